Source: an optimization exercise on an open RTL-to-GDS flow (aim: small area). Production flows keep margins and buffers that such runs may drop.
Function was checked by simulation only, so behaviour that the tests miss may differ from the original.
The runs stand in the order in which they began. Some may have run side by side, so a run need not build on the results above it, and the first need not be the original design.
Not every run is shown, and edits may drop behaviour that the tests do not exercise.
Power and IR drop assume default switching activity.

$ cat design/flow/design.v
`timescale 1ns / 1ps
module ascii2hex(
    input [7:0] ascii_input,
    output [3:0] hex_output,
	 output error
    );
	wire [3:0] hex_data;
	assign hex_data = ((ascii_input >= "0") & (ascii_input <= "9"))? ascii_input - "0" :
								( 
									(ascii_input >= "A" & ascii_input <= "F") ? ascii_input - "A" + 8'hA :
									( 
										(ascii_input >= "a" & ascii_input <= "f") ? ascii_input - "a" + 8'hA : 4'h0
									)
								);
	assign hex_output = hex_data;
	assign error = (ascii_input < "0") | ((ascii_input > "9") & (ascii_input < "A")) | 
						((ascii_input > "F") & (ascii_input < "a")) | (ascii_input > "f");
endmodule
`timescale 1ns / 1ps
module hex2ascii(
    input [3:0] hex_input,
    output [7:0] ascii_output
    );
	assign ascii_output = ((hex_input < 4'hA) ? "0" : "A"-8'h0A) +{4'h0, hex_input};
endmodule
module async_receiver(clk, rst, RxD, RxD_data_ready, RxD_data, RxD_endofpacket, RxD_idle);
input clk, rst, RxD;
output RxD_data_ready;   
output [7:0] RxD_data;
parameter ClkFrequency = 100000000;  
parameter Baud = 460800;
output RxD_endofpacket;   
output RxD_idle;   
parameter Baud8 = Baud*8;
parameter Baud8GeneratorAccWidth = 16;
wire [Baud8GeneratorAccWidth:0] Baud8GeneratorInc = ((Baud8<<(Baud8GeneratorAccWidth-7))+(ClkFrequency>>8))/(ClkFrequency>>7);
reg [Baud8GeneratorAccWidth:0] Baud8GeneratorAcc;
always @(posedge clk) if(rst) Baud8GeneratorAcc <= 0; else Baud8GeneratorAcc <= Baud8GeneratorAcc[Baud8GeneratorAccWidth-1:0] + Baud8GeneratorInc;
wire Baud8Tick = Baud8GeneratorAcc[Baud8GeneratorAccWidth];
reg [1:0] RxD_sync_inv;
always @(posedge clk) if(rst) RxD_sync_inv <= 0; else if(Baud8Tick) RxD_sync_inv <= {RxD_sync_inv[0], ~RxD};
reg [1:0] RxD_cnt_inv;
reg RxD_bit_inv;
always @(posedge clk)
if(rst)
begin
	RxD_cnt_inv <= 0;
	RxD_bit_inv <= 0;
end
else if(Baud8Tick)
begin
	if( RxD_sync_inv[1] && RxD_cnt_inv!=2'b11) RxD_cnt_inv <= RxD_cnt_inv + 2'h1;
	else 
	if(~RxD_sync_inv[1] && RxD_cnt_inv!=2'b00) RxD_cnt_inv <= RxD_cnt_inv - 2'h1;
	if(RxD_cnt_inv==2'b00) RxD_bit_inv <= 1'b0;
	else
	if(RxD_cnt_inv==2'b11) RxD_bit_inv <= 1'b1;
end
reg [3:0] state;
reg [3:0] bit_spacing;
wire next_bit = (bit_spacing==4'd10);
always @(posedge clk)
if(rst || state==0)
	bit_spacing <= 4'b0000;
else
if(Baud8Tick)
	bit_spacing <= {bit_spacing[2:0] + 4'b0001} | {bit_spacing[3], 3'b000};
always @(posedge clk)
if(rst)
	state <= 4'b0000;
else if(Baud8Tick)
case(state)
	4'b0000: if(RxD_bit_inv) state <= 4'b1000;   
	4'b1000: if(next_bit) state <= 4'b1001;   
	4'b1001: if(next_bit) state <= 4'b1010;   
	4'b1010: if(next_bit) state <= 4'b1011;   
	4'b1011: if(next_bit) state <= 4'b1100;   
	4'b1100: if(next_bit) state <= 4'b1101;   
	4'b1101: if(next_bit) state <= 4'b1110;   
	4'b1110: if(next_bit) state <= 4'b1111;   
	4'b1111: if(next_bit) state <= 4'b0001;   
	4'b0001: if(next_bit) state <= 4'b0000;   
	default: state <= 4'b0000;
endcase
reg [7:0] RxD_data;
always @(posedge clk)
if(rst) RxD_data <= 8'h00; else
if(Baud8Tick && next_bit && state[3]) RxD_data <= {~RxD_bit_inv, RxD_data[7:1]};
reg RxD_data_ready, RxD_data_error;
always @(posedge clk)
if(rst)
begin
	RxD_data_ready <= 1'b0;
	RxD_data_error <= 1'b0;
end
else
begin
	RxD_data_ready <= (Baud8Tick && next_bit && state==4'b0001 && ~RxD_bit_inv);   
	RxD_data_error <= (Baud8Tick && next_bit && state==4'b0001 &&  RxD_bit_inv);   
end
reg [4:0] gap_count;
always @(posedge clk) if (rst || state!=0) gap_count<=5'h00; else if(Baud8Tick & ~gap_count[4]) gap_count <= gap_count + 5'h01;
assign RxD_idle = gap_count[4];
reg RxD_endofpacket; always @(posedge clk) if (rst) RxD_endofpacket <= 1'b0; else RxD_endofpacket <= Baud8Tick & (gap_count==5'h0F);
endmodule
module async_transmitter(clk, rst, TxD_start, TxD_data, TxD, TxD_busy);
input clk, rst, TxD_start;
input [7:0] TxD_data;
output TxD, TxD_busy;
parameter ClkFrequency = 25000000;	 
parameter Baud = 115200;
parameter RegisterInputData = 1;	 
parameter BaudGeneratorAccWidth = 16;
reg [BaudGeneratorAccWidth:0] BaudGeneratorAcc;
wire [BaudGeneratorAccWidth:0] BaudGeneratorInc = ((Baud<<(BaudGeneratorAccWidth-4))+(ClkFrequency>>5))/(ClkFrequency>>4);
wire BaudTick = BaudGeneratorAcc[BaudGeneratorAccWidth];
wire TxD_busy;
always @(posedge clk) if(rst) BaudGeneratorAcc <= 'h0; else if(TxD_busy) BaudGeneratorAcc <= BaudGeneratorAcc[BaudGeneratorAccWidth-1:0] + BaudGeneratorInc;
reg [3:0] state;
wire TxD_ready = (state==0);
assign TxD_busy = ~TxD_ready;
reg [7:0] TxD_dataReg;
always @(posedge clk) if(rst) TxD_dataReg <= 8'h00; else if(TxD_ready & TxD_start) TxD_dataReg <= TxD_data;
wire [7:0] TxD_dataD = RegisterInputData ? TxD_dataReg : TxD_data;
always @(posedge clk)
if(rst) state <= 4'b0000; else
case(state)
	4'b0000: if(TxD_start) state <= 4'b0001;
	4'b0001: if(BaudTick) state <= 4'b0100;
	4'b0100: if(BaudTick) state <= 4'b1000;   
	4'b1000: if(BaudTick) state <= 4'b1001;   
	4'b1001: if(BaudTick) state <= 4'b1010;   
	4'b1010: if(BaudTick) state <= 4'b1011;   
	4'b1011: if(BaudTick) state <= 4'b1100;   
	4'b1100: if(BaudTick) state <= 4'b1101;   
	4'b1101: if(BaudTick) state <= 4'b1110;   
	4'b1110: if(BaudTick) state <= 4'b1111;   
	4'b1111: if(BaudTick) state <= 4'b0010;   
	4'b0010: if(BaudTick) state <= 4'b0011;   
	4'b0011: if(BaudTick) state <= 4'b0000;   
	default: if(BaudTick) state <= 4'b0000;
endcase
reg muxbit;
always @( * )
case(state[2:0])
	3'd0: muxbit <= TxD_dataD[0];
	3'd1: muxbit <= TxD_dataD[1];
	3'd2: muxbit <= TxD_dataD[2];
	3'd3: muxbit <= TxD_dataD[3];
	3'd4: muxbit <= TxD_dataD[4];
	3'd5: muxbit <= TxD_dataD[5];
	3'd6: muxbit <= TxD_dataD[6];
	3'd7: muxbit <= TxD_dataD[7];
endcase
reg TxD;
always @(posedge clk) if(rst) TxD <= 1'b0; else TxD <= (state<4) | (state[3] & muxbit);   
endmodule
`timescale 1ns / 1ps
module tx_fifo #(
    parameter DEPTH_LOG2 = 6
) (
    input  wire       clk,
    input  wire       rst,
    input  wire [7:0] din,
    input  wire       wr_en,
    input  wire       rd_en,
    output wire [7:0] dout,
    output wire       full,
    output reg        overflow,
    output wire       empty,
    output reg        underflow
);
reg [7:0] mem [0:(1<<DEPTH_LOG2)-1];
reg [DEPTH_LOG2:0] wr_ptr;
reg [DEPTH_LOG2:0] rd_ptr;
assign empty = (wr_ptr == rd_ptr);
assign full  = (wr_ptr[DEPTH_LOG2-1:0] == rd_ptr[DEPTH_LOG2-1:0]) && (wr_ptr[DEPTH_LOG2] != rd_ptr[DEPTH_LOG2]);
assign dout  = mem[rd_ptr[DEPTH_LOG2-1:0]];
always @(posedge clk) begin
    if (wr_en && !full && !rst)
        mem[wr_ptr[DEPTH_LOG2-1:0]] <= din;
end
always @(posedge clk) begin
    if (rst) begin
        wr_ptr <= 'd0;
        rd_ptr <= 'd0;
        overflow <= 1'b0;
        underflow <= 1'b0;
    end
    else begin
        overflow <= wr_en && full;
        underflow <= rd_en && empty;
        if (wr_en && !full)
            wr_ptr <= wr_ptr + 'd1;
        if (rd_en && !empty)
            rd_ptr <= rd_ptr + 'd1;
    end
end
endmodule
`timescale 1ns / 1ps
module data_receiver
    #(
      parameter BTF_RX_BUFFER_COUNT_WIDTH = 9,
      parameter BTF_RX_BUFFER_BYTES = 9'h100,  
      parameter BTF_RX_BUFFER_WIDTH = 8 * BTF_RX_BUFFER_BYTES,
      parameter BaudRate = 57600,     
      parameter ClkFreq = 100000000,	 
      parameter CMD_RX_BUFFER_BYTES = 4'hf,
      parameter CMD_RX_BUFFER_WIDTH = 8 * CMD_RX_BUFFER_BYTES,
      parameter WAVEFORM_WIDTH = 16,
      parameter WAVEFORM_MAX_DEPTH = 1024-1,
      parameter WAVEFORM_COUNTER_WIDTH = 10
      )  
    (
    input RxD,
    input clk,
    input rst,
    output reg [BTF_RX_BUFFER_WIDTH-1:0] BTF_Buffer,
    output reg [BTF_RX_BUFFER_COUNT_WIDTH-1:0] BTF_Length,
    output reg [CMD_RX_BUFFER_WIDTH-1:0] CMD_Buffer,
    output reg [3:0] CMD_Length,
    output reg CMD_Ready,
    output reg BTF_Ready,
    output reg esc_char_detected,
    output reg [7:0] esc_char,
    output reg wrong_format,
    output reg [WAVEFORM_WIDTH-1:0] trigger_mask,
    output reg [WAVEFORM_WIDTH-1:0] trigger_pattern,
    output reg [WAVEFORM_COUNTER_WIDTH-1:0] points_to_capture_after_trigger,
    output [3:0] FSMState,
    output reg debug1,
    output reg debug2,
    output reg debug3    
    );
	wire [7:0] usbdata ;
	wire usbready ;
	async_receiver RXUSB(.clk(clk), .rst(rst), .RxD(RxD), .RxD_data_ready(usbready), .RxD_data(usbdata));
	defparam RXUSB.ClkFrequency = ClkFreq;
	defparam RXUSB.Baud         = BaudRate;
	wire [3:0] hexadecimal_value;
	wire non_hexadecimal;
	ascii2hex ascii2hex_moudule(.ascii_input(usbdata), .hex_output(hexadecimal_value), .error(non_hexadecimal));
	reg [3:0] escape_state;
	parameter ESC_IDLE = 4'h0;
    parameter ESC_DETECT = 4'h1;
    parameter ESC_C_FOUND = 4'h2;
    parameter ESC_R_FOUND = 4'h3;
    parameter ESC_W_FOUND = 4'h4;
    parameter ESC_A_FOUND = 4'h5;
    always @ (posedge clk)
        if (rst) begin
            escape_state <= ESC_IDLE;
            esc_char_detected <= 1'b0;
            esc_char <= 8'h00;
            trigger_mask <= 16'hffff;  
            trigger_pattern <= 16'h0001;  
            points_to_capture_after_trigger <= WAVEFORM_MAX_DEPTH-'d32;
        end
        else
        case (escape_state)
            ESC_IDLE: begin
                    esc_char_detected <= 1'b0;
                    if (usbready == 1) begin
                        if (usbdata[7:0] == 8'h10) begin
                            escape_state <= ESC_DETECT;
                        end
                    end
                end
            ESC_DETECT:
                if (usbready == 1) begin
                    if (usbdata[7:0] == 8'h10) begin  
                        escape_state <= ESC_IDLE;
                    end
                    else if (usbdata[7:0] == "C") begin
                        escape_state <= ESC_C_FOUND;
                        esc_char_detected <= 1'b1;
                        esc_char <= "C";
                    end
                    else if (usbdata[7:0] == "R") begin
                        escape_state <= ESC_R_FOUND;
                        esc_char_detected <= 1'b1;
                        esc_char <= "R";
                     end
                    else if (usbdata[7:0] == "T") begin  
                        trigger_mask <= BTF_Buffer[2*WAVEFORM_WIDTH+16-1:WAVEFORM_WIDTH+16];
                        trigger_pattern <= BTF_Buffer[WAVEFORM_WIDTH+16-1:16];
                        points_to_capture_after_trigger <= BTF_Buffer[16-1:0];
                        escape_state <= ESC_IDLE;
                       end
                    else if (usbdata[7:0] == "A") begin  
                             escape_state <= ESC_A_FOUND;
                             esc_char_detected <= 1'b1;
                             esc_char <= "A";
                          end
                    else if (usbdata[7:0] == "W") begin  
                         escape_state <= ESC_W_FOUND;
                         esc_char_detected <= 1'b1;
                         esc_char <= "W";
                      end
                    else begin  
                        escape_state <= ESC_IDLE;
                    end
                end
            ESC_C_FOUND: begin
                    escape_state <= ESC_IDLE;
                    esc_char_detected <= 1'b0;
                end  
            ESC_R_FOUND: begin
                    escape_state <= ESC_IDLE;
                    esc_char_detected <= 1'b0;
                end  
            ESC_A_FOUND: begin
                    escape_state <= ESC_IDLE;
                    esc_char_detected <= 1'b0;
                end  
            ESC_W_FOUND: begin
                    escape_state <= ESC_IDLE;
                    esc_char_detected <= 1'b0;
                end  
            default:  
                escape_state <= ESC_IDLE;
        endcase  
	reg [3:0] main_state;
	assign FSMState = main_state;
	parameter MAIN_IDLE = 4'h0;
	parameter MAIN_BTF_READ_NUM_DIGITS = 4'h1;
	reg [3:0] btf_num_digits;
	parameter MAIN_BTF_READ_BYTE_COUNT = 4'h2;
	reg [BTF_RX_BUFFER_COUNT_WIDTH-1:0] btf_byte_count;
	reg [BTF_RX_BUFFER_COUNT_WIDTH-1:0] btf_actual_byte_count;
	parameter MAIN_BTF_READ_RAW_DATA = 4'h3;
    reg [BTF_RX_BUFFER_WIDTH-1:0] BTF_RXBuffer;
    parameter MAIN_BTF_READ_RAW_DATA_ESC_DETECTED = 4'h4;
	parameter MAIN_BTF_CHECK_TERMINATOR = 4'h5;
	parameter MAIN_BTF_EXECUTION = 4'h6;  
    parameter MAIN_CMD_READ_BYTE_COUNT = 4'h7;
    reg [3:0] cmd_byte_count;
    reg [3:0] cmd_actual_byte_count;
    parameter MAIN_CMD_READ_ASCII_STRING = 4'h8;
    reg [CMD_RX_BUFFER_WIDTH-1:0] CMD_RXBuffer;
    parameter MAIN_CMD_READ_ASCII_STRING_ESC_DETECTED = 4'h9;
	parameter MAIN_CMD_CHECK_TERMINATOR = 4'ha;
	parameter MAIN_CMD_EXECUTION = 4'hb;
    parameter MAIN_ESC_CHAR_DETECTED = 4'hc;
    parameter MAIN_WRONG_FORMAT = 4'hd;
    parameter MAIN_IDLE_FIRST_ESC_DETECTED = 4'he;
    reg [7:0] TERMINATOR_CURRENT_CHAR;
    parameter TERMINATOR_LENGTH = 'd2;
    reg TERMINATOR_CURRENT_CHAR_POINTER;
    always @(TERMINATOR_CURRENT_CHAR_POINTER)
        case(TERMINATOR_CURRENT_CHAR_POINTER)
            0: TERMINATOR_CURRENT_CHAR = 13;
            1: TERMINATOR_CURRENT_CHAR = 10;  
            default: TERMINATOR_CURRENT_CHAR = 'd0;
        endcase
    always @ (posedge clk)
        if (rst) begin
            main_state <= MAIN_IDLE;
            CMD_Ready <= 1'b0;
            BTF_Ready <= 1'b0;
            wrong_format <= 1'b0;
            BTF_RXBuffer <= 0;
            BTF_Buffer <= 0;
            BTF_Length <= 0;
            btf_num_digits <= 0;
            btf_byte_count <= 0;
            btf_actual_byte_count <= 0;
            CMD_RXBuffer <= 0;
            CMD_Buffer <= 0;
            CMD_Length <= 0;
            cmd_byte_count <= 0;
            cmd_actual_byte_count <= 0;
            TERMINATOR_CURRENT_CHAR_POINTER <= 1'h0;
            debug1 <= 1'b0;
            debug2 <= 1'b0;
            debug3 <= 1'b0;
        end
        else if (esc_char_detected == 1'b1) begin
            main_state <= MAIN_ESC_CHAR_DETECTED;
            CMD_Ready <= 1'b0;
            BTF_Ready <= 1'b0;
            wrong_format <= 1'b0;
        end
        else begin  
            case (main_state)
                MAIN_IDLE: begin 
                        CMD_Ready <= 1'b0;
                        BTF_Ready <= 1'b0;
                        wrong_format <= 1'b0;
                        if (usbready == 1) begin
                            if (usbdata[7:0] == "#") begin
                                main_state <= MAIN_BTF_READ_NUM_DIGITS;
                            end
                            else if (usbdata[7:0] == "!") begin
                                main_state <=  MAIN_CMD_READ_BYTE_COUNT;
                            end
                            else if (usbdata[7:0] == 8'h10) begin  
                                main_state <=  MAIN_IDLE_FIRST_ESC_DETECTED;
                            end
                            else begin
                                main_state <= MAIN_WRONG_FORMAT;
                            end
                        end
                    end
                MAIN_IDLE_FIRST_ESC_DETECTED:
                    if (usbready == 1) begin
                        if ((usbdata[7:0] != "C") && (usbdata[7:0] != "R") && (usbdata[7:0] != "T") &&
                            (usbdata[7:0] != "A") && (usbdata[7:0] != "W")) begin
                            main_state <= MAIN_WRONG_FORMAT;
                        end
                        else begin
                            main_state <= MAIN_IDLE;
                        end
                    end
                MAIN_BTF_READ_NUM_DIGITS: 
                    if (usbready == 1) begin
                        if (non_hexadecimal == 0) begin
                            btf_num_digits[3:0] <= hexadecimal_value[3:0];
                            main_state <= MAIN_BTF_READ_BYTE_COUNT;
                            btf_byte_count[BTF_RX_BUFFER_COUNT_WIDTH-1:0] <= 0;
                        end
                        else begin
                            main_state <= MAIN_WRONG_FORMAT;
                        end
                    end
                MAIN_BTF_READ_BYTE_COUNT: 
                    if  (usbready == 1) begin
                        if (non_hexadecimal == 0) begin
                            btf_byte_count[BTF_RX_BUFFER_COUNT_WIDTH-1:0] <= {btf_byte_count[BTF_RX_BUFFER_COUNT_WIDTH-1-4:0], hexadecimal_value[3:0]};
                            btf_num_digits[3:0] <= btf_num_digits[3:0] - 'h1;
                            if (btf_num_digits[3:0] == 'h1) begin
                                main_state <= MAIN_BTF_READ_RAW_DATA;
                                btf_actual_byte_count <= 'h0;
                            end
                        end
                        else begin
                            main_state <= MAIN_WRONG_FORMAT;
                        end
                    end
                MAIN_BTF_READ_RAW_DATA: 
                    if  (usbready == 1) begin
                        BTF_RXBuffer[BTF_RX_BUFFER_WIDTH-1:0] <= {BTF_RXBuffer[BTF_RX_BUFFER_WIDTH-1-8:0], usbdata[7:0]};
                        btf_byte_count[BTF_RX_BUFFER_COUNT_WIDTH-1:0] <= btf_byte_count[BTF_RX_BUFFER_COUNT_WIDTH-1:0] - 'h1;
                        btf_actual_byte_count[BTF_RX_BUFFER_COUNT_WIDTH-1:0] <= btf_actual_byte_count[BTF_RX_BUFFER_COUNT_WIDTH-1:0] + 'h1;
                        if (usbdata[7:0] == 8'h10) begin  
                            main_state <= MAIN_BTF_READ_RAW_DATA_ESC_DETECTED;
                        end
                        else if (btf_byte_count[BTF_RX_BUFFER_COUNT_WIDTH-1:0] == 'h1) begin
                            main_state <= MAIN_BTF_CHECK_TERMINATOR;
                            TERMINATOR_CURRENT_CHAR_POINTER <= 'h0;
                        end
                    end
                MAIN_BTF_READ_RAW_DATA_ESC_DETECTED: 
                    if  (usbready == 1) begin
                        if (usbdata[7:0] == 8'h10) begin  
                            if (btf_byte_count[BTF_RX_BUFFER_COUNT_WIDTH-1:0] == 'h0) begin  
                                main_state <= MAIN_BTF_CHECK_TERMINATOR;
                                TERMINATOR_CURRENT_CHAR_POINTER <= 'h0;
                            end
                            else begin
                                main_state <= MAIN_BTF_READ_RAW_DATA;
                            end
                        end
                        else begin
                            main_state <= MAIN_WRONG_FORMAT;
                        end
                    end
                MAIN_BTF_CHECK_TERMINATOR: 
                    if  (usbready == 1) begin
                        if (usbdata[7:0] == TERMINATOR_CURRENT_CHAR) begin
                            if (TERMINATOR_CURRENT_CHAR_POINTER == (TERMINATOR_LENGTH - 1)) begin
                                main_state <= MAIN_BTF_EXECUTION;
                                TERMINATOR_CURRENT_CHAR_POINTER <= 'd0;
                                BTF_Buffer <= BTF_RXBuffer;
                                BTF_Length <= btf_actual_byte_count;
                                BTF_Ready <= 1'b1;
                            end
                            else begin
                                TERMINATOR_CURRENT_CHAR_POINTER <= TERMINATOR_CURRENT_CHAR_POINTER + 'd1;
                            end
                        end
                        else begin
                            main_state <= MAIN_WRONG_FORMAT;
                        end
                    end
                MAIN_BTF_EXECUTION: 
                    begin
                        main_state <= MAIN_IDLE;
                        BTF_Ready <= 1'b0;
                        debug2 <= ~debug2;
                    end
                MAIN_CMD_READ_BYTE_COUNT:
                    if  (usbready == 1'b1) begin
                        if (non_hexadecimal == 1'b0) begin
                            cmd_byte_count[3:0] <= hexadecimal_value[3:0];
                            main_state <= MAIN_CMD_READ_ASCII_STRING;
                            cmd_actual_byte_count[3:0] <= 'd0;
                        end
                        else begin
                            main_state <= MAIN_WRONG_FORMAT;
                        end
                    end
                MAIN_CMD_READ_ASCII_STRING:
                    if  (usbready == 1) begin
                        CMD_RXBuffer[CMD_RX_BUFFER_WIDTH-1:0] <= {CMD_RXBuffer[CMD_RX_BUFFER_WIDTH-1-8:0], usbdata[7:0]};
                        cmd_byte_count[3:0] <= cmd_byte_count[3:0] - 'd1;
                        cmd_actual_byte_count[3:0] <= cmd_actual_byte_count[3:0] + 'd1;
                        if (usbdata[7:0] == 8'h10) begin  
                            main_state <= MAIN_CMD_READ_ASCII_STRING_ESC_DETECTED;
                        end
                        else if (cmd_byte_count[3:0] == 'd1) begin  
                            main_state <= MAIN_CMD_CHECK_TERMINATOR;
                            TERMINATOR_CURRENT_CHAR_POINTER <= 'h0;
                        end
                    end
                MAIN_CMD_READ_ASCII_STRING_ESC_DETECTED:
                    if  (usbready == 1) begin
                        if (usbdata[7:0] == 8'h10) begin  
                            if (cmd_byte_count[3:0] == 'd0) begin 
                                main_state <= MAIN_CMD_CHECK_TERMINATOR;
                                TERMINATOR_CURRENT_CHAR_POINTER <= 'h0;
                            end
                            else begin
                                main_state <= MAIN_CMD_READ_ASCII_STRING;
                            end
                        end
                        else begin
                            main_state <= MAIN_WRONG_FORMAT;
                        end
                    end
                MAIN_CMD_CHECK_TERMINATOR:
                    if  (usbready == 1) begin
                        if (usbdata[7:0] == TERMINATOR_CURRENT_CHAR) begin
                            if (TERMINATOR_CURRENT_CHAR_POINTER == (TERMINATOR_LENGTH - 1)) begin
                                main_state <= MAIN_CMD_EXECUTION;
                                TERMINATOR_CURRENT_CHAR_POINTER <= 'd0;
                                CMD_Buffer <= CMD_RXBuffer;
                                CMD_Length <= cmd_actual_byte_count;
                                CMD_Ready <= 1'b1;
                            end
                            else begin
                                TERMINATOR_CURRENT_CHAR_POINTER <= TERMINATOR_CURRENT_CHAR_POINTER + 'd1;
                            end
                        end
                        else begin
                            main_state <= MAIN_WRONG_FORMAT;
                        end
                    end
                MAIN_CMD_EXECUTION: begin
                        CMD_Ready <= 1'b0;
                        main_state <= MAIN_IDLE;
                        debug3 <= ~debug3;
                    end
                MAIN_ESC_CHAR_DETECTED: begin
                        debug1 <= ~debug1;
                        main_state <= MAIN_IDLE;
                    end
                MAIN_WRONG_FORMAT: begin
                        wrong_format <= 1'b1;
                        main_state <= MAIN_IDLE;
                    end
                default: 
                    main_state <= MAIN_IDLE;
            endcase  
        end
endmodule
`timescale 1ns / 1ps
module data_sender
#(parameter BaudRate = 57600,     
  parameter ClkFreq = 100000000,     
  parameter TX_BUFFER1_BYTES = 4'hf,
  parameter TX_BUFFER1_WIDTH = 8 * TX_BUFFER1_BYTES,
  parameter TX_BUFFER1_LENGTH_WIDTH = 4, 
  parameter TX_BUFFER2_BYTES = 9'h100,
  parameter TX_BUFFER2_WIDTH = 8 * TX_BUFFER2_BYTES,
  parameter TX_BUFFER2_LENGTH_WIDTH = 9,
  parameter TX_WAVEFORM_BUFFER_BYTES =  8'h80,
  parameter TX_WAVEFORM_BTF_HEADER = "#280",
  parameter TX_WAVEFORM_BUFFER_WIDTH = 8 * TX_WAVEFORM_BUFFER_BYTES,
  parameter TX_WAVEFORM_BUFFER_LENGTH_WIDTH = 8
)  
(
    output [3:0] FSMState,
    input clk,
    input rst,
    output TxD,
    input esc_char_detected,
    input [7:0] esc_char,
    input wrong_format,
    input [TX_BUFFER1_LENGTH_WIDTH-1:0] TX_buffer1_length,
    input [1:TX_BUFFER1_WIDTH] TX_buffer1,
    input TX_buffer1_ready,
    input [TX_BUFFER2_LENGTH_WIDTH-1:0] TX_buffer2_length,
    input [1:TX_BUFFER2_WIDTH] TX_buffer2,
    input TX_buffer2_ready,
    input [1:TX_WAVEFORM_BUFFER_WIDTH] TX_waveform_buffer,
    input TX_waveform_buffer_ready,  
    output TX_FIFO_ready,
    input [1:32] bits_to_send,
    input capture_waveform_data_implemented,
    input armed, 
    input triggered
);
    wire [7:0] TX_buffer1_length_ascii;
    hex2ascii buffer1_length_ascii(.hex_input(TX_buffer1_length), .ascii_output(TX_buffer1_length_ascii));
    wire [3*8-1:0] TX_buffer2_length_ascii;
    wire [8:0] TX_buffer2_length_9 = TX_buffer2_length;
    hex2ascii buffer2_0_length_ascii(.hex_input(TX_buffer2_length_9[3:0]), .ascii_output(TX_buffer2_length_ascii[1*8-1:0*8]));
    hex2ascii buffer2_1_length_ascii(.hex_input(TX_buffer2_length_9[7:4]), .ascii_output(TX_buffer2_length_ascii[2*8-1:1*8]));
    hex2ascii buffer2_2_length_ascii(.hex_input({3'b000, TX_buffer2_length_9[8]}), .ascii_output(TX_buffer2_length_ascii[3*8-1:2*8]));
	wire TX_buffer1_PosEdge;
	reg TX_buffer1_ready_delay;
	assign TX_buffer1_PosEdge = (TX_buffer1_ready & ~TX_buffer1_ready_delay);
	wire TX_buffer2_PosEdge;
	reg TX_buffer2_ready_delay;
	assign TX_buffer2_PosEdge = (TX_buffer2_ready & ~TX_buffer2_ready_delay);
	wire TX_waveform_buffer_PosEdge;
	reg TX_waveform_buffer_ready_delay;
	assign TX_waveform_buffer_PosEdge = (TX_waveform_buffer_ready & ~TX_waveform_buffer_ready_delay);
    always @ (posedge clk)
        if (rst) begin
            TX_buffer1_ready_delay <= 1'b0;
            TX_buffer2_ready_delay <= 1'b0;
            TX_waveform_buffer_ready_delay <= 1'b0;
        end
        else begin
            TX_buffer1_ready_delay <= TX_buffer1_ready;
            TX_buffer2_ready_delay <= TX_buffer2_ready;
            TX_waveform_buffer_ready_delay <= TX_waveform_buffer_ready;
        end
    reg reset_FIFO;
    reg [7:0] FIFO_din;
    reg FIFO_wr_en;
    reg FIFO_rd_en;
    wire [7:0] FIFO_dout;
    wire FIFO_full;
    wire FIFO_overflow;
    wire FIFO_empty;
    wire FIFO_underflow;
    tx_fifo transmitter_FIFO(
    .clk(clk),
    .rst(reset_FIFO | rst),
    .din(FIFO_din),
    .wr_en(FIFO_wr_en),
    .rd_en(FIFO_rd_en),
    .dout(FIFO_dout),
    .full(FIFO_full),
    .overflow(FIFO_overflow),
    .empty(FIFO_empty),
    .underflow(FIFO_underflow)
  );
	reg [7:0] TERMINATOR_CURRENT_CHAR;
    parameter TERMINATOR_LENGTH = 'd2;
    reg [1:0] TERMINATOR_CURRENT_CHAR_POINTER;
    always @(TERMINATOR_CURRENT_CHAR_POINTER)
        case(TERMINATOR_CURRENT_CHAR_POINTER)
            'd0: TERMINATOR_CURRENT_CHAR = "\r";
            'd1: TERMINATOR_CURRENT_CHAR = "\n";  
            default: TERMINATOR_CURRENT_CHAR = 'd0;
        endcase
	reg [5:0] main_state;
	assign FSMState = main_state;
	parameter MAIN_FIFO_INITIALIZE = 'd0;
	parameter MAIN_FIFO_INITIALIZE_WAIT = 'd1;
	parameter MAIN_IDLE = 'd4;
    parameter MAIN_ESC_CHAR_SEND = 'd5;
    parameter MAIN_SEND_FINISH = 'd6;
    reg [7:0] esc_char_latch;
	parameter MAIN_BUFFER1_SEND = 'd8;
    reg [1+TX_BUFFER1_LENGTH_WIDTH-1:0] TX_full_buffer1_length;
    parameter TX_FULL_BUFFER1_WIDTH = 2*8+TX_BUFFER1_WIDTH; 
    reg [1:TX_FULL_BUFFER1_WIDTH] TX_full_buffer1;
    reg esc_already_encountered;
	parameter MAIN_BUFFER2_SEND = 'd9;    
    reg [1+TX_BUFFER2_LENGTH_WIDTH-1:0] TX_full_buffer2_length;
    parameter TX_FULL_BUFFER2_WIDTH = 5*8+TX_BUFFER2_WIDTH; 
    reg [1:TX_FULL_BUFFER2_WIDTH] TX_full_buffer2;
	parameter MAIN_WAVEFORM_BUFFER_SEND = 'd10;
    reg [1+TX_WAVEFORM_BUFFER_LENGTH_WIDTH-1:0] TX_full_waveform_buffer_length;
    parameter TX_FULL_WAVEFORM_BUFFER_WIDTH = $bits(TX_WAVEFORM_BTF_HEADER)+TX_WAVEFORM_BUFFER_WIDTH;
    reg [1:TX_FULL_WAVEFORM_BUFFER_WIDTH] TX_full_waveform_buffer;
	parameter MAIN_SEND_TERMINATOR = 'd16;
    parameter MAIN_ESC_DETECTED = 'd17;
    parameter FIFO_RESET_WAIT_COUNTER_WIDTH = 4;
    parameter FIFO_RESET_WAIT_INTERVAL = 2 ** FIFO_RESET_WAIT_COUNTER_WIDTH - 1;
    reg [FIFO_RESET_WAIT_COUNTER_WIDTH-1:0] FIFO_reset_wait_counter;  
    reg TX_FIFO_busy;
    always @ (posedge clk)
        if (rst) begin
            main_state <= MAIN_FIFO_INITIALIZE;
            esc_char_latch <= 'd0;
            TX_FIFO_busy <= 1'b0;
            FIFO_reset_wait_counter <= FIFO_RESET_WAIT_INTERVAL;
            esc_already_encountered <= 1'b0;
            reset_FIFO <= 1'b0;
            FIFO_din <= 8'h00;
            FIFO_wr_en <= 1'b0;
            TERMINATOR_CURRENT_CHAR_POINTER <= 'd0;
            TX_full_buffer1_length <= 'd0;
            TX_full_buffer1 <= 'd0;
            TX_full_buffer2_length <= 'd0;
            TX_full_buffer2 <= 'd0;
            TX_full_waveform_buffer_length <= 'd0;
            TX_full_waveform_buffer <= 'd0;
        end
        else if (esc_char_detected == 1'b1) begin
            if ((esc_char == "C") || (esc_char == "R") || (esc_char == "W")) begin
                reset_FIFO <= 1'b1;
                FIFO_wr_en <= 1'b0;
                esc_char_latch <= esc_char;
                main_state <= MAIN_ESC_DETECTED;
                FIFO_reset_wait_counter <= FIFO_RESET_WAIT_INTERVAL;
            end
        end
        else begin
            case (main_state)
                MAIN_FIFO_INITIALIZE: begin
                        main_state <= MAIN_FIFO_INITIALIZE_WAIT;
                        reset_FIFO <= 1'b1;
                        FIFO_wr_en <= 1'b0;
                        FIFO_reset_wait_counter <= FIFO_RESET_WAIT_INTERVAL;
                        TX_FIFO_busy <= 1'b1;
                    end
                MAIN_FIFO_INITIALIZE_WAIT: begin
                        reset_FIFO <= 1'b0;
                        if (FIFO_reset_wait_counter == 'd0) begin
                            main_state <= MAIN_IDLE;
                            TX_FIFO_busy <= 1'b0;
                        end
                        else begin
                            FIFO_reset_wait_counter <= FIFO_reset_wait_counter - 'd1;
                        end
                    end
                MAIN_IDLE:
                    if (wrong_format == 1'b1) begin
                        main_state <= MAIN_BUFFER1_SEND;
                        TX_FIFO_busy <= 1'b1;
                        TX_full_buffer1_length <= 'd2 + 'd12;
                        TX_full_buffer1[1:14*8] <= {"!", "C", "Wrong format"};
                    end
                    else if (TX_buffer1_PosEdge == 1'b1) begin
                        main_state <= MAIN_BUFFER1_SEND;
                        TX_FIFO_busy <= 1'b1;
                        TX_full_buffer1_length <= 'd2 + {1'b0, TX_buffer1_length};
                        TX_full_buffer1[1:TX_FULL_BUFFER1_WIDTH] <= {"!", TX_buffer1_length_ascii[7:0], TX_buffer1[1:TX_BUFFER1_WIDTH]};
                    end
                    else if (TX_buffer2_PosEdge == 1'b1) begin
                        main_state <= MAIN_BUFFER2_SEND;
                        TX_FIFO_busy <= 1'b1;
                        TX_full_buffer2_length <= 'd2 +'d3 + {1'b0, TX_buffer2_length};
                        TX_full_buffer2[1:TX_FULL_BUFFER2_WIDTH] <= {"#3", TX_buffer2_length_ascii[3*8-1:0], TX_buffer2[1:TX_BUFFER2_WIDTH]};
                        esc_already_encountered <= 1'b0;
                    end
                    else if (TX_waveform_buffer_PosEdge == 1'b1) begin
                        main_state <= MAIN_WAVEFORM_BUFFER_SEND;
                        TX_FIFO_busy <= 1'b1;
                        TX_full_waveform_buffer_length <= $bits(TX_WAVEFORM_BTF_HEADER)/8 + TX_WAVEFORM_BUFFER_BYTES;
                        TX_full_waveform_buffer[1:TX_FULL_WAVEFORM_BUFFER_WIDTH] <= {TX_WAVEFORM_BTF_HEADER, TX_waveform_buffer[1:TX_WAVEFORM_BUFFER_WIDTH]};
                        esc_already_encountered <= 1'b0;
                    end
                    else begin
                        TX_FIFO_busy <= 1'b0;
                    end
                MAIN_ESC_DETECTED: begin
                        reset_FIFO <= 1'b0;
                        if (FIFO_reset_wait_counter == 'd0) begin
                            main_state <= MAIN_ESC_CHAR_SEND;
                            TX_FIFO_busy <= 1'b1;
                            FIFO_din <= 8'h10;
                            FIFO_wr_en <= 1'b1;
                        end
                        else begin
                            FIFO_reset_wait_counter <= FIFO_reset_wait_counter - 'd1;
                        end
                    end
                MAIN_ESC_CHAR_SEND: begin
                        TX_FIFO_busy <= 1'b1;
                        FIFO_din <= esc_char_latch;
                        FIFO_wr_en <= 1'b1;
                        if (esc_char_latch == "R") begin
                            main_state <= MAIN_BUFFER1_SEND;
                            TX_full_buffer1_length <= 'd5;
                            TX_full_buffer1[1:5*8] <= {bits_to_send, {5{1'b0}}, capture_waveform_data_implemented, armed, triggered };
                            TERMINATOR_CURRENT_CHAR_POINTER <= 'd0;
                        end
                        else begin  
                            main_state <= MAIN_SEND_FINISH;
                        end
                    end
                MAIN_SEND_FINISH: begin
                        main_state <= MAIN_IDLE;
                        TX_FIFO_busy <= 1'b0;
                        FIFO_wr_en <= 1'b0;
                    end
                MAIN_BUFFER1_SEND:
                    if (TX_full_buffer1_length > 0) begin
                        FIFO_din <= TX_full_buffer1[1:8];
                        FIFO_wr_en <= 1'b1;
                        TERMINATOR_CURRENT_CHAR_POINTER <= 'd0;
                        if ((TX_full_buffer1[1:8] == 8'h10) && (esc_already_encountered == 1'b0)) begin  
                            esc_already_encountered <= 1'b1;
                        end
                        else begin
                            esc_already_encountered <= 1'b0;
                            TX_full_buffer1_length <= TX_full_buffer1_length - 'd1;
                            TX_full_buffer1[1:TX_FULL_BUFFER1_WIDTH] <= {TX_full_buffer1[9:TX_FULL_BUFFER1_WIDTH], 8'h00};
                        end
                    end
                    else begin
                        main_state <= MAIN_SEND_TERMINATOR;
                        FIFO_din <= TERMINATOR_CURRENT_CHAR;
                        FIFO_wr_en <= 1'b1;
                        TERMINATOR_CURRENT_CHAR_POINTER <= TERMINATOR_CURRENT_CHAR_POINTER + 'd1;
                    end
                MAIN_SEND_TERMINATOR:
                    if (TERMINATOR_CURRENT_CHAR_POINTER == TERMINATOR_LENGTH) begin
                        main_state <= MAIN_IDLE;
                        FIFO_din <= TERMINATOR_CURRENT_CHAR;
                        FIFO_wr_en <= 1'b0;
                        TX_FIFO_busy <= 1'b0;
                        TERMINATOR_CURRENT_CHAR_POINTER <= 'd0;
                    end
                    else begin
                        FIFO_din <= TERMINATOR_CURRENT_CHAR;
                        FIFO_wr_en <= 1'b1;
                        TERMINATOR_CURRENT_CHAR_POINTER <= TERMINATOR_CURRENT_CHAR_POINTER + 'd1;
                    end
                MAIN_BUFFER2_SEND:
                        if (TX_full_buffer2_length > 0) begin
                            FIFO_din <= TX_full_buffer2[1:8];
                            FIFO_wr_en <= 1'b1;
                            TERMINATOR_CURRENT_CHAR_POINTER <= 'd0;
                            if ((TX_full_buffer2[1:8] == 8'h10) && (esc_already_encountered == 1'b0)) begin  
                                esc_already_encountered <= 1'b1;
                            end
                            else begin
                                esc_already_encountered <= 1'b0;
                                TX_full_buffer2_length <= TX_full_buffer2_length - 'd1;
                                TX_full_buffer2[1:TX_FULL_BUFFER2_WIDTH] <= {TX_full_buffer2[9:TX_FULL_BUFFER2_WIDTH], 8'h00};
                            end
                        end
                        else begin
                            main_state <= MAIN_SEND_TERMINATOR;
                            FIFO_din <= TERMINATOR_CURRENT_CHAR;
                            FIFO_wr_en <= 1'b1;
                            TERMINATOR_CURRENT_CHAR_POINTER <= TERMINATOR_CURRENT_CHAR_POINTER + 'd1;
                        end
                MAIN_WAVEFORM_BUFFER_SEND:
                        if (TX_full_waveform_buffer_length > 0) begin
                            FIFO_din <= TX_full_waveform_buffer[1:8];
                            FIFO_wr_en <= 1'b1;
                            TERMINATOR_CURRENT_CHAR_POINTER <= 'd0;
                            if ((TX_full_waveform_buffer[1:8] == 8'h10) && (esc_already_encountered == 1'b0)) begin  
                                esc_already_encountered <= 1'b1;
                            end
                            else begin
                                esc_already_encountered <= 1'b0;
                                TX_full_waveform_buffer_length <= TX_full_waveform_buffer_length - 'd1;
                                TX_full_waveform_buffer[1:TX_FULL_WAVEFORM_BUFFER_WIDTH] <= {TX_full_waveform_buffer[9:TX_FULL_WAVEFORM_BUFFER_WIDTH], 8'h00};
                            end
                        end
                        else begin
                            main_state <= MAIN_SEND_TERMINATOR;
                            FIFO_din <= TERMINATOR_CURRENT_CHAR;
                            FIFO_wr_en <= 1'b1;
                            TERMINATOR_CURRENT_CHAR_POINTER <= TERMINATOR_CURRENT_CHAR_POINTER + 'd1;
                        end
                default:
                    main_state <= MAIN_IDLE;
		endcase
	end
    assign TX_FIFO_ready = ~(TX_FIFO_busy | FIFO_full); 
	wire TxD_busy;
	reg TxD_start;
	async_transmitter TXUSB(.clk(clk), .rst(rst), .TxD(TxD), .TxD_busy(TxD_busy), .TxD_start(TxD_start),
									.TxD_data(FIFO_dout));
	defparam TXUSB.ClkFrequency = ClkFreq;
	defparam TXUSB.Baud         = BaudRate;
	reg [3:0] transmitter_state;
	parameter TX_IDLE = 4'h0;
	parameter TX_WAIT1 = 4'h1;
	parameter TX_WAIT2 = 4'h2;
    always @ (posedge clk)
        if (rst) begin
            transmitter_state <= TX_IDLE;
            TxD_start <= 1'b0;
            FIFO_rd_en <= 1'b0;
        end
        else
        case (transmitter_state)
            TX_IDLE:
                if (FIFO_empty != 1'b1) begin
                    TxD_start <= 1'b1;
                    transmitter_state <= TX_WAIT1;
                end
                else begin
                    TxD_start <= 1'b0;
                end
            TX_WAIT1:  
                begin
                    TxD_start <= 1'b0;
                    FIFO_rd_en <= 1'b1;
                    transmitter_state <= TX_WAIT2;
                end
            TX_WAIT2:
                begin
                    FIFO_rd_en <= 1'b0;
                    if (TxD_busy == 1'b0)  
                    transmitter_state <= TX_IDLE;
                end
            default:
                transmitter_state <= TX_IDLE;
		endcase
endmodule
`timescale 1ns / 1ps
module clock_divider(
    input wire CLK100MHZ,
    input wire reset,
    input wire [7:0] divide,
    input wire count_enable,
    output wire count_end
    );
reg[7:0] count;
assign count_end = (count == 8'h0);
always @(posedge CLK100MHZ) begin
    if(reset) begin
        count[7:0] <= 8'h0;
    end
    else begin
        if(count_enable == 1'b1) begin
            count[7:0] <= count[7:0] - 8'h1;
            if( count[7:0] == 8'h0 ) begin
                count[7:0] <= {1'b0,divide[7:1]} - 8'h1;
            end
        end
        else begin
            count[7:0] <= {1'b0,divide[7:1]} - 8'h1;
        end
    end
end
endmodule
`timescale 1ns / 1ps
module shift_register_out(
    input wire CLK100MHZ,
    input wire reset,
    input wire lsb_first,
    input wire data_load,
    input wire [31:0] data_in,
    input wire write,
    output wire sdo
    );
reg [33:0] data;
assign sdo = (lsb_first)? data[0]:data[33];
always @(posedge CLK100MHZ) begin
    if(reset) begin
        data[33:0] <= 34'h0;
    end
    else begin
        if(write == 1'b1) begin
            data[33:0] <= {1'b0,data_in[31:0],1'b0};
        end
        else if(data_load == 1'b1) begin
            if( lsb_first == 1'b1 ) begin
                data[33:0] <= {1'b0, data[33:1]};
            end
            else begin
                data[33:0] <= {data[32:0], 1'b0};
            end
        end
    end
end
endmodule
`timescale 1ns / 1ps
module shift_register_in(
    input wire CLK100MHZ,
    input wire reset,
    input wire lsb_first,
    input wire data_load,
    input wire sdi,
    input wire clear_register,
    output wire [31:0] data_out
    );
reg[31:0] data;
assign data_out[31:0] = data[31:0];
always@(posedge CLK100MHZ) begin
    if(reset) begin
        data[31:0] <= 32'h0;
    end
    else begin
        if( clear_register == 1'b1) begin
            data[31:0] <= 32'b0;
        end
        else if(data_load == 1'b1) begin
            if(lsb_first == 1'b1) begin
                data[31:0] <= {data[30:0], sdi};
            end
            else begin
                data[31:0] <= {sdi,data[31:1]};
            end
        end
    end
end
endmodule
`timescale 1ns / 1ps
module spi_fsm_module
#(
    parameter NUM_CS = 1
)
(
    input  wire CLK100MHZ,
    input  wire reset,
    input  wire [31:0] spi_config_in,
    input  wire spi_config_selected,
    input  wire [31:0] spi_data_in,
    input  wire spi_data_selected,
    input  wire sdi,
    output wire busy,
    output wire [31:0] spi_data_out,
    output wire data_write,
    output wire sdo,
    output wire cpha,
    output wire cpol,
    output wire cspol,
    output wire slave_en,
    output wire cs_next,
    output wire sck_next,
    output wire[NUM_CS-1:0] cs_val
);
reg config_lsb_first;
reg config_slave_en;
reg config_end_spi;
reg[4:0] config_dummy;
reg[7:0] config_cs;
reg[4:0] config_length;
reg config_cspol;
reg config_cpol;
reg config_cpha;
reg[7:0] clk_div;
reg busy_state;
reg spi_start;
reg [4:0] data_remain;
reg data_load;
reg sck_next_state;
reg cs_next_state;
reg spi_counter_state;
reg write_en;
reg initialize_reg;
reg [31:0] data_buffer;
wire spi_counter_end;
wire reduced_config_cpha;
typedef enum logic [3:0] {IDLE, LOW, HIGH, WAIT_LOW, LAST_HIGH, LAST_LOW, EXTEND_LOW} state_type;
state_type spi_fsm_state;
assign busy = busy_state;
assign cpha = config_cpha;
assign cpol = config_cpol;
assign cspol = config_cspol;
assign slave_en = config_slave_en;
assign cs_next = cs_next_state;
assign sck_next = sck_next_state;
assign cs_val[NUM_CS-1:0] = config_cs[NUM_CS-1:0];
assign reduced_config_cpha = config_cpha ^ config_slave_en;
assign data_write = write_en;
clock_divider clock_divider_0 (
    .CLK100MHZ(CLK100MHZ),
    .reset(reset),
    .divide(clk_div),
    .count_enable(spi_counter_state),
    .count_end(spi_counter_end)
);
shift_register_out shift_register_out_0(
    .CLK100MHZ(CLK100MHZ),
    .reset(reset),
    .lsb_first(config_lsb_first),
    .data_load(data_load),
    .data_in(data_buffer),
    .write(initialize_reg),
    .sdo(sdo)
);
shift_register_in shift_register_in_0(
    .CLK100MHZ(CLK100MHZ),
    .reset(reset),
    .lsb_first(config_lsb_first),
    .data_load(data_load),
    .sdi(sdi),
    .clear_register(initialize_reg),
    .data_out(spi_data_out)
);
always @(posedge CLK100MHZ) begin
    if(reset) begin
        spi_start <= 1'b0;
        data_buffer[31:0] <= 32'h0;
        {config_lsb_first, config_slave_en, config_end_spi, config_dummy, config_cs, config_length, config_cspol, config_cpol, config_cpha, clk_div} <= 32'h0;
    end
    else begin
        if( spi_config_selected & ~busy_state) begin
            {config_lsb_first, config_slave_en, config_end_spi, config_dummy, config_cs, config_length, config_cspol, config_cpol, config_cpha, clk_div} <= spi_config_in;
        end
        spi_start <= spi_data_selected & ~busy_state;
        data_buffer[31:0] <= spi_data_in[31:0];
    end
end
always @(posedge CLK100MHZ) begin
    if(reset) begin
        busy_state <= 1'b0;
        spi_fsm_state <= IDLE;
        data_remain[4:0] <= 5'h0;
        data_load <= 1'b0;
        sck_next_state <= 1'b0;
        cs_next_state <= 1'b0;
        spi_counter_state <= 1'b0;
        write_en <= 1'b0;
        initialize_reg <= 1'b0;
    end
    else begin
        case(spi_fsm_state)
            IDLE:
            begin
                data_remain[4:0] <= config_length[4:0];
                if(spi_start == 1'b1) begin
                    busy_state <= 1'b1;
                    cs_next_state <= 1'b1;
                    if(reduced_config_cpha == 1'b0) begin
                        data_load <= 1'b1;
                        spi_fsm_state <= LOW;
                    end
                    else begin
                        data_load <= 1'b0;
                        spi_fsm_state <= EXTEND_LOW;
                    end
                    spi_counter_state <= 1'b1;
                    sck_next_state <= 1'b0;
                    write_en <= 1'b0;
                    initialize_reg <= 1'b0;
                end
                else begin
                    cs_next_state <= 1'b0;
                    sck_next_state <= 1'b0;
                    busy_state <= spi_data_selected;
                    data_load <= 1'b0;
                    spi_counter_state <= 1'b0;
                    initialize_reg <= 1'b1;
                    write_en <= 1'b0;
                end
            end
            LOW:
            begin
                initialize_reg <= 1'b0;
                if(spi_counter_end == 1'b1) begin
                    if(data_remain[4:0] == 5'h0) begin
                        spi_fsm_state <= LAST_HIGH;
                        sck_next_state <= 1'b1;
                        if( reduced_config_cpha == 1'b1 ) begin
                            data_load <= 1'b1;
                        end
                        else begin
                            data_load <= 1'b0;
                        end
                    end
                    else begin
                        spi_fsm_state <= HIGH;
                        sck_next_state <= 1'b1;
                        if( reduced_config_cpha == 1'b1 ) begin
                            data_load <= 1'b1;
                        end
                        else begin
                            data_load <= 1'b0;
                        end
                    end
                end
                else begin
                    sck_next_state <= 1'b0;
                    data_load <= 1'b0;
                end
            end
            HIGH:
            begin
                if( spi_counter_end == 1'b1 ) begin
                    data_remain[4:0] <= data_remain[4:0] - 5'h1;
                    spi_fsm_state <= LOW;
                    if( reduced_config_cpha == 1'b1 ) begin
                        data_load <= 1'b0;
                    end
                    else begin
                        data_load <= 1'b1;
                    end
                    sck_next_state <= 1'b0;
                end
                else begin
                    sck_next_state <= 1'b1;
                    data_load <= 1'b0;
                end
            end
            WAIT_LOW:
            begin
                data_remain[4:0] <= config_length[4:0];
                if(spi_start == 1'b1) begin
                    busy_state <= 1'b1;
                    if(reduced_config_cpha == 1'b0) begin
                        spi_fsm_state <= LOW;
                        data_load <= 1'b1;
                    end
                    else begin
                        spi_fsm_state <= EXTEND_LOW;
                        data_load <= 1'b0;
                    end
                    write_en <= 1'b0;
                    spi_counter_state <= 1'b1;
                    initialize_reg <= 1'b0;
                    sck_next_state <= 1'b0;
                end
                else begin
                    initialize_reg <= 1'b1;
                    spi_counter_state <= 1'b0;
                    busy_state <= 1'b0;
                    data_load <= 1'b0;
                    write_en <= 1'b0;
                    sck_next_state <= 1'b0;
                end
            end
            LAST_HIGH:
            begin
                if(spi_counter_end == 1'b1) begin
                    spi_fsm_state <= LAST_LOW;
                    if( reduced_config_cpha == 1'b1 ) begin
                        data_load <= 1'b0;
                    end
                    else if( config_slave_en == 1'b0) begin
                        data_load <= 1'b1;
                    end
                    sck_next_state <= 1'b0;
                end
                else begin
                    sck_next_state <= 1'b1;
                    data_load <= 1'b0;
                end
            end
            LAST_LOW:
            begin
                if(spi_counter_end == 1'b1) begin
                    if(config_end_spi == 1'b1) begin
                        sck_next_state <= 1'b0;
                        spi_fsm_state <= IDLE;
                        data_load <= 1'b0;
                        busy_state <= 1'b1;
                        write_en <= config_slave_en;
                        cs_next_state <= 1'b0;
                    end
                    else begin
                        spi_fsm_state <= WAIT_LOW;
                        sck_next_state <= 1'b0;
                        data_load <= 1'b0;
                        busy_state <= 1'b1;
                        write_en <= config_slave_en;
                    end
                end
                else begin
                    sck_next_state <= 1'b0;
                    data_load <= 1'b0;
                end
            end
            EXTEND_LOW:
            begin
                initialize_reg <= 1'b0;
                if(spi_counter_end == 1'b1) begin
                    begin
                        spi_fsm_state <= LOW;
                        sck_next_state <= 1'b0;
                        data_load <= 1'b0;
                    end
                end
                else begin
                    sck_next_state <= 1'b0;
                    data_load <= 1'b0;
                end
            end
        endcase
    end
end
endmodule
`timescale 1ns / 1ps
module spi_multiple_single_output
#(
    parameter NUM_CS = 1
)
(
    input wire CLK100MHZ,
    input wire cpol,
    input wire cspol,
    input wire slave_en,
    input wire cs_next,
    input wire sdo,
    input wire sck_next,
    input wire [NUM_CS - 1:0]cs_val,
    output wire io_out,
    output wire io_oe,
    output wire sck,
    output wire [NUM_CS - 1:0] cs
);
genvar i;
reg sck_buffer;
reg[NUM_CS -1 :0] cs_buffer;
generate
    for (i = 0; i < NUM_CS; i = i + 1) begin : io_buf_gen
        always @(posedge CLK100MHZ) begin
            cs_buffer[i] <= ~ ( cspol ^( cs_next && cs_val[i] ));
        end
    end
endgenerate
assign io_out = sdo;
assign io_oe = ~slave_en;
assign sck = sck_buffer;
assign cs[NUM_CS-1:0] = cs_buffer[NUM_CS-1:0];
always @(posedge CLK100MHZ) begin
    sck_buffer <= sck_next ^ cpol;
end
endmodule
`timescale 1ns / 1ps
module dac8734_ctrl(
    input  wire       clk,
    input  wire       reset,
    input  wire       uart_rxd,
    output wire       uart_txd,
    output wire       sck,
    output wire [7:0] cs,
    output wire       io_out,
    output wire       io_oe,
    output wire       ldac_n
);
    function integer bits_to_represent;  
        input integer value;
        begin
            for (bits_to_represent=0; value>0; bits_to_represent=bits_to_represent+1)
                value = value>>1;
        end
    endfunction
wire CLK100MHZ = clk;
wire Uart_RXD = uart_rxd;
wire Uart_TXD;
assign uart_txd = Uart_TXD;
parameter ClkFreq                       = 100000000;	 
parameter BaudRate                      = 460800;     
parameter BTF_MAX_BYTES                 = 32;
parameter BTF_MAX_BUFFER_WIDTH          = 8 * BTF_MAX_BYTES;
parameter BTF_MAX_BUFFER_COUNT_WIDTH    = bits_to_represent(BTF_MAX_BYTES);
parameter BTF_RX_BUFFER_BYTES           = BTF_MAX_BYTES;
parameter BTF_RX_BUFFER_WIDTH           = BTF_MAX_BUFFER_WIDTH;
parameter BTF_RX_BUFFER_COUNT_WIDTH     = BTF_MAX_BUFFER_COUNT_WIDTH;
parameter CMD_RX_BUFFER_BYTES           = 4'hf;
parameter CMD_RX_BUFFER_WIDTH           = 8 * CMD_RX_BUFFER_BYTES;
wire [BTF_RX_BUFFER_WIDTH:1] BTF_Buffer;
wire [BTF_RX_BUFFER_COUNT_WIDTH-1:0] BTF_Length;
wire [CMD_RX_BUFFER_WIDTH:1] CMD_Buffer;
wire [3:0] CMD_Length;    
wire CMD_Ready;
wire esc_char_detected;
wire [7:0] esc_char;
wire wrong_format;
data_receiver receiver(
    .RxD                                (Uart_RXD), 
    .clk                                (CLK100MHZ), 
    .rst                                (reset), 
    .BTF_Buffer                         (BTF_Buffer), 
    .BTF_Length                         (BTF_Length), 
    .CMD_Buffer                         (CMD_Buffer), 
    .CMD_Length                         (CMD_Length), 
    .CMD_Ready                          (CMD_Ready), 
    .esc_char_detected                  (esc_char_detected), 
    .esc_char                           (esc_char),
    .wrong_format                       (wrong_format)
);
defparam receiver.BTF_RX_BUFFER_COUNT_WIDTH = BTF_RX_BUFFER_COUNT_WIDTH;
defparam receiver.BTF_RX_BUFFER_BYTES   = BTF_RX_BUFFER_BYTES;  
defparam receiver.BTF_RX_BUFFER_WIDTH   = BTF_RX_BUFFER_WIDTH;
defparam receiver.ClkFreq               = ClkFreq;
defparam receiver.BaudRate              = BaudRate;
defparam receiver.CMD_RX_BUFFER_BYTES   = CMD_RX_BUFFER_BYTES;
defparam receiver.CMD_RX_BUFFER_WIDTH   = CMD_RX_BUFFER_WIDTH;
parameter TX_BUFFER1_BYTES              = 4'hf;
parameter TX_BUFFER1_WIDTH              = 8 * TX_BUFFER1_BYTES;
parameter TX_BUFFER1_LENGTH_WIDTH       = bits_to_represent(TX_BUFFER1_BYTES);
parameter TX_BUFFER2_BYTES              = BTF_MAX_BYTES;
parameter TX_BUFFER2_WIDTH              = BTF_MAX_BUFFER_WIDTH;
parameter TX_BUFFER2_LENGTH_WIDTH       = BTF_MAX_BUFFER_COUNT_WIDTH;
reg [TX_BUFFER1_LENGTH_WIDTH-1:0] TX_buffer1_length;
reg [1:TX_BUFFER1_WIDTH] TX_buffer1;
reg TX_buffer1_ready;
reg [TX_BUFFER2_LENGTH_WIDTH-1:0] TX_buffer2_length;
reg [1:TX_BUFFER2_WIDTH] TX_buffer2;
reg TX_buffer2_ready;
wire TX_FIFO_ready;
wire [1:32] monitoring_32bits;
data_sender sender(
    .FSMState                               (),
    .clk                                    (CLK100MHZ),
    .rst                                    (reset),
    .TxD                                    (Uart_TXD),
    .esc_char_detected                      (esc_char_detected),
    .esc_char                               (esc_char),
    .wrong_format                           (wrong_format),
    .TX_buffer1_length                      (TX_buffer1_length),
    .TX_buffer1                             (TX_buffer1),
    .TX_buffer1_ready                       (TX_buffer1_ready),
    .TX_buffer2_length                      (TX_buffer2_length),
    .TX_buffer2                             (TX_buffer2),
    .TX_buffer2_ready                       (TX_buffer2_ready),
    .TX_FIFO_ready                          (TX_FIFO_ready),
    .bits_to_send                           (monitoring_32bits),
    .TX_waveform_buffer                     ({(8*8'h80){1'b0}}),
    .TX_waveform_buffer_ready               (1'b0),
    .capture_waveform_data_implemented      (1'b0),
    .armed                                  (1'b0),
    .triggered                              (1'b0)
);
defparam sender.ClkFreq                 = ClkFreq;
defparam sender.BaudRate                = BaudRate;
defparam sender.TX_BUFFER1_LENGTH_WIDTH = TX_BUFFER1_LENGTH_WIDTH;
defparam sender.TX_BUFFER1_BYTES        =  TX_BUFFER1_BYTES;
defparam sender.TX_BUFFER1_WIDTH        = TX_BUFFER1_WIDTH;
defparam sender.TX_BUFFER2_LENGTH_WIDTH = TX_BUFFER2_LENGTH_WIDTH;
defparam sender.TX_BUFFER2_BYTES        = TX_BUFFER2_BYTES;
defparam sender.TX_BUFFER2_WIDTH        = TX_BUFFER2_WIDTH;
reg waveform_capture_start_trigger;
reg [7:0] LED_intensity;  
parameter CMD_IDN                       = "*IDN?";
parameter IDN_REPLY                     = "DAC v1_10";  
parameter CMD_TEST                      = {8'h10, "TEST", 8'h10};
localparam NUM_CS                        = 8;
parameter CMD_SET_SPI_CONFIG            = "SET CONFIG";
parameter CMD_WRITE_REG                 = "WRITE REG";  
parameter CMD_RESET                     = "RESET";
parameter DAC_DATA_WIDTH                = 24;
reg spi_reset;
reg [31:0] spi_config_in;
reg spi_config_selected;
reg [31:0] spi_data_in;
reg spi_data_selected;
wire sdi;
wire busy;
wire [31:0] spi_data_out;
wire data_write;
wire sdo;
wire cpha;
wire cpol;
wire cspol;
wire slave_en;
wire cs_next;
wire sck_next;
wire [NUM_CS-1:0] cs_val;
wire io;
spi_fsm_module #(
    .NUM_CS                              (NUM_CS)
) spi_fsm_inst (
    .CLK100MHZ                           (CLK100MHZ),
    .reset                               (spi_reset | reset),
    .spi_config_in                       (spi_config_in),
    .spi_config_selected                 (spi_config_selected),
    .spi_data_in                         (spi_data_in),
    .spi_data_selected                   (spi_data_selected),
    .sdi                                 (sdi),
    .busy                                (busy),
    .spi_data_out                        (spi_data_out),
    .data_write                          (data_write),
    .sdo                                 (sdo),
    .cpha                                (cpha),
    .cpol                                (cpol),
    .cspol                               (cspol),
    .slave_en                            (slave_en),
    .cs_next                             (cs_next),
    .sck_next                            (sck_next),
    .cs_val                              (cs_val)
);
spi_multiple_single_output #(
    .NUM_CS                              (NUM_CS)
) spi_mso_inst (
    .CLK100MHZ                           (CLK100MHZ),
    .cpol                                (cpol),
    .cspol                               (cspol),
    .slave_en                            (slave_en),
    .cs_next                             (cs_next),
    .sdo                                 (sdo),
    .sck_next                            (sck_next),
    .cs_val                              (cs_val),
    .io_out                              (io_out),
    .io_oe                               (io_oe),
    .sck                                 (sck),
    .cs                                  (cs)
);
reg ldac_bar;  
assign sdi = 1'b0;  
assign ldac_n = ldac_bar;
parameter CMD_LDAC                      = "LDAC";  
parameter CMD_UPDATE_LDAC_LENGTH        = "LDAC LENGTH";  
reg [7:0] ldac_length;
reg [7:0] ldac_pause_count;  
parameter CMD_ADJUST_INTENSITY          = "ADJ INTENSITY";  
parameter CMD_READ_INTENSITY            = "READ INTENSITY";  
parameter CMD_CAPTURE_BTF_BUFFER        = "CAPTURE BTF";  
reg [BTF_RX_BUFFER_WIDTH:1] BTF_capture;
parameter CMD_SET_BTF_BUFFER_READING_COUNT = "BTF READ COUNT";  
reg [BTF_RX_BUFFER_COUNT_WIDTH-1:0] BTF_read_count;
parameter CMD_READ_BTF_BUFFER           = "READ BTF";  
parameter CMD_UPDATE_BIT_PATTERNS       = "UPDATE BITS";  
parameter PATTERN_BYTES = 4;
parameter PATTERN_WIDTH = PATTERN_BYTES * 8; 
reg [1:PATTERN_WIDTH] patterns;
wire [1:PATTERN_WIDTH] pattern_masks;
wire [1:PATTERN_WIDTH] pattern_data;
assign pattern_masks = BTF_Buffer[2*PATTERN_WIDTH:PATTERN_WIDTH+1];
assign pattern_data = BTF_Buffer[PATTERN_WIDTH:1];
parameter CMD_READ_BIT_PATTERNS         = "READ BITS";  
typedef enum logic [3:0] {MAIN_IDLE, 
                        MAIN_SPI_CONFIG,
                        MAIN_RESET,
                        MAIN_DAC_WAIT_FOR_BUSY_ON, 
                        MAIN_DAC_WAIT_FOR_BUSY_OFF,
                        MAIN_DAC_LDAC_PAUSE, 
                        MAIN_DAC_LDAC_OFF, 
                        MAIN_UNKNOWN_CMD} state_type;
state_type main_state;
wire [7:0] BTF_Length_8 = BTF_Length;  
always @ (posedge CLK100MHZ) begin
    if (reset) begin
        main_state <= MAIN_IDLE;
        patterns <= 'd0;
        TX_buffer1_ready <= 1'b0;
        TX_buffer2_ready <= 1'b0;
        waveform_capture_start_trigger <= 1'b0;
        TX_buffer1_length <= 'd0;
        TX_buffer1 <= 'd0;
        TX_buffer2_length <= 'd0;
        TX_buffer2 <= 'd0;
        LED_intensity <= 8'd0;
        spi_reset <= 1'b0;
        spi_config_in <= 32'h0;
        spi_config_selected <= 1'b0;
        spi_data_in <= 32'h0;
        spi_data_selected <= 1'b0;
        ldac_bar <= 1'b1;
        ldac_length <= 8'd40;
        ldac_pause_count <= 8'd0;
        BTF_capture <= 'd0;
        BTF_read_count <= 'd0;
    end
    else if (esc_char_detected == 1'b1) begin
        if (esc_char == "C") begin
            TX_buffer1_ready <= 1'b0;
            TX_buffer2_ready <= 1'b0;
            main_state <= MAIN_IDLE;
            spi_reset <= 1'b0;
            spi_config_in <= 32'h0;
            spi_config_selected <= 1'b0;
            spi_data_in <= 32'h0;
            spi_data_selected <= 1'b0;
        end
    end
    else begin
        case (main_state)
            MAIN_IDLE: begin
                spi_config_in <= 32'h0;
                spi_config_selected <= 1'b0;
                spi_data_in <= 32'h0;
                spi_data_selected <= 1'b0;
                if (CMD_Ready == 1'b1) begin
                    if ((CMD_Length == $bits(CMD_IDN)/8) && (CMD_Buffer[$bits(CMD_IDN):1] == CMD_IDN)) begin
                        TX_buffer1[1:$bits(IDN_REPLY)] <= IDN_REPLY;
                        TX_buffer1_length[TX_BUFFER1_LENGTH_WIDTH-1:0] <= $bits(IDN_REPLY)/8;
                        TX_buffer1_ready <= 1'b1;
                    end
                    else if ((CMD_Length == $bits(CMD_TEST)/8) && (CMD_Buffer[$bits(CMD_TEST):1] == CMD_TEST)) begin
                        TX_buffer1[1:10*8] <= "Test rec'd";
                        TX_buffer1_length[TX_BUFFER1_LENGTH_WIDTH-1:0] <= 'd10;
                        TX_buffer1_ready <= 1'b1;
                    end
                    else if ((CMD_Length == $bits(CMD_WRITE_REG)/8) && (CMD_Buffer[$bits(CMD_WRITE_REG):1] == CMD_WRITE_REG)) begin
                        if (BTF_Length != (4)) begin
                            TX_buffer1[1:13*8] <= {"Wrong length", BTF_Length_8};  
                            TX_buffer1_length[TX_BUFFER1_LENGTH_WIDTH-1:0] <= 'd13;
                            TX_buffer1_ready <= 1'b1;
                        end
                        else if (busy != 1'b1) begin
                            spi_data_in <= BTF_Buffer[32:1];
                            main_state <= MAIN_DAC_WAIT_FOR_BUSY_ON;
                            spi_data_selected <= 1'b1;
                        end
                    end
                    else if ((CMD_Length == $bits(CMD_SET_SPI_CONFIG)/8) && (CMD_Buffer[$bits(CMD_SET_SPI_CONFIG):1] == CMD_SET_SPI_CONFIG)) begin
                        if (BTF_Length != (8)) begin
                            TX_buffer1[1:13*8] <= {"Wrong length", BTF_Length_8};  
                            TX_buffer1_length[TX_BUFFER1_LENGTH_WIDTH-1:0] <= 'd13;
                            TX_buffer1_ready <= 1'b1;
                        end
                        else if (busy != 1'b1) begin
                            spi_config_in <= BTF_Buffer[32:1];
                            main_state <= MAIN_SPI_CONFIG;
                            spi_config_selected <= 1'b1;
                        end
                    end
                    else if ((CMD_Length == $bits(CMD_RESET)/8) && (CMD_Buffer[$bits(CMD_RESET):1] == CMD_RESET)) begin
                        spi_reset <= 1'b1;
                        main_state <= MAIN_RESET;
                    end
                    else if ((CMD_Length == $bits(CMD_LDAC)/8) && (CMD_Buffer[$bits(CMD_LDAC):1] == CMD_LDAC)) begin
                        ldac_bar <= 1'b0;
                        ldac_pause_count <= ldac_length;
                        main_state <= MAIN_DAC_LDAC_PAUSE;
                    end
                    else if ((CMD_Length == $bits(CMD_UPDATE_LDAC_LENGTH)/8) && (CMD_Buffer[$bits(CMD_UPDATE_LDAC_LENGTH):1] == CMD_UPDATE_LDAC_LENGTH)) begin
                        ldac_length[7:0] <= BTF_Buffer[8:1];
                    end
                    else if ((CMD_Length == $bits(CMD_ADJUST_INTENSITY)/8) && (CMD_Buffer[$bits(CMD_ADJUST_INTENSITY):1] == CMD_ADJUST_INTENSITY)) begin
                        LED_intensity[7:0] <= BTF_Buffer[8:1];
                    end
                    else if ((CMD_Length == $bits(CMD_READ_INTENSITY)/8) && (CMD_Buffer[$bits(CMD_READ_INTENSITY):1] == CMD_READ_INTENSITY)) begin
                        TX_buffer1[1:8] <= LED_intensity;
                        TX_buffer1_length[TX_BUFFER1_LENGTH_WIDTH-1:0] <= 'd1;
                        TX_buffer1_ready <= 1'b1;
                        main_state <= MAIN_IDLE;
                    end
                    else if ((CMD_Length == $bits(CMD_CAPTURE_BTF_BUFFER)/8) && (CMD_Buffer[$bits(CMD_CAPTURE_BTF_BUFFER):1] == CMD_CAPTURE_BTF_BUFFER)) begin
                        BTF_capture[BTF_RX_BUFFER_WIDTH:1] <= BTF_Buffer[BTF_RX_BUFFER_WIDTH:1];
                        main_state <= MAIN_IDLE;
                    end
                    else if ((CMD_Length == $bits(CMD_SET_BTF_BUFFER_READING_COUNT)/8) && (CMD_Buffer[$bits(CMD_SET_BTF_BUFFER_READING_COUNT):1] == CMD_SET_BTF_BUFFER_READING_COUNT)) begin
                        BTF_read_count[BTF_RX_BUFFER_COUNT_WIDTH-1:0] <= BTF_Buffer[BTF_RX_BUFFER_COUNT_WIDTH:1];
                        main_state <= MAIN_IDLE;
                    end
                    else if ((CMD_Length == $bits(CMD_READ_BTF_BUFFER)/8) && (CMD_Buffer[$bits(CMD_READ_BTF_BUFFER):1] == CMD_READ_BTF_BUFFER)) begin
                        TX_buffer2[1:TX_BUFFER2_WIDTH] <= BTF_capture[BTF_RX_BUFFER_WIDTH:1];
                        TX_buffer2_length[TX_BUFFER2_LENGTH_WIDTH-1:0] <= BTF_read_count[BTF_RX_BUFFER_COUNT_WIDTH-1:0];
                        TX_buffer2_ready <= 1'b1;
                        main_state <= MAIN_IDLE;
                    end
                    else if ((CMD_Length == $bits(CMD_UPDATE_BIT_PATTERNS)/8) && (CMD_Buffer[$bits(CMD_UPDATE_BIT_PATTERNS):1] == CMD_UPDATE_BIT_PATTERNS)) begin
                        patterns <= (patterns & ~pattern_masks) | (pattern_masks & pattern_data);
                    end
                    else if ((CMD_Length == $bits(CMD_READ_BIT_PATTERNS)/8) && (CMD_Buffer[$bits(CMD_READ_BIT_PATTERNS):1] == CMD_READ_BIT_PATTERNS)) begin
                        TX_buffer1[1:PATTERN_WIDTH] <= patterns;
                        TX_buffer1_length[TX_BUFFER1_LENGTH_WIDTH-1:0] <= PATTERN_WIDTH/8;
                        TX_buffer1_ready <= 1'b1;
                        main_state <= MAIN_IDLE;
                    end
                    else begin
                        main_state <= MAIN_UNKNOWN_CMD;
                    end
                end
                else begin
                    TX_buffer1_ready <= 1'b0;
                    TX_buffer2_ready <= 1'b0;
                end
            end
            MAIN_DAC_WAIT_FOR_BUSY_ON: begin
                spi_data_selected <= 1'b0;
                if (busy != 1'b1) begin
                    main_state <= MAIN_DAC_WAIT_FOR_BUSY_OFF;
                end
            end
            MAIN_DAC_WAIT_FOR_BUSY_OFF: begin
                if (busy != 1'b1) begin 
                    main_state <= MAIN_IDLE;
                end
            end
            MAIN_SPI_CONFIG : begin
                if (busy != 1'b1) begin 
                    main_state <= MAIN_IDLE;
                end
            end
            MAIN_DAC_LDAC_PAUSE: begin  
                if (ldac_pause_count == 0) begin
                    main_state <= MAIN_DAC_LDAC_OFF;
                end
                ldac_pause_count <= ldac_pause_count - 'd1;
            end
            MAIN_DAC_LDAC_OFF: begin
                ldac_bar <= 1'b1;
                main_state <= MAIN_IDLE;
            end
            MAIN_RESET: begin
                spi_reset <= 1'b0;
                main_state <= MAIN_IDLE;
            end
            MAIN_UNKNOWN_CMD: begin
                TX_buffer1[1:11*8] <= "Unknown CMD";
                TX_buffer1_length[TX_BUFFER1_LENGTH_WIDTH-1:0] <= 'd11;
                TX_buffer1_ready <= 1'b1;
                main_state <= MAIN_IDLE;
            end
            default: begin
                main_state <= MAIN_IDLE;
            end
        endcase
    end            
end
assign monitoring_32bits = patterns[1:32];
endmodule
$ cat design/flow/run.sh
#!/bin/bash
# synth_recipe.tcl (not shown) runs the flow's synth.tcl, then flattens the netlist and writes it again
# the make line also repeats each setting of config.mk as NAME=value (left out here)
make -C /OpenROAD-flow-scripts/flow DESIGN_CONFIG=/design/flow/config.mk WORK_HOME=/design/flow/orfs CLKGATE_MAP_FILE= SYNTH_SCRIPT=/design/flow/synth_recipe.tcl finish
$ cat design/flow/config.mk
export PLATFORM = sky130hd
export DESIGN_NAME = dac8734_ctrl
export DESIGN_NICKNAME = dac8734_ctrl
export VERILOG_FILES = /design/flow/design.v
export SDC_FILE = /design/flow/constraint.sdc
export NUM_CORES = 4
export LEC_CHECK = 0
export CAP_MARGIN = 20
export CORE_MARGIN = 2
export CORE_UTILIZATION = 40
export SLEW_MARGIN = 20
$ cat design/flow/constraint.sdc
create_clock -name core_clock -period 10.0 [get_ports {clk}]
set_input_delay 2.0000 -clock core_clock [delete_from_list [all_inputs] [get_ports {clk}]]
set_output_delay 2.0000 -clock core_clock [all_outputs]
set_load 0.01 [all_outputs]
==> impl_metrics.tcl, run 1 <==
set metrics [dict create \
    fin_worst_skew_ns 0.09376 \
    synth_edf_count 512 \
    rows 187 \
    detail_route.wl_per_cell_um 18.79 \
    ys_seq_area_share_pct 55.96 \
    fin_tns_setup_ns 0 \
    wirelength_um 278900 \
    grt_pass1_vias 77890 \
    num_io_pins 16 \
    rsz0062_at_grt "false" \
    maxSlewViolCount 0 \
    run_status "complete, no violations" \
    rrSetupSlack_ns 4.78 \
    critPathMaxStageDelay_ns 0.89 \
    path_clk_slew_ns 0.06 \
    syn_area_per_cell_um2 9.039 \
    tightest_slew_ns 1.229 \
    finish.utilization_pct 44.87 \
    syn_nets 11640 \
    post_cts_buffers 0 \
    ys.warnings.count 11 \
    dieArea_um2 265900 \
    cts_made_buffers 300 \
    clock_path_buffers 4 \
    synth_top_family_by_area "simple AND/OR/NAND/NOR gates" \
    end_kind "flip-flop" \
    cts_root_buf "clkbuf_16" \
    drt_iter0_markers 7005 \
    post-route-min-period_ns 5.221 \
    crit_chain "nor4b_1, and2_1, nand3_1, nor4_1, or4_4, buf_12, buf_4, nand2_1, a21oi_1" \
    cts_tree "yes" \
    post-route-cell-area_um2 116600 \
    clk_latency_ns 0.94 \
    synth-simple-area-share_pct 20.21 \
    grt_pass1_wl_um 440600 \
    area_growth_pct 11.40 \
    port_buffers 15 \
    nFillCells 24750 \
    finalHoldViolCount 0 \
    htreeDepth 5 \
    synth_seq_cells 2671 \
    gp_congestion 0.8903 \
    start_util_pct 40.28 \
    antenna_found_initial 3 \
    p_leak_nw 36.47 \
    cts_sinks 2671 \
    largest_register_ffs 512 \
    synth-xor-area-share_pct 0.6942 \
    multi_input_area_um2 42330 \
    synth.cell_area_um2 104700 \
    grt_overflow 0 \
    crit_type "reg2reg" \
    synthFlopType "dfxtp_1" \
    hold_ws_ns 0.4116 \
    regArea_um2 58620 \
    fp.dieH_um 515.6 \
    drive_gt1_share_pct 7.260 \
    core-area_um2 259900 \
    place_area_um2 106800 \
    max-slew-margin-rel_pct 17.32 \
    start_kind "flip-flop" \
    critical_path.max_fanout 113 \
    p_total_mw 25.42 \
    cts_resized 0 \
    vias_per_cell 5.469 \
    max_cap_viol_count 0 \
    die_x_um 515.6 \
    p_per_area_nw_per_um2 218.0 \
    synth-compound-area-share_pct 13.85 \
    drcViolationCount 0 \
    vias 81190 \
    synth.distinct_cells 93 \
    nNetsFinal 11190 \
    vdd_drop_max_mv 0.2277 \
    grt_max_degree 234 \
    period_share_pct 52.21 \
    dpl.hpwl_um 163300 \
    cts_hold_buf 0 \
    slowest_stage "nor4_1" \
    gr-usage-all-layers_pct 20.39 \
    synth.area.mux_share_pct 4.897 \
    ys_async_sr_fraction_pct 0 \
    firstDrtPassIters 5 \
    hold_class "reg2reg" \
    setup_viol 0 \
    syn_inst 11580 \
    max_freq_ghz 0.1915 \
    worstPathRequired_ns 10.84 \
    ant_nets 0 \
    arrival_ns 6.06 \
    synth_fa_ha_area_share_pct 0.6213 \
]
cells by family after synthesis:
family / Yosys count
adder cells (fa/ha/maj): 51
buffers and inverters: 955
XOR/XNOR: 83
flip-flops: 2671
AO/OA/AOI/OAI: 2444
multiplexers: 299
AND/OR/NAND/NOR: 5081
metal layers:
metal | GRT usage, % | up-vias | share of wire, %
li1 | - | 39010 | -
met1 | 28.43 | 39510 | 46
met2 | 32.84 | 2177 | 46
met3 | 2.686 | 488 | 5.6
met4 | 6.138 | 0 | 2.7
met5 | 0 | - | 0
synth_stat cells, types with 31 or more instances:
master	n	area [um^2]
nand2_1	3417	12830
dfxtp_1	2159	43220
a21oi_1	1611	8063
nor2_1	899	3374
clkbuf_1	747	2804
edfxtp_1	512	15370
a311oi_1	277	2426
mux4_2	170	3829
nor3_1	136	680.7
nand3_1	127	635.6
mux2i_1	123	1231
o21ai_0	120	600.6
a211oi_1	113	848.3
a22oi_1	90	675.7
nand4_1	76	475.5
inv_1	71	266.5
xor2_1	52	455.4
ha_1	48	600.6
nor2b_1	47	294.0
and2_1	46	287.8
buf_2	44	220.2
nor4_1	44	275.3
buf_1	41	153.9
or3_1	41	256.5
and3_1	37	231.5
o211ai_1	33	247.7
xnor2_1	31	271.5
through the flow:
stage | instances | setup slack [ns]
5_1_grt | 14850 | 4.462
4_1_cts | 14850 | 4.854
2_1_floorplan | 11580 | 6.221
3_3_place_gp | 14330 | 4.731
6_report | 14850 | 4.779
3_5_place_dp | 14330 | 4.593
final cells by class:
cell class              count  area share (%)
repair buffers            131           1.050
clock inverters            97           1.048
clock buffers             419           7.363
flip-flops and latches   2671           50.26
multi-input cells        7958           36.29
well taps                3496           3.750
inverters                  74          0.2381
diodes                      1        0.002145
cell usage in the layout, fill, tap and decap left out, drive strengths merged, types with 24 or more instances in the layout:
cell type  instances
clkbuf           419
nor3             137
nor3b             24
buf              117
ha                48
clkinv            53
xnor2             31
dfxtp           2159
nand3            130
a31oi             25
nor2b             47
nand4             76
inv               86
and2              48
a22oi             90
a21oi           1612
o211ai            33
or3               41
a221oi            26
a311oi           277
o21ai            123
nor4b             31
mux2i            123
and3              37
nor4              47
mux4             170
nor2             899
bufinv            25
xor2              52
edfxtp           512
nand2b            27
nand2           3417
a211oi           113
critical path, delay by kind of cell, from the launching register on:
kind / cells / cell delay, ns
buffers and inverters: 2 / 1.26
AOI/OAI and AO/OA: 1 / 0.17
DFF: 1 / 0.35
and+or+nand+nor: 6 / 3.16
where the power goes:
group	switching, mW	internal, mW
combinational	1.76	0.798
sequential	0.359	11.5
clock	4.35	6.63
worst paths after layout:
| path | startpoint | end | depth (start not counted) |
|---|---|---|---|
| setup / recovery | receiver.CMD_Buffer[44] | TX_buffer2[29] | 9 |
| hold / removal | BTF_capture[93] | TX_buffer2[164] | 2 |
| setup reg to reg | receiver.CMD_Buffer[44] | TX_buffer2[29] | 9 |
| hold reg to reg | BTF_capture[93] | TX_buffer2[164] | 2 |
==> run 2: changes to the inputs <==
==> design/flow/design.v (replaced) <==
`timescale 1ns / 1ps
module ascii2hex(
    input [7:0] ascii_input,
    output [3:0] hex_output,
	 output error
    );
	wire [3:0] hex_data;
	assign hex_data = ((ascii_input >= "0") & (ascii_input <= "9"))? ascii_input - "0" :
								( 
									(ascii_input >= "A" & ascii_input <= "F") ? ascii_input - "A" + 8'hA :
									( 
										(ascii_input >= "a" & ascii_input <= "f") ? ascii_input - "a" + 8'hA : 4'h0
									)
								);
	assign hex_output = hex_data;
	assign error = (ascii_input < "0") | ((ascii_input > "9") & (ascii_input < "A")) | 
						((ascii_input > "F") & (ascii_input < "a")) | (ascii_input > "f");
endmodule
`timescale 1ns / 1ps
module hex2ascii(
    input [3:0] hex_input,
    output [7:0] ascii_output
    );
	assign ascii_output = ((hex_input < 4'hA) ? "0" : "A"-8'h0A) +{4'h0, hex_input};
endmodule
module async_receiver(clk, rst, RxD, RxD_data_ready, RxD_data);
input clk, rst, RxD;
output reg RxD_data_ready;   
output reg [7:0] RxD_data;
reg [11:0] acc;
reg Baud8Tick;
always @(posedge clk)
    if (rst) {Baud8Tick, acc} <= 13'd0;
    else {Baud8Tick, acc} <= {1'b0, acc} + 13'd151;
reg [1:0] RxD_sync_inv;
always @(posedge clk) if(rst) RxD_sync_inv <= 0; else if(Baud8Tick) RxD_sync_inv <= {RxD_sync_inv[0], ~RxD};
reg [1:0] RxD_cnt_inv;
reg RxD_bit_inv;
always @(posedge clk)
if(rst)
begin
	RxD_cnt_inv <= 0;
	RxD_bit_inv <= 0;
end
else if(Baud8Tick)
begin
	if( RxD_sync_inv[1] && RxD_cnt_inv!=2'b11) RxD_cnt_inv <= RxD_cnt_inv + 2'h1;
	else
	if(~RxD_sync_inv[1] && RxD_cnt_inv!=2'b00) RxD_cnt_inv <= RxD_cnt_inv - 2'h1;
	if(RxD_cnt_inv==2'b00) RxD_bit_inv <= 1'b0;
	else
	if(RxD_cnt_inv==2'b11) RxD_bit_inv <= 1'b1;
end
reg [3:0] state;
reg [3:0] bit_spacing;
wire next_bit = (bit_spacing==4'd10);
always @(posedge clk)
if(rst || state==0)
	bit_spacing <= 4'b0000;
else
if(Baud8Tick)
	bit_spacing <= {bit_spacing[2:0] + 4'b0001} | {bit_spacing[3], 3'b000};
always @(posedge clk)
if(rst)
	state <= 4'b0000;
else if(Baud8Tick)
case(state)
	4'b0000: if(RxD_bit_inv) state <= 4'b1000;   
	4'b1000: if(next_bit) state <= 4'b1001;   
	4'b1001: if(next_bit) state <= 4'b1010;   
	4'b1010: if(next_bit) state <= 4'b1011;   
	4'b1011: if(next_bit) state <= 4'b1100;   
	4'b1100: if(next_bit) state <= 4'b1101;   
	4'b1101: if(next_bit) state <= 4'b1110;   
	4'b1110: if(next_bit) state <= 4'b1111;   
	4'b1111: if(next_bit) state <= 4'b0001;   
	4'b0001: if(next_bit) state <= 4'b0000;   
	default: state <= 4'b0000;
endcase
always @(posedge clk)
if(rst) RxD_data <= 8'h00; else
if(Baud8Tick && next_bit && state[3]) RxD_data <= {~RxD_bit_inv, RxD_data[7:1]};
always @(posedge clk)
if(rst)
	RxD_data_ready <= 1'b0;
else
	RxD_data_ready <= (Baud8Tick && next_bit && state==4'b0001 && ~RxD_bit_inv);   
endmodule
module async_transmitter(clk, rst, TxD_start, TxD_data, TxD, TxD_busy);
input clk, rst, TxD_start;
input [7:0] TxD_data;
output TxD, TxD_busy;
reg [14:0] acc;
reg BaudTick;
wire TxD_busy;
always @(posedge clk)
    if (rst) {BaudTick, acc} <= 16'd0;
    else if (TxD_busy) {BaudTick, acc} <= {1'b0, acc} + 16'd151;
reg [3:0] state;
wire TxD_ready = (state==0);
assign TxD_busy = ~TxD_ready;
reg [7:0] TxD_dataReg;
always @(posedge clk) if(rst) TxD_dataReg <= 8'h00; else if(TxD_ready & TxD_start) TxD_dataReg <= TxD_data;
always @(posedge clk)
if(rst) state <= 4'b0000; else
case(state)
	4'b0000: if(TxD_start) state <= 4'b0001;
	4'b0001: if(BaudTick) state <= 4'b0100;
	4'b0100: if(BaudTick) state <= 4'b1000;   
	4'b1000: if(BaudTick) state <= 4'b1001;   
	4'b1001: if(BaudTick) state <= 4'b1010;   
	4'b1010: if(BaudTick) state <= 4'b1011;   
	4'b1011: if(BaudTick) state <= 4'b1100;   
	4'b1100: if(BaudTick) state <= 4'b1101;   
	4'b1101: if(BaudTick) state <= 4'b1110;   
	4'b1110: if(BaudTick) state <= 4'b1111;   
	4'b1111: if(BaudTick) state <= 4'b0010;   
	4'b0010: if(BaudTick) state <= 4'b0011;   
	4'b0011: if(BaudTick) state <= 4'b0000;   
	default: if(BaudTick) state <= 4'b0000;
endcase
wire muxbit = TxD_dataReg[state[2:0]];
reg TxD;
always @(posedge clk) if(rst) TxD <= 1'b0; else TxD <= (state<4) | (state[3] & muxbit);
endmodule
`timescale 1ns / 1ps
module tx_fifo #(
    parameter DEPTH_LOG2 = 6
) (
    input  wire       clk,
    input  wire       rst,
    input  wire [7:0] din,
    input  wire       wr_en,
    input  wire       rd_en,
    output wire [7:0] dout,
    output wire       empty
);
reg [7:0] mem [0:(1<<DEPTH_LOG2)-1];
reg [DEPTH_LOG2:0] wr_ptr;
reg [DEPTH_LOG2:0] rd_ptr;
wire full = (wr_ptr[DEPTH_LOG2-1:0] == rd_ptr[DEPTH_LOG2-1:0]) && (wr_ptr[DEPTH_LOG2] != rd_ptr[DEPTH_LOG2]);
assign empty = (wr_ptr == rd_ptr);
assign dout  = mem[rd_ptr[DEPTH_LOG2-1:0]];
always @(posedge clk) begin
    if (wr_en && !full && !rst)
        mem[wr_ptr[DEPTH_LOG2-1:0]] <= din;
end
always @(posedge clk) begin
    if (rst) begin
        wr_ptr <= 'd0;
        rd_ptr <= 'd0;
    end
    else begin
        if (wr_en && !full)
            wr_ptr <= wr_ptr + 'd1;
        if (rd_en && !empty)
            rd_ptr <= rd_ptr + 'd1;
    end
end
endmodule
`timescale 1ns / 1ps
module data_receiver
    #(
      parameter BTF_RX_BUFFER_COUNT_WIDTH = 6,
      parameter BTF_RX_BUFFER_BYTES = 32,
      parameter BTF_RX_BUFFER_WIDTH = 8 * BTF_RX_BUFFER_BYTES
      )
    (
    input RxD,
    input clk,
    input rst,
    output reg [BTF_RX_BUFFER_WIDTH-1:0] BTF_Buffer,
    output reg [BTF_RX_BUFFER_COUNT_WIDTH-1:0] BTF_Length,
    output [13:0] CMD_Hit,           
    output CMD_Ready,
    output esc_char_detected,
    output reg [1:0] esc_char,       
    output reg wrong_format
    );
	wire [7:0] usbdata ;
	wire usbready ;
	async_receiver RXUSB(.clk(clk), .rst(rst), .RxD(RxD), .RxD_data_ready(usbready), .RxD_data(usbdata));
	wire [3:0] hexadecimal_value;
	wire non_hexadecimal;
	ascii2hex ascii2hex_moudule(.ascii_input(usbdata), .hex_output(hexadecimal_value), .error(non_hexadecimal));
    wire is_dle = (usbdata == 8'h10);
    wire is_C = (usbdata == "C");
    wire is_R = (usbdata == "R");
    wire is_T = (usbdata == "T");
    wire is_A = (usbdata == "A");
    wire is_W = (usbdata == "W");
    reg esc_detect;    
    reg esc_found;     
    assign esc_char_detected = esc_found;
    always @ (posedge clk)
        if (rst) begin
            esc_detect <= 1'b0;
            esc_found <= 1'b0;
        end
        else begin
            esc_found <= 1'b0;
            if (esc_found) begin
                esc_detect <= 1'b0;
            end
            else if (usbready) begin
                if (!esc_detect) begin
                    esc_detect <= is_dle;
                end
                else begin
                    esc_detect <= 1'b0;
                    esc_found <= is_C | is_R | is_A | is_W;
                end
            end
        end
    always @ (posedge clk)
        if (usbready & esc_detect & ~esc_found)
            esc_char <= {is_A | is_W, is_R | is_W};
	reg [3:0] main_state;
	localparam MAIN_IDLE = 4'h0;
	localparam MAIN_BTF_READ_NUM_DIGITS = 4'h1;
	localparam MAIN_BTF_READ_BYTE_COUNT = 4'h2;
	localparam MAIN_BTF_READ_RAW_DATA = 4'h3;
    localparam MAIN_BTF_READ_RAW_DATA_ESC_DETECTED = 4'h4;
	localparam MAIN_BTF_CHECK_TERMINATOR = 4'h5;
	localparam MAIN_BTF_EXECUTION = 4'h6;
    localparam MAIN_CMD_READ_BYTE_COUNT = 4'h7;
    localparam MAIN_CMD_READ_ASCII_STRING = 4'h8;
    localparam MAIN_CMD_READ_ASCII_STRING_ESC_DETECTED = 4'h9;
	localparam MAIN_CMD_CHECK_TERMINATOR = 4'ha;
	localparam MAIN_CMD_EXECUTION = 4'hb;
    localparam MAIN_ESC_CHAR_DETECTED = 4'hc;
    localparam MAIN_WRONG_FORMAT = 4'hd;
    localparam MAIN_IDLE_FIRST_ESC_DETECTED = 4'he;
	reg [3:0] btf_num_digits;
	reg [BTF_RX_BUFFER_COUNT_WIDTH-1:0] btf_byte_count;
	reg [BTF_RX_BUFFER_COUNT_WIDTH-1:0] btf_actual_byte_count;
    reg [BTF_RX_BUFFER_WIDTH-1:0] BTF_RXBuffer;
    reg [3:0] cmd_byte_count;
    reg [3:0] cmd_actual_byte_count;
    reg term_ptr;    
    assign CMD_Ready = (main_state == MAIN_CMD_EXECUTION);
    wire term_ok = (usbdata == (term_ptr ? 8'd10 : 8'd13));
    localparam NCMD = 14;
    localparam [8*14-1:0] S1  = "*IDN?";
    localparam [8*14-1:0] S2  = {8'h10, "TEST", 8'h10};
    localparam [8*14-1:0] S3  = "WRITE REG";
    localparam [8*14-1:0] S4  = "SET CONFIG";
    localparam [8*14-1:0] S5  = "RESET";
    localparam [8*14-1:0] S6  = "LDAC";
    localparam [8*14-1:0] S7  = "LDAC LENGTH";
    localparam [8*14-1:0] S8  = "ADJ INTENSITY";
    localparam [8*14-1:0] S9  = "READ INTENSITY";
    localparam [8*14-1:0] S10 = "CAPTURE BTF";
    localparam [8*14-1:0] S11 = "BTF READ COUNT";
    localparam [8*14-1:0] S12 = "READ BTF";
    localparam [8*14-1:0] S13 = "UPDATE BITS";
    localparam [8*14-1:0] S14 = "READ BITS";
    localparam [8*14*NCMD-1:0] SALL = {S14, S13, S12, S11, S10, S9, S8, S7, S6, S5, S4, S3, S2, S1};
    localparam [4*NCMD-1:0] LALL = {4'd9, 4'd11, 4'd8, 4'd14, 4'd11, 4'd14, 4'd13, 4'd11, 4'd4, 4'd5, 4'd10, 4'd9, 4'd6, 4'd5};
    reg [NCMD-1:0] cmd_match;
    wire [NCMD-1:0] cmd_match_next;
    wire [NCMD-1:0] cmd_hit;
    genvar gk, gp;
    generate
        for (gk = 0; gk < NCMD; gk = gk + 1) begin : match_gen
            localparam [3:0] LEN = LALL[4*gk +: 4];
            wire [LEN-1:0] pos_ok;
            for (gp = 0; gp < LEN; gp = gp + 1) begin : pos_gen
                assign pos_ok[gp] = (cmd_actual_byte_count == gp) &&
                                    (usbdata == SALL[8*14*gk + 8*(LEN-1-gp) +: 8]);
            end
            assign cmd_match_next[gk] = cmd_match[gk] & (|pos_ok);
            assign cmd_hit[gk] = cmd_match[gk] & (cmd_actual_byte_count == LEN);
        end
    endgenerate
    assign CMD_Hit = cmd_hit;
    always @ (posedge clk)
        if (rst) begin
            main_state <= MAIN_IDLE;
            wrong_format <= 1'b0;
            BTF_RXBuffer <= 0;
            BTF_Buffer <= 0;
            BTF_Length <= 0;
            btf_num_digits <= 0;
            btf_byte_count <= 0;
            btf_actual_byte_count <= 0;
            cmd_byte_count <= 0;
            cmd_actual_byte_count <= 0;
            term_ptr <= 1'b0;
        end
        else if (esc_char_detected == 1'b1) begin
            main_state <= MAIN_ESC_CHAR_DETECTED;
            wrong_format <= 1'b0;
        end
        else begin
            case (main_state)
                MAIN_IDLE: begin
                        wrong_format <= 1'b0;
                        if (usbready == 1) begin
                            if (usbdata[7:0] == "#")
                                main_state <= MAIN_BTF_READ_NUM_DIGITS;
                            else if (usbdata[7:0] == "!")
                                main_state <=  MAIN_CMD_READ_BYTE_COUNT;
                            else if (is_dle)
                                main_state <=  MAIN_IDLE_FIRST_ESC_DETECTED;
                            else
                                main_state <= MAIN_WRONG_FORMAT;
                        end
                    end
                MAIN_IDLE_FIRST_ESC_DETECTED:
                    if (usbready == 1) begin
                        if (!(is_C | is_R | is_T | is_A | is_W))
                            main_state <= MAIN_WRONG_FORMAT;
                        else
                            main_state <= MAIN_IDLE;
                    end
                MAIN_BTF_READ_NUM_DIGITS:
                    if (usbready == 1) begin
                        if (non_hexadecimal == 0) begin
                            btf_num_digits[3:0] <= hexadecimal_value[3:0];
                            main_state <= MAIN_BTF_READ_BYTE_COUNT;
                            btf_byte_count <= 0;
                        end
                        else
                            main_state <= MAIN_WRONG_FORMAT;
                    end
                MAIN_BTF_READ_BYTE_COUNT:
                    if  (usbready == 1) begin
                        if (non_hexadecimal == 0) begin
                            btf_byte_count <= {btf_byte_count[BTF_RX_BUFFER_COUNT_WIDTH-1-4:0], hexadecimal_value[3:0]};
                            btf_num_digits[3:0] <= btf_num_digits[3:0] - 'h1;
                            if (btf_num_digits[3:0] == 'h1) begin
                                main_state <= MAIN_BTF_READ_RAW_DATA;
                                btf_actual_byte_count <= 'h0;
                            end
                        end
                        else
                            main_state <= MAIN_WRONG_FORMAT;
                    end
                MAIN_BTF_READ_RAW_DATA:
                    if  (usbready == 1) begin
                        BTF_RXBuffer <= {BTF_RXBuffer[BTF_RX_BUFFER_WIDTH-1-8:0], usbdata[7:0]};
                        btf_byte_count <= btf_byte_count - 'h1;
                        btf_actual_byte_count <= btf_actual_byte_count + 'h1;
                        if (is_dle)
                            main_state <= MAIN_BTF_READ_RAW_DATA_ESC_DETECTED;
                        else if (btf_byte_count == 'h1) begin
                            main_state <= MAIN_BTF_CHECK_TERMINATOR;
                            term_ptr <= 1'b0;
                        end
                    end
                MAIN_BTF_READ_RAW_DATA_ESC_DETECTED:
                    if  (usbready == 1) begin
                        if (is_dle) begin
                            if (btf_byte_count == 'h0) begin
                                main_state <= MAIN_BTF_CHECK_TERMINATOR;
                                term_ptr <= 1'b0;
                            end
                            else
                                main_state <= MAIN_BTF_READ_RAW_DATA;
                        end
                        else
                            main_state <= MAIN_WRONG_FORMAT;
                    end
                MAIN_BTF_CHECK_TERMINATOR:
                    if  (usbready == 1) begin
                        if (term_ok) begin
                            if (term_ptr) begin
                                main_state <= MAIN_BTF_EXECUTION;
                                term_ptr <= 1'b0;
                                BTF_Buffer <= BTF_RXBuffer;
                                BTF_Length <= btf_actual_byte_count;
                            end
                            else
                                term_ptr <= 1'b1;
                        end
                        else
                            main_state <= MAIN_WRONG_FORMAT;
                    end
                MAIN_BTF_EXECUTION:
                    main_state <= MAIN_IDLE;
                MAIN_CMD_READ_BYTE_COUNT:
                    if  (usbready == 1'b1) begin
                        if (non_hexadecimal == 1'b0) begin
                            cmd_byte_count[3:0] <= hexadecimal_value[3:0];
                            main_state <= MAIN_CMD_READ_ASCII_STRING;
                            cmd_actual_byte_count[3:0] <= 'd0;
                        end
                        else
                            main_state <= MAIN_WRONG_FORMAT;
                    end
                MAIN_CMD_READ_ASCII_STRING:
                    if  (usbready == 1) begin
                        cmd_byte_count[3:0] <= cmd_byte_count[3:0] - 'd1;
                        cmd_actual_byte_count[3:0] <= cmd_actual_byte_count[3:0] + 'd1;
                        if (is_dle)
                            main_state <= MAIN_CMD_READ_ASCII_STRING_ESC_DETECTED;
                        else if (cmd_byte_count[3:0] == 'd1) begin
                            main_state <= MAIN_CMD_CHECK_TERMINATOR;
                            term_ptr <= 1'b0;
                        end
                    end
                MAIN_CMD_READ_ASCII_STRING_ESC_DETECTED:
                    if  (usbready == 1) begin
                        if (is_dle) begin
                            if (cmd_byte_count[3:0] == 'd0) begin
                                main_state <= MAIN_CMD_CHECK_TERMINATOR;
                                term_ptr <= 1'b0;
                            end
                            else
                                main_state <= MAIN_CMD_READ_ASCII_STRING;
                        end
                        else
                            main_state <= MAIN_WRONG_FORMAT;
                    end
                MAIN_CMD_CHECK_TERMINATOR:
                    if  (usbready == 1) begin
                        if (term_ok) begin
                            if (term_ptr) begin
                                main_state <= MAIN_CMD_EXECUTION;
                                term_ptr <= 1'b0;
                            end
                            else
                                term_ptr <= 1'b1;
                        end
                        else
                            main_state <= MAIN_WRONG_FORMAT;
                    end
                MAIN_CMD_EXECUTION:
                    main_state <= MAIN_IDLE;
                MAIN_ESC_CHAR_DETECTED:
                    main_state <= MAIN_IDLE;
                MAIN_WRONG_FORMAT: begin
                        wrong_format <= 1'b1;
                        main_state <= MAIN_IDLE;
                    end
                default:
                    main_state <= MAIN_IDLE;
            endcase
        end
    always @ (posedge clk)
        if (!rst && !esc_char_detected && usbready) begin
            if (main_state == MAIN_CMD_READ_BYTE_COUNT)
                cmd_match <= {NCMD{1'b1}};
            else if (main_state == MAIN_CMD_READ_ASCII_STRING)
                cmd_match <= cmd_match_next;
        end
endmodule
`timescale 1ns / 1ps
module data_sender
(
    input clk,
    input rst,
    output TxD,
    input esc_char_detected,
    input [1:0] esc_char,             
    input wrong_format,
    input [2:0] tx1_kind,
    input TX_buffer1_ready,
    input TX_buffer2_ready,
    input [255:0] BTF_capture,
    input [5:0] BTF_read_count,
    input [5:0] BTF_Length,
    input [7:0] LED_intensity,
    input [31:0] patterns
);
    localparam [2:0] K_WF = 3'd0, K_RSTAT = 3'd1, K_IDN = 3'd2, K_TEST = 3'd3,
                     K_WLEN = 3'd4, K_LED = 3'd5, K_UNK = 3'd6, K_PAT = 3'd7;
	reg TX_buffer1_ready_delay;
	reg TX_buffer2_ready_delay;
	wire TX_buffer1_PosEdge = TX_buffer1_ready & ~TX_buffer1_ready_delay;
	wire TX_buffer2_PosEdge = TX_buffer2_ready & ~TX_buffer2_ready_delay;
    always @ (posedge clk)
        if (rst) begin
            TX_buffer1_ready_delay <= 1'b0;
            TX_buffer2_ready_delay <= 1'b0;
        end
        else begin
            TX_buffer1_ready_delay <= TX_buffer1_ready;
            TX_buffer2_ready_delay <= TX_buffer2_ready;
        end
    reg reset_FIFO;
    reg [7:0] FIFO_din;
    reg FIFO_wr_en;
    reg FIFO_rd_en;
    wire [7:0] FIFO_dout;
    wire FIFO_empty;
    tx_fifo transmitter_FIFO(
    .clk(clk),
    .rst(reset_FIFO | rst),
    .din(FIFO_din),
    .wr_en(FIFO_wr_en),
    .rd_en(FIFO_rd_en),
    .dout(FIFO_dout),
    .empty(FIFO_empty)
  );
    reg [2:0] kind;
    reg [6:0] idx;       
    reg [1:0] TERMINATOR_CURRENT_CHAR_POINTER;
    wire [7:0] TERMINATOR_CURRENT_CHAR = (TERMINATOR_CURRENT_CHAR_POINTER == 2'd0) ? 8'h0d :
                                         (TERMINATOR_CURRENT_CHAR_POINTER == 2'd1) ? 8'h0a : 8'h00;
    function [7:0] hexc(input [3:0] v);
        hexc = ((v < 4'hA) ? "0" : "A"-8'h0A) + {4'h0, v};
    endfunction
    function [7:0] str_byte(input [8*14-1:0] s, input [3:0] n, input [3:0] i);
        str_byte = s[8*(n-1-i) +: 8];
    endfunction
    reg [7:0] b1_byte;
    reg [4:0] b1_len;
    always @(*) begin
        b1_byte = 8'h00;
        b1_len = 5'd0;
        case (kind)
            K_WF: begin
                b1_len = 5'd14;
                b1_byte = str_byte("!CWrong format", 4'd14, idx[3:0]);
            end
            K_RSTAT: begin
                b1_len = 5'd5;
                case (idx[2:0])
                    3'd0: b1_byte = patterns[31:24];
                    3'd1: b1_byte = patterns[23:16];
                    3'd2: b1_byte = patterns[15:8];
                    3'd3: b1_byte = patterns[7:0];
                    default: b1_byte = 8'h00;
                endcase
            end
            K_IDN: begin
                b1_len = 5'd11;
                b1_byte = str_byte("!9DAC v1_10", 4'd11, idx[3:0]);
            end
            K_TEST: begin
                b1_len = 5'd12;
                b1_byte = str_byte("!ATest rec'd", 4'd12, idx[3:0]);
            end
            K_WLEN: begin
                b1_len = 5'd15;
                b1_byte = (idx[3:0] == 4'd14) ? {2'b00, BTF_Length} : str_byte("!DWrong length", 4'd14, idx[3:0]);
            end
            K_LED: begin
                b1_len = 5'd3;
                b1_byte = (idx[1:0] == 2'd0) ? "!" : (idx[1:0] == 2'd1) ? "1" : LED_intensity;
            end
            K_UNK: begin
                b1_len = 5'd13;
                b1_byte = str_byte("!BUnknown CMD", 4'd13, idx[3:0]);
            end
            K_PAT: begin
                b1_len = 5'd6;
                case (idx[2:0])
                    3'd0: b1_byte = "!";
                    3'd1: b1_byte = "4";
                    3'd2: b1_byte = patterns[31:24];
                    3'd3: b1_byte = patterns[23:16];
                    3'd4: b1_byte = patterns[15:8];
                    default: b1_byte = patterns[7:0];
                endcase
            end
        endcase
    end
    wire b1_more = (idx[4:0] != b1_len);
    reg [7:0] b2_byte;
    always @(*) begin
        if (idx[6]) begin
            case (idx[2:0])
                3'd3: b2_byte = "#";
                3'd4: b2_byte = "3";
                3'd5: b2_byte = "0";
                3'd6: b2_byte = hexc({2'b00, BTF_read_count[5:4]});
                default: b2_byte = hexc(BTF_read_count[3:0]);
            endcase
        end
        else if (idx[5])
            b2_byte = 8'h00;
        else
            b2_byte = BTF_capture[8*(31-idx[4:0]) +: 8];
    end
    wire b2_more = (idx != {1'b0, BTF_read_count});
	localparam [3:0] MAIN_FIFO_INITIALIZE = 4'd0;
	localparam [3:0] MAIN_FIFO_INITIALIZE_WAIT = 4'd1;
	localparam [3:0] MAIN_IDLE = 4'd2;
    localparam [3:0] MAIN_ESC_CHAR_SEND = 4'd3;
    localparam [3:0] MAIN_SEND_FINISH = 4'd4;
	localparam [3:0] MAIN_BUFFER1_SEND = 4'd5;
	localparam [3:0] MAIN_BUFFER2_SEND = 4'd6;
	localparam [3:0] MAIN_SEND_TERMINATOR = 4'd7;
    localparam [3:0] MAIN_ESC_DETECTED = 4'd8;
	reg [3:0] main_state;
    reg [1:0] esc_char_latch;
    reg esc_already_encountered;
    reg [3:0] FIFO_reset_wait_counter;
    wire [7:0] head = (main_state == MAIN_BUFFER2_SEND) ? b2_byte : b1_byte;
    wire more = (main_state == MAIN_BUFFER2_SEND) ? b2_more : b1_more;
    always @ (posedge clk)
        if (rst) begin
            main_state <= MAIN_FIFO_INITIALIZE;
            esc_char_latch <= 2'd0;
            FIFO_reset_wait_counter <= 4'd15;
            esc_already_encountered <= 1'b0;
            reset_FIFO <= 1'b0;
            FIFO_din <= 8'h00;
            FIFO_wr_en <= 1'b0;
            TERMINATOR_CURRENT_CHAR_POINTER <= 'd0;
        end
        else if (esc_char_detected == 1'b1) begin
            if (esc_char != 2'd2) begin    
                reset_FIFO <= 1'b1;
                FIFO_wr_en <= 1'b0;
                esc_char_latch <= esc_char;
                main_state <= MAIN_ESC_DETECTED;
                FIFO_reset_wait_counter <= 4'd15;
            end
        end
        else begin
            case (main_state)
                MAIN_FIFO_INITIALIZE: begin
                        main_state <= MAIN_FIFO_INITIALIZE_WAIT;
                        reset_FIFO <= 1'b1;
                        FIFO_wr_en <= 1'b0;
                        FIFO_reset_wait_counter <= 4'd15;
                    end
                MAIN_FIFO_INITIALIZE_WAIT: begin
                        reset_FIFO <= 1'b0;
                        if (FIFO_reset_wait_counter == 'd0)
                            main_state <= MAIN_IDLE;
                        else
                            FIFO_reset_wait_counter <= FIFO_reset_wait_counter - 'd1;
                    end
                MAIN_IDLE:
                    if (wrong_format == 1'b1) begin
                        main_state <= MAIN_BUFFER1_SEND;
                        kind <= K_WF;
                        idx <= 7'd0;
                    end
                    else if (TX_buffer1_PosEdge == 1'b1) begin
                        main_state <= MAIN_BUFFER1_SEND;
                        kind <= tx1_kind;
                        idx <= 7'd0;
                    end
                    else if (TX_buffer2_PosEdge == 1'b1) begin
                        main_state <= MAIN_BUFFER2_SEND;
                        idx <= 7'd123;
                        esc_already_encountered <= 1'b0;
                    end
                MAIN_ESC_DETECTED: begin
                        reset_FIFO <= 1'b0;
                        if (FIFO_reset_wait_counter == 'd0) begin
                            main_state <= MAIN_ESC_CHAR_SEND;
                            FIFO_din <= 8'h10;
                            FIFO_wr_en <= 1'b1;
                        end
                        else
                            FIFO_reset_wait_counter <= FIFO_reset_wait_counter - 'd1;
                    end
                MAIN_ESC_CHAR_SEND: begin
                        FIFO_din <= (esc_char_latch == 2'd0) ? "C" : (esc_char_latch == 2'd1) ? "R" : "W";
                        FIFO_wr_en <= 1'b1;
                        if (esc_char_latch == 2'd1) begin
                            main_state <= MAIN_BUFFER1_SEND;
                            kind <= K_RSTAT;
                            idx <= 7'd0;
                            TERMINATOR_CURRENT_CHAR_POINTER <= 'd0;
                        end
                        else
                            main_state <= MAIN_SEND_FINISH;
                    end
                MAIN_SEND_FINISH: begin
                        main_state <= MAIN_IDLE;
                        FIFO_wr_en <= 1'b0;
                    end
                MAIN_BUFFER1_SEND, MAIN_BUFFER2_SEND:
                    if (more) begin
                        FIFO_din <= head;
                        FIFO_wr_en <= 1'b1;
                        TERMINATOR_CURRENT_CHAR_POINTER <= 'd0;
                        if ((head == 8'h10) && (esc_already_encountered == 1'b0))
                            esc_already_encountered <= 1'b1;
                        else begin
                            esc_already_encountered <= 1'b0;
                            idx <= idx + 7'd1;
                        end
                    end
                    else begin
                        main_state <= MAIN_SEND_TERMINATOR;
                        FIFO_din <= TERMINATOR_CURRENT_CHAR;
                        FIFO_wr_en <= 1'b1;
                        TERMINATOR_CURRENT_CHAR_POINTER <= TERMINATOR_CURRENT_CHAR_POINTER + 'd1;
                    end
                MAIN_SEND_TERMINATOR:
                    if (TERMINATOR_CURRENT_CHAR_POINTER == 2'd2) begin
                        main_state <= MAIN_IDLE;
                        FIFO_din <= TERMINATOR_CURRENT_CHAR;
                        FIFO_wr_en <= 1'b0;
                        TERMINATOR_CURRENT_CHAR_POINTER <= 'd0;
                    end
                    else begin
                        FIFO_din <= TERMINATOR_CURRENT_CHAR;
                        FIFO_wr_en <= 1'b1;
                        TERMINATOR_CURRENT_CHAR_POINTER <= TERMINATOR_CURRENT_CHAR_POINTER + 'd1;
                    end
                default:
                    main_state <= MAIN_IDLE;
		endcase
	end
	wire TxD_busy;
	reg TxD_start;
	async_transmitter TXUSB(.clk(clk), .rst(rst), .TxD(TxD), .TxD_busy(TxD_busy), .TxD_start(TxD_start),
									.TxD_data(FIFO_dout));
	reg [1:0] transmitter_state;
	localparam [1:0] TX_IDLE = 2'd0;
	localparam [1:0] TX_WAIT1 = 2'd1;
	localparam [1:0] TX_WAIT2 = 2'd2;
    always @ (posedge clk)
        if (rst) begin
            transmitter_state <= TX_IDLE;
            TxD_start <= 1'b0;
            FIFO_rd_en <= 1'b0;
        end
        else
        case (transmitter_state)
            TX_IDLE:
                if (FIFO_empty != 1'b1) begin
                    TxD_start <= 1'b1;
                    transmitter_state <= TX_WAIT1;
                end
                else
                    TxD_start <= 1'b0;
            TX_WAIT1:
                begin
                    TxD_start <= 1'b0;
                    FIFO_rd_en <= 1'b1;
                    transmitter_state <= TX_WAIT2;
                end
            TX_WAIT2:
                begin
                    FIFO_rd_en <= 1'b0;
                    if (TxD_busy == 1'b0)
                        transmitter_state <= TX_IDLE;
                end
            default:
                transmitter_state <= TX_IDLE;
		endcase
endmodule
`timescale 1ns / 1ps
module clock_divider(
    input wire CLK100MHZ,
    input wire reset,
    input wire [7:0] divide,
    input wire count_enable,
    output wire count_end
    );
reg[7:0] count;
assign count_end = (count == 8'h0);
always @(posedge CLK100MHZ) begin
    if(reset) begin
        count[7:0] <= 8'h0;
    end
    else begin
        if(count_enable == 1'b1) begin
            count[7:0] <= count[7:0] - 8'h1;
            if( count[7:0] == 8'h0 ) begin
                count[7:0] <= {1'b0,divide[7:1]} - 8'h1;
            end
        end
        else begin
            count[7:0] <= {1'b0,divide[7:1]} - 8'h1;
        end
    end
end
endmodule
`timescale 1ns / 1ps
module shift_register_out(
    input wire CLK100MHZ,
    input wire reset,
    input wire lsb_first,
    input wire data_load,
    input wire [31:0] data_in,
    input wire write,
    output wire sdo
    );
reg [33:0] data;
assign sdo = (lsb_first)? data[0]:data[33];
always @(posedge CLK100MHZ) begin
    if(reset) begin
        data[33:0] <= 34'h0;
    end
    else begin
        if(write == 1'b1) begin
            data[33:0] <= {1'b0,data_in[31:0],1'b0};
        end
        else if(data_load == 1'b1) begin
            if( lsb_first == 1'b1 ) begin
                data[33:0] <= {1'b0, data[33:1]};
            end
            else begin
                data[33:0] <= {data[32:0], 1'b0};
            end
        end
    end
end
endmodule
`timescale 1ns / 1ps
module shift_register_in(
    input wire CLK100MHZ,
    input wire reset,
    input wire lsb_first,
    input wire data_load,
    input wire sdi,
    input wire clear_register,
    output wire [31:0] data_out
    );
reg[31:0] data;
assign data_out[31:0] = data[31:0];
always@(posedge CLK100MHZ) begin
    if(reset) begin
        data[31:0] <= 32'h0;
    end
    else begin
        if( clear_register == 1'b1) begin
            data[31:0] <= 32'b0;
        end
        else if(data_load == 1'b1) begin
            if(lsb_first == 1'b1) begin
                data[31:0] <= {data[30:0], sdi};
            end
            else begin
                data[31:0] <= {sdi,data[31:1]};
            end
        end
    end
end
endmodule
`timescale 1ns / 1ps
module spi_fsm_module
#(
    parameter NUM_CS = 1
)
(
    input  wire CLK100MHZ,
    input  wire reset,
    input  wire [31:0] spi_word,
    input  wire spi_config_selected,
    input  wire spi_data_selected,
    output wire busy,
    output wire sdo,
    output wire cpol,
    output wire cspol,
    output wire slave_en,
    output wire cs_next,
    output wire sck_next,
    output wire[NUM_CS-1:0] cs_val
);
reg config_lsb_first;
reg config_slave_en;
reg config_end_spi;
reg[7:0] config_cs;
reg[4:0] config_length;
reg config_cspol;
reg config_cpol;
reg config_cpha;
reg[7:0] clk_div;
reg busy_state;
reg spi_start;
reg [4:0] data_remain;
reg data_load;
reg sck_next_state;
reg cs_next_state;
reg spi_counter_state;
reg initialize_reg;
wire spi_counter_end;
wire reduced_config_cpha = config_cpha ^ config_slave_en;
localparam [2:0] IDLE = 3'd0, LOW = 3'd1, HIGH = 3'd2, WAIT_LOW = 3'd3,
                 LAST_HIGH = 3'd4, LAST_LOW = 3'd5, EXTEND_LOW = 3'd6;
reg [2:0] spi_fsm_state;
assign busy = busy_state;
assign cpol = config_cpol;
assign cspol = config_cspol;
assign slave_en = config_slave_en;
assign cs_next = cs_next_state;
assign sck_next = sck_next_state;
assign cs_val[NUM_CS-1:0] = config_cs[NUM_CS-1:0];
clock_divider clock_divider_0 (
    .CLK100MHZ(CLK100MHZ),
    .reset(reset),
    .divide(clk_div),
    .count_enable(spi_counter_state),
    .count_end(spi_counter_end)
);
shift_register_out shift_register_out_0(
    .CLK100MHZ(CLK100MHZ),
    .reset(reset),
    .lsb_first(config_lsb_first),
    .data_load(data_load),
    .data_in(spi_word),
    .write(initialize_reg),
    .sdo(sdo)
);
always @(posedge CLK100MHZ) begin
    if(reset) begin
        spi_start <= 1'b0;
        {config_lsb_first, config_slave_en, config_end_spi, config_cs, config_length, config_cspol, config_cpol, config_cpha, clk_div} <= 27'h0;
    end
    else begin
        if( spi_config_selected & ~busy_state) begin
            {config_lsb_first, config_slave_en, config_end_spi} <= spi_word[31:29];
            {config_cs, config_length, config_cspol, config_cpol, config_cpha, clk_div} <= spi_word[23:0];
        end
        spi_start <= spi_data_selected & ~busy_state;
    end
end
always @(posedge CLK100MHZ) begin
    if(reset) begin
        busy_state <= 1'b0;
        spi_fsm_state <= IDLE;
        data_remain[4:0] <= 5'h0;
        data_load <= 1'b0;
        sck_next_state <= 1'b0;
        cs_next_state <= 1'b0;
        spi_counter_state <= 1'b0;
        initialize_reg <= 1'b0;
    end
    else begin
        case(spi_fsm_state)
            IDLE:
            begin
                data_remain[4:0] <= config_length[4:0];
                if(spi_start == 1'b1) begin
                    busy_state <= 1'b1;
                    cs_next_state <= 1'b1;
                    if(reduced_config_cpha == 1'b0) begin
                        data_load <= 1'b1;
                        spi_fsm_state <= LOW;
                    end
                    else begin
                        data_load <= 1'b0;
                        spi_fsm_state <= EXTEND_LOW;
                    end
                    spi_counter_state <= 1'b1;
                    sck_next_state <= 1'b0;
                    initialize_reg <= 1'b0;
                end
                else begin
                    cs_next_state <= 1'b0;
                    sck_next_state <= 1'b0;
                    busy_state <= spi_data_selected;
                    data_load <= 1'b0;
                    spi_counter_state <= 1'b0;
                    initialize_reg <= 1'b1;
                end
            end
            LOW:
            begin
                initialize_reg <= 1'b0;
                if(spi_counter_end == 1'b1) begin
                    spi_fsm_state <= (data_remain[4:0] == 5'h0) ? LAST_HIGH : HIGH;
                    sck_next_state <= 1'b1;
                    data_load <= reduced_config_cpha;
                end
                else begin
                    sck_next_state <= 1'b0;
                    data_load <= 1'b0;
                end
            end
            HIGH:
            begin
                if( spi_counter_end == 1'b1 ) begin
                    data_remain[4:0] <= data_remain[4:0] - 5'h1;
                    spi_fsm_state <= LOW;
                    data_load <= ~reduced_config_cpha;
                    sck_next_state <= 1'b0;
                end
                else begin
                    sck_next_state <= 1'b1;
                    data_load <= 1'b0;
                end
            end
            WAIT_LOW:
            begin
                data_remain[4:0] <= config_length[4:0];
                if(spi_start == 1'b1) begin
                    busy_state <= 1'b1;
                    if(reduced_config_cpha == 1'b0) begin
                        spi_fsm_state <= LOW;
                        data_load <= 1'b1;
                    end
                    else begin
                        spi_fsm_state <= EXTEND_LOW;
                        data_load <= 1'b0;
                    end
                    spi_counter_state <= 1'b1;
                    initialize_reg <= 1'b0;
                    sck_next_state <= 1'b0;
                end
                else begin
                    initialize_reg <= 1'b1;
                    spi_counter_state <= 1'b0;
                    busy_state <= 1'b0;
                    data_load <= 1'b0;
                    sck_next_state <= 1'b0;
                end
            end
            LAST_HIGH:
            begin
                if(spi_counter_end == 1'b1) begin
                    spi_fsm_state <= LAST_LOW;
                    if( reduced_config_cpha == 1'b1 )
                        data_load <= 1'b0;
                    else if( config_slave_en == 1'b0)
                        data_load <= 1'b1;
                    sck_next_state <= 1'b0;
                end
                else begin
                    sck_next_state <= 1'b1;
                    data_load <= 1'b0;
                end
            end
            LAST_LOW:
            begin
                sck_next_state <= 1'b0;
                data_load <= 1'b0;
                if(spi_counter_end == 1'b1) begin
                    busy_state <= 1'b1;
                    if(config_end_spi == 1'b1) begin
                        spi_fsm_state <= IDLE;
                        cs_next_state <= 1'b0;
                    end
                    else
                        spi_fsm_state <= WAIT_LOW;
                end
            end
            EXTEND_LOW:
            begin
                initialize_reg <= 1'b0;
                sck_next_state <= 1'b0;
                data_load <= 1'b0;
                if(spi_counter_end == 1'b1)
                    spi_fsm_state <= LOW;
            end
            default: ;
        endcase
    end
end
endmodule
`timescale 1ns / 1ps
module spi_multiple_single_output
#(
    parameter NUM_CS = 1
)
(
    input wire CLK100MHZ,
    input wire cpol,
    input wire cspol,
    input wire slave_en,
    input wire cs_next,
    input wire sdo,
    input wire sck_next,
    input wire [NUM_CS - 1:0]cs_val,
    output wire io_out,
    output wire io_oe,
    output wire sck,
    output wire [NUM_CS - 1:0] cs
);
genvar i;
reg sck_buffer;
reg[NUM_CS -1 :0] cs_buffer;
generate
    for (i = 0; i < NUM_CS; i = i + 1) begin : io_buf_gen
        always @(posedge CLK100MHZ) begin
            cs_buffer[i] <= ~ ( cspol ^( cs_next && cs_val[i] ));
        end
    end
endgenerate
assign io_out = sdo;
assign io_oe = ~slave_en;
assign sck = sck_buffer;
assign cs[NUM_CS-1:0] = cs_buffer[NUM_CS-1:0];
always @(posedge CLK100MHZ) begin
    sck_buffer <= sck_next ^ cpol;
end
endmodule
`timescale 1ns / 1ps
module dac8734_ctrl(
    input  wire       clk,
    input  wire       reset,
    input  wire       uart_rxd,
    output wire       uart_txd,
    output wire       sck,
    output wire [7:0] cs,
    output wire       io_out,
    output wire       io_oe,
    output wire       ldac_n
);
localparam NUM_CS = 8;
localparam C_IDN = 0, C_TEST = 1, C_WRITE_REG = 2, C_SET_CONFIG = 3, C_RESET = 4,
           C_LDAC = 5, C_LDAC_LENGTH = 6, C_ADJ_INTENSITY = 7, C_READ_INTENSITY = 8,
           C_CAPTURE_BTF = 9, C_BTF_READ_COUNT = 10, C_READ_BTF = 11,
           C_UPDATE_BITS = 12, C_READ_BITS = 13;
localparam [2:0] K_IDN = 3'd2, K_TEST = 3'd3, K_WLEN = 3'd4, K_LED = 3'd5,
                 K_UNK = 3'd6, K_PAT = 3'd7;
wire [255:0] BTF_Buffer;
wire [5:0] BTF_Length;
wire [13:0] CMD_Hit;
wire CMD_Ready;
wire esc_char_detected;
wire [1:0] esc_char;
wire wrong_format;
data_receiver receiver(
    .RxD                                (uart_rxd),
    .clk                                (clk),
    .rst                                (reset),
    .BTF_Buffer                         (BTF_Buffer),
    .BTF_Length                         (BTF_Length),
    .CMD_Hit                            (CMD_Hit),
    .CMD_Ready                          (CMD_Ready),
    .esc_char_detected                  (esc_char_detected),
    .esc_char                           (esc_char),
    .wrong_format                       (wrong_format)
);
reg [2:0] tx1_kind;
reg TX_buffer1_ready;
reg TX_buffer2_ready;
reg [255:0] BTF_capture;
reg [5:0] BTF_read_count;
reg [7:0] LED_intensity;
reg [31:0] patterns;
data_sender sender(
    .clk                                    (clk),
    .rst                                    (reset),
    .TxD                                    (uart_txd),
    .esc_char_detected                      (esc_char_detected),
    .esc_char                               (esc_char),
    .wrong_format                           (wrong_format),
    .tx1_kind                               (tx1_kind),
    .TX_buffer1_ready                       (TX_buffer1_ready),
    .TX_buffer2_ready                       (TX_buffer2_ready),
    .BTF_capture                            (BTF_capture),
    .BTF_read_count                         (BTF_read_count),
    .BTF_Length                             (BTF_Length),
    .LED_intensity                          (LED_intensity),
    .patterns                               (patterns)
);
reg spi_reset;
reg spi_config_selected;
reg spi_data_selected;
wire busy;
wire sdo;
wire cpol;
wire cspol;
wire slave_en;
wire cs_next;
wire sck_next;
wire [NUM_CS-1:0] cs_val;
spi_fsm_module #(
    .NUM_CS                              (NUM_CS)
) spi_fsm_inst (
    .CLK100MHZ                           (clk),
    .reset                               (spi_reset | reset),
    .spi_word                            (BTF_Buffer[31:0]),
    .spi_config_selected                 (spi_config_selected),
    .spi_data_selected                   (spi_data_selected),
    .busy                                (busy),
    .sdo                                 (sdo),
    .cpol                                (cpol),
    .cspol                               (cspol),
    .slave_en                            (slave_en),
    .cs_next                             (cs_next),
    .sck_next                            (sck_next),
    .cs_val                              (cs_val)
);
spi_multiple_single_output #(
    .NUM_CS                              (NUM_CS)
) spi_mso_inst (
    .CLK100MHZ                           (clk),
    .cpol                                (cpol),
    .cspol                               (cspol),
    .slave_en                            (slave_en),
    .cs_next                             (cs_next),
    .sdo                                 (sdo),
    .sck_next                            (sck_next),
    .cs_val                              (cs_val),
    .io_out                              (io_out),
    .io_oe                               (io_oe),
    .sck                                 (sck),
    .cs                                  (cs)
);
reg ldac_bar;
assign ldac_n = ldac_bar;
reg [7:0] ldac_length;
reg [7:0] ldac_pause_count;
wire [31:0] pattern_masks = BTF_Buffer[63:32];
wire [31:0] pattern_data = BTF_Buffer[31:0];
localparam [2:0] MAIN_IDLE = 3'd0,
                 MAIN_SPI_CONFIG = 3'd1,
                 MAIN_RESET = 3'd2,
                 MAIN_DAC_WAIT_FOR_BUSY_ON = 3'd3,
                 MAIN_DAC_WAIT_FOR_BUSY_OFF = 3'd4,
                 MAIN_DAC_LDAC_PAUSE = 3'd5,
                 MAIN_DAC_LDAC_OFF = 3'd6,
                 MAIN_UNKNOWN_CMD = 3'd7;
reg [2:0] main_state;
always @ (posedge clk) begin
    if (reset) begin
        main_state <= MAIN_IDLE;
        patterns <= 'd0;
        TX_buffer1_ready <= 1'b0;
        TX_buffer2_ready <= 1'b0;
        LED_intensity <= 8'd0;
        spi_reset <= 1'b0;
        spi_config_selected <= 1'b0;
        spi_data_selected <= 1'b0;
        ldac_bar <= 1'b1;
        ldac_length <= 8'd40;
        ldac_pause_count <= 8'd0;
        BTF_capture <= 'd0;
        BTF_read_count <= 'd0;
    end
    else if (esc_char_detected == 1'b1) begin
        if (esc_char == 2'd0) begin    
            TX_buffer1_ready <= 1'b0;
            TX_buffer2_ready <= 1'b0;
            main_state <= MAIN_IDLE;
            spi_reset <= 1'b0;
            spi_config_selected <= 1'b0;
            spi_data_selected <= 1'b0;
        end
    end
    else begin
        case (main_state)
            MAIN_IDLE: begin
                spi_config_selected <= 1'b0;
                spi_data_selected <= 1'b0;
                if (CMD_Ready == 1'b1) begin
                    if (CMD_Hit[C_IDN]) begin
                        tx1_kind <= K_IDN;
                        TX_buffer1_ready <= 1'b1;
                    end
                    else if (CMD_Hit[C_TEST]) begin
                        tx1_kind <= K_TEST;
                        TX_buffer1_ready <= 1'b1;
                    end
                    else if (CMD_Hit[C_WRITE_REG]) begin
                        if (BTF_Length != 6'd4) begin
                            tx1_kind <= K_WLEN;
                            TX_buffer1_ready <= 1'b1;
                        end
                        else if (busy != 1'b1) begin
                            main_state <= MAIN_DAC_WAIT_FOR_BUSY_ON;
                            spi_data_selected <= 1'b1;
                        end
                    end
                    else if (CMD_Hit[C_SET_CONFIG]) begin
                        if (BTF_Length != 6'd8) begin
                            tx1_kind <= K_WLEN;
                            TX_buffer1_ready <= 1'b1;
                        end
                        else if (busy != 1'b1) begin
                            main_state <= MAIN_SPI_CONFIG;
                            spi_config_selected <= 1'b1;
                        end
                    end
                    else if (CMD_Hit[C_RESET]) begin
                        spi_reset <= 1'b1;
                        main_state <= MAIN_RESET;
                    end
                    else if (CMD_Hit[C_LDAC]) begin
                        ldac_bar <= 1'b0;
                        ldac_pause_count <= ldac_length;
                        main_state <= MAIN_DAC_LDAC_PAUSE;
                    end
                    else if (CMD_Hit[C_LDAC_LENGTH]) begin
                        ldac_length <= BTF_Buffer[7:0];
                    end
                    else if (CMD_Hit[C_ADJ_INTENSITY]) begin
                        LED_intensity <= BTF_Buffer[7:0];
                    end
                    else if (CMD_Hit[C_READ_INTENSITY]) begin
                        tx1_kind <= K_LED;
                        TX_buffer1_ready <= 1'b1;
                    end
                    else if (CMD_Hit[C_CAPTURE_BTF]) begin
                        BTF_capture <= BTF_Buffer;
                    end
                    else if (CMD_Hit[C_BTF_READ_COUNT]) begin
                        BTF_read_count <= BTF_Buffer[5:0];
                    end
                    else if (CMD_Hit[C_READ_BTF]) begin
                        TX_buffer2_ready <= 1'b1;
                    end
                    else if (CMD_Hit[C_UPDATE_BITS]) begin
                        patterns <= (patterns & ~pattern_masks) | (pattern_masks & pattern_data);
                    end
                    else if (CMD_Hit[C_READ_BITS]) begin
                        tx1_kind <= K_PAT;
                        TX_buffer1_ready <= 1'b1;
                    end
                    else begin
                        main_state <= MAIN_UNKNOWN_CMD;
                    end
                end
                else begin
                    TX_buffer1_ready <= 1'b0;
                    TX_buffer2_ready <= 1'b0;
                end
            end
            MAIN_DAC_WAIT_FOR_BUSY_ON: begin
                spi_data_selected <= 1'b0;
                if (busy != 1'b1)
                    main_state <= MAIN_DAC_WAIT_FOR_BUSY_OFF;
            end
            MAIN_DAC_WAIT_FOR_BUSY_OFF: begin
                if (busy != 1'b1)
                    main_state <= MAIN_IDLE;
            end
            MAIN_SPI_CONFIG : begin
                if (busy != 1'b1)
                    main_state <= MAIN_IDLE;
            end
            MAIN_DAC_LDAC_PAUSE: begin
                if (ldac_pause_count == 0)
                    main_state <= MAIN_DAC_LDAC_OFF;
                ldac_pause_count <= ldac_pause_count - 'd1;
            end
            MAIN_DAC_LDAC_OFF: begin
                ldac_bar <= 1'b1;
                main_state <= MAIN_IDLE;
            end
            MAIN_RESET: begin
                spi_reset <= 1'b0;
                main_state <= MAIN_IDLE;
            end
            MAIN_UNKNOWN_CMD: begin
                tx1_kind <= K_UNK;
                TX_buffer1_ready <= 1'b1;
                main_state <= MAIN_IDLE;
            end
        endcase
    end
end
endmodule
==> impl_metrics.tcl, run 2 <==
set metrics [dict create \
    cts_sinks 1617 \
    grt_pass1_wl_um 278200 \
    max-slew-margin-rel_pct 17.05 \
    htreeDepth 4 \
    cts_tree "yes" \
    cts_made_buffers 170 \
    power.share.sequential_pct 47.9 \
    layout_common_cells "nand2_1 (1,919), dfxtp_1 (1,062), a21oi_1 (1,034), edfxtp_1 (541), nor2_1 (393)" \
    synth_edf_count 541 \
    finish.utilization_pct 44.70 \
    p_total_mw 14.48 \
    gr-usage-all-layers_pct 20.09 \
    start_kind "flip-flop" \
    power_frac_comb_pct 6.4 \
    rows 151 \
    arrival_ns 5.79 \
    p_leak_nw 23.77 \
    cts_resized 0 \
    port_buffers 15 \
    ys_seq_area_share_pct 55.41 \
    post_cts_buffers 0 \
    yosysMostFrequentCell "nand2_1" \
    vdd_drop_max_mv 0.1303 \
    run_status "complete, no violations" \
    antenna_found_initial 1 \
    critical_path.max_fanout 43 \
    path_clk_slew_ns 0.06 \
    p_int_mw 11.05 \
    nFillCells 15970 \
    grt_overflow 0 \
    synth_seq_cells 1617 \
    cts_root_buf "clkbuf_16" \
    vias 50290 \
    period_share_pct 52.97 \
    drt_iter0_markers 4880 \
    dieArea_um2 173800 \
    finalHoldViolCount 0 \
    wirelength_um 179000 \
    syn_nets 7080 \
    fin_worst_skew_ns 0.02841 \
    grt_max_degree 251 \
    start_util_pct 40.29 \
    dp_worst_setup_slack_ns 4.766 \
    tightest_slew_ns 1.244 \
    switchingPower_mw 3.429 \
    vias_per_cell 5.520 \
    hold_class "reg2reg" \
    post-route-cell-area_um2 75670 \
    num_io_pins 16 \
    detail_route.wl_per_cell_um 19.65 \
    fp.dieH_um 416.9 \
    drcViolationCount 0 \
    dpl.cell_count 8792 \
    worstPathRequired_ns 10.49 \
    layout_commonest_cell "nand2_1" \
    ys.warnings.count 10 \
    ant_nets 0 \
    nNetsFinal 6809 \
    maxSlewViolCount 0 \
    swShare_pct 23.69 \
    drive_gt1_share_pct 8.999 \
    post-route-min-period_ns 5.297 \
    grt_pass1_vias 46980 \
    die_x_um 416.9 \
    end_kind "flip-flop" \
    finalNonFillerCells 9109 \
    ys_async_sr_fraction_pct 0 \
    max_cap_viol_count 0 \
    place_area_um2 69700 \
    synth_top_cells_by_count "nand2_1 (1,919), dfxtp_1 (1,076), a21oi_1 (1,034)" \
    synth_top_area_share_pct 31.59 \
    firstDrtPassIters 7 \
    largest_register_ffs 512 \
    yosys.area.top_type "dfxtp_1" \
    p_per_area_nw_per_um2 191.3 \
    setup_viol 0 \
    syn_area_per_cell_um2 9.719 \
    p_clk_share_pct 45.7 \
    fin_ws_ns 4.703 \
    area_growth_pct 10.96 \
    synth.distinct_cells 100 \
    hold_ws_ns 0.4395 \
    syn_inst 7017 \
    max_freq_ghz 0.1888 \
    rsz0062_at_grt "false" \
    crit_type "reg2reg" \
    synthFlopType "dfxtp_1" \
    clock_path_buffers 3 \
    gp_congestion 0.9144 \
    synth.cell_area_um2 68200 \
    core-area_um2 169300 \
    fin_tns_setup_ns 0 \
    cts_hold_buf 0 \
    clk_latency_ns 0.83 \
    ys_top_cells_by_area "dfxtp_1 (32%), edfxtp_1 (24%), nand2_1 (11%), a21oi_1 (7.6%), mux4_2 (7.3%)" \
    dpl.hpwl_um 108900 \
]
-- run 2: cell type report --
| cell class | instances | area (um^2) | share of cell area [%] |
|---|---|---|---|
| inverter | 70 | 265.3 | 0.3505 |
| tap | 2218 | 2775 | 3.667 |
| multi-input combinational | 4809 | 28140 | 37.19 |
| antenna | 1 | 2.502 | 0.003307 |
| sequential | 1617 | 37810 | 49.97 |
| clock inverter | 80 | 1145 | 1.513 |
| timing repair buffer | 78 | 715.7 | 0.9458 |
| clock buffer | 236 | 4812 | 6.359 |
-- run 2: power groups by stage --
stage | registers (mW) | logic, mW | clock network, mW
2_1_floorplan | 7.05 | 0.674 | 0
3_5_place_dp | 7.07 | 0.913 | 0
6_report | 6.93 | 0.927 | 6.62
5_1_grt | 6.93 | 1.01 | 7.02
3_3_place_gp | 7.07 | 0.908 | 0
4_1_cts | 6.93 | 0.917 | 6.76
-- run 2: worst paths after layout --
check / start / end / slack (ns) / cells after the start
worst min register to register: receiver.BTF_Buffer[184] / BTF_capture[184] / 0.44 / 2
worst max register to register: sender.idx[1] / sender.idx[2] / 4.70 / 12
worst max-delay path: sender.idx[1] / sender.idx[2] / 4.70 / 12
worst min-delay path: receiver.BTF_Buffer[184] / BTF_capture[184] / 0.44 / 2
-- run 2: cells by family (layout without fill, tap and decap cells) --
| logic type | count (synthesis) | after routing | share of synthesized area, % |
|---|---|---|---|
| fa+ha+maj | 62 | 62 | 1.141 |
| simple gates | 2782 | 2782 | 16.99 |
| compound gates | 1549 | 1549 | 13.06 |
| other cells | 0 | 1 | 0 |
| buf+inv | 591 | 464 | 3.418 |
| mux | 319 | 319 | 8.737 |
| xor+xnor | 97 | 97 | 1.246 |
| flops | 1617 | 1617 | 55.41 |
-- run 2: per-layer routing --
| layer | vias up | part of all wire [%] | GRT usage [%] |
|---|---|---|---|
| li1 | 24100 | - | - |
| met1 | 24570 | 46 | 28.30 |
| met4 | 0 | 2.6 | 5.994 |
| met3 | 291 | 5.2 | 3.046 |
| met5 | - | 0 | 0 |
| met2 | 1326 | 46 | 31.95 |
-- run 2: worst max-delay path, cell delays in order (launching register included) --
cell and delay, ns:
edfxtp_1 0.32, buf_4 0.45, buf_4 0.72, ha_1 0.38, ha_1 0.65, nor2_1 0.20, and3b_1 0.33, a221oi_1 0.38
nor2_1 0.09, a2111oi_0 0.70, a31oi_1 0.22, nor2_1 0.19, a31oi_1 0.28
==> run 3: changes to the inputs <==
--- a/design/flow/config.mk
+++ b/design/flow/config.mk
@@ -5,6 +5,7 @@
 export SDC_FILE = /design/flow/constraint.sdc
 export NUM_CORES = 4
 export LEC_CHECK = 0
+export ABC_AREA = 1
 export CAP_MARGIN = 20
 export CORE_MARGIN = 2
 export CORE_UTILIZATION = 40
==> impl_metrics.tcl, run 3 <==
set metrics [dict create \
    gr-usage-all-layers_pct 21.02 \
    arrival_ns 5.23 \
    htreeDepth 4 \
    nNetsFinal 7947 \
    clock_path_buffers 3 \
    synth_top_cells_by_count "o21ai_0 (1,163), nor2_1 (1,089), dfxtp_1 (1,076)" \
    p_total_mw 14.69 \
    synth.cell_area_um2 68630 \
    worstPathRequired_ns 10.47 \
    synth_top_area_share_pct 31.39 \
    firstDrtPassIters 6 \
    drt_iter0_markers 4832 \
    rrSetupSlack_ns 5.25 \
    max-slew-margin-rel_pct 26.87 \
    hold_ws_ns 0.4205 \
    detail_route.wl_per_cell_um 18.28 \
    start_kind "flip-flop" \
    cp_num_buf_inv 4 \
    post_cts_buffers 0 \
    end_kind "flip-flop" \
    finish.utilization_pct 44.25 \
    layout_commonest_cell "o21ai_0" \
    rows 152 \
    power_frac_comb_pct 9.7 \
    largest_register_ffs 512 \
    cts_root_buf "clkbuf_16" \
    layout_common_cells "o21ai_0 (1,163), nor2_1 (1,084), dfxtp_1 (1,065), inv_1 (912), nand2_1 (836)" \
    rsz0062_at_grt "false" \
    cts_sinks 1617 \
    critical_path.max_fanout 38 \
    num_io_pins 16 \
    grt_pass1_vias 51800 \
    cts_tree "yes" \
    syn_nets 8219 \
    p_per_area_nw_per_um2 194.1 \
    antenna_found_initial 1 \
    ys_top_cells_by_area "dfxtp_1 (31%), edfxtp_1 (24%), o21ai_0 (8.5%), nor2_1 (6.0%), a21oi_1 (5.8%)" \
    r2r-end "sender.idx[2]" \
    wirelength_um 187400 \
    path_delay_family "simple AND/OR/NAND/NOR gates" \
    drcViolationCount 0 \
    vias_per_cell 5.353 \
    r2r_start "sender.idx[1]" \
    power.share.sequential_pct 47.7 \
    drive_gt1_share_pct 4.442 \
    dpl.hpwl_um 113200 \
    ys.warnings.count 10 \
    gp_congestion 0.9391 \
    area_growth_pct 10.26 \
    synth_edf_count 541 \
    fp.dieH_um 418.2 \
    vdd_drop_max_mv 0.1540 \
    fin_tns_setup_ns 0 \
    port_buffers 15 \
    cts_made_buffers 169 \
    grt_pass1_wl_um 295000 \
    slowest_stage "ha_1" \
    die_x_um 418.2 \
    cts_hold_buf 0 \
    hold_class "reg2reg" \
    ant_nets 0 \
    cp_num_cells 18 \
    critPathMaxStageDelay_ns 0.71 \
    p_leak_nw 26.59 \
    cpMostUsedCell "nand3_1" \
    core-area_um2 171000 \
    ys_async_sr_fraction_pct 0 \
    path_clk_slew_ns 0.06 \
    crit_chain "buf_4, buf_4, ha_1, ha_1, nor2_1, nand3_1, inv_1, nand2_1, nand3_1, nand2_1, nor2_1, nand3_1, nand2_1, nand2_1, nor2_1, nand3_1, nand3_1, inv_1" \
    maxSlewViolCount 0 \
    grt_max_degree 265 \
    p_int_mw 10.95 \
    start_util_pct 40.14 \
    switchingPower_mw 3.744 \
    yosysMostFrequentCell "o21ai_0" \
    synth_seq_cells 1617 \
    yosys.area.top_type "dfxtp_1" \
    vias 54860 \
    syn_inst 8156 \
    synth.distinct_cells 52 \
    synthFlopType "dfxtp_1" \
    max_freq_ghz 0.2105 \
    cts_resized 0 \
    min_from "receiver.RXUSB.acc[0]" \
    ys_seq_area_share_pct 55.06 \
    crit_type "reg2reg" \
    max_cap_viol_count 0 \
    fin_worst_skew_ns 0.02987 \
    post-route-min-period_ns 4.751 \
    swShare_pct 25.49 \
    setup_viol 0 \
    dieArea_um2 174900 \
    finalHoldViolCount 0 \
    grt_overflow 0 \
    ff2ff_path_depth 18 \
    run_status "complete, no violations" \
    syn_area_per_cell_um2 8.414 \
    p_clk_share_pct 42.6 \
    hold_depth 1 \
    clk_latency_ns 0.81 \
    tightest_slew_ns 1.097 \
    min_to "receiver.RXUSB.acc[0]" \
    period_share_pct 47.51 \
]
==> run 3: changes by cell type after synthesis, sizes merged, moves of 42 or more <==
cell,delta
nand2,-1083
o21ai,+1037
inv,+854
nor2,+698
a21oi,-246
mux4,-220
a211oi,+205
nand3,+194
mux2i,-89
o22ai,+66
o211ai,+60
a31oi,+44
nor2b,-42
==> run 3: power groups by stage <==
stage	combinational [mW]	sequential, mW	clock [mW]
after detailed placement	1.41	7.15	0
final	1.43	7.01	6.25
after global routing	1.61	7.02	6.63
after CTS	1.42	7.01	6.37
after global placement	1.39	7.15	0
after floorplan	0.995	7.14	0
==> run 3: worst max path at each step <==
stage                                             start                       end  slack [ns]
after floorplan                                   reset     receiver.cmd_match[0]        6.11
after global placement                            reset  receiver.BTF_Buffer[232]        5.42
after detailed placement                  sender.idx[1]             sender.idx[4]        5.34
after CTS                 spi_fsm_inst.config_lsb_first                    io_out        4.93
after global routing                      sender.idx[1]             sender.idx[2]        4.92
final                                     sender.idx[1]             sender.idx[2]        5.25
==> run 3: cells by family after synthesis <==
logic type | after synthesis | synth area share [%]
AO/OA/AOI/OAI | 2587 | 21.02
XOR/XNOR | 34 | 0.4339
adder cells (fa/ha/maj) | 60 | 1.105
buffers and inverters | 1446 | 8.044
flip-flops | 1617 | 55.06
AND/OR/NAND/NOR | 2412 | 14.33
==> run 3: layout make-up <==
type,count,area [um^2]
Fill cell,16820,95310
Sequential cell,1617,37810
Multi-Input combinational cell,5093,25350
Clock buffer,244,4986
Inverter,929,3505
Tap cell,2233,2794
Timing Repair Buffer,74,705.7
Clock inverter,58,514.2
Antenna cell,1,2.502
==> run 3: routing by layer <==
metal | up-vias | wire (um) | track usage, %
li1 | 27290 | - | -
met1 | 26000 | 86300 | 28.61
met2 | 1280 | 87520 | 34.84
met3 | 293 | 8950 | 2.841
met4 | 0 | 4620 | 6.052
met5 | - | 0 | 0
==> run 3: metrics by stage <==
stage	setup slack, ns	instances	instance area [um^2]
global placement	5.416	9945	70130
detailed placement	5.341	9945	70130
CTS	4.926	10250	75630
finish	5.249	10250	75660
global route	4.923	10250	75660
floorplan	6.111	8156	68630
==> run 4: changes to the inputs <==
--- a/design/flow/design.v
+++ b/design/flow/design.v
@@ -78,7 +78,6 @@
 	default: state <= 4'b0000;
 endcase
 always @(posedge clk)
-if(rst) RxD_data <= 8'h00; else
 if(Baud8Tick && next_bit && state[3]) RxD_data <= {~RxD_bit_inv, RxD_data[7:1]};
 always @(posedge clk)
 if(rst)
@@ -100,7 +99,7 @@
 wire TxD_ready = (state==0);
 assign TxD_busy = ~TxD_ready;
 reg [7:0] TxD_dataReg;
-always @(posedge clk) if(rst) TxD_dataReg <= 8'h00; else if(TxD_ready & TxD_start) TxD_dataReg <= TxD_data;
+always @(posedge clk) if(TxD_ready & TxD_start) TxD_dataReg <= TxD_data;
 always @(posedge clk)
 if(rst) state <= 4'b0000; else
 case(state)
@@ -124,9 +123,7 @@
 always @(posedge clk) if(rst) TxD <= 1'b0; else TxD <= (state<4) | (state[3] & muxbit);
 endmodule
 `timescale 1ns / 1ps
-module tx_fifo #(
-    parameter DEPTH_LOG2 = 6
-) (
+module tx_fifo (
     input  wire       clk,
     input  wire       rst,
     input  wire [7:0] din,
@@ -135,28 +132,22 @@
     output wire [7:0] dout,
     output wire       empty
 );
-reg [7:0] mem [0:(1<<DEPTH_LOG2)-1];
-reg [DEPTH_LOG2:0] wr_ptr;
-reg [DEPTH_LOG2:0] rd_ptr;
-wire full = (wr_ptr[DEPTH_LOG2-1:0] == rd_ptr[DEPTH_LOG2-1:0]) && (wr_ptr[DEPTH_LOG2] != rd_ptr[DEPTH_LOG2]);
-assign empty = (wr_ptr == rd_ptr);
-assign dout  = mem[rd_ptr[DEPTH_LOG2-1:0]];
-always @(posedge clk) begin
-    if (wr_en && !full && !rst)
-        mem[wr_ptr[DEPTH_LOG2-1:0]] <= din;
-end
-always @(posedge clk) begin
-    if (rst) begin
-        wr_ptr <= 'd0;
-        rd_ptr <= 'd0;
-    end
-    else begin
-        if (wr_en && !full)
-            wr_ptr <= wr_ptr + 'd1;
-        if (rd_en && !empty)
-            rd_ptr <= rd_ptr + 'd1;
-    end
-end
+reg [511:0] mem;
+reg [6:0] count;
+wire full = count[6];
+assign empty = (count == 7'd0);
+wire [5:0] head = count[5:0] - 6'd1;
+assign dout = mem[8*head +: 8];
+wire wr = wr_en && !full;
+wire rd = rd_en && !empty;
+always @(posedge clk)
+    if (wr && !rst)
+        mem <= {mem[503:0], din};
+always @(posedge clk)
+    if (rst)
+        count <= 7'd0;
+    else
+        count <= count + {6'd0, wr} - {6'd0, rd};
 endmodule
 `timescale 1ns / 1ps
 module data_receiver
@@ -169,7 +160,9 @@
     input RxD,
     input clk,
     input rst,
-    output reg [BTF_RX_BUFFER_WIDTH-1:0] BTF_Buffer,
+    output btf_wr,                   
+    output [7:0] btf_byte,
+    output btf_commit,               
     output reg [BTF_RX_BUFFER_COUNT_WIDTH-1:0] BTF_Length,
     output [13:0] CMD_Hit,           
     output CMD_Ready,
@@ -234,12 +227,15 @@
 	reg [3:0] btf_num_digits;
 	reg [BTF_RX_BUFFER_COUNT_WIDTH-1:0] btf_byte_count;
 	reg [BTF_RX_BUFFER_COUNT_WIDTH-1:0] btf_actual_byte_count;
-    reg [BTF_RX_BUFFER_WIDTH-1:0] BTF_RXBuffer;
     reg [3:0] cmd_byte_count;
     reg [3:0] cmd_actual_byte_count;
     reg term_ptr;    
     assign CMD_Ready = (main_state == MAIN_CMD_EXECUTION);
+    wire active = !rst && !esc_char_detected && usbready;
+    assign btf_byte = usbdata;
+    assign btf_wr = active && (main_state == MAIN_BTF_READ_RAW_DATA);
     wire term_ok = (usbdata == (term_ptr ? 8'd10 : 8'd13));
+    assign btf_commit = active && (main_state == MAIN_BTF_CHECK_TERMINATOR) && term_ok && term_ptr;
     localparam NCMD = 14;
     localparam [8*14-1:0] S1  = "*IDN?";
     localparam [8*14-1:0] S2  = {8'h10, "TEST", 8'h10};
@@ -278,15 +274,7 @@
         if (rst) begin
             main_state <= MAIN_IDLE;
             wrong_format <= 1'b0;
-            BTF_RXBuffer <= 0;
-            BTF_Buffer <= 0;
             BTF_Length <= 0;
-            btf_num_digits <= 0;
-            btf_byte_count <= 0;
-            btf_actual_byte_count <= 0;
-            cmd_byte_count <= 0;
-            cmd_actual_byte_count <= 0;
-            term_ptr <= 1'b0;
         end
         else if (esc_char_detected == 1'b1) begin
             main_state <= MAIN_ESC_CHAR_DETECTED;
@@ -339,7 +327,6 @@
                     end
                 MAIN_BTF_READ_RAW_DATA:
                     if  (usbready == 1) begin
-                        BTF_RXBuffer <= {BTF_RXBuffer[BTF_RX_BUFFER_WIDTH-1-8:0], usbdata[7:0]};
                         btf_byte_count <= btf_byte_count - 'h1;
                         btf_actual_byte_count <= btf_actual_byte_count + 'h1;
                         if (is_dle)
@@ -368,7 +355,6 @@
                             if (term_ptr) begin
                                 main_state <= MAIN_BTF_EXECUTION;
                                 term_ptr <= 1'b0;
-                                BTF_Buffer <= BTF_RXBuffer;
                                 BTF_Length <= btf_actual_byte_count;
                             end
                             else
@@ -446,6 +432,75 @@
                 cmd_match <= cmd_match_next;
         end
 endmodule
+module btf_rings(
+    input clk,
+    input rst,
+    input rx_wr,              
+    input [7:0] rx_byte,      
+    input commit,             
+    input capture,            
+    input [4:0] rd_j,         
+    output reg [63:0] S,      
+    output [7:0] rd_byte
+);
+    reg [255:0] R, B, C;
+    reg [4:0] ph;
+    reg clr;                  
+    reg [4:0] hR, hB, hC;
+    reg rx_pend;
+    reg cb_req, cb_act, cc_req, cc_act;
+    wire wr_now = rx_pend && (ph == hR + 5'd1);
+    wire zero = rst | clr;
+    wire [7:0] R_out = R[255:248];
+    wire [7:0] B_out = B[255:248];
+    wire [7:0] C_out = C[255:248];
+    always @(posedge clk) begin
+        R <= {R[247:0], zero ? 8'h00 : (wr_now ? rx_byte : R_out)};
+        B <= {B[247:0], zero ? 8'h00 : (cb_act ? R_out : B_out)};
+        C <= {C[247:0], zero ? 8'h00 : (cc_act ? B_out : C_out)};
+    end
+    wire [4:0] kS = hR - ph;
+    always @(posedge clk)
+        if (rst) begin
+            ph <= 5'd0;
+            clr <= 1'b1;
+            hR <= 5'd0;
+            hB <= 5'd0;
+            hC <= 5'd0;
+            rx_pend <= 1'b0;
+            cb_req <= 1'b0;
+            cb_act <= 1'b0;
+            cc_req <= 1'b0;
+            cc_act <= 1'b0;
+            S <= 64'd0;
+        end
+        else begin
+            ph <= ph + 5'd1;
+            if (ph == 5'd31) clr <= 1'b0;
+            if (rx_wr) rx_pend <= 1'b1;
+            else if (wr_now) begin
+                rx_pend <= 1'b0;
+                hR <= hR + 5'd1;
+            end
+            if (commit) cb_req <= 1'b1;
+            else if (cb_req && ph == 5'd31) begin
+                cb_req <= 1'b0;
+                cb_act <= 1'b1;
+                hB <= hR;
+            end
+            else if (cb_act && ph == 5'd31) cb_act <= 1'b0;
+            if (cb_act && kS[4:3] == 2'b00) S[8*kS[2:0] +: 8] <= R_out;
+            if (capture) cc_req <= 1'b1;
+            else if (cc_req && ph == 5'd31) begin
+                cc_req <= 1'b0;
+                cc_act <= 1'b1;
+                hC <= hB;
+            end
+            else if (cc_act && ph == 5'd31) cc_act <= 1'b0;
+        end
+    wire [4:0] rd_pos = ph - hC - 5'd2 - rd_j;
+    assign rd_byte = C[8*rd_pos +: 8];
+endmodule
 `timescale 1ns / 1ps
 module data_sender
 (
@@ -458,7 +513,8 @@
     input [2:0] tx1_kind,
     input TX_buffer1_ready,
     input TX_buffer2_ready,
-    input [255:0] BTF_capture,
+    output [4:0] cap_rd_j,            
+    input [7:0] cap_rd_byte,
     input [5:0] BTF_read_count,
     input [5:0] BTF_Length,
     input [7:0] LED_intensity,
@@ -573,8 +629,9 @@
         else if (idx[5])
             b2_byte = 8'h00;
         else
-            b2_byte = BTF_capture[8*(31-idx[4:0]) +: 8];
+            b2_byte = cap_rd_byte;
     end
+    assign cap_rd_j = idx[4:0];
     wire b2_more = (idx != {1'b0, BTF_read_count});
 	localparam [3:0] MAIN_FIFO_INITIALIZE = 4'd0;
 	localparam [3:0] MAIN_FIFO_INITIALIZE_WAIT = 4'd1;
@@ -594,13 +651,9 @@
     always @ (posedge clk)
         if (rst) begin
             main_state <= MAIN_FIFO_INITIALIZE;
-            esc_char_latch <= 2'd0;
-            FIFO_reset_wait_counter <= 4'd15;
             esc_already_encountered <= 1'b0;
             reset_FIFO <= 1'b0;
-            FIFO_din <= 8'h00;
             FIFO_wr_en <= 1'b0;
-            TERMINATOR_CURRENT_CHAR_POINTER <= 'd0;
         end
         else if (esc_char_detected == 1'b1) begin
             if (esc_char != 2'd2) begin    
@@ -752,10 +805,7 @@
 reg[7:0] count;
 assign count_end = (count == 8'h0);
 always @(posedge CLK100MHZ) begin
-    if(reset) begin
-        count[7:0] <= 8'h0;
-    end
-    else begin
+    begin
         if(count_enable == 1'b1) begin
             count[7:0] <= count[7:0] - 8'h1;
             if( count[7:0] == 8'h0 ) begin
@@ -912,7 +962,6 @@
     if(reset) begin
         busy_state <= 1'b0;
         spi_fsm_state <= IDLE;
-        data_remain[4:0] <= 5'h0;
         data_load <= 1'b0;
         sck_next_state <= 1'b0;
         cs_next_state <= 1'b0;
@@ -1097,7 +1146,12 @@
            C_UPDATE_BITS = 12, C_READ_BITS = 13;
 localparam [2:0] K_IDN = 3'd2, K_TEST = 3'd3, K_WLEN = 3'd4, K_LED = 3'd5,
                  K_UNK = 3'd6, K_PAT = 3'd7;
-wire [255:0] BTF_Buffer;
+wire [63:0] BTF_Buffer;       
+wire btf_wr, btf_commit;
+wire [7:0] btf_byte;
+wire btf_capture;
+wire [4:0] cap_rd_j;
+wire [7:0] cap_rd_byte;
 wire [5:0] BTF_Length;
 wire [13:0] CMD_Hit;
 wire CMD_Ready;
@@ -1108,7 +1162,9 @@
     .RxD                                (uart_rxd),
     .clk                                (clk),
     .rst                                (reset),
-    .BTF_Buffer                         (BTF_Buffer),
+    .btf_wr                             (btf_wr),
+    .btf_byte                           (btf_byte),
+    .btf_commit                         (btf_commit),
     .BTF_Length                         (BTF_Length),
     .CMD_Hit                            (CMD_Hit),
     .CMD_Ready                          (CMD_Ready),
@@ -1116,10 +1172,20 @@
     .esc_char                           (esc_char),
     .wrong_format                       (wrong_format)
 );
+btf_rings rings(
+    .clk                                (clk),
+    .rst                                (reset),
+    .rx_wr                              (btf_wr),
+    .rx_byte                            (btf_byte),
+    .commit                             (btf_commit),
+    .capture                            (btf_capture),
+    .rd_j                               (cap_rd_j),
+    .S                                  (BTF_Buffer),
+    .rd_byte                            (cap_rd_byte)
+);
 reg [2:0] tx1_kind;
 reg TX_buffer1_ready;
 reg TX_buffer2_ready;
-reg [255:0] BTF_capture;
 reg [5:0] BTF_read_count;
 reg [7:0] LED_intensity;
 reg [31:0] patterns;
@@ -1133,7 +1199,8 @@
     .tx1_kind                               (tx1_kind),
     .TX_buffer1_ready                       (TX_buffer1_ready),
     .TX_buffer2_ready                       (TX_buffer2_ready),
-    .BTF_capture                            (BTF_capture),
+    .cap_rd_j                               (cap_rd_j),
+    .cap_rd_byte                            (cap_rd_byte),
     .BTF_read_count                         (BTF_read_count),
     .BTF_Length                             (BTF_Length),
     .LED_intensity                          (LED_intensity),
@@ -1198,6 +1265,7 @@
                  MAIN_DAC_LDAC_OFF = 3'd6,
                  MAIN_UNKNOWN_CMD = 3'd7;
 reg [2:0] main_state;
+assign btf_capture = !reset && !esc_char_detected && main_state == MAIN_IDLE && CMD_Ready && CMD_Hit[C_CAPTURE_BTF];
 always @ (posedge clk) begin
     if (reset) begin
         main_state <= MAIN_IDLE;
@@ -1210,8 +1278,6 @@
         spi_data_selected <= 1'b0;
         ldac_bar <= 1'b1;
         ldac_length <= 8'd40;
-        ldac_pause_count <= 8'd0;
-        BTF_capture <= 'd0;
         BTF_read_count <= 'd0;
     end
     else if (esc_char_detected == 1'b1) begin
@@ -1278,7 +1344,6 @@
                         TX_buffer1_ready <= 1'b1;
                     end
                     else if (CMD_Hit[C_CAPTURE_BTF]) begin
-                        BTF_capture <= BTF_Buffer;
                     end
                     else if (CMD_Hit[C_BTF_READ_COUNT]) begin
                         BTF_read_count <= BTF_Buffer[5:0];
--- a/design/flow/config.mk
+++ b/design/flow/config.mk
@@ -5,7 +5,6 @@
 export SDC_FILE = /design/flow/constraint.sdc
 export NUM_CORES = 4
 export LEC_CHECK = 0
-export ABC_AREA = 1
 export CAP_MARGIN = 20
 export CORE_MARGIN = 2
 export CORE_UTILIZATION = 40
==> impl_metrics.tcl, run 4 <==
set metrics [dict create \
    syn_nets 4702 \
    layout_common_cells "dfxtp_1 (1,085), edfxtp_1 (611), nor2_1 (415), nand2_1 (382), mux4_2 (234)" \
    layout_commonest_cell "dfxtp_1" \
    synthFlopType "dfxtp_1" \
    path_clk_slew_ns 0.06 \
    largest_register_ffs 512 \
    r2r_start "sender.idx[0]" \
    ys_seq_area_share_pct 65.76 \
    drive_gt1_share_pct 12.34 \
    post-route-min-period_ns 5.758 \
    port_buffers 15 \
    cts_made_buffers 162 \
    syn_inst 4605 \
    synth.distinct_cells 100 \
    fin_worst_skew_ns 0.04343 \
    tightest_slew_ns 1.174 \
    yosys.area.top_type "dfxtp_1" \
    cts_root_buf "clkbuf_16" \
    finalHoldViolCount 0 \
    synth_top_area_share_pct 35.71 \
    grt_pass1_vias 34620 \
    critical_path.max_fanout 43 \
    synth_top_cells_by_count "dfxtp_1 (1,089), edfxtp_1 (611), nor2_1 (416)" \
    nNetsFinal 4672 \
    firstDrtPassIters 7 \
    htreeDepth 4 \
    ant_nets 0 \
    fin_ws_ns 4.242 \
    wirelength_um 125100 \
    hold_depth 0 \
    ys_top_cells_by_area "dfxtp_1 (36%), edfxtp_1 (30%), mux4_2 (8.6%), nor2_1 (2.6%), nand2_1 (2.4%)" \
    run_status "complete, no violations" \
    max_freq_ghz 0.1737 \
    synth.cell_area_um2 61050 \
    r2r-end "sender.idx[4]" \
    gp_congestion 0.9010 \
    grt_max_degree 203 \
    p_per_area_nw_per_um2 233.3 \
    die_x_um 394.7 \
    cts_sinks 1700 \
    p_total_mw 15.97 \
    clk_latency_ns 0.80 \
    p_leak_nw 22.88 \
    cts_tree "yes" \
    min_to "rings.R[240]" \
    drcViolationCount 0 \
    post_cts_buffers 0 \
    synth_seq_cells 1700 \
    post-route-cell-area_um2 68480 \
    fp.dieH_um 394.7 \
    synth_edf_count 611 \
    start_util_pct 40.24 \
    yosysMostFrequentCell "dfxtp_1" \
    ys.warnings.count 11 \
    vias 35630 \
    max-slew-margin-rel_pct 21.63 \
    start_kind "flip-flop" \
    rows 143 \
    clock_path_buffers 3 \
    gr-usage-all-layers_pct 15.82 \
    setup_viol 0 \
    detail_route.wl_per_cell_um 18.57 \
    min_from "rings.R[232]" \
    num_io_pins 16 \
    period_share_pct 57.58 \
    arrival_ns 6.24 \
    ff2ff_path_depth 12 \
    core-area_um2 151700 \
    nFillCells 13680 \
    vias_per_cell 5.287 \
    rsz0062_at_grt "false" \
    crit_type "reg2reg" \
    dpl.hpwl_um 78360 \
    max_cap_viol_count 0 \
    dieArea_um2 155800 \
    hold_class "reg2reg" \
    place_area_um2 63110 \
    maxSlewViolCount 0 \
    dp_worst_setup_slack_ns 4.227 \
    grt_overflow 0 \
    drt_iter0_markers 3092 \
    grt_pass1_wl_um 197900 \
    worstPathRequired_ns 10.48 \
    rrSetupSlack_ns 4.24 \
    syn_area_per_cell_um2 13.26 \
    vdd_drop_max_mv 0.2410 \
    cts_resized 0 \
    ys_async_sr_fraction_pct 0 \
    end_kind "flip-flop" \
    area_growth_pct 12.16 \
    cts_hold_buf 0 \
    antenna_found_initial 8 \
]
run 4: cell count changes in the layout (fill, tap and decap cells not counted), moves of 70 or more:
cell / before / now
nand3_1: 312 / 113
mux4_2: 0 / 234
inv_1: 912 / 109
a21oi_1: 789 / 226
a211oi_1: 276 / 60
nand2_1: 836 / 382
nor2_1: 1084 / 415
edfxtp_1: 541 / 611
o21ai_0: 1163 / 115
mux2i_1: 0 / 113
a22oi_1: 3 / 91
run 4: metrics by stage:
| step | hold slack [ns] | utilization, % | TNS, ns | instances |
|---|---|---|---|---|
| after floorplan | 0.3096 | - | -41.11 | 4605 |
| after global placement | 0.3097 | 41.60 | 0 | 6441 |
| after detailed placement | 0.3121 | 41.60 | 0 | 6441 |
| after CTS | 0.3088 | 45.12 | 0 | 6737 |
| after global routing | 0.3220 | 45.13 | 0 | 6737 |
| final | 0.3121 | 45.13 | 0 | 6738 |
run 4: where the power goes:
group	leakage [nW]	internal [mW]	switching [mW]
Combinational	6.34	1.14	1.42
Clock	2.61	3.39	2.63
Sequential	13.9	7.27	0.107
run 4: area by class of cell:
cell class | instances | area (um^2) | share of cell area (%)
multi-input cells | 2539 | 19470 | 28.44
diodes | 1 | 2.502 | 0.003654
well taps | 2030 | 2540 | 3.709
inverters | 112 | 436.7 | 0.6377
repair buffers | 60 | 514.2 | 0.7510
flip-flops and latches | 1700 | 40160 | 58.65
clock inverters | 65 | 735.7 | 1.074
clock buffers | 231 | 4617 | 6.742
run 4: layer usage:
layer / part of all wire (%) / wire, um / track usage, % / vias to the layer above
li1: - / - / - / 16850
met1: 47 / 59290 / 23.04 / 17700
met2: 44 / 55550 / 23.72 / 881
met3: 5.7 / 7111 / 2.944 / 187
met4: 2.5 / 3165 / 5.282 / 0
met5: 0 / 0 / 0 / -
run 4: cells by family after synthesis:
kind of cell	Yosys count	synth area share (%)
xor gates and xnor gates	115	1.711
and+or+nand+nor	1223	9.235
muxes	352	10.58
DFF	1700	65.76
adders and majority gates	96	2.070
AOI/OAI and AO/OA	753	8.153
buffers and inverters	366	2.494
run 4: critical path, stage by stage, from the launching register on:
cell and delay [ns]:
edfxtp_1 0.32, buf_4 0.41, inv_1 0.42, fa_4 1.30, buf_4 0.67, mux4_2 0.57, and2_1 0.16, a211oi_1 0.21
a311oi_1 0.08, a21oi_1 0.31, o21ai_0 0.15, a22o_1 0.31, o31a_1 0.44
run 4: worst max-delay path by stage:
| stage | cells past startpoint | from | end | slack [ns] |
|---|---|---|---|---|
| 6_report | 12 | sender.idx[0] | sender.idx[4] | 4.24 |
| 5_1_grt | 12 | sender.idx[0] | sender.idx[5] | 3.82 |
| 4_1_cts | 12 | sender.idx[0] | sender.idx[4] | 4.19 |
| 3_5_place_dp | 12 | sender.idx[0] | sender.idx[3] | 4.23 |
| 3_3_place_gp | 12 | sender.idx[0] | sender.idx[3] | 4.27 |
| 2_1_floorplan | 3 | reset | sender.transmitter_FIFO.mem[0] | -0.08 |
==> run 5: changes to the inputs <==
--- a/design/flow/design.v
+++ b/design/flow/design.v
@@ -440,7 +440,9 @@
     input commit,             
     input capture,            
     input [4:0] rd_j,         
-    output reg [63:0] S,      
+    output reg [31:0] S,      
+    output [7:0] B_out,       
+    output [4:0] B_k,         
     output [7:0] rd_byte
 );
     reg [255:0] R, B, C;
@@ -452,7 +454,8 @@
     wire wr_now = rx_pend && (ph == hR + 5'd1);
     wire zero = rst | clr;
     wire [7:0] R_out = R[255:248];
-    wire [7:0] B_out = B[255:248];
+    assign B_out = B[255:248];
+    assign B_k = hB - ph;
     wire [7:0] C_out = C[255:248];
     always @(posedge clk) begin
         R <= {R[247:0], zero ? 8'h00 : (wr_now ? rx_byte : R_out)};
@@ -472,7 +475,7 @@
             cb_act <= 1'b0;
             cc_req <= 1'b0;
             cc_act <= 1'b0;
-            S <= 64'd0;
+            S <= 32'd0;
         end
         else begin
             ph <= ph + 5'd1;
@@ -489,7 +492,7 @@
                 hB <= hR;
             end
             else if (cb_act && ph == 5'd31) cb_act <= 1'b0;
-            if (cb_act && kS[4:3] == 2'b00) S[8*kS[2:0] +: 8] <= R_out;
+            if (cb_act && kS[4:2] == 3'b000) S[8*kS[1:0] +: 8] <= R_out;
             if (capture) cc_req <= 1'b1;
             else if (cc_req && ph == 5'd31) begin
                 cc_req <= 1'b0;
@@ -1146,10 +1149,13 @@
            C_UPDATE_BITS = 12, C_READ_BITS = 13;
 localparam [2:0] K_IDN = 3'd2, K_TEST = 3'd3, K_WLEN = 3'd4, K_LED = 3'd5,
                  K_UNK = 3'd6, K_PAT = 3'd7;
-wire [63:0] BTF_Buffer;       
+wire [31:0] BTF_Buffer;       
+wire [7:0] B_out;
+wire [4:0] B_k;
 wire btf_wr, btf_commit;
 wire [7:0] btf_byte;
 wire btf_capture;
+wire upd_set;
 wire [4:0] cap_rd_j;
 wire [7:0] cap_rd_byte;
 wire [5:0] BTF_Length;
@@ -1181,6 +1187,8 @@
     .capture                            (btf_capture),
     .rd_j                               (cap_rd_j),
     .S                                  (BTF_Buffer),
+    .B_out                              (B_out),
+    .B_k                                (B_k),
     .rd_byte                            (cap_rd_byte)
 );
 reg [2:0] tx1_kind;
@@ -1254,8 +1262,26 @@
 assign ldac_n = ldac_bar;
 reg [7:0] ldac_length;
 reg [7:0] ldac_pause_count;
-wire [31:0] pattern_masks = BTF_Buffer[63:32];
-wire [31:0] pattern_data = BTF_Buffer[31:0];
+reg upd_pend, upd_act;
+wire upd_now = (upd_pend && B_k == 5'd7) || upd_act;
+wire [1:0] upd_m = B_k[1:0];            
+wire [7:0] upd_data = BTF_Buffer[8*upd_m +: 8];
+always @(posedge clk)
+    if (reset) begin
+        upd_pend <= 1'b0;
+        upd_act <= 1'b0;
+        patterns <= 32'd0;
+    end
+    else begin
+        if (upd_set) upd_pend <= 1'b1;
+        else if (upd_pend && B_k == 5'd7) begin
+            upd_pend <= 1'b0;
+            upd_act <= 1'b1;
+        end
+        else if (upd_act && B_k == 5'd4) upd_act <= 1'b0;
+        if (upd_now)
+            patterns[8*upd_m +: 8] <= (patterns[8*upd_m +: 8] & ~B_out) | (B_out & upd_data);
+    end
 localparam [2:0] MAIN_IDLE = 3'd0,
                  MAIN_SPI_CONFIG = 3'd1,
                  MAIN_RESET = 3'd2,
@@ -1265,11 +1291,11 @@
                  MAIN_DAC_LDAC_OFF = 3'd6,
                  MAIN_UNKNOWN_CMD = 3'd7;
 reg [2:0] main_state;
+assign upd_set = !reset && !esc_char_detected && main_state == MAIN_IDLE && CMD_Ready && CMD_Hit[C_UPDATE_BITS];
 assign btf_capture = !reset && !esc_char_detected && main_state == MAIN_IDLE && CMD_Ready && CMD_Hit[C_CAPTURE_BTF];
 always @ (posedge clk) begin
     if (reset) begin
         main_state <= MAIN_IDLE;
-        patterns <= 'd0;
         TX_buffer1_ready <= 1'b0;
         TX_buffer2_ready <= 1'b0;
         LED_intensity <= 8'd0;
@@ -1352,7 +1378,6 @@
                         TX_buffer2_ready <= 1'b1;
                     end
                     else if (CMD_Hit[C_UPDATE_BITS]) begin
-                        patterns <= (patterns & ~pattern_masks) | (pattern_masks & pattern_data);
                     end
                     else if (CMD_Hit[C_READ_BITS]) begin
                         tx1_kind <= K_PAT;
--- a/design/flow/config.mk
+++ b/design/flow/config.mk
@@ -8,4 +8,6 @@
 export CAP_MARGIN = 20
 export CORE_MARGIN = 2
 export CORE_UTILIZATION = 40
+export CTS_CLUSTER_DIAMETER = 100
+export CTS_CLUSTER_SIZE = 25
 export SLEW_MARGIN = 20
==> impl_metrics.tcl, run 5 <==
set metrics [dict create \
    clk_latency_ns 0.73 \
    fin_worst_skew_ns 0.03277 \
    arrival_ns 6.79 \
    critical_path.max_fanout 46 \
    dpl.hpwl_um 77730 \
    grt_pass1_vias 33050 \
    finish.utilization_pct 43.25 \
    synth.distinct_cells 97 \
    cp_num_buf_inv 3 \
    ys_seq_area_share_pct 65.49 \
    slowest_stage "fa_4" \
    finalHoldViolCount 0 \
    p_per_area_nw_per_um2 209.7 \
    crit_chain "buf_4, clkinv_1, fa_4, buf_4, mux4_2, and3_1, o311a_1, a2111oi_1, and4_1, nand4_1, o31a_1" \
    ant_nets 0 \
    ys.warnings.count 11 \
    path_clk_slew_ns 0.10 \
    gr-usage-all-layers_pct 15.40 \
    ys_async_sr_fraction_pct 0 \
    synth_top_area_share_pct 35.11 \
    largest_register_ffs 512 \
    worstPathRequired_ns 10.45 \
    syn_inst 4469 \
    start_kind "flip-flop" \
    clock_path_buffers 3 \
    nNetsFinal 4470 \
    area_growth_pct 7.399 \
    layout_commonest_cell "dfxtp_1" \
    end_kind "flip-flop" \
    antenna_found_initial 2 \
    vias 34240 \
    post_cts_buffers 0 \
    p_total_mw 13.60 \
    maxSlewViolCount 0 \
    hold_class "reg2reg" \
    switchingPower_mw 3.640 \
    yosys.area.top_type "dfxtp_1" \
    dieArea_um2 154100 \
    power.share.sequential_pct 53.6 \
    synth_seq_cells 1670 \
    swShare_pct 26.76 \
    wirelength_um 120000 \
    detail_route.wl_per_cell_um 18.73 \
    die_x_um 392.5 \
    grt_overflow 0 \
    cts_made_buffers 79 \
    tightest_slew_ns 1.048 \
    drive_gt1_share_pct 10.18 \
    ys_top_cells_by_area "dfxtp_1 (35%), edfxtp_1 (30%), mux4_2 (9.5%), nor2_1 (2.5%), ha_1 (1.9%)" \
    cp_num_cells 11 \
    crit_type "reg2reg" \
    power_frac_comb_pct 19.8 \
    htreeDepth 3 \
    vdd_drop_max_mv 0.2804 \
    gp_congestion 0.8980 \
    cts_tree "yes" \
    synth_edf_count 611 \
    hold_depth 0 \
    max_cap_viol_count 0 \
    nFillCells 13600 \
    synth_top_cells_by_count "dfxtp_1 (1,059), edfxtp_1 (611), nor2_1 (410)" \
    cts_sinks 1670 \
    fin_ws_ns 3.662 \
    start_util_pct 40.27 \
    firstDrtPassIters 8 \
    p_int_mw 9.962 \
    p_clk_share_pct 26.6 \
    layout_common_cells "dfxtp_1 (1,055), edfxtp_1 (611), nor2_1 (409), nand2_1 (271), mux4_2 (254)" \
    period_share_pct 63.38 \
    p_leak_nw 21.86 \
    drt_iter0_markers 2803 \
    rsz0062_at_grt "false" \
    num_io_pins 16 \
    fp.dieH_um 392.5 \
    drcViolationCount 0 \
    path_delay_family "buffers and inverters" \
    run_status "complete, no violations" \
    cts_hold_buf 0 \
    dp_worst_setup_slack_ns 3.678 \
    port_buffers 15 \
    synthFlopType "dfxtp_1" \
    syn_nets 4575 \
    core-area_um2 150000 \
    hold_ws_ns 0.3261 \
    vias_per_cell 5.343 \
    grt_max_degree 164 \
    cpMostUsedCell "buf_4" \
    ff2ff_path_depth 11 \
    syn_area_per_cell_um2 13.51 \
    max-slew-margin-rel_pct 29.15 \
    critPathMaxStageDelay_ns 1.57 \
    max_freq_ghz 0.1578 \
    cts_root_buf "clkbuf_16" \
    post-route-min-period_ns 6.338 \
    cts_resized 0 \
    rows 142 \
    setup_viol 0 \
    synth.cell_area_um2 60390 \
    grt_pass1_wl_um 189600 \
    yosysMostFrequentCell "dfxtp_1" \
]
[run 5: changes by cell type after synthesis, sizes merged, moves of 9 or more]
| cell | before | now |
|---|---|---|
| a21oi | 226 | 203 |
| a22o | 8 | 22 |
| a22oi | 91 | 73 |
| buf | 77 | 51 |
| clkbuf | 177 | 188 |
| dfxtp | 1089 | 1059 |
| ha | 85 | 94 |
| mux4 | 234 | 254 |
| nand2 | 384 | 271 |
| nand2b | 29 | 42 |
| nand3 | 113 | 91 |
| nor2b | 37 | 50 |
| nor4b | 14 | 5 |
| or3 | 18 | 27 |
[run 5: cell type report]
type | instances | area, um^2 | share of cell area (%)
diodes | 1 | 2.502 | 0.003858
multi-input cells | 2452 | 19570 | 30.18
well taps | 2016 | 2522 | 3.889
clock buffers | 95 | 2037 | 3.141
repair buffers | 53 | 459.2 | 0.7080
inverters | 108 | 405.4 | 0.6251
flip-flops and latches | 1670 | 39560 | 60.99
clock inverters | 13 | 300.3 | 0.4630
[run 5: final timing paths]
| path | to | start | slack (ns) |
|---|---|---|---|
| setup reg to reg | sender.idx[4] | sender.idx[0] | 3.66 |
| hold reg to reg | rings.B[177] | rings.B[169] | 0.33 |
| setup / recovery | sender.idx[4] | sender.idx[0] | 3.66 |
| hold / removal | rings.B[177] | rings.B[169] | 0.33 |
[run 5: power by group through the flow]
stage | Clock [mW] | Combinational [mW] | Sequential (mW)
3_3_place_gp | 0 | 2.73 | 7.44
2_1_floorplan | 0 | 2.11 | 7.37
5_1_grt | 4.00 | 2.92 | 7.31
6_report | 3.62 | 2.70 | 7.29
3_5_place_dp | 0 | 2.75 | 7.45
4_1_cts | 3.77 | 2.75 | 7.29
[run 5: logic make-up after synthesis]
family | synth area share, %
AND/OR/NAND/NOR | 8.847
adder cells (fa/ha/maj) | 2.246
XOR/XNOR | 1.697
AO/OA/AOI/OAI | 8.000
flip-flops | 65.49
multiplexers | 11.49
buffers and inverters | 2.232
[run 5: routing by layer]
metal	part of all wire, %	up-vias	GRT usage [%]
li1	-	16190	-
met1	47	17090	22.21
met2	44	785	23.40
met3	5.0	169	2.786
met4	3.2	2	5.183
met5	0.0083	-	0
[run 5: per-stage QoR]
stage               std cells  area (um^2)  TNS [ns]
CTS                      6407        64850         0
global route             6408        64850         0
global placement         6298        62510         0
finish                   6408        64850         0
floorplan                4469        60420   -243.91
detailed placement       6299        62520         0
==> run 6: changes to the inputs <==
--- a/design/flow/design.v
+++ b/design/flow/design.v
@@ -439,6 +439,7 @@
     input [7:0] rx_byte,      
     input commit,             
     input capture,            
+    input s_ok,               
     input [4:0] rd_j,         
     output reg [31:0] S,      
     output [7:0] B_out,       
@@ -451,6 +452,7 @@
     reg [4:0] hR, hB, hC;
     reg rx_pend;
     reg cb_req, cb_act, cc_req, cc_act;
+    reg [3:0] s_pend;         
     wire wr_now = rx_pend && (ph == hR + 5'd1);
     wire zero = rst | clr;
     wire [7:0] R_out = R[255:248];
@@ -462,7 +464,6 @@
         B <= {B[247:0], zero ? 8'h00 : (cb_act ? R_out : B_out)};
         C <= {C[247:0], zero ? 8'h00 : (cc_act ? B_out : C_out)};
     end
-    wire [4:0] kS = hR - ph;
     always @(posedge clk)
         if (rst) begin
             ph <= 5'd0;
@@ -475,6 +476,7 @@
             cb_act <= 1'b0;
             cc_req <= 1'b0;
             cc_act <= 1'b0;
+            s_pend <= 4'd0;
             S <= 32'd0;
         end
         else begin
@@ -491,8 +493,14 @@
                 cb_act <= 1'b1;
                 hB <= hR;
             end
-            else if (cb_act && ph == 5'd31) cb_act <= 1'b0;
-            if (cb_act && kS[4:2] == 3'b000) S[8*kS[1:0] +: 8] <= R_out;
+            else if (cb_act && ph == 5'd31) begin
+                cb_act <= 1'b0;
+                s_pend <= 4'hf;
+            end
+            if (s_ok && B_k[4:2] == 3'b000 && s_pend[B_k[1:0]]) begin
+                S[8*B_k[1:0] +: 8] <= B_out;
+                s_pend[B_k[1:0]] <= 1'b0;
+            end
             if (capture) cc_req <= 1'b1;
             else if (cc_req && ph == 5'd31) begin
                 cc_req <= 1'b0;
@@ -831,26 +839,15 @@
     input wire write,
     output wire sdo
     );
-reg [33:0] data;
-assign sdo = (lsb_first)? data[0]:data[33];
-always @(posedge CLK100MHZ) begin
-    if(reset) begin
-        data[33:0] <= 34'h0;
-    end
-    else begin
-        if(write == 1'b1) begin
-            data[33:0] <= {1'b0,data_in[31:0],1'b0};
-        end
-        else if(data_load == 1'b1) begin
-            if( lsb_first == 1'b1 ) begin
-                data[33:0] <= {1'b0, data[33:1]};
-            end
-            else begin
-                data[33:0] <= {data[32:0], 1'b0};
-            end
-        end
-    end
-end
+reg [5:0] k;     
+always @(posedge CLK100MHZ)
+    if (reset || write)
+        k <= 6'd0;
+    else if (data_load && k != 6'd33)
+        k <= k + 6'd1;
+wire [4:0] j = k[4:0] - 5'd1;                   
+wire [4:0] sel = lsb_first ? j : ~j;
+assign sdo = (k != 6'd0) && (k[5] == 1'b0 || k[4:0] == 5'd0) && data_in[sel];
 endmodule
 `timescale 1ns / 1ps
 module shift_register_in(
@@ -895,6 +892,7 @@
     input  wire spi_config_selected,
     input  wire spi_data_selected,
     output wire busy,
+    output wire loading,            
     output wire sdo,
     output wire cpol,
     output wire cspol,
@@ -926,6 +924,7 @@
                  LAST_HIGH = 3'd4, LAST_LOW = 3'd5, EXTEND_LOW = 3'd6;
 reg [2:0] spi_fsm_state;
 assign busy = busy_state;
+assign loading = initialize_reg;
 assign cpol = config_cpol;
 assign cspol = config_cspol;
 assign slave_en = config_slave_en;
@@ -1185,6 +1184,7 @@
     .rx_byte                            (btf_byte),
     .commit                             (btf_commit),
     .capture                            (btf_capture),
+    .s_ok                               (spi_loading),
     .rd_j                               (cap_rd_j),
     .S                                  (BTF_Buffer),
     .B_out                              (B_out),
@@ -1218,6 +1218,7 @@
 reg spi_config_selected;
 reg spi_data_selected;
 wire busy;
+wire spi_loading;
 wire sdo;
 wire cpol;
 wire cspol;
@@ -1234,6 +1235,7 @@
     .spi_config_selected                 (spi_config_selected),
     .spi_data_selected                   (spi_data_selected),
     .busy                                (busy),
+    .loading                             (spi_loading),
     .sdo                                 (sdo),
     .cpol                                (cpol),
     .cspol                               (cspol),
==> impl_metrics.tcl, run 6 <==
set metrics [dict create \
    grt_pass1_vias 32050 \
    period_share_pct 59.64 \
    p_leak_nw 21.11 \
    grt_max_degree 186 \
    num_io_pins 16 \
    antenna_found_initial 2 \
    multi_input_area_um2 18980 \
    port_buffers 15 \
    swShare_pct 26.42 \
    cts_resized 0 \
    clock_path_buffers 3 \
    num_antenna_cells 0 \
    run_status "complete, no violations" \
    layout_common_cells "dfxtp_1 (1,034), edfxtp_1 (611), nor2_1 (332), nand2_1 (306), mux4_2 (254)" \
    rsz0062_at_grt "false" \
    synth_top_area_share_pct 34.97 \
    tightest_slew_ns 1.075 \
    vias 33200 \
    syn_inst 4286 \
    vdd_drop_max_mv 0.1953 \
    dieArea_um2 151200 \
    worstPathRequired_ns 8.00 \
    hold_class "reg2reg" \
    fin_ws_ns 4.036 \
    p_per_area_nw_per_um2 206.1 \
    p_int_mw 9.647 \
    cts_made_buffers 76 \
    post_cts_buffers 0 \
    crit_type "reg2out" \
    firstDrtPassIters 6 \
    grt_overflow 0 \
    ys.warnings.count 11 \
    largest_register_ffs 512 \
    start_util_pct 40.17 \
    ff2ff_path_depth 11 \
    ant_nets 0 \
    power_frac_comb_pct 18.8 \
    dp_worst_setup_slack_ns 3.804 \
    die_x_um 388.9 \
    regArea_um2 39070 \
    p_clk_share_pct 26.6 \
    clk_latency_ns 0.70 \
    rows 141 \
    ys_top_cells_by_area "dfxtp_1 (35%), edfxtp_1 (31%), mux4_2 (9.7%), nor2_1 (2.1%), nand2_1 (1.9%)" \
    yosys.area.top_type "dfxtp_1" \
    layout_commonest_cell "dfxtp_1" \
    synth.cell_area_um2 59250 \
    max_freq_ghz 0.1677 \
    ys_async_sr_fraction_pct 0 \
    grt_pass1_wl_um 182300 \
    maxSlewViolCount 0 \
    fin_worst_skew_ns 0.02992 \
    path_clk_slew_ns 0.09 \
    synth_seq_cells 1646 \
    nNetsFinal 4299 \
    synth_top_cells_by_count "dfxtp_1 (1,035), edfxtp_1 (611), nor2_1 (333)" \
    gp_congestion 0.8901 \
    drt_iter0_markers 3136 \
    power.share.sequential_pct 54.6 \
    critical_path.max_fanout 8 \
    hold_ws_ns 0.3089 \
    syn_nets 4385 \
    arrival_ns 3.96 \
    fp.dieH_um 388.9 \
    max-slew-margin-rel_pct 27.35 \
    p_total_mw 13.11 \
    setup_viol 0 \
    cts_hold_buf 0 \
    wirelength_um 114400 \
    htreeDepth 3 \
    synth_edf_count 611 \
    cts_root_buf "clkbuf_16" \
    cts_sinks 1646 \
    synth.distinct_cells 97 \
    switchingPower_mw 3.464 \
    hold_depth 0 \
    start_kind "flip-flop" \
    gr-usage-all-layers_pct 14.87 \
    ys_seq_area_share_pct 65.94 \
    dpl.hpwl_um 73750 \
    max_cap_viol_count 0 \
    nFillCells 13320 \
    drive_gt1_share_pct 10.58 \
    drcViolationCount 0 \
    core-area_um2 147500 \
    area_growth_pct 7.372 \
    post-route-min-period_ns 5.964 \
    vias_per_cell 5.376 \
    yosysMostFrequentCell "dfxtp_1" \
    cts_tree "yes" \
    finish.utilization_pct 43.13 \
    finalHoldViolCount 0 \
    synthFlopType "dfxtp_1" \
    syn_area_per_cell_um2 13.82 \
    end_kind "primary output" \
    detail_route.wl_per_cell_um 18.52 \
]
[run 6: cells by family (layout without fill, tap and decap cells)]
group	count (synthesis)	count (layout)	synth area share (%)
DFF	1646	1646	65.94
adders and majority gates	97	97	2.146
buffers and inverters	329	288	2.243
AOI/OAI and AO/OA	661	661	7.550
muxes	366	366	11.64
xor gates and xnor gates	131	131	1.972
and+or+nand+nor	1056	1056	8.511
[run 6: final cells by class]
class / count / share of cell area [%]
flip-flops and latches: 1646 / 61.42
multi-input cells: 2311 / 29.83
well taps: 1930 / 3.796
clock buffers: 116 / 3.292
repair buffers: 61 / 0.8084
inverters: 104 / 0.6333
clock inverters: 7 / 0.2203
[run 6: metrics by stage]
step,area [um^2],setup TNS [ns],std cells
finish,63620,0,6175
global route,63620,0,6175
CTS,63590,0,6174
detailed placement,61360,0,6051
global placement,61350,0,6051
floorplan,59310,-106.89,4286
[run 6: critical path, stage by stage, from the launching register on]
cell	delay, ns
dfxtp_1	0.48
inv_1	0.08
ha_1	0.34
xnor2_2	0.49
mux4_1	0.64
mux2_2	0.28
nand2_1	0.06
o21ai_0	0.13
mux2i_1	0.17
o32ai_1	0.11
clkdlybuf4s50_1	0.49
[run 6: layer usage]
layer	part of all wire [%]	vias up	track usage (%)	routed length, um
met5	0	-	0	0
met3	4.5	198	1.884	5170
met4	2.5	0	3.791	2908
li1	-	15610	-	-
met2	45	853	23.31	51930
met1	48	16530	21.89	54350
[run 6: power groups by stage]
| stage | clock, mW | combinational, mW | sequential, mW |
|---|---|---|---|
| 6_report | 3.49 | 2.46 | 7.16 |
| 5_1_grt | 3.87 | 2.67 | 7.18 |
| 4_1_cts | 3.64 | 2.52 | 7.16 |
| 3_5_place_dp | 0 | 2.52 | 7.31 |
| 3_3_place_gp | 0 | 2.50 | 7.31 |
| 2_1_floorplan | 0 | 1.92 | 7.24 |
[run 6: worst paths after layout]
path	from	to	slack (ns)
min	rings.B[143]	rings.B[151]	0.31
max	spi_fsm_inst.shift_register_out_0.k[0]	io_out	4.04
max reg2reg	sender.idx[0]	sender.idx[4]	4.21
min reg2reg	rings.B[143]	rings.B[151]	0.31
==> run 7: changes to the inputs <==
==> design/flow/flow/run.sh (new file) <==
#!/bin/bash
# Own layout flow: the standard layout (standard.sh), except that the
# standard synthesis maps its combinational logic with an area-oriented ABC
# script (flow/abc_area.script) instead of ORFS's speed script. Everything
# else in the synthesis, registers included, is unchanged: the only change
# is the -script argument of yosys's abc call.
# Each tool's output goes to a log file of its own in the work folder.
set -euo pipefail
W=$(pwd)
F="$W/flow"

# synthesis script: synth_recipe.tcl with abc's -script argument replaced
{
  echo "proc abc {args} { set i [lsearch \$args -script]; lset args [expr {\$i+1}] {$F/abc_area.script}; yosys abc {*}\$args }"
  cat "$W/synth_recipe.tcl"
} > "$W/own_synth.tcl"

# the standard make command with that synthesis script, for the synthesis only
sed "s#SYNTH_SCRIPT=[^ ]*#SYNTH_SCRIPT=$W/own_synth.tcl#" "$W/standard.sh" > "$W/own_synth.sh"
grep -q "SYNTH_SCRIPT=$W/own_synth.tcl" "$W/own_synth.sh"

bash "$W/own_synth.sh" synth > "$W/synth.log" 2>&1
# the rest of the standard layout, from the floorplan to the final DEF
bash "$W/standard.sh" finish > "$W/layout.log" 2>&1
test -f "$W/out/final.def"
==> design/flow/flow/abc_area.script (new file) <==
&get -n
&st
&synch2
&dch -f
&nf -R 1000 -p -F 8 -A 4 -a
&put
==> design/flow/standard.sh (new file) <==
#!/bin/bash
# synth_recipe.tcl (not shown) runs the flow's synth.tcl, then flattens the netlist and writes it again
# the make line also repeats each setting of config.mk as NAME=value (left out here)
make -C /OpenROAD-flow-scripts/flow DESIGN_CONFIG=/design/flow/config.mk WORK_HOME=/design/flow/orfs CLKGATE_MAP_FILE= SYNTH_SCRIPT=/design/flow/synth_recipe.tcl "${@:-finish}"
removed: design/flow/run.sh
==> impl_metrics.tcl, run 7 <==
set metrics [dict create \
    run_status "complete, no violations" \
    cts_hold_buf 0 \
    p_per_area_nw_per_um2 245.4 \
    vias_per_cell 5.337 \
    wirelength_um 115500 \
    ys_async_sr_fraction_pct 0 \
    grt_overflow 0 \
    cts_resized 0 \
    nNetsFinal 4363 \
    core-area_um2 141800 \
    power_frac_comb_pct 26.7 \
    swShare_pct 31.28 \
    die_x_um 382.1 \
    switchingPower_mw 4.796 \
    clk_latency_ns 0.74 \
    ys_seq_area_share_pct 68.31 \
    synth.cell_area_um2 57190 \
    hold_ws_ns 0.3055 \
    fp.dieH_um 382.1 \
    p_clk_share_pct 23.0 \
    p_total_mw 15.33 \
    synth.distinct_cells 65 \
    syn_area_per_cell_um2 13.86 \
    fin_worst_skew_ns 0.05041 \
    layout_common_cells "dfxtp_1 (1,034), edfxtp_1 (611), nor2_1 (396), nand2_1 (337), a21oi_1 (232)" \
    cts_tree "yes" \
    max_freq_ghz 0.1663 \
    post_cts_buffers 0 \
    start_util_pct 40.35 \
    clock_path_buffers 3 \
    dpl.hpwl_um 73360 \
    gp_congestion 0.9102 \
    htreeDepth 3 \
    vias 33090 \
    synth_seq_cells 1646 \
    path_clk_slew_ns 0.10 \
    post-route-min-period_ns 6.012 \
    port_buffers 15 \
    worstPathRequired_ns 8.00 \
    synth_top_cells_by_count "dfxtp_1 (1,035), edfxtp_1 (611), nor2_1 (397)" \
    arrival_ns 4.01 \
    end_kind "primary output" \
    synthFlopType "dfxtp_1" \
    detail_route.wl_per_cell_um 18.63 \
    cts_sinks 1646 \
    nFillCells 12790 \
    critical_path.max_fanout 15 \
    ys.warnings.count 11 \
    syn_nets 4225 \
    drt_iter0_markers 3049 \
    yosys.area.top_type "dfxtp_1" \
    cts_root_buf "clkbuf_16" \
    vdd_drop_max_mv 0.2068 \
    area_growth_pct 9.232 \
    gr-usage-all-layers_pct 15.60 \
    ys_top_cells_by_area "dfxtp_1 (36%), edfxtp_1 (32%), mux4_2 (8.3%), nor2_1 (2.6%), nand2_1 (2.2%)" \
    start_kind "flip-flop" \
    syn_inst 4126 \
    finalHoldViolCount 0 \
    cts_made_buffers 75 \
    drcViolationCount 0 \
    crit_type "reg2out" \
    max_cap_viol_count 0 \
    setup_viol 0 \
    num_antenna_cells 0 \
    antenna_found_initial 0 \
    largest_register_ffs 512 \
    p_leak_nw 21.27 \
    tightest_slew_ns 1.089 \
    dieArea_um2 146000 \
    p_int_mw 10.53 \
    period_share_pct 60.12 \
    power.share.sequential_pct 50.3 \
    rows 138 \
    maxSlewViolCount 0 \
    fin_tns_setup_ns 0 \
    synth_edf_count 611 \
    yosysMostFrequentCell "dfxtp_1" \
    grt_pass1_vias 32340 \
    synth_top_area_share_pct 36.23 \
    ant_nets 0 \
    rsz0062_at_grt "false" \
    max-slew-margin-rel_pct 27.00 \
    num_io_pins 16 \
    layout_commonest_cell "dfxtp_1" \
    grt_max_degree 191 \
    firstDrtPassIters 9 \
    hold_class "reg2reg" \
    drive_gt1_share_pct 8.285 \
    grt_pass1_wl_um 184900 \
]
-- run 7: power groups by stage --
stage          logic [mW]  clock network, mW  registers (mW)
2_1_floorplan        3.01                  0            7.96
3_3_place_gp         4.16                  0            7.85
3_5_place_dp         4.18                  0            7.86
4_1_cts              4.20               3.65            7.71
5_1_grt              4.53               3.89            7.76
6_report             4.10               3.52            7.71
-- run 7: final timing paths --
check,start,to,slack [ns],depth (start not counted)
setup / recovery,spi_fsm_inst.shift_register_out_0.k[0],io_out,3.99,11
hold / removal,rings.R[216],rings.R[224],0.31,0
setup reg to reg,sender.idx[2],sender.idx[0],4.31,14
hold reg to reg,rings.R[216],rings.R[224],0.31,0
-- run 7: metrics by stage --
stage               util [%]  setup WS, ns  area [um^2]  std cells
CTS                    44.06         3.956        62460       6199
floorplan                  -       -0.2660        57200       4126
detailed placement     42.46         4.355        60200       6077
global placement       42.46         4.420        60190       6077
finish                 44.07         3.988        62470       6199
global route           44.07         3.673        62470       6199
-- run 7: kinds of logic after synthesis --
| logic type | Yosys count | share of synthesized area [%] |
|---|---|---|
| AO/OA/AOI/OAI | 767 | 8.514 |
| AND/OR/NAND/NOR | 1096 | 8.578 |
| flip-flops | 1646 | 68.31 |
| multiplexers | 297 | 9.814 |
| adder cells (fa/ha/maj) | 96 | 2.205 |
| buffers and inverters | 97 | 0.6366 |
| XOR/XNOR | 127 | 1.945 |
-- run 7: metal layers --
metal	track usage [%]	part of all wire (%)	routed length [um]
met3	2.159	3.9	4477
met5	0	0	0
met2	24.56	46	52760
met1	22.67	48	55620
met4	4.046	2.3	2611
-- run 7: final cells by class --
cell class	instances	area [um^2]	area share [%]
Sequential cell	1646	39070	62.54
Clock buffer	114	2023	3.238
Tap cell	1890	2365	3.785
Clock inverter	8	240.2	0.3845
Inverter	97	364.1	0.5828
Multi-Input combinational cell	2383	17880	28.62
Timing Repair Buffer	61	529.3	0.8472
-- run 7: critical path: stages, from the launching register on --
cell and delay, ns:
dfxtp_1 0.49, clkinv_1 0.17, ha_1 0.38, xor2_1 0.83, nand2_1 0.11, nand2_1 0.10
a21oi_1 0.04, a21oi_1 0.13, mux4_2 0.26, mux2i_1 0.07, nor2_1 0.13, clkdlybuf4s50_1 0.56
==> run 8: changes to the inputs <==
--- a/design/flow/design.v
+++ b/design/flow/design.v
@@ -224,11 +224,9 @@
     localparam MAIN_ESC_CHAR_DETECTED = 4'hc;
     localparam MAIN_WRONG_FORMAT = 4'hd;
     localparam MAIN_IDLE_FIRST_ESC_DETECTED = 4'he;
-	reg [3:0] btf_num_digits;
-	reg [BTF_RX_BUFFER_COUNT_WIDTH-1:0] btf_byte_count;
-	reg [BTF_RX_BUFFER_COUNT_WIDTH-1:0] btf_actual_byte_count;
-    reg [3:0] cmd_byte_count;
-    reg [3:0] cmd_actual_byte_count;
+	reg [5:0] cnt_rem;
+	reg [5:0] cnt_act;
+    wire [3:0] cmd_actual_byte_count = cnt_act[3:0];
     reg term_ptr;    
     assign CMD_Ready = (main_state == MAIN_CMD_EXECUTION);
     wire active = !rst && !esc_char_detected && usbready;
@@ -305,9 +303,9 @@
                 MAIN_BTF_READ_NUM_DIGITS:
                     if (usbready == 1) begin
                         if (non_hexadecimal == 0) begin
-                            btf_num_digits[3:0] <= hexadecimal_value[3:0];
+                            cnt_act <= {2'b00, hexadecimal_value[3:0]};
                             main_state <= MAIN_BTF_READ_BYTE_COUNT;
-                            btf_byte_count <= 0;
+                            cnt_rem <= 0;
                         end
                         else
                             main_state <= MAIN_WRONG_FORMAT;
@@ -315,11 +313,11 @@
                 MAIN_BTF_READ_BYTE_COUNT:
                     if  (usbready == 1) begin
                         if (non_hexadecimal == 0) begin
-                            btf_byte_count <= {btf_byte_count[BTF_RX_BUFFER_COUNT_WIDTH-1-4:0], hexadecimal_value[3:0]};
-                            btf_num_digits[3:0] <= btf_num_digits[3:0] - 'h1;
-                            if (btf_num_digits[3:0] == 'h1) begin
+                            cnt_rem <= {cnt_rem[1:0], hexadecimal_value[3:0]};
+                            cnt_act <= cnt_act - 6'd1;
+                            if (cnt_act[3:0] == 4'h1) begin
                                 main_state <= MAIN_BTF_READ_RAW_DATA;
-                                btf_actual_byte_count <= 'h0;
+                                cnt_act <= 6'h0;
                             end
                         end
                         else
@@ -327,11 +325,11 @@
                     end
                 MAIN_BTF_READ_RAW_DATA:
                     if  (usbready == 1) begin
-                        btf_byte_count <= btf_byte_count - 'h1;
-                        btf_actual_byte_count <= btf_actual_byte_count + 'h1;
+                        cnt_rem <= cnt_rem - 6'd1;
+                        cnt_act <= cnt_act + 6'd1;
                         if (is_dle)
                             main_state <= MAIN_BTF_READ_RAW_DATA_ESC_DETECTED;
-                        else if (btf_byte_count == 'h1) begin
+                        else if (cnt_rem == 6'h1) begin
                             main_state <= MAIN_BTF_CHECK_TERMINATOR;
                             term_ptr <= 1'b0;
                         end
@@ -339,7 +337,7 @@
                 MAIN_BTF_READ_RAW_DATA_ESC_DETECTED:
                     if  (usbready == 1) begin
                         if (is_dle) begin
-                            if (btf_byte_count == 'h0) begin
+                            if (cnt_rem == 6'h0) begin
                                 main_state <= MAIN_BTF_CHECK_TERMINATOR;
                                 term_ptr <= 1'b0;
                             end
@@ -355,7 +353,7 @@
                             if (term_ptr) begin
                                 main_state <= MAIN_BTF_EXECUTION;
                                 term_ptr <= 1'b0;
-                                BTF_Length <= btf_actual_byte_count;
+                                BTF_Length <= cnt_act;
                             end
                             else
                                 term_ptr <= 1'b1;
@@ -368,20 +366,20 @@
                 MAIN_CMD_READ_BYTE_COUNT:
                     if  (usbready == 1'b1) begin
                         if (non_hexadecimal == 1'b0) begin
-                            cmd_byte_count[3:0] <= hexadecimal_value[3:0];
+                            cnt_rem <= {2'b00, hexadecimal_value[3:0]};
                             main_state <= MAIN_CMD_READ_ASCII_STRING;
-                            cmd_actual_byte_count[3:0] <= 'd0;
+                            cnt_act <= 6'd0;
                         end
                         else
                             main_state <= MAIN_WRONG_FORMAT;
                     end
                 MAIN_CMD_READ_ASCII_STRING:
                     if  (usbready == 1) begin
-                        cmd_byte_count[3:0] <= cmd_byte_count[3:0] - 'd1;
-                        cmd_actual_byte_count[3:0] <= cmd_actual_byte_count[3:0] + 'd1;
+                        cnt_rem <= cnt_rem - 6'd1;
+                        cnt_act <= cnt_act + 6'd1;
                         if (is_dle)
                             main_state <= MAIN_CMD_READ_ASCII_STRING_ESC_DETECTED;
-                        else if (cmd_byte_count[3:0] == 'd1) begin
+                        else if (cnt_rem[3:0] == 4'd1) begin
                             main_state <= MAIN_CMD_CHECK_TERMINATOR;
                             term_ptr <= 1'b0;
                         end
@@ -389,7 +387,7 @@
                 MAIN_CMD_READ_ASCII_STRING_ESC_DETECTED:
                     if  (usbready == 1) begin
                         if (is_dle) begin
-                            if (cmd_byte_count[3:0] == 'd0) begin
+                            if (cnt_rem[3:0] == 4'd0) begin
                                 main_state <= MAIN_CMD_CHECK_TERMINATOR;
                                 term_ptr <= 1'b0;
                             end
@@ -561,11 +559,9 @@
     .dout(FIFO_dout),
     .empty(FIFO_empty)
   );
-    reg [2:0] kind;
+    reg [1:0] src;
     reg [6:0] idx;       
-    reg [1:0] TERMINATOR_CURRENT_CHAR_POINTER;
-    wire [7:0] TERMINATOR_CURRENT_CHAR = (TERMINATOR_CURRENT_CHAR_POINTER == 2'd0) ? 8'h0d :
-                                         (TERMINATOR_CURRENT_CHAR_POINTER == 2'd1) ? 8'h0a : 8'h00;
+    wire [2:0] kind = (src == 2'd0) ? K_WF : (src == 2'd1) ? K_RSTAT : tx1_kind;
     function [7:0] hexc(input [3:0] v);
         hexc = ((v < 4'hA) ? "0" : "A"-8'h0A) + {4'h0, v};
     endfunction
@@ -654,9 +650,7 @@
 	localparam [3:0] MAIN_SEND_TERMINATOR = 4'd7;
     localparam [3:0] MAIN_ESC_DETECTED = 4'd8;
 	reg [3:0] main_state;
-    reg [1:0] esc_char_latch;
     reg esc_already_encountered;
-    reg [3:0] FIFO_reset_wait_counter;
     wire [7:0] head = (main_state == MAIN_BUFFER2_SEND) ? b2_byte : b1_byte;
     wire more = (main_state == MAIN_BUFFER2_SEND) ? b2_more : b1_more;
     always @ (posedge clk)
@@ -670,9 +664,9 @@
             if (esc_char != 2'd2) begin    
                 reset_FIFO <= 1'b1;
                 FIFO_wr_en <= 1'b0;
-                esc_char_latch <= esc_char;
+                src <= esc_char;
                 main_state <= MAIN_ESC_DETECTED;
-                FIFO_reset_wait_counter <= 4'd15;
+                idx <= 7'd15;
             end
         end
         else begin
@@ -681,24 +675,24 @@
                         main_state <= MAIN_FIFO_INITIALIZE_WAIT;
                         reset_FIFO <= 1'b1;
                         FIFO_wr_en <= 1'b0;
-                        FIFO_reset_wait_counter <= 4'd15;
+                        idx <= 7'd15;
                     end
                 MAIN_FIFO_INITIALIZE_WAIT: begin
                         reset_FIFO <= 1'b0;
-                        if (FIFO_reset_wait_counter == 'd0)
+                        if (idx[3:0] == 4'd0)
                             main_state <= MAIN_IDLE;
                         else
-                            FIFO_reset_wait_counter <= FIFO_reset_wait_counter - 'd1;
+                            idx <= idx - 7'd1;
                     end
                 MAIN_IDLE:
                     if (wrong_format == 1'b1) begin
                         main_state <= MAIN_BUFFER1_SEND;
-                        kind <= K_WF;
+                        src <= 2'd0;
                         idx <= 7'd0;
                     end
                     else if (TX_buffer1_PosEdge == 1'b1) begin
                         main_state <= MAIN_BUFFER1_SEND;
-                        kind <= tx1_kind;
+                        src <= 2'd2;
                         idx <= 7'd0;
                     end
                     else if (TX_buffer2_PosEdge == 1'b1) begin
@@ -708,22 +702,20 @@
                     end
                 MAIN_ESC_DETECTED: begin
                         reset_FIFO <= 1'b0;
-                        if (FIFO_reset_wait_counter == 'd0) begin
+                        if (idx[3:0] == 4'd0) begin
                             main_state <= MAIN_ESC_CHAR_SEND;
                             FIFO_din <= 8'h10;
                             FIFO_wr_en <= 1'b1;
                         end
                         else
-                            FIFO_reset_wait_counter <= FIFO_reset_wait_counter - 'd1;
+                            idx <= idx - 7'd1;
                     end
                 MAIN_ESC_CHAR_SEND: begin
-                        FIFO_din <= (esc_char_latch == 2'd0) ? "C" : (esc_char_latch == 2'd1) ? "R" : "W";
+                        FIFO_din <= (src == 2'd0) ? "C" : (src == 2'd1) ? "R" : "W";
                         FIFO_wr_en <= 1'b1;
-                        if (esc_char_latch == 2'd1) begin
+                        if (src == 2'd1) begin    
                             main_state <= MAIN_BUFFER1_SEND;
-                            kind <= K_RSTAT;
                             idx <= 7'd0;
-                            TERMINATOR_CURRENT_CHAR_POINTER <= 'd0;
                         end
                         else
                             main_state <= MAIN_SEND_FINISH;
@@ -736,7 +728,6 @@
                     if (more) begin
                         FIFO_din <= head;
                         FIFO_wr_en <= 1'b1;
-                        TERMINATOR_CURRENT_CHAR_POINTER <= 'd0;
                         if ((head == 8'h10) && (esc_already_encountered == 1'b0))
                             esc_already_encountered <= 1'b1;
                         else begin
@@ -746,21 +737,19 @@
                     end
                     else begin
                         main_state <= MAIN_SEND_TERMINATOR;
-                        FIFO_din <= TERMINATOR_CURRENT_CHAR;
+                        FIFO_din <= 8'h0d;
                         FIFO_wr_en <= 1'b1;
-                        TERMINATOR_CURRENT_CHAR_POINTER <= TERMINATOR_CURRENT_CHAR_POINTER + 'd1;
+                        idx <= 7'd1;
                     end
                 MAIN_SEND_TERMINATOR:
-                    if (TERMINATOR_CURRENT_CHAR_POINTER == 2'd2) begin
+                    if (idx[1]) begin
                         main_state <= MAIN_IDLE;
-                        FIFO_din <= TERMINATOR_CURRENT_CHAR;
                         FIFO_wr_en <= 1'b0;
-                        TERMINATOR_CURRENT_CHAR_POINTER <= 'd0;
                     end
                     else begin
-                        FIFO_din <= TERMINATOR_CURRENT_CHAR;
+                        FIFO_din <= 8'h0a;
                         FIFO_wr_en <= 1'b1;
-                        TERMINATOR_CURRENT_CHAR_POINTER <= TERMINATOR_CURRENT_CHAR_POINTER + 'd1;
+                        idx <= 7'd2;
                     end
                 default:
                     main_state <= MAIN_IDLE;
==> impl_metrics.tcl, run 8 <==
set metrics [dict create \
    grt_pass1_wl_um 182400 \
    path_clk_slew_ns 0.10 \
    cts_sinks 1625 \
    rows 138 \
    fin_worst_skew_ns 0.04079 \
    yosysMostFrequentCell "dfxtp_1" \
    ff2ff_path_depth 15 \
    synth_top_family_by_area "multiplexers" \
    vdd_drop_max_mv 0.2425 \
    end_kind "primary output" \
    core-area_um2 141100 \
    clock_path_buffers 3 \
    start_util_pct 40.13 \
    p_total_mw 15.17 \
    grt_max_degree 161 \
    grt_overflow 0 \
    setup_viol 0 \
    critPathMaxStageDelay_ns 0.85 \
    clk_latency_ns 0.71 \
    multi_input_area_um2 17930 \
    switchingPower_mw 4.863 \
    ys_top_cells_by_area "dfxtp_1 (37%), edfxtp_1 (31%), mux4_2 (8.4%), nor2_1 (2.6%), nand2_1 (2.2%)" \
    num_io_pins 16 \
    r2r_start "sender.idx[0]" \
    post-route-min-period_ns 6.168 \
    wirelength_um 114700 \
    cts_root_buf "clkbuf_16" \
    die_x_um 380.2 \
    synth-xor-area-share_pct 1.795 \
    run_status "complete, no violations" \
    tightest_slew_ns 1.101 \
    synth_fa_ha_area_share_pct 2.108 \
    synth-simple-area-share_pct 8.940 \
    hold_class "reg2reg" \
    layout_common_cells "dfxtp_1 (1,034), edfxtp_1 (590), nor2_1 (396), nand2_1 (335), a21oi_1 (222)" \
    num_antenna_cells 0 \
    synth_seq_cells 1625 \
    fp.dieH_um 380.2 \
    ant_nets 0 \
    period_share_pct 61.68 \
    drive_gt1_share_pct 8.666 \
    synth-compound-area-share_pct 8.628 \
    cpMostUsedCell "mux2i_1" \
    cp_num_buf_inv 2 \
    grt-busiest-layer "met2" \
    vias 33020 \
    nFillCells 12810 \
    p_leak_nw 21.01 \
    p_int_mw 10.31 \
    port_buffers 15 \
    drcViolationCount 0 \
    grt_pass1_vias 32130 \
    fin_ws_ns 3.832 \
    hold_depth 0 \
    regArea_um2 38440 \
    rsz0062_at_grt "false" \
    synth_top_area_share_pct 36.60 \
    synth.cell_area_um2 56610 \
    cts_hold_buf 0 \
    vias_per_cell 5.351 \
    gr-usage-all-layers_pct 15.51 \
    synth.area.mux_share_pct 10.01 \
    dpl.hpwl_um 72680 \
    slowest_stage "xor2_1" \
    gp_congestion 0.9001 \
    post_cts_buffers 0 \
    synth_edf_count 590 \
    swShare_pct 32.05 \
    finalNonFillerCells 6171 \
    met1_usage_pct 22.88 \
    power.share.sequential_pct 49.4 \
    p_clk_share_pct 22.9 \
    syn_area_per_cell_um2 13.81 \
    r2r-end "sender.idx[3]" \
    dp_worst_setup_slack_ns 3.920 \
    finish.utilization_pct 43.86 \
    min_from "rings.R[196]" \
    cts_resized 0 \
    crit_chain "clkinv_1, ha_1, xor2_1, mux2i_1, a22oi_1, mux4_2, mux2i_1, nor2_1, clkdlybuf4s50_1" \
    max_freq_ghz 0.1621 \
    htreeDepth 3 \
    firstDrtPassIters 6 \
    drt_iter0_markers 3141 \
    ys.warnings.count 11 \
    path_delay_family "multiplexers" \
    finalHoldViolCount 0 \
    use_met3_pct 2.167 \
    syn_inst 4100 \
    dpl.cell_count 6060 \
    detail_route.wl_per_cell_um 18.58 \
    grtUsageMet2_pct 23.68 \
    antenna_found_initial 0 \
    arrival_ns 4.17 \
    nNetsFinal 4340 \
    critical_path.max_fanout 14 \
    syn_nets 4193 \
    cts_made_buffers 75 \
    dieArea_um2 144600 \
    max_cap_viol_count 0 \
    synth_top_cells_by_count "dfxtp_1 (1,035), edfxtp_1 (590), nor2_1 (397)" \
    synth.distinct_cells 68 \
    synthFlopType "dfxtp_1" \
    ys_async_sr_fraction_pct 0 \
    layout_commonest_cell "dfxtp_1" \
    largest_register_ffs 512 \
    max-slew-margin-rel_pct 25.97 \
    min_to "rings.R[204]" \
    start_kind "flip-flop" \
    worstPathRequired_ns 8.00 \
    maxSlewViolCount 0 \
    power_frac_comb_pct 27.7 \
    crit_type "reg2out" \
    yosys.area.top_type "dfxtp_1" \
    ys_seq_area_share_pct 67.90 \
    p_per_area_nw_per_um2 245.2 \
    area_growth_pct 9.287 \
    rrSetupSlack_ns 4.03 \
    cts_tree "yes" \
]
==> run 8: cell types whose count changed in the layout (fill, tap and decap cells not counted), sizes merged, moves of 9 or more <==
cell,delta
xor2,-9
edfxtp,-21
clkbuf,-12
buf,+9
a31oi,-11
nor4,-9
a22oi,+12
o21ai,-14
nand2b,+10
and2,-9
a21oi,-10
==> run 8: worst max path at each step <==
| stage | startpoint | end | slack [ns] | cells after the start |
|---|---|---|---|---|
| finish | spi_fsm_inst.shift_register_out_0.k[0] | io_out | 3.83 | 9 |
| global route | sender.idx[0] | sender.idx[4] | 3.45 | 15 |
| global placement | sender.idx[0] | sender.idx[5] | 4.02 | 15 |
| detailed placement | sender.idx[0] | sender.idx[6] | 3.92 | 15 |
| floorplan | reset | sender.transmitter_FIFO.mem[0] | -0.27 | 2 |
| CTS | spi_fsm_inst.shift_register_out_0.k[0] | io_out | 3.82 | 9 |
==> run 8: worst reg2reg max path, cell delays in order, from the launching register on <==
cell	delay, ns
edfxtp_1	0.34
buf_4	0.33
clkinv_1	0.56
fa_4	1.58
buf_4	0.57
mux4_2	0.58
a22oi_1	0.19
nand2_1	0.08
o211ai_1	0.26
nand3_1	0.12
o21ai_0	0.12
nor3b_1	0.23
nand4_1	0.12
nor4_1	0.31
nor2_1	0.12
o21a_1	0.22
==> run 8: area by class of cell <==
type                       count  share of cell area [%]
clock buffer                 102                   3.282
clock inverter                 9                  0.2568
inverter                      94                  0.5703
multi-input combinational   2381                   28.98
sequential                  1625                   62.13
tap                         1890                   3.822
timing repair buffer          70                  0.9525
==> run 8: power groups by stage <==
stage          logic [mW]  clock network (mW)  registers [mW]
2_1_floorplan        3.02                   0            7.67
3_3_place_gp         4.20                   0            7.63
3_5_place_dp         4.22                   0            7.65
4_1_cts              4.24                3.61            7.50
5_1_grt              4.62                3.83            7.55
6_report             4.20                3.48            7.50
==> run 8: layer usage <==
metal  up-vias  share of wire, %
met2       776                44
met4         0               2.9
met1     16370                48
li1      15690                 -
met3       179               4.6
met5         -                 0
==> run 8: kinds of logic after synthesis <==
kind of cell | count (synthesis)
fa+ha+maj | 90
mux | 301
flops | 1625
simple gates | 1116
compound gates | 758
buf+inv | 94
xor+xnor | 116
==> run 8: metrics by stage <==
step                      area, um^2  hold slack (ns)  TNS [ns]
after floorplan                56620           0.3096   -136.21
after global placement         59670           0.3098         0
after detailed placement       59680           0.3121         0
after CTS                      61870           0.3034         0
after global routing           61870           0.3183         0
final                          61870           0.2990         0
==> run 9: changes to the inputs <==
==> design/flow/run.sh (new file) <==
#!/bin/bash
# synth_recipe.tcl (not shown) runs the flow's synth.tcl, then flattens the netlist and writes it again
# the make line also repeats each setting of config.mk as NAME=value (left out here)
make -C /OpenROAD-flow-scripts/flow DESIGN_CONFIG=/design/flow/config.mk WORK_HOME=/design/flow/orfs CLKGATE_MAP_FILE= SYNTH_SCRIPT=/design/flow/synth_recipe.tcl finish
removed: design/flow/flow/run.sh
removed: design/flow/flow/abc_area.script
removed: design/flow/standard.sh
==> impl_metrics.tcl, run 9 <==
set metrics [dict create \
    tightest_slew_ns 1.088 \
    clock_path_buffers 3 \
    drcViolationCount 0 \
    gr-usage-all-layers_pct 15.51 \
    post_cts_buffers 0 \
    gp_congestion 0.9005 \
    drive_gt1_share_pct 10.63 \
    syn_inst 4271 \
    cts_tree "yes" \
    max-slew-margin-rel_pct 27.22 \
    path_clk_slew_ns 0.11 \
    end_kind "flip-flop" \
    arrival_ns 6.67 \
    largest_register_ffs 512 \
    vias_per_cell 5.378 \
    slowest_stage "fa_2" \
    critPathMaxStageDelay_ns 1.15 \
    syn_area_per_cell_um2 13.69 \
    firstDrtPassIters 6 \
    max_freq_ghz 0.1579 \
    place_area_um2 60540 \
    grt_pass1_wl_um 185500 \
    fin_worst_skew_ns 0.03953 \
    layout_common_cells "dfxtp_1 (1,034), edfxtp_1 (590), nor2_1 (347), nand2_1 (289), mux4_2 (252)" \
    crit_type "reg2reg" \
    ys_top_cells_by_area "dfxtp_1 (35%), edfxtp_1 (30%), mux4_2 (9.7%), nor2_1 (2.2%), nand2_1 (1.9%)" \
    syn_nets 4364 \
    synth_top_family_by_area "multiplexers" \
    grt_max_degree 185 \
    clk_latency_ns 0.73 \
    area_growth_pct 7.282 \
    p_leak_nw 21.21 \
    port_buffers 15 \
    rsz0062_at_grt "false" \
    rrSetupSlack_ns 3.67 \
    start_kind "flip-flop" \
    nFillCells 13240 \
    nNetsFinal 4281 \
    ys_seq_area_share_pct 65.76 \
    dieArea_um2 149200 \
    ys.warnings.count 11 \
    synthFlopType "dfxtp_1" \
    antenna_found_initial 2 \
    finish.utilization_pct 43.13 \
    setup_viol 0 \
    synth_seq_cells 1625 \
    fp.dieH_um 386.3 \
    ant_nets 0 \
    cts_made_buffers 75 \
    hold_class "reg2reg" \
    num_io_pins 16 \
    synth-xor-area-share_pct 1.963 \
    yosys.area.top_type "dfxtp_1" \
    p_per_area_nw_per_um2 232.8 \
    synth.distinct_cells 98 \
    dpl.hpwl_um 75230 \
    rows 140 \
    cts_resized 0 \
    run_status "complete, no violations" \
    synth_top_cells_by_count "dfxtp_1 (1,035), edfxtp_1 (590), nor2_1 (349)" \
    synth.area.mux_share_pct 11.64 \
    die_x_um 386.3 \
    worstPathRequired_ns 10.34 \
    post-route-min-period_ns 6.334 \
    cpMostUsedCell "buf_4" \
    core-area_um2 145400 \
    start_util_pct 40.20 \
    maxSlewViolCount 0 \
    synth-compound-area-share_pct 8.128 \
    synth.cell_area_um2 58450 \
    cts_hold_buf 0 \
    num_antenna_cells 0 \
    cts_sinks 1625 \
    finalHoldViolCount 0 \
    vias 33020 \
    ys_async_sr_fraction_pct 0 \
    synth_fa_ha_area_share_pct 2.042 \
    cts_root_buf "clkbuf_16" \
    fin_ws_ns 3.666 \
    wirelength_um 117000 \
    grt_overflow 0 \
    vdd_drop_max_mv 0.2428 \
    drt_iter0_markers 2827 \
    max_cap_viol_count 0 \
    critical_path.max_fanout 37 \
    grt_pass1_vias 32100 \
    synth-simple-area-share_pct 8.248 \
    period_share_pct 63.34 \
    htreeDepth 3 \
    detail_route.wl_per_cell_um 19.06 \
    synth_top_area_share_pct 35.45 \
    dp_worst_setup_slack_ns 3.697 \
    crit_chain "buf_4, clkinv_1, fa_1, ha_1, inv_1, fa_2, buf_4, mux4_2, and3_1, a21oi_1, nand3_1, a221oi_1, a41o_1, and2_1, and4_1, nor3_1" \
    yosysMostFrequentCell "dfxtp_1" \
    post-route-cell-area_um2 62710 \
    layout_commonest_cell "dfxtp_1" \
    synth_edf_count 590 \
]
run 9: path summary, 6_finish.rpt:
kind | startpoint | cells past startpoint | endpoint
min | rings.R[229] | 0 | rings.R[237]
max reg2reg | sender.idx[1] | 16 | sender.idx[3]
min reg2reg | rings.R[229] | 0 | rings.R[237]
max | sender.idx[1] | 16 | sender.idx[3]
run 9: cells by family (layout without fill, tap and decap cells):
group                    Yosys count  after routing
flip-flops                      1625           1625
AND/OR/NAND/NOR                 1031           1031
AO/OA/AOI/OAI                    715            715
multiplexers                     360            360
buffers and inverters            324            276
XOR/XNOR                         126            126
adder cells (fa/ha/maj)           90             90
run 9: routing by layer:
metal  GRT usage (%)  routed length, um  vias up  share of wire, %
met1           22.44              55290    16530                47
met3           2.696               5685      179               4.9
li1                -                  -    15550                 -
met4           4.436               3239        0               2.8
met5               0                  0        -                 0
met2           23.93              52810      768                45
run 9: cell type report:
type	instances	area, um^2	share of cell area (%)
clock inverter	10	155.1	0.2474
multi-input combinational	2322	18790	29.96
inverter	100	375.4	0.5986
tap	1917	2399	3.825
sequential	1625	38440	61.30
clock buffer	102	2001	3.190
timing repair buffer	64	548.0	0.8739
run 9: per-stage QoR:
step	instances	setup TNS, ns	total power, mW	hold WS (ns)
after global placement	6028	0	11.31	0.3099
after floorplan	4271	-173.75	10.40	0.3096
after global routing	6140	0	15.34	0.3189
final	6140	0	14.60	0.3090
after detailed placement	6028	0	11.33	0.3121
after CTS	6140	0	14.79	0.3149
run 9: worst max-delay path, delay by kind of cell, from the launching register on:
family	cells	cell delay (ns)
compound gates	3	0.45
fa+ha+maj	3	2.03
buf+inv	4	1.46
flops	1	0.33
mux	1	0.24
simple gates	5	1.40
run 9: where the power goes:
group / total (mW) / switching, mW / internal, mW
logic: 3.67 / 2.18 / 1.49
registers: 7.49 / 0.206 / 7.28
clock network: 3.44 / 1.99 / 1.45
total: 14.6 / 4.37 / 10.2
==> run 10: changes to the inputs <==
--- a/design/flow/design.v
+++ b/design/flow/design.v
@@ -251,20 +251,35 @@
     localparam [8*14-1:0] S14 = "READ BITS";
     localparam [8*14*NCMD-1:0] SALL = {S14, S13, S12, S11, S10, S9, S8, S7, S6, S5, S4, S3, S2, S1};
     localparam [4*NCMD-1:0] LALL = {4'd9, 4'd11, 4'd8, 4'd14, 4'd11, 4'd14, 4'd13, 4'd11, 4'd4, 4'd5, 4'd10, 4'd9, 4'd6, 4'd5};
-    reg [NCMD-1:0] cmd_match;
-    wire [NCMD-1:0] cmd_match_next;
-    wire [NCMD-1:0] cmd_hit;
+    reg [3:0] cmd_k;
+    wire [NCMD-1:0] first_hit;    
+    wire [NCMD-1:0] next_ok;      
     genvar gk, gp;
     generate
         for (gk = 0; gk < NCMD; gk = gk + 1) begin : match_gen
             localparam [3:0] LEN = LALL[4*gk +: 4];
             wire [LEN-1:0] pos_ok;
-            for (gp = 0; gp < LEN; gp = gp + 1) begin : pos_gen
+            assign pos_ok[0] = 1'b0;
+            for (gp = 1; gp < LEN; gp = gp + 1) begin : pos_gen
                 assign pos_ok[gp] = (cmd_actual_byte_count == gp) &&
                                     (usbdata == SALL[8*14*gk + 8*(LEN-1-gp) +: 8]);
             end
-            assign cmd_match_next[gk] = cmd_match[gk] & (|pos_ok);
-            assign cmd_hit[gk] = cmd_match[gk] & (cmd_actual_byte_count == LEN);
+            assign first_hit[gk] = (cnt_rem[3:0] == LEN) && (usbdata == SALL[8*14*gk + 8*(LEN-1) +: 8]);
+            assign next_ok[gk] = (cmd_k == gk + 1) && (|pos_ok);
+        end
+    endgenerate
+    reg [3:0] k_first;
+    integer ki;
+    always @(*) begin
+        k_first = 4'd0;
+        for (ki = 0; ki < NCMD; ki = ki + 1)
+            if (first_hit[ki]) k_first = k_first | (ki + 1);
+    end
+    wire k_ok = |next_ok;
+    wire [NCMD-1:0] cmd_hit;
+    generate
+        for (gk = 0; gk < NCMD; gk = gk + 1) begin : hit_gen
+            assign cmd_hit[gk] = (cmd_k == gk + 1);
         end
     endgenerate
     assign CMD_Hit = cmd_hit;
@@ -423,12 +438,8 @@
             endcase
         end
     always @ (posedge clk)
-        if (!rst && !esc_char_detected && usbready) begin
-            if (main_state == MAIN_CMD_READ_BYTE_COUNT)
-                cmd_match <= {NCMD{1'b1}};
-            else if (main_state == MAIN_CMD_READ_ASCII_STRING)
-                cmd_match <= cmd_match_next;
-        end
+        if (!rst && !esc_char_detected && usbready && main_state == MAIN_CMD_READ_ASCII_STRING)
+            cmd_k <= (cmd_actual_byte_count == 4'd0) ? k_first : (k_ok ? cmd_k : 4'd0);
 endmodule
 module btf_rings(
     input clk,
==> design/flow/flow/run.sh (new file) <==
#!/bin/bash
# Own layout flow: the standard layout (standard.sh), except that
# - the standard synthesis maps its combinational logic with an area-oriented
#   ABC script (flow/abc_area.script) instead of ORFS's speed script; the rest
#   of the synthesis, registers included, is unchanged: the only change is
#   the -script argument of yosys's abc call;
# - clock tree synthesis inserts no dummy loads and uses clkbuf_8 above the
#   sink clusters (CTS_ARGS, which ORFS's cts.tcl uses in place of its own).
# Each tool's output goes to a log file of its own in the work folder.
set -euo pipefail
W=$(pwd)
F="$W/flow"

# synthesis script: synth_recipe.tcl with abc's -script argument replaced
{
  echo "proc abc {args} { set i [lsearch \$args -script]; lset args [expr {\$i+1}] {$F/abc_area.script}; yosys abc {*}\$args }"
  cat "$W/synth_recipe.tcl"
} > "$W/own_synth.tcl"

# the standard make command with that synthesis script, for the synthesis only
sed "s#SYNTH_SCRIPT=[^ ]*#SYNTH_SCRIPT=$W/own_synth.tcl#" "$W/standard.sh" > "$W/own_synth.sh"
grep -q "SYNTH_SCRIPT=$W/own_synth.tcl" "$W/own_synth.sh"

bash "$W/own_synth.sh" synth > "$W/synth.log" 2>&1
# the rest of the standard layout, from the floorplan to the final DEF
B=sky130_fd_sc_hd__clkbuf
CTS="-sink_clustering_enable -repair_clock_nets -dont_use_dummy_load -sink_clustering_size 25 -sink_clustering_max_diameter 120 -tree_buf ${B}_8 -root_buf ${B}_8"
bash "$W/standard.sh" "CTS_ARGS=$CTS" finish > "$W/layout.log" 2>&1
test -f "$W/out/final.def"
==> design/flow/flow/abc_area.script (new file) <==
&get -n
&st
&synch2
&dch -f
&nf -R 1000 -p -F 8 -A 4 -a
&put
==> design/flow/standard.sh (new file) <==
#!/bin/bash
# synth_recipe.tcl (not shown) runs the flow's synth.tcl, then flattens the netlist and writes it again
# the make line also repeats each setting of config.mk as NAME=value (left out here)
make -C /OpenROAD-flow-scripts/flow DESIGN_CONFIG=/design/flow/config.mk WORK_HOME=/design/flow/orfs CLKGATE_MAP_FILE= SYNTH_SCRIPT=/design/flow/synth_recipe.tcl "${@:-finish}"
removed: design/flow/run.sh
==> impl_metrics.tcl, run 10 <==
set metrics [dict create \
    ys_seq_area_share_pct 67.74 \
    synth_top_cells_by_count "dfxtp_1 (1,035), edfxtp_1 (580), nor2_1 (390)" \
    crit_type "reg2out" \
    period_share_pct 59.86 \
    syn_inst 4137 \
    grt_overflow 0 \
    path_delay_family "XOR/XNOR gates" \
    finalNonFillerCells 6152 \
    antenna_found_initial 3 \
    post-route-min-period_ns 5.986 \
    nFillCells 12720 \
    num_io_pins 16 \
    ant_nets 0 \
    slowest_stage "xnor2_1" \
    largest_register_ffs 512 \
    ys.warnings.count 11 \
    ys_async_sr_fraction_pct 0 \
    synth_seq_cells 1615 \
    area_growth_pct 8.514 \
    drcViolationCount 0 \
    path_clk_slew_ns 0.09 \
    arrival_ns 3.99 \
    cts_resized 0 \
    max-slew-margin-rel_pct 24.44 \
    setup_viol 0 \
    hold_class "reg2reg" \
    start_kind "flip-flop" \
    wirelength_um 115400 \
    critical_path.max_fanout 13 \
    fp.dieH_um 379.2 \
    start_util_pct 40.35 \
    cts_hold_buf 0 \
    port_buffers 15 \
    end_kind "primary output" \
    tightest_slew_ns 1.133 \
    die_x_um 379.2 \
    clock_path_buffers 3 \
    fin_ws_ns 4.014 \
    gp_congestion 0.9208 \
    layout_commonest_cell "dfxtp_1" \
    cts_root_buf "clkbuf_8" \
    clk_latency_ns 0.86 \
    synth_top_area_share_pct 36.80 \
    grt_pass1_wl_um 182500 \
    drive_gt1_share_pct 8.290 \
    cts_sinks 1615 \
    post_cts_buffers 0 \
    worstPathRequired_ns 8.00 \
    layout_common_cells "dfxtp_1 (1,034), edfxtp_1 (580), nor2_1 (387), nand2_1 (347), a21oi_1 (275)" \
    dpl.cell_count 6071 \
    core-area_um2 139500 \
    cts_tree "yes" \
    maxSlewViolCount 0 \
    grt_max_degree 203 \
    yosys.area.top_type "dfxtp_1" \
    synth.cell_area_um2 56300 \
    vias_per_cell 5.365 \
    crit_chain "clkinv_1, ha_1, xnor2_1, a21oi_1, a32oi_1, mux4_2, mux2i_1, nor2_1, clkdlybuf4s50_1" \
    dpl.hpwl_um 74120 \
    synth.distinct_cells 67 \
    run_status "complete, no violations" \
    cts_made_buffers 75 \
    vdd_drop_max_mv 0.2802 \
    ys_top_cells_by_area "dfxtp_1 (37%), edfxtp_1 (31%), mux4_2 (8.5%), nor2_1 (2.6%), a21oi_1 (2.4%)" \
    htreeDepth 3 \
    dieArea_um2 143800 \
    vias 33010 \
    finalHoldViolCount 0 \
    critPathMaxStageDelay_ns 0.82 \
    dp_worst_setup_slack_ns 4.241 \
    max_cap_viol_count 0 \
    firstDrtPassIters 7 \
    rsz0062_at_grt "false" \
    syn_nets 4232 \
    synth_edf_count 580 \
    cp_num_buf_inv 2 \
    synthFlopType "dfxtp_1" \
    nNetsFinal 4367 \
    yosysMostFrequentCell "dfxtp_1" \
    hold_ws_ns 0.2417 \
    max_freq_ghz 0.1671 \
    detail_route.wl_per_cell_um 18.76 \
    gr-usage-all-layers_pct 15.88 \
    grt_pass1_vias 32000 \
    drt_iter0_markers 2898 \
    fin_worst_skew_ns 0.1114 \
    syn_area_per_cell_um2 13.61 \
    p_leak_nw 20.71 \
    p_per_area_nw_per_um2 248.3 \
    rows 137 \
]
-- run 10: cell types whose count changed in the layout (fill, tap and decap cells not counted), moves of 39 or more --
cell      delta
clkinv_1    +99
mux4_2      -39
mux2i_1     -42
nand2_1     +58
nor2_1      +40
a21oi_1     +83
inv_1       -95
o21ai_0     +46
-- run 10: power by group --
group	internal, mW	switching (mW)
combinational	1.76	2.79
sequential	7.26	0.247
clock	1.25	1.86
-- run 10: area by class of cell --
type / count / area, um^2 / area share, %
antenna: 6 / 15.01 / 0.02458
clock buffer: 75 / 1775 / 2.906
inverter: 103 / 386.6 / 0.6329
multi-input combinational: 2419 / 17910 / 29.32
sequential: 1615 / 38140 / 62.43
tap: 1876 / 2347 / 3.842
timing repair buffer: 58 / 511.7 / 0.8377
-- run 10: path summary, 6_finish.rpt --
| kind | cells past startpoint | to | slack, ns | from |
|---|---|---|---|---|
| hold / removal | 0 | rings.B[213] | 0.24 | rings.B[205] |
| hold reg to reg | 0 | rings.B[213] | 0.24 | rings.B[205] |
| setup / recovery | 9 | io_out | 4.01 | spi_fsm_inst.shift_register_out_0.k[0] |
| setup reg to reg | 14 | sender.idx[0] | 4.34 | sender.idx[0] |
-- run 10: layer usage --
metal | wire [um] | vias to the layer above | track usage [%]
met3 | 5479 | 184 | 2.655
li1 | - | 15780 | -
met2 | 51400 | 773 | 24.24
met1 | 54600 | 16270 | 22.88
met5 | 8 | - | 0
met4 | 3920 | 2 | 5.443
-- run 10: worst register-to-register path: stages (launching register included) --
cell and delay, ns:
edfxtp_1 0.33, buf_4 0.30, clkinv_1 0.53, fa_4 1.36, buf_4 0.71, mux4_2 0.60
o22ai_1 0.16, nor3_1 0.07, o21ai_0 0.31, nand3_1 0.11, o21ai_0 0.19, nand4_1 0.13
nor3_1 0.27, nor2_1 0.10, o21a_1 0.22
-- run 10: cell families after synthesis --
group	Yosys count	synth area share, %
AO/OA/AOI/OAI	828	9.203
buffers and inverters	103	0.6867
AND/OR/NAND/NOR	1118	8.941
multiplexers	267	9.490
adder cells (fa/ha/maj)	92	2.165
flip-flops	1615	67.74
XOR/XNOR	114	1.774
-- run 10: stage by stage --
step	instance area [um^2]	power, mW	setup TNS [ns]	utilization, %
after floorplan	56310	11.05	-136.21	-
after global placement	59280	12.24	0	42.48
after detailed placement	59280	12.26	0	42.48
after CTS	61050	15.39	0	43.76
after global routing	61080	16.02	0	43.77
final	61090	15.17	0	43.78
==> run 11: changes to the inputs <==
--- a/design/flow/design.v
+++ b/design/flow/design.v
@@ -134,20 +134,28 @@
 );
 reg [511:0] mem;
 reg [6:0] count;
+reg [5:0] wptr;
+reg [7:0] slot0;
 wire full = count[6];
 assign empty = (count == 7'd0);
 wire [5:0] head = count[5:0] - 6'd1;
-assign dout = mem[8*head +: 8];
+assign dout = empty ? slot0 : mem[8*head +: 8];
 wire wr = wr_en && !full;
 wire rd = rd_en && !empty;
 always @(posedge clk)
-    if (wr && !rst)
+    if (wr && !rst) begin
         mem <= {mem[503:0], din};
+        if (wptr == 6'd0) slot0 <= din;
+    end
 always @(posedge clk)
-    if (rst)
+    if (rst) begin
         count <= 7'd0;
-    else
+        wptr <= 6'd0;
+    end
+    else begin
         count <= count + {6'd0, wr} - {6'd0, rd};
+        if (wr) wptr <= wptr + 6'd1;
+    end
 endmodule
 `timescale 1ns / 1ps
 module data_receiver
==> impl_metrics.tcl, run 11 <==
set metrics [dict create \
    switchingPower_mw 4.757 \
    hold_class "reg2reg" \
    firstDrtPassIters 6 \
    max_cap_viol_count 0 \
    nNetsFinal 4439 \
    start_kind "flip-flop" \
    nFillCells 12740 \
    synthFlopType "dfxtp_1" \
    ys.warnings.count 11 \
    slowest_stage "fa_4" \
    grt_pass1_wl_um 185800 \
    clock_path_buffers 3 \
    path_clk_slew_ns 0.09 \
    p_clk_share_pct 21.2 \
    cts_made_buffers 75 \
    dpl.hpwl_um 75080 \
    area_growth_pct 8.532 \
    synth.cell_area_um2 56970 \
    crit_chain "buf_4, clkinv_1, fa_4, buf_4, mux4_2, a22oi_1, nand2_1, o211ai_1, nand3_1, o21ai_0, nand2_1, nor4_1, nor3_1, o31a_1" \
    cp_num_buf_inv 3 \
    antenna_found_initial 2 \
    syn_inst 4196 \
    gp_congestion 0.8903 \
    post_cts_buffers 0 \
    core-area_um2 141400 \
    critPathMaxStageDelay_ns 1.50 \
    swShare_pct 32.01 \
    num_io_pins 16 \
    cts_resized 0 \
    syn_nets 4294 \
    max-slew-margin-rel_pct 22.89 \
    setup_viol 0 \
    cts_root_buf "clkbuf_8" \
    power.share.sequential_pct 51.0 \
    p_int_mw 10.10 \
    run_status "complete, no violations" \
    synth_top_area_share_pct 36.58 \
    rows 138 \
    vdd_drop_max_mv 0.2135 \
    cts_hold_buf 0 \
    port_buffers 15 \
    die_x_um 381.4 \
    fin_tns_setup_ns 0 \
    crit_start "sender.idx[0]" \
    worstPathRequired_ns 10.56 \
    drive_gt1_share_pct 8.389 \
    r2r_start "sender.idx[0]" \
    cts_tree "yes" \
    synth_edf_count 588 \
    post-route-min-period_ns 6.313 \
    yosysMostFrequentCell "dfxtp_1" \
    period_share_pct 63.13 \
    grt_overflow 0 \
    tightest_slew_ns 1.157 \
    arrival_ns 6.87 \
    finalHoldViolCount 0 \
    layout_common_cells "dfxtp_1 (1,040), edfxtp_1 (588), nor2_1 (411), nand2_1 (354), a21oi_1 (232)" \
    yosys.area.top_type "dfxtp_1" \
    drt_iter0_markers 3123 \
    fin_worst_skew_ns 0.1023 \
    start_util_pct 40.29 \
    p_total_mw 14.86 \
    clk_latency_ns 0.87 \
    syn_area_per_cell_um2 13.58 \
    largest_register_ffs 512 \
    place_area_um2 60040 \
    path_delay_family "adder cells" \
    detail_route.wl_per_cell_um 18.76 \
    htreeDepth 3 \
    ant_nets 0 \
    grt_max_degree 201 \
    rsz0062_at_grt "false" \
    vias 33580 \
    critical_path.max_fanout 35 \
    synth.distinct_cells 67 \
    fp.dieH_um 381.4 \
    crit_type "reg2reg" \
    synth_top_cells_by_count "dfxtp_1 (1,041), edfxtp_1 (588), nor2_1 (413)" \
    min_from "rings.R[202]" \
    p_per_area_nw_per_um2 240.3 \
    wirelength_um 116900 \
    ys_seq_area_share_pct 67.57 \
    p_leak_nw 20.92 \
    gr-usage-all-layers_pct 15.81 \
    dieArea_um2 145500 \
    end_kind "flip-flop" \
    max_freq_ghz 0.1584 \
    cts_sinks 1629 \
    grt_pass1_vias 32540 \
    drcViolationCount 0 \
    synth_seq_cells 1629 \
    post-route-cell-area_um2 61840 \
    vias_per_cell 5.388 \
    ys_top_cells_by_area "dfxtp_1 (37%), edfxtp_1 (31%), mux4_2 (8.5%), nor2_1 (2.7%), nand2_1 (2.3%)" \
    ys_async_sr_fraction_pct 0 \
    maxSlewViolCount 0 \
    power_frac_comb_pct 27.8 \
    layout_commonest_cell "dfxtp_1" \
]
[run 11: changes by cell type in the layout (fill, tap and decap cells not counted), moves of 10 or more]
cell | previous run | this run
clkinv_1 | 103 | 115
nor3_1 | 79 | 93
a21oi_1 | 275 | 232
nor2_1 | 387 | 411
o21ai_0 | 180 | 191
nand4_1 | 28 | 18
buf_4 | 40 | 50
[run 11: worst reg2reg max path, delay by kind of cell (launching register included)]
| kind | cells | cell delay (ns) |
|---|---|---|
| fa+ha+maj | 1 | 1.50 |
| flops | 1 | 0.34 |
| simple gates | 5 | 1.15 |
| buf+inv | 3 | 1.41 |
| mux | 1 | 0.59 |
| compound gates | 4 | 1.06 |
[run 11: power by group through the flow]
stage / clock [mW] / sequential, mW / combinational [mW]
2_1_floorplan: 0 / 7.78 / 2.94
3_3_place_gp: 0 / 7.71 / 4.14
3_5_place_dp: 0 / 7.72 / 4.15
4_1_cts: 3.28 / 7.57 / 4.17
5_1_grt: 3.50 / 7.62 / 4.53
6_report: 3.15 / 7.57 / 4.13
[run 11: stage by stage]
step                      hold WS [ns]  util [%]  std cells  setup WS (ns)
after detailed placement        0.3121     42.46       6154          3.668
final                           0.2758     43.73       6233          3.687
after floorplan                 0.3096         -       4196         -1.205
after global placement          0.3096     42.44       6152          3.926
after global routing            0.2776     43.73       6233          3.291
after CTS                       0.2789     43.72       6229          3.665
[run 11: layout make-up]
class	count	area, um^2	share of cell area (%)
Clock buffer	75	1775	2.871
Inverter	115	431.7	0.6981
Multi-Input combinational cell	2452	18180	29.40
Sequential cell	1629	38500	62.26
Timing Repair Buffer	68	571.8	0.9247
Tap cell	1890	2365	3.824
Antenna cell	4	10.01	0.01619
[run 11: routing by layer]
layer / up-vias / global-route usage [%] / routed length (um)
li1: 15960 / - / -
met1: 16640 / 22.66 / 54600
met2: 818 / 24.78 / 53280
met3: 164 / 2.620 / 5784
met4: 0 / 4.458 / 3248
met5: - / 0 / 0
[run 11: path summary, 6_finish.rpt]
kind / to / slack (ns) / depth (start not counted)
max: sender.idx[6] / 3.69 / 14
min: rings.R[210] / 0.28 / 0
max reg2reg: sender.idx[6] / 3.69 / 14
min reg2reg: rings.R[210] / 0.28 / 0
[run 11: cell families (layout without fill, tap and decap cells)]
group                      Yosys count  count (layout)  synth area share, %
other                                0               4                    0
muxes                              271             271                9.509
DFF                               1629            1629                67.57
AOI/OAI and AO/OA                  818             818                9.120
xor gates and xnor gates           120             120                1.845
buffers and inverters              115             258               0.7576
adders and majority gates           95              95                2.205
and+or+nand+nor                   1148            1148                8.995
==> run 12: changes to the inputs <==
==> design/flow/run.sh (new file) <==
#!/bin/bash
# synth_recipe.tcl (not shown) runs the flow's synth.tcl, then flattens the netlist and writes it again
# the make line also repeats each setting of config.mk as NAME=value (left out here)
make -C /OpenROAD-flow-scripts/flow DESIGN_CONFIG=/design/flow/config.mk WORK_HOME=/design/flow/orfs CLKGATE_MAP_FILE= SYNTH_SCRIPT=/design/flow/synth_recipe.tcl finish
removed: design/flow/flow/run.sh
removed: design/flow/flow/abc_area.script
removed: design/flow/standard.sh
==> impl_metrics.tcl, run 12 <==
set metrics [dict create \
    run_status "complete, no violations" \
    dpl.cell_count 6094 \
    crit_chain "inv_1, ha_1, xnor2_1, mux4_2, mux2_2, nand2_1, o21ai_0, mux2i_1, o32ai_1, clkdlybuf4s50_1" \
    p_per_area_nw_per_um2 229.6 \
    grt_max_degree 187 \
    syn_area_per_cell_um2 13.57 \
    vdd_drop_max_mv 0.1571 \
    antenna_found_initial 1 \
    synth-simple-area-share_pct 8.655 \
    period_share_pct 59.07 \
    num_io_pins 16 \
    syn_nets 4445 \
    synth_edf_count 588 \
    nNetsFinal 4352 \
    switchingPower_mw 4.271 \
    synth_seq_cells 1629 \
    fp.dieH_um 388.1 \
    synth-xor-area-share_pct 1.919 \
    area_growth_pct 7.183 \
    ys_top_cells_by_area "dfxtp_1 (35%), edfxtp_1 (30%), mux4_2 (9.5%), nor2_1 (2.4%), nand2_1 (1.9%)" \
    crit_type "reg2out" \
    rsz0062_at_grt "false" \
    synth.area.mux_share_pct 11.74 \
    critical_path.max_fanout 7 \
    maxSlewViolCount 0 \
    num_antenna_cells 0 \
    synth_top_family_by_area "multiplexers" \
    hold_class "reg2reg" \
    yosys.area.top_type "dfxtp_1" \
    start_util_pct 40.39 \
    ant_nets 0 \
    core-area_um2 146100 \
    gr-usage-all-layers_pct 15.51 \
    swShare_pct 29.42 \
    cts_sinks 1629 \
    ys_async_sr_fraction_pct 0 \
    post-route-cell-area_um2 63240 \
    firstDrtPassIters 7 \
    tightest_slew_ns 1.139 \
    arrival_ns 3.91 \
    max_freq_ghz 0.1693 \
    clk_latency_ns 0.72 \
    place_area_um2 61060 \
    cts_hold_buf 0 \
    dieArea_um2 150600 \
    finalNonFillerCells 6207 \
    synth_fa_ha_area_share_pct 2.146 \
    p_leak_nw 21.22 \
    synth-compound-area-share_pct 8.118 \
    wirelength_um 118700 \
    drt_iter0_markers 3292 \
    critPathMaxStageDelay_ns 0.58 \
    synth.distinct_cells 100 \
    grt_pass1_wl_um 187700 \
    port_buffers 15 \
    end_kind "primary output" \
    grt_pass1_vias 32290 \
    max_cap_viol_count 0 \
    start_kind "flip-flop" \
    cts_root_buf "clkbuf_16" \
    p_clk_share_pct 23.8 \
    largest_register_ffs 512 \
    worstPathRequired_ns 8.00 \
    power_frac_comb_pct 24.5 \
    gp_congestion 0.9189 \
    layout_common_cells "dfxtp_1 (1,040), edfxtp_1 (588), nor2_1 (370), nand2_1 (300), mux4_2 (249)" \
    slowest_stage "mux4_2" \
    setup_viol 0 \
    synth_top_cells_by_count "dfxtp_1 (1,041), edfxtp_1 (588), nor2_1 (371)" \
    fin_ws_ns 4.093 \
    cts_made_buffers 75 \
    synth_top_area_share_pct 35.32 \
    ys_seq_area_share_pct 65.25 \
    drive_gt1_share_pct 10.42 \
    yosysMostFrequentCell "dfxtp_1" \
    ys.warnings.count 11 \
    finalHoldViolCount 0 \
    htreeDepth 3 \
    rows 140 \
    power.share.sequential_pct 51.7 \
    fin_worst_skew_ns 0.03937 \
    syn_inst 4347 \
    synthFlopType "dfxtp_1" \
    post_cts_buffers 0 \
    vias 33470 \
    dp_worst_setup_slack_ns 4.237 \
    fin_tns_setup_ns 0 \
    grt_overflow 0 \
    dpl.hpwl_um 76800 \
    synth.cell_area_um2 59000 \
    path_clk_slew_ns 0.10 \
    post-route-min-period_ns 5.907 \
    vias_per_cell 5.393 \
    finish.utilization_pct 43.29 \
    clock_path_buffers 3 \
    cts_tree "yes" \
    detail_route.wl_per_cell_um 19.13 \
    p_int_mw 10.25 \
    layout_commonest_cell "dfxtp_1" \
    drcViolationCount 0 \
    max-slew-margin-rel_pct 23.47 \
    path_delay_family "multiplexers" \
    cp_num_buf_inv 2 \
    cts_resized 0 \
    die_x_um 388.1 \
]
-- run 12: changes by cell type in the layout (fill, tap and decap cells not counted), sizes merged, moves of 18 or more --
cell    change
mux2       +21
nand3      -26
mux2i      +40
nor3       -21
clkbuf     +30
nand2      -54
nor2b      +25
o21ai      -48
nor2       -42
inv        +91
mux4       +38
or3        +18
clkinv    -109
a21oi      -32
-- run 12: power groups by stage --
| stage | Clock, mW | Combinational, mW | Sequential, mW |
|---|---|---|---|
| after global placement | 0 | 3.59 | 7.65 |
| final | 3.45 | 3.56 | 7.51 |
| after floorplan | 0 | 2.72 | 7.60 |
| after detailed placement | 0 | 3.61 | 7.66 |
| after global routing | 3.81 | 3.90 | 7.56 |
| after CTS | 3.60 | 3.62 | 7.51 |
-- run 12: layer usage --
| layer | vias to the layer above | track usage (%) | wire, um | share of wire [%] |
|---|---|---|---|---|
| met3 | 156 | 2.098 | 5281 | 4.4 |
| li1 | 15830 | - | - | - |
| met4 | 0 | 4.690 | 3152 | 2.7 |
| met5 | - | 0 | 0 | 0 |
| met1 | 16680 | 22.47 | 56220 | 47 |
| met2 | 813 | 24.22 | 54090 | 46 |
-- run 12: layout make-up --
type	count	area (um^2)
fillers	13250	82850
flip-flops and latches	1629	38500
multi-input cells	2397	19300
well taps	1917	2399
clock buffers	105	2053
repair buffers	60	530.5
inverters	91	341.6
clock inverters	8	108.9
-- run 12: logic make-up after synthesis --
kind of cell | count (synthesis)
flops | 1629
simple gates | 1082
compound gates | 723
mux | 370
buf+inv | 321
xor+xnor | 126
fa+ha+maj | 96
-- run 12: final timing paths --
path	end	start	cells after the start	slack (ns)
max	io_out	spi_fsm_inst.shift_register_out_0.k[0]	10	4.09
min	rings.R[195]	rings.R[187]	0	0.30
max reg2reg	sender.idx[5]	sender.idx[2]	14	4.22
min reg2reg	rings.R[195]	rings.R[187]	0	0.30
-- run 12: through the flow --
| stage | total power [mW] | hold WS, ns |
|---|---|---|
| 2_1_floorplan | 10.32 | 0.3096 |
| 3_3_place_gp | 11.24 | 0.3100 |
| 3_5_place_dp | 11.27 | 0.3121 |
| 4_1_cts | 14.73 | 0.3088 |
| 5_1_grt | 15.27 | 0.3165 |
| 6_report | 14.52 | 0.3008 |
==> run 13: changes to the inputs <==
--- a/design/flow/design.v
+++ b/design/flow/design.v
@@ -125,37 +125,102 @@
 `timescale 1ns / 1ps
 module tx_fifo (
     input  wire       clk,
-    input  wire       rst,
+    input  wire       rst,      
+    input  wire       grst,     
     input  wire [7:0] din,
     input  wire       wr_en,
     input  wire       rd_en,
     output wire [7:0] dout,
     output wire       empty
 );
-reg [511:0] mem;
-reg [6:0] count;
-reg [5:0] wptr;
+reg [6:0] wr_ptr;
+reg [6:0] rd_ptr;
+wire full = (wr_ptr[5:0] == rd_ptr[5:0]) && (wr_ptr[6] != rd_ptr[6]);
+assign empty = (wr_ptr == rd_ptr);
+wire acc = wr_en && !full && !rst;
+reg [5:0] ph;
+reg [511:0] ring;
+reg [7:0] d0, d1, d2;
+reg [5:0] l0, l1, l2;
+reg v0, v1, v2;
+wire [5:0] ph1 = ph + 6'd1;
+wire [5:0] q_in = ph1 - wr_ptr[5:0];
+wire [5:0] q0 = ph1 - l0;
+wire [5:0] q1 = ph1 - l1;
+wire [5:0] q2 = ph1 - l2;
+wire c_in = acc && q_in[1:0] == 2'd0;
+wire c0 = v0 && q0[1:0] == 2'd0;
+wire c1 = v1 && q1[1:0] == 2'd0;
+wire c2 = v2;                     
+wire we = c_in | c0 | c1 | c2;
+wire [7:0] wbus = c_in ? din : c0 ? d0 : c1 ? d1 : d2;
+wire [3:0] wtap = c_in ? q_in[5:2] : c0 ? q0[5:2] : c1 ? q1[5:2] : q2[5:2];
+integer t;
+always @(posedge clk) begin
+    ring <= {ring[503:0], ring[511:504]};
+    for (t = 0; t < 16; t = t + 1)
+        if (we && wtap == t)
+            ring[32*t +: 8] <= wbus;
+end
+always @(posedge clk) begin
+    d0 <= din;
+    l0 <= wr_ptr[5:0];
+    v0 <= acc && !c_in;
+    d1 <= d0;
+    l1 <= l0;
+    v1 <= v0 && !c0;
+    d2 <= d1;
+    l2 <= l1;
+    v2 <= v1 && !c1;
+end
+reg [7:0] hreg;
 reg [7:0] slot0;
-wire full = count[6];
-assign empty = (count == 7'd0);
-wire [5:0] head = count[5:0] - 6'd1;
-assign dout = empty ? slot0 : mem[8*head +: 8];
-wire wr = wr_en && !full;
-wire rd = rd_en && !empty;
-always @(posedge clk)
-    if (wr && !rst) begin
-        mem <= {mem[503:0], din};
-        if (wptr == 6'd0) slot0 <= din;
+reg [2:0] fwait;
+reg fact;
+assign dout = hreg;
+wire rd = rd_en && !empty && !rst;
+wire [5:0] hcell = ph - rd_ptr[5:0];
+always @(posedge clk) begin
+    if (acc && wr_ptr[5:0] == 6'd0)
+        slot0 <= din;
+    if (rst) begin
+        hreg <= slot0;
+        fwait <= 3'd0;
+        fact <= 1'b0;
+    end
+    else if (acc && empty) begin
+        hreg <= din;
+        fwait <= 3'd0;
+        fact <= 1'b0;
+    end
+    else if (rd) begin
+        fwait <= 3'd4;
+        fact <= 1'b0;
+    end
+    else if (fwait != 3'd0) begin
+        fwait <= fwait - 3'd1;
+        if (fwait == 3'd1) fact <= 1'b1;
+    end
+    else if (fact && hcell == 6'd63) begin
+        hreg <= ring[511:504];
+        fact <= 1'b0;
     end
+end
 always @(posedge clk)
+    if (grst) ph <= 6'd0;
+    else ph <= ph + 6'd1;
+always @(posedge clk) begin
     if (rst) begin
-        count <= 7'd0;
-        wptr <= 6'd0;
+        wr_ptr <= 'd0;
+        rd_ptr <= 'd0;
     end
     else begin
-        count <= count + {6'd0, wr} - {6'd0, rd};
-        if (wr) wptr <= wptr + 6'd1;
+        if (wr_en && !full)
+            wr_ptr <= wr_ptr + 'd1;
+        if (rd_en && !empty)
+            rd_ptr <= rd_ptr + 'd1;
     end
+end
 endmodule
 `timescale 1ns / 1ps
 module data_receiver
@@ -572,6 +637,7 @@
     tx_fifo transmitter_FIFO(
     .clk(clk),
     .rst(reset_FIFO | rst),
+    .grst(rst),
     .din(FIFO_din),
     .wr_en(FIFO_wr_en),
     .rd_en(FIFO_rd_en),
==> design/flow/flow/run.sh (new file) <==
#!/bin/bash
# Own layout flow: the standard layout (standard.sh), except that
# - the standard synthesis maps its combinational logic with an area-oriented
#   ABC script (flow/abc_area.script) instead of ORFS's speed script; the rest
#   of the synthesis, registers included, is unchanged: the only change is
#   the -script argument of yosys's abc call;
# - clock tree synthesis inserts no dummy loads and uses clkbuf_8 above the
#   sink clusters (CTS_ARGS, which ORFS's cts.tcl uses in place of its own).
# Each tool's output goes to a log file of its own in the work folder.
set -euo pipefail
W=$(pwd)
F="$W/flow"

# synthesis script: synth_recipe.tcl with abc's -script argument replaced
{
  echo "proc abc {args} { set i [lsearch \$args -script]; lset args [expr {\$i+1}] {$F/abc_area.script}; yosys abc {*}\$args }"
  cat "$W/synth_recipe.tcl"
} > "$W/own_synth.tcl"

# the standard make command with that synthesis script, for the synthesis only
sed "s#SYNTH_SCRIPT=[^ ]*#SYNTH_SCRIPT=$W/own_synth.tcl#" "$W/standard.sh" > "$W/own_synth.sh"
grep -q "SYNTH_SCRIPT=$W/own_synth.tcl" "$W/own_synth.sh"

bash "$W/own_synth.sh" synth > "$W/synth.log" 2>&1
# the rest of the standard layout, from the floorplan to the final DEF
B=sky130_fd_sc_hd__clkbuf
CTS="-sink_clustering_enable -repair_clock_nets -dont_use_dummy_load -sink_clustering_size 25 -sink_clustering_max_diameter 120 -tree_buf ${B}_8 -root_buf ${B}_8"
bash "$W/standard.sh" "CTS_ARGS=$CTS" finish > "$W/layout.log" 2>&1
test -f "$W/out/final.def"
==> design/flow/flow/abc_area.script (new file) <==
&get -n
&st
&synch2
&dch -f
&nf -R 1000 -p -F 8 -A 4 -a
&put
==> design/flow/standard.sh (new file) <==
#!/bin/bash
# synth_recipe.tcl (not shown) runs the flow's synth.tcl, then flattens the netlist and writes it again
# the make line also repeats each setting of config.mk as NAME=value (left out here)
make -C /OpenROAD-flow-scripts/flow DESIGN_CONFIG=/design/flow/config.mk WORK_HOME=/design/flow/orfs CLKGATE_MAP_FILE= SYNTH_SCRIPT=/design/flow/synth_recipe.tcl "${@:-finish}"
removed: design/flow/run.sh
==> impl_metrics.tcl, run 13 <==
set metrics [dict create \
    run_status "complete, no violations" \
    setup_viol 0 \
    start_kind "flip-flop" \
    end_kind "primary output" \
    htreeDepth 3 \
    tightest_slew_ns 1.059 \
    vias 31790 \
    maxSlewViolCount 0 \
    synth.distinct_cells 65 \
    r2r_start "sender.idx[0]" \
    ys_top_cells_by_area "dfxtp_1 (62%), edfxtp_1 (4.9%), mux4_2 (3.9%), nor2_1 (3.3%), nand2_1 (2.9%)" \
    p_leak_nw 20.53 \
    syn_area_per_cell_um2 11.80 \
    gr-usage-all-layers_pct 16.36 \
    cts_resized 0 \
    gp_congestion 0.8849 \
    path_clk_slew_ns 0.09 \
    crit_type "reg2out" \
    p_total_mw 13.23 \
    min_from "sender.transmitter_FIFO.ring[342]" \
    dpl.hpwl_um 72880 \
    cts_sinks 1693 \
    layout_common_cells "dfxtp_1 (1,609), nor2_1 (460), nand2_1 (398), o21ai_0 (263), a21oi_1 (252)" \
    critical_path.max_fanout 11 \
    cts_root_buf "clkbuf_8" \
    num_io_pins 16 \
    p_per_area_nw_per_um2 234.7 \
    worstPathRequired_ns 8.00 \
    synth_top_area_share_pct 62.26 \
    grt_overflow 0 \
    crit_start "spi_fsm_inst.shift_register_out_0.k[0]" \
    max_freq_ghz 0.1603 \
    post_cts_buffers 0 \
    rrSetupSlack_ns 4.35 \
    cts_hold_buf 0 \
    vias_per_cell 5.082 \
    clk_latency_ns 0.88 \
    synth_seq_cells 1693 \
    drt_iter0_markers 2739 \
    ys_seq_area_share_pct 67.13 \
    fp.dieH_um 363.6 \
    arrival_ns 4.24 \
    fin_worst_skew_ns 0.1174 \
    vdd_drop_max_mv 0.2066 \
    grt_pass1_wl_um 172800 \
    synth.cell_area_um2 51740 \
    fin_tns_setup_ns 0 \
    syn_inst 4383 \
    layout_commonest_cell "dfxtp_1" \
    core-area_um2 128000 \
    grt_pass1_vias 30420 \
    die_x_um 363.6 \
    period_share_pct 62.38 \
    clock_path_buffers 3 \
    ys_async_sr_fraction_pct 0 \
    yosys.area.top_type "dfxtp_1" \
    max_cap_viol_count 0 \
    drcViolationCount 0 \
    start_util_pct 40.42 \
    hold_class "reg2reg" \
    rsz0062_at_grt "false" \
    syn_nets 4496 \
    ys.warnings.count 11 \
    synth_edf_count 84 \
    wirelength_um 108800 \
    firstDrtPassIters 6 \
    area_growth_pct 8.926 \
    cts_made_buffers 78 \
    grt_max_degree 73 \
    drive_gt1_share_pct 5.129 \
    max-slew-margin-rel_pct 28.88 \
    synth_top_cells_by_count "dfxtp_1 (1,609), nor2_1 (461), nand2_1 (398)" \
    detail_route.wl_per_cell_um 17.39 \
    nNetsFinal 4638 \
    antenna_found_initial 2 \
    cts_tree "yes" \
    post-route-min-period_ns 6.238 \
    dieArea_um2 132200 \
    ant_nets 0 \
    synthFlopType "dfxtp_1" \
    rows 131 \
    finalHoldViolCount 0 \
    yosysMostFrequentCell "dfxtp_1" \
    port_buffers 15 \
    largest_register_ffs 512 \
]
==> run 13: changes by cell type after synthesis, moves of 101 or more <==
cell	change
dfxtp_1	+568
mux4_2	-160
clkinv_1	+101
clkbuf_1	-168
edfxtp_1	-504
o21ai_0	+121
==> run 13: path summary, 6_finish.rpt <==
path	depth (start not counted)	to
max	8	io_out
max reg2reg	15	sender.idx[0]
min	0	sender.transmitter_FIFO.ring[350]
min reg2reg	0	sender.transmitter_FIFO.ring[350]
==> run 13: metrics by stage <==
| stage | hold slack [ns] | worst slack [ns] | cells | area, um^2 | util, % |
|---|---|---|---|---|---|
| 6_report | 0.2392 | 3.762 | 6255 | 56360 | 44.02 |
| 5_1_grt | 0.2324 | 3.494 | 6255 | 56360 | 44.02 |
| 4_1_cts | 0.2307 | 3.636 | 6252 | 56330 | 44.01 |
| 3_5_place_dp | 0.3121 | 4.316 | 6174 | 54480 | 42.56 |
| 3_3_place_gp | 0.3096 | 4.325 | 6173 | 54480 | 42.56 |
| 2_1_floorplan | 0.3096 | 3.194 | 4383 | 51740 | - |
==> run 13: critical path, stage by stage, from the launching register on <==
cell and delay, ns:
dfxtp_1 0.45, clkinv_1 0.17, ha_1 0.37, xor2_1 0.71
mux4_2 0.58, mux4_2 0.45, mux2i_1 0.15, nor2_1 0.06
clkdlybuf4s50_1 0.47
==> run 13: kinds of logic (layout without fill, tap and decap cells) <==
logic type / Yosys count / after routing / share of synthesized area [%]
simple gates: 1284 / 1284 / 11.14
buf+inv: 104 / 244 / 0.7545
flops: 1693 / 1693 / 67.13
fa+ha+maj: 110 / 110 / 2.776
compound gates: 885 / 885 / 10.43
xor+xnor: 143 / 143 / 2.421
mux: 164 / 164 / 5.347
other cells: 0 / 3 / 0
==> run 13: power by group <==
| group | internal, mW | switching, mW | total, mW |
|---|---|---|---|
| clock | 1.31 | 1.95 | 3.25 |
| combinational | 0.792 | 1.54 | 2.34 |
| sequential | 7.40 | 0.236 | 7.64 |
==> run 13: metal layers <==
layer	track usage (%)	vias to the layer above	wire length, um
met4	4.914	0	2982
met5	0	-	0
met1	22.87	15180	51900
met2	26.11	742	49000
met3	2.574	178	4884
li1	-	15700	-
==> run 13: final cells by class <==
class,instances,area (um^2)
Inverter,104,390.4
Antenna cell,3,7.507
Timing Repair Buffer,62,501.7
Sequential cell,1693,34730
Clock buffer,78,1851
Tap cell,1729,2163
Fill cell,11950,71660
Multi-Input combinational cell,2586,16710
==> run 14: changes to the inputs <==
--- a/design/flow/design.v
+++ b/design/flow/design.v
@@ -173,39 +173,11 @@
     l2 <= l1;
     v2 <= v1 && !c1;
 end
-reg [7:0] hreg;
-reg [7:0] slot0;
-reg [2:0] fwait;
-reg fact;
-assign dout = hreg;
-wire rd = rd_en && !empty && !rst;
-wire [5:0] hcell = ph - rd_ptr[5:0];
-always @(posedge clk) begin
-    if (acc && wr_ptr[5:0] == 6'd0)
-        slot0 <= din;
-    if (rst) begin
-        hreg <= slot0;
-        fwait <= 3'd0;
-        fact <= 1'b0;
-    end
-    else if (acc && empty) begin
-        hreg <= din;
-        fwait <= 3'd0;
-        fact <= 1'b0;
-    end
-    else if (rd) begin
-        fwait <= 3'd4;
-        fact <= 1'b0;
-    end
-    else if (fwait != 3'd0) begin
-        fwait <= fwait - 3'd1;
-        if (fwait == 3'd1) fact <= 1'b1;
-    end
-    else if (fact && hcell == 6'd63) begin
-        hreg <= ring[511:504];
-        fact <= 1'b0;
-    end
-end
+wire [5:0] H = rd_ptr[5:0];
+wire [5:0] hpos = ph - H;
+assign dout = (v0 && l0 == H) ? d0 :
+              (v1 && l1 == H) ? d1 :
+              (v2 && l2 == H) ? d2 : ring[8*hpos +: 8];
 always @(posedge clk)
     if (grst) ph <= 6'd0;
     else ph <= ph + 6'd1;
==> impl_metrics.tcl, run 14 <==
set metrics [dict create \
    fin_worst_skew_ns 0.09986 \
    largest_register_ffs 512 \
    min_from "rings.B[192]" \
    vias 35630 \
    cts_hold_buf 0 \
    clk_latency_ns 0.87 \
    min_to "rings.B[200]" \
    r2r-end "sender.idx[0]" \
    area_growth_pct 8.833 \
    die_x_um 375.5 \
    fp.dieH_um 375.5 \
    post-route-min-period_ns 6.075 \
    finish.utilization_pct 43.80 \
    layout_commonest_cell "dfxtp_1" \
    ys_seq_area_share_pct 61.91 \
    yosys.area.top_type "dfxtp_1" \
    core-area_um2 137200 \
    maxSlewViolCount 0 \
    critPathMaxStageDelay_ns 0.59 \
    tightest_slew_ns 1.126 \
    place_area_um2 58240 \
    vdd_drop_max_mv 0.1772 \
    cp_num_buf_inv 2 \
    fin_tns_setup_ns 0 \
    post-route-cell-area_um2 60080 \
    dieArea_um2 141000 \
    syn_nets 4791 \
    cts_root_buf "clkbuf_8" \
    period_share_pct 60.75 \
    path_clk_slew_ns 0.10 \
    crit_type "reg2out" \
    num_io_pins 16 \
    grt_max_degree 103 \
    arrival_ns 4.08 \
    crit_chain "clkinv_1, ha_1, xor2_2, mux4_2, mux4_2, mux2i_1, nor2_1, clkdlybuf4s50_1" \
    synth_top_cells_by_count "dfxtp_1 (1,605), nor2_1 (462), nand2_1 (432)" \
    end_kind "primary output" \
    path_delay_family "multiplexers" \
    critical_path.max_fanout 12 \
    synth_edf_count 68 \
    syn_area_per_cell_um2 11.79 \
    rsz0062_at_grt "false" \
    cts_sinks 1673 \
    ys.warnings.count 11 \
    ant_nets 0 \
    synth.cell_area_um2 55200 \
    hold_depth 0 \
    wirelength_um 126400 \
    start_kind "flip-flop" \
    p_per_area_nw_per_um2 243.3 \
    htreeDepth 3 \
    firstDrtPassIters 6 \
    start_util_pct 40.25 \
    drcViolationCount 0 \
    dpl.hpwl_um 84830 \
    ys_top_cells_by_area "dfxtp_1 (58%), mux4_2 (9.3%), edfxtp_1 (3.7%), a21oi_1 (3.5%), nor2_1 (3.1%)" \
    grt_overflow 0 \
    finalHoldViolCount 0 \
    max_freq_ghz 0.1646 \
    detail_route.wl_per_cell_um 19.06 \
    synth_seq_cells 1673 \
    clock_path_buffers 3 \
    worstPathRequired_ns 8.00 \
    synthFlopType "dfxtp_1" \
    cts_made_buffers 76 \
    cts_tree "yes" \
    grt_pass1_vias 34480 \
    run_status "complete, no violations" \
    hold_class "reg2reg" \
    post_cts_buffers 0 \
    hold_ws_ns 0.2436 \
    port_buffers 15 \
    max_cap_viol_count 0 \
    layout_common_cells "dfxtp_1 (1,605), nor2_1 (460), nand2_1 (432), a21oi_1 (380), o21ai_0 (244)" \
    p_total_mw 14.61 \
    setup_viol 0 \
    cpMostUsedCell "mux4_2" \
    ff2ff_path_depth 14 \
    nFillCells 12800 \
    max-slew-margin-rel_pct 24.50 \
    slowest_stage "mux4_2" \
    nNetsFinal 4946 \
    p_leak_nw 21.90 \
    vias_per_cell 5.370 \
    ys_async_sr_fraction_pct 0 \
    synth_top_area_share_pct 58.21 \
    gr-usage-all-layers_pct 17.71 \
    syn_inst 4682 \
    r2r_start "sender.idx[0]" \
    cts_resized 0 \
    drive_gt1_share_pct 8.190 \
    synth.distinct_cells 68 \
    drt_iter0_markers 2999 \
    grt_pass1_wl_um 199800 \
    gp_congestion 0.9289 \
    rrSetupSlack_ns 4.17 \
    yosysMostFrequentCell "dfxtp_1" \
    antenna_found_initial 3 \
    rows 136 \
]
[run 14: cell types whose count changed after synthesis, moves of 11 or more]
| cell | before | now |
|---|---|---|
| a21oi_1 | 258 | 385 |
| nand3_1 | 73 | 84 |
| mux4_2 | 89 | 227 |
| edfxtp_1 | 84 | 68 |
| o21ai_0 | 263 | 244 |
| nand2_1 | 398 | 432 |
[run 14: how the worst max path moves through the flow]
stage                                           startpoint                           endpoint  slack (ns)  cells after the start
global placement                                     reset  sender.transmitter_FIFO.ring[487]        3.98                     11
finish              spi_fsm_inst.shift_register_out_0.k[0]                             io_out        3.92                      8
floorplan                    sender.transmitter_FIFO.ph[0]        sender.TXUSB.TxD_dataReg[0]        2.49                     11
detailed placement                                   reset  sender.transmitter_FIFO.ring[231]        4.04                     10
global route                                 sender.idx[0]                      sender.idx[2]        3.66                     14
CTS                 spi_fsm_inst.shift_register_out_0.k[0]                             io_out        3.56                      8
[run 14: report_power, final]
| group | total, mW | internal (mW) | switching [mW] |
|---|---|---|---|
| clock | 3.22 | 1.27 | 1.95 |
| sequential | 8.01 | 7.52 | 0.483 |
| combinational | 3.38 | 1.34 | 2.04 |
| total | 14.6 | 10.1 | 4.47 |
[run 14: cell type report]
cell class              count  area [um^2]  area share (%)
clock buffers              76         1800           2.997
diodes                      6        15.01         0.02499
multi-input cells        2900        20810           34.63
well taps                1794         2245           3.736
inverters                 109        409.1          0.6810
flip-flops and latches   1673        34170           56.88
repair buffers             77        629.4           1.048
[run 14: per-stage QoR]
stage | cells | worst slack (ns)
finish | 6635 | 3.925
global route | 6633 | 3.659
CTS | 6629 | 3.561
detailed placement | 6553 | 4.041
global placement | 6553 | 3.978
floorplan | 4682 | 2.487
[run 14: kinds of logic (layout without fill, tap and decap cells)]
group,count (synthesis),after routing,share of synthesized area (%)
buf+inv,109,262,0.7412
other cells,0,6,0
compound gates,989,989,10.69
simple gates,1339,1339,10.89
flops,1673,1673,61.91
mux,305,305,10.70
fa+ha+maj,106,106,2.525
xor+xnor,161,161,2.554
[run 14: worst register-to-register path, stage by stage, from the launching register on]
cell and delay (ns):
edfxtp_1 0.34, buf_4 0.29, clkinv_1 0.55, fa_4 1.55, buf_4 0.59, mux4_2 0.57
a22oi_1 0.20, nand2_1 0.09, a21oi_1 0.27, o221ai_1 0.15, o21ai_0 0.18, nand4_1 0.12
nor4_1 0.33, nor3_1 0.12, o21a_1 0.22
[run 14: layer usage]
metal	vias to the layer above	GRT usage (%)	wire (um)	part of all wire (%)
met1	17480	25.07	59540	47
met3	162	2.717	6047	4.8
li1	17170	-	-	-
met2	816	28.38	57670	46
met5	-	0	13	0.010
met4	2	4.440	3164	2.5
==> run 15: changes to the inputs <==
--- a/design/flow/design.v
+++ b/design/flow/design.v
@@ -85,10 +85,11 @@
 else
 	RxD_data_ready <= (Baud8Tick && next_bit && state==4'b0001 && ~RxD_bit_inv);   
 endmodule
-module async_transmitter(clk, rst, TxD_start, TxD_data, TxD, TxD_busy);
+module async_transmitter(clk, rst, TxD_start, TxD_data, TxD, TxD_busy, TxD_hold, TxD_done);
 input clk, rst, TxD_start;
 input [7:0] TxD_data;
 output TxD, TxD_busy;
+output TxD_hold, TxD_done;
 reg [14:0] acc;
 reg BaudTick;
 wire TxD_busy;
@@ -98,8 +99,6 @@
 reg [3:0] state;
 wire TxD_ready = (state==0);
 assign TxD_busy = ~TxD_ready;
-reg [7:0] TxD_dataReg;
-always @(posedge clk) if(TxD_ready & TxD_start) TxD_dataReg <= TxD_data;
 always @(posedge clk)
 if(rst) state <= 4'b0000; else
 case(state)
@@ -118,7 +117,9 @@
 	4'b0011: if(BaudTick) state <= 4'b0000;   
 	default: if(BaudTick) state <= 4'b0000;
 endcase
-wire muxbit = TxD_dataReg[state[2:0]];
+wire muxbit = TxD_data[state[2:0]];
+assign TxD_hold = (state == 4'd1) || state[3] || state[2] || (TxD_ready && TxD_start);
+assign TxD_done = (state == 4'b1111) && BaudTick;
 reg TxD;
 always @(posedge clk) if(rst) TxD <= 1'b0; else TxD <= (state<4) | (state[3] & muxbit);
 endmodule
@@ -127,6 +128,8 @@
     input  wire       clk,
     input  wire       rst,      
     input  wire       grst,     
+    input  wire       hold,     
+    input  wire       refresh,  
     input  wire [7:0] din,
     input  wire       wr_en,
     input  wire       rd_en,
@@ -173,11 +176,38 @@
     l2 <= l1;
     v2 <= v1 && !c1;
 end
-wire [5:0] H = rd_ptr[5:0];
-wire [5:0] hpos = ph - H;
-assign dout = (v0 && l0 == H) ? d0 :
-              (v1 && l1 == H) ? d1 :
-              (v2 && l2 == H) ? d2 : ring[8*hpos +: 8];
+reg [7:0] hreg;
+reg [7:0] slot0;
+reg [2:0] fwait;
+reg fact;
+assign dout = hreg;
+wire [5:0] hcell = ph - rd_ptr[5:0];
+always @(posedge clk) begin
+    if (acc && wr_ptr[5:0] == 6'd0)
+        slot0 <= din;
+    if (rst && !hold) begin
+        hreg <= slot0;
+        fwait <= 3'd0;
+        fact <= 1'b0;
+    end
+    else if (acc && empty && !hold) begin
+        hreg <= din;
+        fwait <= 3'd0;
+        fact <= 1'b0;
+    end
+    else if (refresh) begin
+        fwait <= 3'd4;
+        fact <= 1'b0;
+    end
+    else if (fwait != 3'd0) begin
+        fwait <= fwait - 3'd1;
+        if (fwait == 3'd1) fact <= 1'b1;
+    end
+    else if (fact && hcell == 6'd63) begin
+        hreg <= ring[511:504];
+        fact <= 1'b0;
+    end
+end
 always @(posedge clk)
     if (grst) ph <= 6'd0;
     else ph <= ph + 6'd1;
@@ -600,6 +630,7 @@
             TX_buffer1_ready_delay <= TX_buffer1_ready;
             TX_buffer2_ready_delay <= TX_buffer2_ready;
         end
+    wire TxD_hold, TxD_done;
     reg reset_FIFO;
     reg [7:0] FIFO_din;
     reg FIFO_wr_en;
@@ -610,6 +641,8 @@
     .clk(clk),
     .rst(reset_FIFO | rst),
     .grst(rst),
+    .hold(TxD_hold),
+    .refresh(TxD_done),
     .din(FIFO_din),
     .wr_en(FIFO_wr_en),
     .rd_en(FIFO_rd_en),
@@ -815,6 +848,7 @@
 	wire TxD_busy;
 	reg TxD_start;
 	async_transmitter TXUSB(.clk(clk), .rst(rst), .TxD(TxD), .TxD_busy(TxD_busy), .TxD_start(TxD_start),
+									.TxD_hold(TxD_hold), .TxD_done(TxD_done),
 									.TxD_data(FIFO_dout));
 	reg [1:0] transmitter_state;
 	localparam [1:0] TX_IDLE = 2'd0;
==> impl_metrics.tcl, run 15 <==
set metrics [dict create \
    synth_edf_count 76 \
    detail_route.wl_per_cell_um 17.09 \
    syn_area_per_cell_um2 11.71 \
    core-area_um2 127800 \
    clock_path_buffers 3 \
    die_x_um 363.2 \
    fin_ws_ns 3.793 \
    yosys.area.top_type "dfxtp_1" \
    cts_resized 0 \
    htreeDepth 3 \
    power_frac_comb_pct 19.2 \
    drcViolationCount 0 \
    dieArea_um2 131900 \
    max-slew-margin-rel_pct 29.69 \
    finalHoldViolCount 0 \
    ys.warnings.count 11 \
    syn_inst 4405 \
    arrival_ns 6.70 \
    antenna_found_initial 2 \
    run_status "complete, no violations" \
    p_total_mw 13.54 \
    gp_congestion 0.9232 \
    dp_worst_setup_slack_ns 3.736 \
    maxSlewViolCount 0 \
    switchingPower_mw 3.872 \
    synth_top_area_share_pct 62.42 \
    p_clk_share_pct 23.7 \
    max_freq_ghz 0.1611 \
    cts_made_buffers 77 \
    cts_sinks 1685 \
    fp.dieH_um 363.2 \
    hold_class "reg2reg" \
    end_kind "flip-flop" \
    rrSetupSlack_ns 3.79 \
    start_util_pct 40.36 \
    vias_per_cell 5.123 \
    crit_type "reg2reg" \
    firstDrtPassIters 8 \
    port_buffers 15 \
    max_cap_viol_count 0 \
    ys_async_sr_fraction_pct 0 \
    dpl.hpwl_um 70510 \
    area_growth_pct 8.738 \
    largest_register_ffs 512 \
    post-route-min-period_ns 6.207 \
    syn_nets 4518 \
    cts_hold_buf 0 \
    finalNonFillerCells 6211 \
    ys_seq_area_share_pct 66.84 \
    path_clk_slew_ns 0.11 \
    post_cts_buffers 0 \
    nNetsFinal 4659 \
    grt_max_degree 85 \
    start_kind "flip-flop" \
    fin_worst_skew_ns 0.1371 \
    yosysMostFrequentCell "dfxtp_1" \
    synthFlopType "dfxtp_1" \
    cts_tree "yes" \
    worstPathRequired_ns 10.49 \
    drive_gt1_share_pct 5.018 \
    num_io_pins 16 \
    gr-usage-all-layers_pct 15.88 \
    grt_pass1_wl_um 168700 \
    finish.utilization_pct 43.89 \
    tightest_slew_ns 1.052 \
    layout_common_cells "dfxtp_1 (1,609), nor2_1 (503), nand2_1 (384), o21ai_0 (253), a21oi_1 (243)" \
    ant_nets 0 \
    grt_pass1_vias 30210 \
    layout_commonest_cell "dfxtp_1" \
    period_share_pct 62.07 \
    grt_overflow 0 \
    vdd_drop_max_mv 0.1714 \
    cts_root_buf "clkbuf_8" \
    synth_top_cells_by_count "dfxtp_1 (1,609), nor2_1 (503), nand2_1 (384)" \
    power.share.sequential_pct 57.1 \
    critical_path.max_fanout 37 \
    ys_top_cells_by_area "dfxtp_1 (62%), edfxtp_1 (4.4%), mux4_2 (3.8%), nor2_1 (3.7%), nand2_1 (2.8%)" \
    p_int_mw 9.670 \
    p_leak_nw 20.57 \
    fin_tns_setup_ns 0 \
    wirelength_um 106100 \
    p_per_area_nw_per_um2 241.3 \
    multi_input_area_um2 16820 \
    synth_seq_cells 1685 \
    vias 31820 \
    dpl.cell_count 6129 \
    rsz0062_at_grt "false" \
    drt_iter0_markers 2540 \
    synth.distinct_cells 68 \
    setup_viol 0 \
    synth.cell_area_um2 51600 \
    regArea_um2 34490 \
    clk_latency_ns 0.88 \
    nFillCells 11930 \
    swShare_pct 28.59 \
    rows 131 \
]
run 15: changes by cell type in the layout (fill, tap and decap cells not counted), sizes merged, moves of 9 or more:
| cell | before | now |
|---|---|---|
| o21ai | 244 | 253 |
| xor2 | 73 | 64 |
| nand2 | 432 | 384 |
| buf | 63 | 48 |
| a21o | 21 | 11 |
| nor2 | 462 | 503 |
| nand2b | 35 | 49 |
| a21oi | 385 | 245 |
| mux4 | 227 | 88 |
run 15: logic make-up (layout without fill, tap and decap cells):
| family | count (synthesis) | in the layout | share of synthesized area, % |
|---|---|---|---|
| DFF | 1685 | 1685 | 66.84 |
| muxes | 165 | 165 | 5.358 |
| adders and majority gates | 110 | 110 | 2.798 |
| AOI/OAI and AO/OA | 855 | 855 | 10.11 |
| and+or+nand+nor | 1344 | 1344 | 11.71 |
| buffers and inverters | 102 | 241 | 0.7419 |
| xor gates and xnor gates | 144 | 144 | 2.444 |
| other | 0 | 5 | 0 |
run 15: final cells by class:
cell class | instances | share of cell area [%]
inverter | 102 | 0.6823
antenna | 5 | 0.02230
multi-input combinational | 2618 | 29.97
tap | 1662 | 3.706
clock buffer | 77 | 3.253
sequential | 1685 | 61.47
timing repair buffer | 62 | 0.8941
run 15: through the flow:
stage	hold slack (ns)	instance area, um^2
after floorplan	0.3096	51600
after global placement	0.3098	54250
after CTS	0.2618	56090
after detailed placement	0.3121	54260
after global routing	0.2716	56110
final	0.2718	56110
run 15: worst paths after layout:
path | depth (start not counted) | from | endpoint
setup reg to reg | 14 | sender.idx[0] | sender.idx[4]
hold reg to reg | 0 | rings.C[169] | rings.C[177]
setup / recovery | 14 | sender.idx[0] | sender.idx[4]
hold / removal | 0 | rings.C[169] | rings.C[177]
run 15: power groups by stage:
stage	registers, mW	logic (mW)	clock network (mW)
3_5_place_dp	7.88	2.59	0
5_1_grt	7.80	2.88	3.57
6_report	7.73	2.60	3.21
3_3_place_gp	7.88	2.58	0
2_1_floorplan	7.81	1.78	0
4_1_cts	7.74	2.60	3.33
run 15: critical path: stages (launching register included):
cell	delay, ns
edfxtp_1	0.34
buf_4	0.32
clkinv_1	0.59
fa_4	1.56
buf_4	0.59
mux4_2	0.57
a22oi_1	0.19
nand2_1	0.09
o211ai_1	0.25
o21ai_0	0.18
a21oi_1	0.23
nand2_1	0.10
nor4_1	0.49
nor2_1	0.13
o31a_1	0.22
run 15: layer usage:
metal | vias up | wire, um | global-route usage, %
met5 | - | 0 | 0
met4 | 0 | 2800 | 4.751
met3 | 174 | 4373 | 2.379
met2 | 669 | 48030 | 25.55
met1 | 15250 | 50930 | 22.10
li1 | 15720 | - | -
==> run 16: changes to the inputs <==
--- a/design/flow/flow/run.sh
+++ b/design/flow/flow/run.sh
@@ -4,7 +4,7 @@
 #   ABC script (flow/abc_area.script) instead of ORFS's speed script; the rest
 #   of the synthesis, registers included, is unchanged: the only change is
 #   the -script argument of yosys's abc call;
-# - clock tree synthesis inserts no dummy loads and uses clkbuf_8 above the
+# - clock tree synthesis inserts no dummy loads and uses clkbuf_4 above the
 #   sink clusters (CTS_ARGS, which ORFS's cts.tcl uses in place of its own).
 # Each tool's output goes to a log file of its own in the work folder.
 set -euo pipefail
@@ -24,6 +24,6 @@
 bash "$W/own_synth.sh" synth > "$W/synth.log" 2>&1
 # the rest of the standard layout, from the floorplan to the final DEF
 B=sky130_fd_sc_hd__clkbuf
-CTS="-sink_clustering_enable -repair_clock_nets -dont_use_dummy_load -sink_clustering_size 25 -sink_clustering_max_diameter 120 -tree_buf ${B}_8 -root_buf ${B}_8"
+CTS="-sink_clustering_enable -repair_clock_nets -dont_use_dummy_load -sink_clustering_size 28 -sink_clustering_max_diameter 120 -tree_buf ${B}_4 -root_buf ${B}_4"
 bash "$W/standard.sh" "CTS_ARGS=$CTS" finish > "$W/layout.log" 2>&1
 test -f "$W/out/final.def"
==> impl_metrics.tcl, run 16 <==
set metrics [dict create \
    drive_gt1_share_pct 4.871 \
    synth.distinct_cells 68 \
    regArea_um2 34490 \
    detail_route.wl_per_cell_um 17.01 \
    synth_seq_cells 1685 \
    die_x_um 363.2 \
    ant_nets 0 \
    rrSetupSlack_ns 3.80 \
    area_growth_pct 8.309 \
    post_cts_buffers 0 \
    start_kind "flip-flop" \
    maxSlewViolCount 0 \
    htreeDepth 3 \
    fin_worst_skew_ns 0.1207 \
    max_freq_ghz 0.1553 \
    cts_root_buf "clkbuf_4" \
    ys_top_cells_by_area "dfxtp_1 (62%), edfxtp_1 (4.4%), mux4_2 (3.8%), nor2_1 (3.7%), nand2_1 (2.8%)" \
    layout_common_cells "dfxtp_1 (1,609), nor2_1 (503), nand2_1 (384), o21ai_0 (253), a21oi_1 (243)" \
    fin_tns_setup_ns 0 \
    synth_top_cells_by_count "dfxtp_1 (1,609), nor2_1 (503), nand2_1 (384)" \
    nFillCells 11970 \
    grt_pass1_vias 30000 \
    worstPathRequired_ns 8.00 \
    num_io_pins 16 \
    gp_congestion 0.9232 \
    p_total_mw 13.33 \
    syn_area_per_cell_um2 11.71 \
    max-slew-margin-rel_pct 28.88 \
    synth_edf_count 76 \
    dp_worst_setup_slack_ns 3.736 \
    largest_register_ffs 512 \
    drcViolationCount 0 \
    hold_depth 0 \
    cts_resized 0 \
    synth_top_area_share_pct 62.42 \
    syn_nets 4518 \
    ys_async_sr_fraction_pct 0 \
    drt_iter0_markers 2573 \
    grt_max_degree 85 \
    antenna_found_initial 3 \
    vias_per_cell 5.095 \
    ys.warnings.count 11 \
    start_util_pct 40.36 \
    dieArea_um2 131900 \
    yosys.area.top_type "dfxtp_1" \
    grt_overflow 0 \
    synthFlopType "dfxtp_1" \
    p_per_area_nw_per_um2 238.6 \
    path_clk_slew_ns 0.11 \
    clk_latency_ns 1.11 \
    syn_inst 4405 \
    layout_commonest_cell "dfxtp_1" \
    post-route-min-period_ns 6.438 \
    p_leak_nw 20.46 \
    cts_sinks 1685 \
    cts_tree "yes" \
    grt_pass1_wl_um 168100 \
    cts_hold_buf 0 \
    yosysMostFrequentCell "dfxtp_1" \
    post-route-cell-area_um2 55890 \
    max_cap_viol_count 0 \
    run_status "complete, no violations" \
    firstDrtPassIters 7 \
    synth.cell_area_um2 51600 \
    crit_type "reg2out" \
    core-area_um2 127800 \
    place_area_um2 54260 \
    critical_path.max_fanout 10 \
    wirelength_um 105600 \
    arrival_ns 4.44 \
    period_share_pct 64.38 \
    setup_viol 0 \
    nNetsFinal 4652 \
    ys_seq_area_share_pct 66.84 \
    gr-usage-all-layers_pct 15.81 \
    multi_input_area_um2 16820 \
    cts_made_buffers 70 \
    end_kind "primary output" \
    clock_path_buffers 3 \
    hold_class "reg2reg" \
    dpl.hpwl_um 70510 \
    finalHoldViolCount 0 \
    rsz0062_at_grt "false" \
    ff2ff_path_depth 14 \
    vdd_drop_max_mv 0.1487 \
    fin_ws_ns 3.562 \
    vias 31630 \
    rows 131 \
    tightest_slew_ns 1.064 \
    fp.dieH_um 363.2 \
    port_buffers 15 \
]
-- run 16: cell counts after synthesis --
No cell type changed its count.
-- run 16: kinds of logic (layout without fill, tap and decap cells) --
family | Yosys count | after routing | share of synthesized area [%]
xor+xnor | 144 | 144 | 2.444
fa+ha+maj | 110 | 110 | 2.798
mux | 165 | 165 | 5.358
flops | 1685 | 1685 | 66.84
other cells | 0 | 9 | 0
simple gates | 1344 | 1344 | 11.71
compound gates | 855 | 855 | 10.11
buf+inv | 102 | 234 | 0.7419
-- run 16: worst max-delay path: stages, from the launching register on --
cell and delay [ns]:
dfxtp_1 0.44, clkinv_1 0.16, ha_1 0.37, xnor2_1 0.72, mux4_2 0.59, mux2_1 0.31, a21oi_1 0.18, a211oi_1 0.10
clkdlybuf4s50_1 0.51
-- run 16: worst paths after layout --
kind                   end                              startpoint
max                 io_out  spi_fsm_inst.shift_register_out_0.k[0]
min           rings.R[198]                            rings.R[190]
max reg2reg  sender.idx[5]                           sender.idx[0]
min reg2reg   rings.R[198]                            rings.R[190]
-- run 16: routing by layer --
layer	routed length, um	share of wire (%)	global-route usage, %
met4	2676	2.5	4.638
met2	47640	45	25.36
met5	0	0	0
met3	4186	4.0	2.276
met1	51110	48	22.15
-- run 16: stage by stage --
step | hold slack (ns) | utilization, % | std cells
after floorplan | 0.3096 | - | 4405
after global placement | 0.3098 | 42.44 | 6128
after detailed placement | 0.3121 | 42.44 | 6129
after CTS | 0.2089 | 43.69 | 6199
after global routing | 0.2149 | 43.72 | 6207
final | 0.2293 | 43.72 | 6208
-- run 16: final cells by class --
| cell class | count | area share [%] |
|---|---|---|
| antenna | 9 | 0.04029 |
| inverter | 102 | 0.6850 |
| clock buffer | 70 | 2.852 |
| multi-input combinational | 2618 | 30.09 |
| timing repair buffer | 62 | 0.8977 |
| sequential | 1685 | 61.71 |
| tap | 1662 | 3.721 |
-- run 16: report_power, final --
| group | switching, mW | internal, mW |
|---|---|---|
| clock network | 1.89 | 1.12 |
| logic | 1.68 | 0.916 |
| registers | 0.262 | 7.47 |

port drivers added, routing unchanged:
No port has a modelled driver above. Below, the same layouts with a new extraction and two added sets of constraints.
Step 1, drivers: a clkbuf_16 drives clk and a buf_2 each remaining input, both assumed.
Step 2 moves the port delays by t, midway between the first and last clock arrival at a register: inputs arrive t later, outputs are due t later. That takes back most of the time a late clock gives input paths.
Three values: ideal, step 1, step 2; two values: the first two.
run | shift t [ns] | slack for setup (ns) | hold WS [ns] | latest minus earliest clock arrival (ns)
run 1 | 0.985 | 4.779 / 4.779 / 4.446 | 0.412 / 0.412 / 0.412 | 0.094 / 0.094
run 2 | 0.899 | 4.703 / 4.703 / 4.703 | 0.439 / 0.439 / 0.439 | 0.037 / 0.037
run 3 | 0.876 | 5.249 / 5.249 / 5.248 | 0.420 / 0.420 / 0.420 | 0.032 / 0.032
run 4 | 0.853 | 4.242 / 4.242 / 4.242 | 0.312 / 0.312 / 0.312 | 0.048 / 0.048
run 5 | 0.787 | 3.662 / 3.662 / 3.662 | 0.326 / 0.326 / 0.326 | 0.040 / 0.040
run 6 | 0.755 | 4.036 / 3.958 / 4.211 | 0.309 / 0.309 / 0.309 | 0.044 / 0.044
run 7 | 0.787 | 3.988 / 3.916 / 4.311 | 0.305 / 0.305 / 0.305 | 0.053 / 0.053
run 8 | 0.762 | 3.832 / 3.761 / 4.029 | 0.299 / 0.299 / 0.299 | 0.048 / 0.048
run 9 | 0.784 | 3.666 / 3.666 / 3.666 | 0.309 / 0.309 / 0.309 | 0.045 / 0.045
run 10 | 0.852 | 4.014 / 3.946 / 4.338 | 0.242 / 0.242 / 0.242 | 0.154 / 0.154
run 11 | 0.890 | 3.687 / 3.687 / 3.687 | 0.276 / 0.276 / 0.276 | 0.108 / 0.107
run 12 | 0.768 | 4.093 / 4.024 / 4.223 | 0.301 / 0.301 / 0.301 | 0.043 / 0.044
run 13 | 0.873 | 3.762 / 3.690 / 4.345 | 0.239 / 0.239 / 0.239 | 0.149 / 0.149
run 14 | 0.888 | 3.925 / 3.857 / 3.903 | 0.244 / 0.244 / 0.244 | 0.107 / 0.107
run 15 | 0.877 | 3.793 / 3.740 / 3.793 | 0.272 / 0.272 / 0.272 | 0.149 / 0.149
run 16 | 1.117 | 3.562 / 3.489 / 3.803 | 0.229 / 0.229 / 0.229 | 0.141 / 0.141
After both steps every run listed still meets setup and hold. The setup slack of run 1, which loses most, moves by 0.000 ns with the drivers and by -0.333 ns with both steps.
